What follows belongs to an exercise in optimizing a design on an open flow for small area, a short achievable clock period and few clock cycles per item; a production flow would make more cautious choices. RTL that was checked went through simulation tests only; none was proved equivalent to the original. The runs stand in the order in which they began. Some may have run side by side, so a run need not build on the results above it, and the first need not be the original design. The series may have gaps, and a smaller design here may also do less where the tests do not look. Function not checked in runs 2 to 4, 8, 9, 12 and 17: the RTL went through the layout flow alone. No activity file was given, so power comes from the tool's default toggle rates.

$ cat run.sh
#!/bin/bash
# synth_recipe.tcl (not shown) runs the flow's synth.tcl, then flattens the netlist and writes it again
# the make line also repeats each setting of config.mk as NAME=value (left out here)
make -C /OpenROAD-flow-scripts/flow DESIGN_CONFIG=/design/flow/config.mk WORK_HOME=/design/flow/orfs CLKGATE_MAP_FILE= SYNTH_SCRIPT=/design/flow/synth_recipe.tcl finish
$ cat constraint.sdc
create_clock -name core_clock -period 10.0 [get_ports {clk}]
set_input_delay 2.0000 -clock core_clock [delete_from_list [all_inputs] [get_ports {clk}]]
set_output_delay 2.0000 -clock core_clock [all_outputs]
set_load 0.01 [all_outputs]
$ cat design.v
`timescale 1ns/10ps
module  CONV(
    input		clk,
    input		reset,
    output reg 	busy,
    input		ready,
    output [11:0]	iaddr,
    input [19:0]	idata,
    output	cwr,
    output reg [11:0]	caddr_wr,
    output reg [19:0]	cdata_wr,
    output	crd,
    output reg [11:0]	caddr_rd,
    input [19:0]	cdata_rd,
    output reg [2:0]	csel
  );
parameter IDLE=4'd0,
          READ_9=4'd1,
          READ_C=4'd2,
          CONV=4'd3,
          RELU=4'd4,
          LAYER0_WRITE=4'd5,
          LAYER0_DONE=4'd6,
          MAX_POOLING=4'd7,
          LAYER1_WRITE=4'd8,
          LAYER1_DONE=4'd9; 
reg [3:0] state,n_state;
reg [6:0] row,col;
reg [6:0] next_row,next_col;
reg [6:0] tmp_row,tmp_col;
reg [3:0] read_counter,next_read_counter;
reg [3:0] conv_count,next_conv_count;
reg [19:0] reg0,reg1,reg2,reg3,reg4,reg5,reg6,reg7,reg8;
wire read_en,conv_en;
wire read9,readc,relu;
wire max_en,layer1_wen;
wire zero_padding;
wire [19:0] tmp_data;
wire [6:0] img_row,img_col;
reg [19:0] weight,img_data;
reg signed [39:0] psum,next_psum,addBias_result;
wire signed [39:0] tmp_result;
reg [19:0] conv_data,next_conv_data;
reg [11:0] caddr_count,next_caddr_count;
reg [19:0] max,n_max;
wire [11:0] max_addr;
assign read9=(state==READ_9)?1'b1:1'b0;
assign readc=(state==READ_C)?1'b1:1'b0;
assign relu=(state==RELU)?1'b1:1'b0;
assign max_en=(state==MAX_POOLING)?1'b1:1'b0;
assign layer1_wen=(state==LAYER1_WRITE)?1'b1:1'b0;
assign read_en=(read9|readc|max_en);  
assign conv_en=(state==CONV)?1'b1:1'b0;  
assign zero_padding=(tmp_row==7'd0||tmp_row==7'd65||tmp_col==7'd0||tmp_col==7'd65)?1'b1:1'b0;
assign cwr=(state==LAYER0_WRITE||state==LAYER1_WRITE)?1'b1:1'b0;
assign crd=(state==MAX_POOLING)?1'b1:1'b0;
assign img_row=tmp_row-7'd1;
assign img_col=tmp_col-7'd1;
assign tmp_data=(zero_padding)?20'd0:idata;
assign iaddr=(zero_padding)?12'd0:(img_row<<6)+img_col;
assign tmp_result=$signed(img_data)*$signed(weight);
assign max_addr=(row<<6)+col;
always@(posedge clk or posedge reset)begin
  if(reset)begin
    state<=IDLE;
  end
  else begin
    state<=n_state;
  end
end
always@(*)begin
  case(state)
      IDLE:begin
        if(ready)begin
          n_state=READ_9;
        end
        else begin
          n_state=state;
        end
      end
      READ_9:begin
        if(read_counter==4'd8)begin
          n_state=CONV;
        end
        else begin
          n_state=state;
        end
      end
      READ_C:begin
        if(read_counter==4'd2)begin
          n_state=CONV;
        end
        else begin
          n_state=state;
        end
      end
      CONV:begin
        if(conv_count==4'd8)begin
          n_state=RELU;
        end
        else begin
          n_state=state;
        end
      end
      RELU:begin
        n_state=LAYER0_WRITE;
      end
      LAYER0_WRITE:begin
        if(caddr_wr==12'd4095)begin
          n_state=LAYER0_DONE;
        end
        else if(col==7'd63)begin
          n_state=READ_9;
        end
        else begin
          n_state=READ_C;
        end
      end
      LAYER0_DONE:begin
        n_state=MAX_POOLING;
      end
      MAX_POOLING:begin
        if(read_counter==4'd3)begin
          n_state=LAYER1_WRITE;
        end
        else begin
          n_state=state;
        end
      end
      LAYER1_WRITE:begin
        if(caddr_wr==12'd1023)begin
          n_state=LAYER1_DONE;
        end
        else begin
          n_state=MAX_POOLING;
        end
      end
      LAYER1_DONE:begin
        n_state=LAYER1_DONE;
      end
      default:begin
        n_state=IDLE;
      end
  endcase
end
always@(posedge clk or posedge reset)begin
  if(reset)begin
    read_counter<=4'd0;
  end
  else if(read_en)begin
    read_counter<=next_read_counter;
  end
  else begin
    read_counter<=4'd0;
  end
end
always@(*)begin
  if(read_en)begin
    next_read_counter=read_counter+4'd1;
  end
  else begin
    next_read_counter=read_counter;
  end
end
always@(posedge clk or posedge reset)begin
  if(reset)begin
    row<=7'd0;
    col<=7'd0;
  end
  else begin
    row<=next_row;
    col<=next_col;
  end
end
always@(*)begin
  if(state==LAYER0_WRITE)begin
    if(row==7'd63 && col==7'd63)begin
      next_row=7'd0;
      next_col=7'd0;
    end
    else if(col==7'd63)begin
      next_row=row+7'd1;
      next_col=7'd0;
    end
    else begin
      next_row=row;
      next_col=col+7'd1;
    end
  end
  else if(state==LAYER1_WRITE)begin
    if(col==7'd62 && row==7'd62)begin
      next_row=7'd0;
      next_col=7'd0;
    end
    else if(col==7'd62)begin
      next_col=7'd0;
      next_row=row+7'd2;
    end
    else begin
      next_col=col+7'd2;
      next_row=row;
    end
  end
  else begin
    next_row=row;
    next_col=col;
  end
end
always@(posedge clk or posedge reset)begin
  if(reset)begin
    reg0<=20'd0;
    reg1<=20'd0;
    reg2<=20'd0;
    reg3<=20'd0;
    reg4<=20'd0;
    reg5<=20'd0;
    reg6<=20'd0;
    reg7<=20'd0;
    reg8<=20'd0;
  end
  else if(read9)begin
    case(read_counter)
        4'd0:reg0<=tmp_data;
        4'd1:reg1<=tmp_data;
        4'd2:reg2<=tmp_data;
        4'd3:reg3<=tmp_data;
        4'd4:reg4<=tmp_data;
        4'd5:reg5<=tmp_data;
        4'd6:reg6<=tmp_data;
        4'd7:reg7<=tmp_data;
        4'd8:reg8<=tmp_data;
        default:begin
        end
    endcase
  end
  else if(readc)begin
    case(read_counter)
        4'd0:begin
            reg0<=reg1;
            reg1<=reg2;
            reg2<=tmp_data;
            reg3<=reg4;
            reg4<=reg5;
            reg5<=20'd0;
            reg6<=reg7;
            reg7<=reg8;
            reg8<=20'd0;
        end
        4'd1:reg5<=tmp_data;
        4'd2:reg8<=tmp_data;
        default:begin
        end
    endcase
  end
  else begin
  end
end
always@(*)begin
  if(read9)begin
    case(read_counter)
      4'd0:begin
        tmp_row=row;
        tmp_col=col;
      end
      4'd1:begin
        tmp_row=row;
        tmp_col=col+7'd1;
      end
      4'd2:begin
        tmp_row=row;
        tmp_col=col+7'd2;
      end
      4'd3:begin
        tmp_row=row+7'd1;
        tmp_col=col;
      end
      4'd4:begin
        tmp_row=row+7'd1;
        tmp_col=col+7'd1;
      end
      4'd5:begin
        tmp_row=row+7'd1;
        tmp_col=col+7'd2;
      end
      4'd6:begin
        tmp_row=row+7'd2;
        tmp_col=col;
      end
      4'd7:begin
        tmp_row=row+7'd2;
        tmp_col=col+7'd1;
      end
      4'd8:begin
        tmp_row=row+7'd2;
        tmp_col=col+7'd2;
      end
      default:begin
        tmp_row=row;
        tmp_col=col;
      end
    endcase
  end
  else if(readc)begin
    case(read_counter)
        4'd0:begin
          tmp_row=row;
          tmp_col=col+7'd2;
        end
        4'd1:begin
          tmp_row=row+7'd1;
          tmp_col=col+7'd2;
        end
        4'd2:begin
          tmp_row=row+7'd2;
          tmp_col=col+7'd2;
        end
        default:begin
          tmp_row=row;
          tmp_col=col;
        end
    endcase
  end
  else begin
    tmp_row=row;
    tmp_col=col;
  end
end
always@(posedge clk or posedge reset)begin
  if(reset)begin
    conv_count<=4'd0;
  end
  else if(conv_en)begin
    conv_count<=next_conv_count;
  end
  else begin
    conv_count<=4'd0;
  end
end
always@(*)begin
  if(conv_en)begin
    next_conv_count=conv_count+4'd1;
  end
  else begin
    next_conv_count=conv_count;
  end
end
always@(*)begin
  if(conv_en)begin
    case(conv_count)
        4'd0:begin
          img_data=reg0;
          weight=20'h0A89E;
        end
        4'd1:begin
          img_data=reg1;
          weight=20'h092D5;
        end
        4'd2:begin
          img_data=reg2;
          weight=20'h06D43;
        end
        4'd3:begin
          img_data=reg3;
          weight=20'h01004;
        end
        4'd4:begin
          img_data=reg4;
          weight=20'hF8F71;
        end
        4'd5:begin
          img_data=reg5;
          weight=20'hF6E54;
        end
        4'd6:begin
          img_data=reg6;
          weight=20'hFA6D7;
        end
        4'd7:begin
          img_data=reg7;
          weight=20'hFC834;
        end
        4'd8:begin
          img_data=reg8;
          weight=20'hFAC19;
        end
        default:begin
          img_data=20'd0;
          weight=20'd0;
        end
    endcase
  end
  else begin
    img_data=20'd0;
    weight=20'd0;
  end
end
always@(posedge clk or posedge reset)begin
  if(reset)begin
    psum<=40'd0;
  end
  else if(conv_en)begin
    psum<=next_psum;
  end
  else begin
    psum<=40'd0;
  end
end
always@(*)begin
  if(conv_en)begin
    next_psum=psum+tmp_result;
  end
  else begin
    next_psum=psum;
  end
end
always@(posedge clk or posedge reset)begin
  if(reset)begin
    conv_data<=20'd0;
  end
  else if(relu)begin
    conv_data<=next_conv_data;
  end
  else begin
    conv_data<=20'd0;
  end
end
always@(*)begin
  addBias_result=psum+{4'd0,20'h01310,16'd0};
  if(relu)begin
    if(addBias_result[39]==1'b1||addBias_result==40'd0)begin
      next_conv_data=20'd0;
    end
    else begin
      if(addBias_result[15]==1'b1)begin
        next_conv_data=addBias_result[35:16]+20'd1;
      end
      else begin
        next_conv_data=addBias_result[35:16];
      end
    end
  end
  else begin
    next_conv_data=conv_data;
  end
end
always@(posedge clk or posedge reset)begin
  if(reset)begin
    max<=20'd0;
  end
  else if(max_en)begin
    max<=n_max;
  end
  else begin
    max<=20'd0;
  end
end
always@(*)begin
  if(max_en)begin
    if(max<cdata_rd)begin
      n_max=cdata_rd;   
    end
    else begin
      n_max=max;
    end
    case(read_counter)
      4'd0:begin
        caddr_rd=max_addr;
      end
      4'd1:begin
        caddr_rd=max_addr+12'd1;
      end
      4'd2:begin
        caddr_rd=max_addr+12'd64;
      end
      4'd3:begin
        caddr_rd=max_addr+12'd65;
      end
      default:begin
        caddr_rd=max_addr;
      end
    endcase
  end
  else begin
    n_max=max;
    caddr_rd=max_addr;
  end
end
always@(posedge clk or posedge reset)begin
  if(reset)begin
    caddr_count<=12'd0;
  end
  else if(layer1_wen)begin
    caddr_count<=next_caddr_count;
  end
  else begin
  end
end
always@(*)begin
  if(layer1_wen)begin
    next_caddr_count=caddr_count+12'd1;
  end
  else begin
    next_caddr_count=caddr_count;
  end
end
always@(*)begin
  if(state==LAYER0_WRITE)begin
    caddr_wr=(row<<6)+col;
    cdata_wr=conv_data;
  end
  else if(state==LAYER1_WRITE)begin
    caddr_wr=caddr_count;
    cdata_wr=max;
  end
  else begin
    caddr_wr=12'd0;
    cdata_wr=20'd0;
  end
end
always@(*)begin
  case(state)
    LAYER0_WRITE:csel=3'b001;
    MAX_POOLING:csel=3'b001;
    LAYER1_WRITE:csel=3'b011;
    default:csel=3'b000;
  endcase
end
always@(posedge clk or posedge reset)begin
  if(reset)begin
    busy<=1'b0;
  end
  else if(ready)begin
    busy<=1'b1;
  end
  else if(state==LAYER1_DONE)begin
    busy<=1'b0;
  end
  else begin
  end
end
endmodule
$ cat config.mk
export PLATFORM = sky130hd
export DESIGN_NAME = CONV
export DESIGN_NICKNAME = CONV
export VERILOG_FILES = /design/flow/design.v
export SDC_FILE = /design/flow/constraint.sdc
export NUM_CORES = 4
export LEC_CHECK = 0
export CAP_MARGIN = 20
export CORE_MARGIN = 2
export CORE_UTILIZATION = 40
export PLACE_DENSITY = 0.6
export SLEW_MARGIN = 20
==> flow_metrics.env, run 1 <==
export IMPL_grt_setup_unrepaired="false"
export IMPL_fin_setup_tns_ns=0
export IMPL_ys_seq_area_share_pct=21.7
export IMPL_antenna_cells=0
export IMPL_grt_pass1_vias=28800
export IMPL_worst_clock_skew_ns=0.0400
export IMPL_muxShareOfSynthArea_pct=0.979
export IMPL_synth_top_area_share_pct=27.1
export IMPL_layout_nets=4674
export IMPL_die_h_um=298
export IMPL_period_needed_ns=9.51
export IMPL_gp_congestion=0.951
export IMPL_crit_family="adder cells"
export IMPL_finalSetupViolations=0
export IMPL_synth_avg_cell_area_um2=8.71
export IMPL_drc=0
export IMPL_initial_core_util_pct=40.5
export IMPL_io_buffers=103
export IMPL_synth_area_mm2=0.0345
export IMPL_syn_num_nets=4650
export IMPL_end_kind="flop"
export IMPL_cpPeakStageDelay_ns=0.95
export IMPL_grt_usage_pct=23.9
export IMPL_worst_hold_path_type="flop to flop"
export IMPL_critPathBufInv=9
export IMPL_dr_pass1_iters=8
export IMPL_synth_top_family_by_area="adder cells"
export IMPL_r2r_end="psum[36]$_DFF_PP0_"
export IMPL_status="timing/DRC/antenna clean"
export IMPL_drv_cap=0
export IMPL_synth_simple_area_share_pct=16.0
export IMPL_reg2reg_depth=33
export IMPL_synth_area_leaders="fa_1, dfrtp_1, inv_1"
export IMPL_cts_sinks=299
export IMPL_worst_r2r_setup_slack_ns=0.49
export IMPL_yosysWarnings=1
export IMPL_timing_fmax_mhz=105
export IMPL_critPathArrivalTime_ns=9.94
export IMPL_timing_hold_violations_final=0
export IMPL_cts_hold_buf=0
export IMPL_clk_pin_slew_ns=0.06
export IMPL_crit_path_top_delay_cell="and2_1"
export IMPL_synth_cells=3959
export IMPL_drt_wl_total_mm=106
export IMPL_required_ns=10.43
export IMPL_ys_seq_elements=299
export IMPL_drive_gt1_share_pct=5.33
export IMPL_ys_types=81
export IMPL_synth_compound_gate_area_share_pct=14.5
export IMPL_min_to="caddr_count[11]$_DFFE_PP0N_"
export IMPL_hp_start="caddr_count[11]$_DFFE_PP0N_"
export IMPL_globalRoute_totalOverflow=0
export IMPL_nFillCells=8451
export IMPL_postCtsSetupBuffers=0
export IMPL_avgViaCountPerCell=5.52
export IMPL_clock_latency_ns=0.60
export IMPL_grt_pass1_wl_mm=167
export IMPL_cts_made_buffers=40
export IMPL_multi_input_area_mm2=0.0236
export IMPL_hpwl_mm=77.3
export IMPL_regArea_mm2=0.00748
export IMPL_clock_path_buffers=3
export IMPL_crit_top_cell="fa_1"
export IMPL_synth_xor_area_share_pct=2.92
export IMPL_synth_edf_count=0
export IMPL_worst_path_max_fanout=17
export IMPL_die_w_um=298
export IMPL_synth_fa_ha_area_share_pct=33.7
export IMPL_slew_headroom_pct=24.6
export IMPL_final_antenna_net_count=0
export IMPL_grt_max_degree=171
export IMPL_cts_tree="built"
export IMPL_crit_type="flop to flop"
export IMPL_synthArstFlopShare_pct=100
export IMPL_reg2reg_from="conv_count[2]$_DFF_PP0_"
export IMPL_num_vias=28500
export IMPL_start_kind="flop"
export IMPL_synth_top_area_cell="fa_1"
export IMPL_slew_violations=0
export IMPL_synthFlopType="dfrtp_1"
export IMPL_cts_root_buffer_cell="clkbuf_16"
export IMPL_syn_to_final_growth_pct=11.1
export IMPL_fin_crit_sh_pct=95.1
export IMPL_die_area_mm2=0.0886
export IMPL_worst_pin_slew_ns=1.13
export IMPL_io_pins=105
export IMPL_num_rows=107
export IMPL_h_tree_depth=2
export IMPL_core_mm2=0.0853
export IMPL_antenna_found_initial=1
export IMPL_min_path_cells=1
export IMPL_first_iter_violations=2589
export IMPL_detail_route_wl_per_cell_um=20.5
cells by family (layout without fill, tap and decap cells):
group,after synthesis,count (layout)
compound gates,744,744
xor+xnor,115,115
fa+ha+maj,648,648
buf+inv,923,979
flops,299,299
mux,33,33
other cells,1,1
simple gates,1196,1196
cells in the mapped netlist (all sizes together), types with 16 or more instances:
cell,n
nor2b,19
nand3,75
xor2,55
dfrtp,299
fa,467
and3,149
mux2i,30
nor3,33
nor2,285
a222oi,20
a221oi,32
a22o,51
a31oi,21
and2,50
inv,695
nand2,491
buf,35
o31ai,130
a21o,30
a221o,22
nand4,16
xnor2,60
clkbuf,193
ha,181
o21ai,130
a21oi,205
final cells by class:
class                           instances  share of cell area [%]
Multi-Input combinational cell       2737                    61.5
Sequential cell                       299                    19.5
Inverter                              695                    6.81
Timing Repair Buffer                  210                    4.97
Tap cell                             1144                    3.73
Clock buffer                           57                    3.01
Clock inverter                         17                   0.493
routing by layer:
metal  vias up  part of all wire, %  GRT usage [%]
met1     14200                   42           32.5
met3       189                  8.4           4.86
met4         4                  3.2           7.55
met5         -                 0.11          0.866
met2      1115                   46           38.1
li1      12900                    -              -
stage by stage:
| stage | hold WS (ns) | cell area, µm² | std cells | util [%] | setup WS, ns |
|---|---|---|---|---|---|
| floorplan | 0.442 | 34500 | 3959 | - | 1.30 |
| global placement | 0.460 | 36900 | 5083 | 43.3 | 0.594 |
| detailed placement | 0.466 | 36900 | 5083 | 43.3 | 0.441 |
| CTS | 0.476 | 38300 | 5157 | 44.9 | 0.385 |
| global route | 0.501 | 38300 | 5159 | 45.0 | 0.132 |
| finish | 0.472 | 38300 | 5159 | 45.0 | 0.492 |
placed cells by master (no fill, tap or decap), types with 55 or more instances in the layout:
cell,netlist,routed
a21oi_1,205,204
and3_1,149,149
buf_4,2,102
clkdlybuf4s50_1,0,103
dfrtp_1,299,299
fa_1,467,467
ha_1,181,180
inv_1,695,694
nand2_1,491,490
nand3_1,75,74
nor2_1,285,283
o21ai_0,124,118
o31ai_1,130,130
xnor2_1,60,60
xor2_1,55,55
what timing repair did:
item                                   CTS  global route
endpoints found under the hold margin    0             0
gates resized for setup                  0             4
setup endpoints to repair                0             5
flip-flops by register name, indices dropped and copies added (netlist names), 7 cells and up:
name and flops:
col 7, row 7, max 20, reg8 20
psum 40, reg3 20, reg5 20, reg7 20
reg6 20, reg0 20, reg2 20, caddr_count 12
conv_data 20, reg1 20, reg4 20
worst max-delay path by stage:
stage / end / slack [ns] / cells past startpoint / startpoint
floorplan: psum[36]$_DFF_PP0_ / 1.30 / 31 / conv_count[2]$_DFF_PP0_
global placement: psum[37]$_DFF_PP0_ / 0.59 / 33 / conv_count[0]$_DFF_PP0_
detailed placement: psum[37]$_DFF_PP0_ / 0.44 / 33 / conv_count[0]$_DFF_PP0_
CTS: psum[37]$_DFF_PP0_ / 0.38 / 33 / conv_count[0]$_DFF_PP0_
global route: psum[36]$_DFF_PP0_ / 0.13 / 34 / conv_count[0]$_DFF_PP0_
finish: psum[36]$_DFF_PP0_ / 0.49 / 33 / conv_count[2]$_DFF_PP0_
Testbench counts, summed over its fixed seeds: cycles 502,808, images 8.
Power of run 1 is not shown: the default activity estimate is doubtful for this run.
## Run 2: large edit since run 1, in outline
design.v: 541 -> 3790 lines; modules unchanged: 0
  CONV: edited, 540 -> 135 lines
  conv_mac: new, 3654 lines, shown in part
==> module CONV as of run 2 <==
module CONV(
    input             clk,
    input             reset,
    output reg        busy,
    input             ready,
    output reg [11:0] iaddr,
    input      [19:0] idata,
    output reg        cwr,
    output reg [11:0] caddr_wr,
    output reg [19:0] cdata_wr,
    output reg        crd,
    output reg [11:0] caddr_rd,
    input      [19:0] cdata_rd,
    output     [2:0]  csel
  );
reg        s_pre, w_pre;
reg  [3:0] s_b, w_b;
reg  [6:0] s_j, w_j;
reg  [3:0] s_ph, w_ph;
reg        s_run, w_run;
reg  [2:0] w_dly;
reg        done;
reg  [3:0] c_ph;       
wire s_last = (s_ph == 4'd9);
always @(posedge clk or posedge reset) begin
  if (reset) begin
    s_pre <= 1'b1; s_b <= 4'd0; s_j <= 7'd0; s_ph <= 4'd0;
  end else if (s_run) begin
    s_ph <= s_last ? 4'd0 : s_ph + 4'd1;
    if (s_last) begin
      if (s_pre) s_pre <= 1'b0;
      else if (s_j == 7'd64) begin s_j <= 7'd0; s_b <= s_b + 4'd1; end
      else s_j <= s_j + 7'd1;
    end
  end
end
wire w_last = (w_ph == 4'd9);
always @(posedge clk or posedge reset) begin
  if (reset) begin
    w_pre <= 1'b1; w_b <= 4'd0; w_j <= 7'd0; w_ph <= 4'd0;
  end else if (w_run) begin
    w_ph <= w_last ? 4'd0 : w_ph + 4'd1;
    if (w_last) begin
      if (w_pre) w_pre <= 1'b0;
      else if (w_j == 7'd64) begin w_j <= 7'd0; w_b <= w_b + 4'd1; end
      else w_j <= w_j + 7'd1;
    end
  end
end
wire w_end = (w_b == 4'd8) && (w_j == 7'd2) && (w_ph == 4'd2);
always @(posedge clk or posedge reset) begin
  if (reset) begin
    busy <= 1'b0; done <= 1'b0; s_run <= 1'b0; w_run <= 1'b0; w_dly <= 3'd0;
  end else begin
    w_dly <= {w_dly[1:0], 1'b0};
    if (ready && !busy && !done) begin
      busy <= 1'b1; s_run <= 1'b1; w_dly[0] <= 1'b1;
    end
    if (w_dly[2]) w_run <= 1'b1;
    if (w_run && w_end) begin
      busy <= 1'b0; done <= 1'b1; s_run <= 1'b0; w_run <= 1'b0;
    end
  end
end
wire [5:0] s_row = {s_b[2:0], 3'b000} + {2'b00, s_ph} - 6'd1;
wire s_zero = s_pre || (s_j == 7'd64) || (s_b[3]) ||
              (s_b[2:0] == 3'd0 && s_ph == 4'd0) || (s_b[2:0] == 3'd7 && s_ph == 4'd9);
reg zero_q;
always @(posedge clk) begin
  iaddr  <= {s_row, s_j[5:0]};
  zero_q <= s_zero;
end
reg [19:0] sr [0:22];
integer k;
always @(posedge clk) begin
  sr[0] <= zero_q ? 20'd0 : idata;
  for (k = 1; k < 23; k = k + 1) sr[k] <= sr[k-1];
end
wire        m_neg;
wire [19:0] m_val;
conv_mac mac(
  .clk(clk),
  .p0(sr[22]), .p1(sr[12]), .p2(sr[2]),
  .p3(sr[21]), .p4(sr[11]), .p5(sr[1]),
  .p6(sr[20]), .p7(sr[10]), .p8(sr[0]),
  .neg(m_neg), .val(m_val)
);
wire [19:0] l0_word = m_neg ? 20'd0 : m_val;
wire [6:0] w_jm3 = w_j - 7'd3;
wire       p_valid = !w_pre && ((w_j >= 7'd3) ? !w_b[3] : (w_j != 7'd2 && w_b != 4'd0));
wire [2:0] p_b     = (w_j >= 7'd3) ? w_b[2:0] : w_b[2:0] - 3'd1;
wire [4:0] p_c     = (w_j >= 7'd3) ? w_jm3[5:1] : 5'd31;
wire       p_h     = (w_j >= 7'd3) ? w_jm3[0] : w_j[0];
wire [6:0] w_jm4 = w_j - 7'd4;
wire       q_valid = !w_pre && ((w_j >= 7'd4) ? !w_b[3] : (w_j != 7'd3 && w_b != 4'd0));
wire [2:0] q_b     = (w_j >= 7'd4) ? w_b[2:0] : w_b[2:0] - 3'd1;
wire [4:0] q_c     = (w_j >= 7'd4) ? w_jm4[5:1] : (w_j == 7'd0 ? 5'd30 : 5'd31);
wire       q_h     = (w_j >= 7'd4) ? w_jm4[0] : (w_j == 7'd0 ? 1'b1 : w_j[1]);
wire [3:0] w_s  = w_ph - 4'd2;
wire       v0   = !w_pre && !w_b[3] && (w_ph >= 4'd2) && (w_j != 7'd0);
wire       v1   = q_valid && (w_ph <= 4'd1);
wire       vrd  = p_valid && (w_ph >= 4'd2);
reg  [19:0] rdq, acc_a, acc_b;
wire [19:0] max_a = (rdq > acc_a) ? rdq : acc_a;
wire [19:0] max_b = (rdq > acc_b) ? rdq : acc_b;
always @(posedge clk) begin
  rdq  <= cdata_rd;
  c_ph <= w_ph;
  if (c_ph == 4'd3) acc_a <= rdq;
  else if (c_ph >= 4'd4 && c_ph <= 4'd6) acc_a <= max_a;
  if (c_ph == 4'd7) acc_b <= rdq;
  else if (c_ph >= 4'd8) acc_b <= max_b;
end
reg cwr_l1;
assign csel = {1'b0, cwr_l1, 1'b1};
always @(posedge clk or posedge reset) begin
  if (reset) begin
    cwr <= 1'b0; crd <= 1'b0; cwr_l1 <= 1'b0;
  end else begin
    cwr    <= w_run && (v0 || v1);
    crd    <= w_run && vrd;
    cwr_l1 <= w_run && v1;
  end
end
always @(posedge clk) begin
  caddr_rd <= {p_b, p_h, w_s[2], w_s[1], p_c, w_s[0]};
  if (v0) begin
    caddr_wr <= {w_b[2:0], w_s[2:0], w_j[5:0] - 6'd1};
    cdata_wr <= l0_word;
  end else begin
    caddr_wr <= {2'b00, q_b, q_h, w_ph[0], q_c};
    cdata_wr <= w_ph[0] ? max_b : acc_a;
  end
end
endmodule
==> module conv_mac as of run 2, first 111 of 3654 lines <==
module conv_mac(
  input clk,
  input [19:0] p0, p1, p2, p3, p4, p5, p6, p7, p8,
  output neg,
  output [19:0] val
);
wire s1, c2;
wire s3, c4;
wire s5, c6;
wire s7, c8;
wire s9, c10;
wire s11, c12;
wire s13, c14;
wire s15, c16;
wire s17, c18;
wire s19, c20;
wire s21, c22;
wire s23, c24;
wire s25, c26;
wire s27, c28;
wire s29, c30;
wire s31, c32;
wire s33, c34;
wire s35, c36;
wire s37, c38;
wire s39, c40;
wire s41, c42;
wire s43, c44;
wire s45, c46;
wire s47, c48;
wire s49, c50;
wire s51, c52;
wire s53, c54;
wire s55, c56;
wire s57, c58;
wire s59, c60;
wire s61, c62;
wire s63, c64;
wire s65, c66;
wire s67, c68;
wire s69, c70;
wire s71, c72;
wire s73, c74;
wire s75, c76;
wire s77, c78;
wire s79, c80;
wire s81, c82;
wire s83, c84;
wire s85, c86;
wire s87, c88;
wire s89, c90;
wire s91, c92;
wire s93, c94;
wire s95, c96;
wire s97, c98;
wire s99, c100;
wire s101, c102;
wire s103, c104;
wire s105, c106;
wire s107, c108;
wire s109, c110;
wire s111, c112;
wire s113, c114;
wire s115, c116;
wire s117, c118;
wire s119, c120;
wire s121, c122;
wire s123, c124;
wire s125, c126;
wire s127, c128;
wire s129, c130;
wire s131, c132;
wire s133, c134;
wire s135, c136;
wire s137, c138;
wire s139, c140;
wire s141, c142;
wire s143, c144;
wire s145, c146;
wire s147, c148;
wire s149, c150;
wire s151, c152;
wire s153, c154;
wire s155, c156;
wire s157, c158;
wire s159, c160;
wire s161, c162;
wire s163, c164;
wire s165, c166;
wire s167, c168;
wire s169, c170;
wire s171, c172;
wire s173, c174;
wire s175, c176;
wire s177, c178;
wire s179, c180;
wire s181, c182;
wire s183, c184;
wire s185, c186;
wire s187, c188;
wire s189, c190;
wire s191, c192;
wire s193, c194;
wire s195, c196;
wire s197, c198;
wire s199, c200;
wire s201, c202;
wire s203, c204;
wire s205, c206;
wire s207, c208;
wire s209, c210;
==> run 2 against run 1 <==
Compared with the run above:
- first-iteration DRC count down 8.8%
- hold slack worse by 0.17 ns
- largest cell class unchanged
- final area grew 42%
- die area increased by 39%
- wire length rose by 41%
==> flow_metrics.env, run 2 <==
export IMPL_status="timing/DRC/antenna clean"
export IMPL_end_kind="flop"
export IMPL_post_route_util_pct=45.6
export IMPL_drv_cap=0
export IMPL_slew_headroom_pct=31.0
export IMPL_worst_clock_skew_ns=0.0384
export IMPL_synth_compound_gate_area_share_pct=3.45
export IMPL_synth_top_area_share_pct=40.1
export IMPL_timing_fmax_mhz=162
export IMPL_avgViaCountPerCell=4.63
export IMPL_timing_hold_violations_final=0
export IMPL_cts_tree="built"
export IMPL_cts_sinks=900
export IMPL_dr_pass1_iters=5
export IMPL_cpPeakStageDelay_ns=0.76
export IMPL_synth_simple_area_share_pct=2.62
export IMPL_crit_top_cell="fa_1"
export IMPL_die_w_um=351
export IMPL_yosysMostFrequentCell="inv_1"
export IMPL_synth_area_leaders="fa_1, dfxtp_1, inv_1"
export IMPL_synth_cells=3859
export IMPL_detail_route_wl_per_cell_um=26.0
export IMPL_worst_pin_slew_ns=1.03
export IMPL_clk_pin_slew_ns=0.06
export IMPL_drt_wl_total_mm=149
export IMPL_globalRoute_totalOverflow=0
export IMPL_synth_top_area_cell="fa_1"
export IMPL_final_common_cell="inv_1"
export IMPL_die_area_mm2=0.123
export IMPL_muxShareOfSynthArea_pct=0.260
export IMPL_yosysWarnings=4
export IMPL_synth_xor_area_share_pct=0.728
export IMPL_crit_path_top_delay_cell="mux2i_4"
export IMPL_path_cells="fa_1, fa_1, inv_1, fa_1, fa_1, inv_1, ha_1, a21oi_1, a211oi_1, or3_1, o2111ai_2, a211o_1, o21a_4, mux2i_4, o32ai_1"
export IMPL_worst_hold_path_type="flop to flop"
export IMPL_initial_core_util_pct=40.2
export IMPL_synthFlopType="dfxtp_1"
export IMPL_regMostFlops="sr"
export IMPL_num_vias=26600
export IMPL_io_buffers=102
export IMPL_critPathArrivalTime_ns=6.73
export IMPL_required_ns=10.55
export IMPL_first_iter_violations=2362
export IMPL_synth_avg_cell_area_um2=12.5
export IMPL_drive_gt1_share_pct=5.40
export IMPL_instances_no_fill=5746
export IMPL_ys_seq_elements=900
export IMPL_nFillCells=11000
export IMPL_grt_usage_pct=25.0
export IMPL_synth_fa_ha_area_share_pct=44.1
export IMPL_synth_common_cells="inv_1, fa_1, dfxtp_1"
export IMPL_num_rows=127
export IMPL_antenna_found_initial=11
export IMPL_gp_congestion=0.997
export IMPL_synth_edf_count=40
export IMPL_layout_nets=5216
export IMPL_fin_setup_tns_ns=0
export IMPL_syn_num_nets=5021
export IMPL_h_tree_depth=3
export IMPL_slew_violations=0
export IMPL_cts_hold_buf=0
export IMPL_hpwl_mm=127
export IMPL_worst_path_max_fanout=19
export IMPL_ys_types=71
export IMPL_critPathBufInv=2
export IMPL_cts_made_buffers=95
export IMPL_io_pins=105
export IMPL_crit_family="adder cells"
export IMPL_crit_type="flop to flop"
export IMPL_grt_pass1_wl_mm=211
export IMPL_period_needed_ns=6.19
export IMPL_die_h_um=351
export IMPL_cts_resized=0
export IMPL_start_kind="flop"
export IMPL_largest_reg_flops=457
export IMPL_clock_path_buffers=3
export IMPL_final_antenna_net_count=0
export IMPL_grt_max_degree=49
export IMPL_dp_cells=5568
export IMPL_grt_pass1_vias=28300
export IMPL_clock_latency_ns=0.72
export IMPL_synth_area_mm2=0.0481
export IMPL_drc=0
export IMPL_synth_top_family_by_area="adder cells"
export IMPL_fin_crit_sh_pct=61.9
export IMPL_syn_to_final_growth_pct=13.4
export IMPL_grt_setup_unrepaired="false"
export IMPL_cts_root_buffer_cell="clkbuf_16"
export IMPL_postCtsSetupBuffers=0
export IMPL_most_common_layout_cells="inv_1, fa_1, dfxtp_1"
export IMPL_ys_seq_area_share_pct=38.7
export IMPL_finalSetupViolations=0
export IMPL_core_mm2=0.120
export IMPL_synthArstFlopShare_pct=4.56
-- run 2: path summary, 6_finish.rpt --
check	from	to	slack, ns	depth (start not counted)
worst min register to register	sr[16][6]$_DFF_P_	sr[17][6]$_DFF_P_	0.31	0
max in group asynchronous	reset	w_b[0]$_DFFE_PP0P_	7.86	3
worst min-delay path	sr[16][6]$_DFF_P_	sr[17][6]$_DFF_P_	0.31	0
worst max-delay path	sr[22][0]$_DFF_P_	cdata_wr[12]$_DFF_P_	3.81	15
worst max register to register	sr[22][0]$_DFF_P_	cdata_wr[12]$_DFF_P_	3.81	15
min in group asynchronous	reset	s_j[1]$_DFFE_PP0P_	1.74	3
-- run 2: routing by layer --
layer / vias up / GRT usage [%] / part of all wire, % / routed length (µm)
li1: 11500 / - / - / -
met1: 13900 / 36.3 / 45 / 67900
met2: 1048 / 37.6 / 44 / 65300
met3: 201 / 5.24 / 7.8 / 11700
met4: 0 / 7.58 / 3.0 / 4500
met5: - / 0 / 0 / 0
-- run 2: cells by family after synthesis --
| logic type | count (synthesis) |
|---|---|
| AO/OA/AOI/OAI | 248 |
| XOR/XNOR | 40 |
| adder cells (fa/ha/maj) | 1119 |
| buffers and inverters | 1284 |
| flip-flops | 900 |
| multiplexers | 11 |
| other | 2 |
| AND/OR/NAND/NOR | 255 |
-- run 2: layout make-up --
cell class                      instances  area [µm²]  share of cell area (%)
Inverter                             1248        4680                    8.59
Multi-Input combinational cell       1675       24700                    45.2
Clock inverter                         59         707                    1.30
Tap cell                             1612        2020                    3.70
Clock buffer                          117        2560                    4.70
Timing Repair Buffer                  134        1280                    2.35
Antenna cell                            1        2.50                 0.00459
Sequential cell                       900       18600                    34.1
-- run 2: stage by stage --
step | setup WS [ns] | area [µm²] | hold slack (ns)
detailed placement | 3.77 | 51300 | 0.312
global route | 3.49 | 54500 | 0.316
floorplan | 5.05 | 48100 | 0.310
global placement | 3.84 | 51300 | 0.310
finish | 3.81 | 54500 | 0.307
CTS | 3.73 | 54500 | 0.314
-- run 2: worst register-to-register path, cell delays in order (launching register included) --
cell and delay [ns]:
dfxtp_1 0.67, fa_1 0.52, fa_1 0.54, inv_1 0.05, fa_1 0.52, fa_1 0.55
inv_1 0.04, ha_1 0.30, a21oi_1 0.17, a211oi_1 0.10, or3_1 0.51, o2111ai_2 0.58
a211o_1 0.31, o21a_4 0.17, mux2i_4 0.76, o32ai_1 0.22
Power of run 2 is not shown: default switching activity piles up to over one toggle a cycle in this logic, so the estimate is an artifact.
--- run 3: outline of the changes from run 2 ---
design.v: 3790 -> 2957 lines; modules unchanged: 0
  CONV: edited, 135 -> 136 lines
  conv_mac: edited, 3654 -> 2812 lines, shown in part
  mac_fa: new, 4 lines
  mac_ha: new, 4 lines
==> module CONV, changes in run 3 <==
@@ -18,7 +18,8 @@
 reg  [6:0] s_j, w_j;
 reg  [3:0] s_ph, w_ph;
 reg        s_run, w_run;
-reg  [2:0] w_dly;
+localparam MACLAT = 2;    
+reg  [MACLAT+1:0] w_dly;
 reg        done;
 reg  [3:0] c_ph;       
 wire s_last = (s_ph == 4'd9);
@@ -50,13 +51,13 @@
 wire w_end = (w_b == 4'd8) && (w_j == 7'd2) && (w_ph == 4'd2);
 always @(posedge clk or posedge reset) begin
   if (reset) begin
-    busy <= 1'b0; done <= 1'b0; s_run <= 1'b0; w_run <= 1'b0; w_dly <= 3'd0;
+    busy <= 1'b0; done <= 1'b0; s_run <= 1'b0; w_run <= 1'b0; w_dly <= 0;
   end else begin
-    w_dly <= {w_dly[1:0], 1'b0};
+    w_dly <= {w_dly[MACLAT:0], 1'b0};
     if (ready && !busy && !done) begin
       busy <= 1'b1; s_run <= 1'b1; w_dly[0] <= 1'b1;
     end
-    if (w_dly[2]) w_run <= 1'b1;
+    if (w_dly[MACLAT+1]) w_run <= 1'b1;
     if (w_run && w_end) begin
       busy <= 1'b0; done <= 1'b1; s_run <= 1'b0; w_run <= 1'b0;
     end
==> module conv_mac as of run 3, first 111 of 2812 lines <==
module conv_mac(
  input clk,
  input [19:0] p0, p1, p2, p3, p4, p5, p6, p7, p8,
  output neg,
  output [19:0] val
);
wire s1, c2;
wire s3, c4;
wire s5, c6;
wire s7, c8;
wire s9, c10;
wire s11, c12;
wire s13, c14;
wire s15, c16;
wire s17, c18;
wire s19, c20;
wire s21, c22;
wire s23, c24;
wire s25, c26;
wire s27, c28;
wire s29, c30;
wire s31, c32;
wire s33, c34;
wire s35, c36;
wire s37, c38;
wire s39, c40;
wire s41, c42;
wire s43, c44;
wire s45, c46;
wire s47, c48;
wire s49, c50;
wire s51, c52;
wire s53, c54;
wire s55, c56;
wire s57, c58;
wire s59, c60;
wire s61, c62;
wire s63, c64;
wire s65, c66;
wire s67, c68;
wire s69, c70;
wire s71, c72;
wire s73, c74;
wire s75, c76;
wire s77, c78;
wire s79, c80;
wire s81, c82;
wire s83, c84;
wire s85, c86;
wire s87, c88;
wire s89, c90;
wire s91, c92;
wire s93, c94;
wire s95, c96;
wire s97, c98;
wire s99, c100;
wire s101, c102;
wire s103, c104;
wire s105, c106;
wire s107, c108;
wire s109, c110;
wire s111, c112;
wire s113, c114;
wire s115, c116;
wire s117, c118;
wire s119, c120;
wire s121, c122;
wire s123, c124;
wire s125, c126;
wire s127, c128;
wire s129, c130;
wire s131, c132;
wire s133, c134;
wire s135, c136;
wire s137, c138;
wire s139, c140;
wire s141, c142;
wire s143, c144;
wire s145, c146;
wire s147, c148;
wire s149, c150;
wire s151, c152;
wire s153, c154;
wire s155, c156;
wire s157, c158;
wire s159, c160;
wire s161, c162;
wire s163, c164;
wire s165, c166;
wire s167, c168;
wire s169, c170;
wire s171, c172;
wire s173, c174;
wire s175, c176;
wire s177, c178;
wire s179, c180;
wire s181, c182;
wire s183, c184;
wire s185, c186;
wire s187, c188;
wire s189, c190;
wire s191, c192;
wire s193, c194;
wire s195, c196;
wire s197, c198;
wire s199, c200;
wire s201, c202;
wire s203, c204;
wire s205, c206;
wire s207, c208;
wire s209, c210;
==> module mac_fa as of run 3 <==
module mac_fa(input a, input b, input c, output s, output co);
assign s = a ^ b ^ c;
assign co = (a & b) | (a & c) | (b & c);
endmodule
==> module mac_ha as of run 3 <==
module mac_ha(input a, input b, output s, output co);
assign s = a ^ b;
assign co = a & b;
endmodule
--- a/config.mk
+++ b/config.mk
@@ -5,8 +5,12 @@
 export SDC_FILE = /design/flow/constraint.sdc
 export NUM_CORES = 4
 export LEC_CHECK = 0
+export ABC_CLOCK_PERIOD_IN_PS = 3000
 export CAP_MARGIN = 20
 export CORE_MARGIN = 2
 export CORE_UTILIZATION = 40
 export PLACE_DENSITY = 0.6
+export SETUP_SLACK_MARGIN = 5
 export SLEW_MARGIN = 20
+export SYNTH_HIERARCHICAL = 1
+export SYNTH_MINIMUM_KEEP_SIZE = 0
==> run 3 against run 2 <==
Compared with the run above:
- cell count is 18% lower
- maximum frequency is 60% higher
- critical path depth is 14 lower
- utilization hardly changed
- critical path type is now flop to output port
==> flow_metrics.env, run 3 <==
export IMPL_dr_pass1_iters=5
export IMPL_met1_length_mm=51.5
export IMPL_synth_cells=2969
export IMPL_gp_congestion=0.989
export IMPL_num_rows=124
export IMPL_end_kind="output port"
export IMPL_required_ns=8.00
export IMPL_most_common_layout_cells="fa_1, dfxtp_1, inv_1"
export IMPL_ys_types=75
export IMPL_path_cells="clkdlybuf4s50_1"
export IMPL_final_antenna_net_count=0
export IMPL_io_buffers=102
export IMPL_regMostFlops="sr"
export IMPL_worst_pin_slew_ns=1.15
export IMPL_synth_avg_cell_area_um2=15.4
export IMPL_yosysMostFrequentCell="fa_1"
export IMPL_syn_num_nets=4166
export IMPL_final_common_cell="fa_1"
export IMPL_post_route_util_pct=45.6
export IMPL_slew_violations=0
export IMPL_crit_family="buffers and inverters"
export IMPL_fin_setup_tns_ns=0
export IMPL_period_needed_ns=3.86
export IMPL_worst_hold_slack_ns=0.290
export IMPL_drive_gt1_share_pct=6.53
export IMPL_critPathBufInv=1
export IMPL_synthArstFlopShare_pct=4.52
export IMPL_globalRoute_totalOverflow=0
export IMPL_cts_sinks=930
export IMPL_wl_met3_mm=11.5
export IMPL_grt_pass1_vias=26400
export IMPL_yosysWarnings=10
export IMPL_ys_seq_elements=930
export IMPL_clock_path_buffers=3
export IMPL_cts_hold_buf=0
export IMPL_largest_reg_flops=460
export IMPL_drc=0
export IMPL_worst_hold_path_type="flop to flop"
export IMPL_die_area_mm2=0.117
export IMPL_synth_area_mm2=0.0458
export IMPL_met2_wirelength_mm=55.6
export IMPL_drv_cap=0
export IMPL_core_mm2=0.114
export IMPL_stdcell_area_mm2=0.0519
export IMPL_cts_made_buffers=96
export IMPL_cts_root_buffer_cell="clkbuf_16"
export IMPL_grt_pass1_wl_mm=183
export IMPL_placed_cell_area_mm2=0.0485
export IMPL_hpwl_mm=95.2
export IMPL_synth_top_area_share_pct=42.4
export IMPL_timing_hold_violations_final=0
export IMPL_crit_path_top_delay_cell="clkdlybuf4s50_1"
export IMPL_avgViaCountPerCell=4.99
export IMPL_antenna_found_initial=7
export IMPL_die_h_um=342
export IMPL_fin_crit_sh_pct=38.6
export IMPL_detail_route_wl_per_cell_um=26.3
export IMPL_regArea_mm2=0.0192
export IMPL_timing_fmax_mhz=259
export IMPL_die_w_um=342
export IMPL_worst_clock_skew_ns=0.0434
export IMPL_cts_resized=0
export IMPL_finalSetupViolations=0
export IMPL_antenna_cells=0
export IMPL_cts_tree="built"
export IMPL_status="timing/DRC/antenna clean"
export IMPL_clk_pin_slew_ns=0.06
export IMPL_grt_setup_unrepaired="false"
export IMPL_synthFlopType="dfxtp_1"
export IMPL_critPathArrivalTime_ns=1.86
export IMPL_synth_edf_count=40
export IMPL_grt_usage_pct=22.2
export IMPL_ys_seq_area_share_pct=42.0
export IMPL_slew_headroom_pct=23.1
export IMPL_clock_latency_ns=0.70
export IMPL_nFillCells=10000
export IMPL_grt_max_degree=48
export IMPL_h_tree_depth=3
export IMPL_multi_input_area_mm2=0.0251
export IMPL_syn_to_final_growth_pct=13.5
export IMPL_num_vias=23600
export IMPL_drt_wl_total_mm=124
export IMPL_crit_type="flop to output port"
export IMPL_io_pins=105
export IMPL_start_kind="flop"
export IMPL_top_layer="met5"
export IMPL_synth_top_area_cell="fa_1"
export IMPL_synth_area_leaders="fa_1, dfxtp_1, ha_1"
export IMPL_cpPeakStageDelay_ns=0.61
export IMPL_initial_core_util_pct=40.2
export IMPL_worst_r2r_setup_slack_ns=6.45
export IMPL_first_iter_violations=1844
export IMPL_postCtsSetupBuffers=0
export IMPL_synth_common_cells="fa_1, dfxtp_1, inv_1"
export IMPL_worst_path_max_fanout=12
export IMPL_layout_nets=4340
-- run 3: area by class of cell --
| cell class | instances | area share, % |
|---|---|---|
| Timing Repair Buffer | 114 | 2.15 |
| Sequential cell | 930 | 37.0 |
| Tap cell | 1512 | 3.64 |
| Inverter | 315 | 2.28 |
| Clock buffer | 123 | 5.21 |
| Clock inverter | 50 | 1.29 |
| Multi-Input combinational cell | 1686 | 48.4 |
-- run 3: per-layer routing --
| layer | up-vias | track usage [%] |
|---|---|---|
| met4 | 2 | 9.11 |
| met5 | - | 0 |
| met2 | 1142 | 34.3 |
| met1 | 12400 | 29.8 |
| met3 | 303 | 5.89 |
| li1 | 9740 | - |
-- run 3: worst paths after layout --
path                                   startpoint                   to  cells past startpoint
worst max-delay path            s_run$_DFFE_PP0P_                 busy                      1
worst min-delay path            sr[7][12]$_DFF_P_    sr[8][12]$_DFF_P_                      0
worst max register to register  mac.q2397$_DFF_P_  cdata_wr[8]$_DFF_P_                     12
worst min register to register  sr[7][12]$_DFF_P_    sr[8][12]$_DFF_P_                      0
max in group asynchronous                   reset    w_pre$_DFFE_PP1P_                      3
min in group asynchronous                   reset   s_j[2]$_DFFE_PP0P_                      3
-- run 3: logic make-up after synthesis --
group	synth area share [%]
fa+ha+maj	47.5
flops	42.0
buf+inv	3.06
simple gates	3.07
compound gates	2.99
xor+xnor	0.881
mux	0.487
other cells	0.0164
-- run 3: per-module statistics from Yosys (local to each module, per instance) --
module	cells	cell area, µm²	flops+latches
mac_fa	1	20.0	0
conv_mac	764	9080	308
CONV	1211	17000	622
mac_ha	1	12.5	0
-- run 3: worst register-to-register path, delay by kind of cell, from the launching register on --
kind | cells | cell delay [ns]
compound gates | 7 | 1.69
buf+inv | 1 | 0.60
simple gates | 2 | 0.44
flops | 1 | 0.30
fa+ha+maj | 1 | 0.29
xor+xnor | 1 | 0.14
-- run 3: through the flow --
step	setup slack (ns)	std cells
floorplan	6.90	2969
detailed placement	6.14	4556
global placement	6.18	4556
finish	6.14	4730
global route	6.05	4730
CTS	6.06	4729
Power of run 3 is left out for the same reason.
==> run 4: changes to the inputs <==
--- a/config.mk
+++ b/config.mk
@@ -8,8 +8,9 @@
 export ABC_CLOCK_PERIOD_IN_PS = 3000
 export CAP_MARGIN = 20
 export CORE_MARGIN = 2
-export CORE_UTILIZATION = 40
-export PLACE_DENSITY = 0.6
+export CORE_UTILIZATION = 60
+export CTS_BUF_LIST = sky130_fd_sc_hd__clkbuf_4 sky130_fd_sc_hd__clkbuf_8
+export PLACE_DENSITY = 0.7
 export SETUP_SLACK_MARGIN = 5
 export SLEW_MARGIN = 20
 export SYNTH_HIERARCHICAL = 1
==> run 4 against run 3 <==
Compared with the run above:
- cell count fell by 9.3%
- register-to-register slack got worse by 0.02 ns
- still clean on timing, DRC and antenna
- critical endpoint unchanged
- non-clock buffer count fell by 4
- synthesized cell count did not move
- critical path depth did not move
==> flow_metrics.env, run 4 <==
export IMPL_status="timing/DRC/antenna clean"
export IMPL_drv_cap=0
export IMPL_largest_reg_flops=460
export IMPL_postCtsSetupBuffers=0
export IMPL_start_kind="flop"
export IMPL_die_area_mm2=0.0785
export IMPL_syn_to_final_growth_pct=12.1
export IMPL_io_buffers=102
export IMPL_worst_pin_slew_ns=1.23
export IMPL_grt_pass1_vias=27900
export IMPL_synth_avg_cell_area_um2=15.4
export IMPL_cts_root_buffer_cell="clkbuf_8"
export IMPL_synthArstFlopShare_pct=4.52
export IMPL_synth_cells=2969
export IMPL_grt_max_degree=52
export IMPL_layout_nets=4389
export IMPL_r2r_end="cdata_wr[11]$_DFF_P_"
export IMPL_first_iter_violations=2016
export IMPL_clock_path_buffers=3
export IMPL_core_mm2=0.0757
export IMPL_most_common_layout_cells="fa_1, dfxtp_1, inv_1"
export IMPL_num_rows=101
export IMPL_cts_hold_buf=0
export IMPL_fin_setup_tns_ns=0
export IMPL_synth_edf_count=40
export IMPL_end_kind="output port"
export IMPL_min_to="sr[8][12]$_DFF_P_"
export IMPL_initial_core_util_pct=60.4
export IMPL_regMostFlops="sr"
export IMPL_grt_pass1_wl_mm=188
export IMPL_finalSetupViolations=0
export IMPL_final_antenna_net_count=0
export IMPL_final_common_cell="fa_1"
export IMPL_die_h_um=280
export IMPL_detail_route_wl_per_cell_um=29.9
export IMPL_synth_top_area_share_pct=42.4
export IMPL_cts_made_buffers=149
export IMPL_crit_type="flop to output port"
export IMPL_hpwl_mm=97.7
export IMPL_cts_tree="built"
export IMPL_hp_start="sr[7][12]$_DFF_P_"
export IMPL_ys_types=75
export IMPL_grt_usage_pct=34.6
export IMPL_worst_clock_skew_ns=0.0732
export IMPL_cts_sinks=930
export IMPL_synth_area_leaders="fa_1, dfxtp_1, ha_1"
export IMPL_dr_pass1_iters=5
export IMPL_yosysMostFrequentCell="fa_1"
export IMPL_min_path_cells=0
export IMPL_drc=0
export IMPL_synth_area_mm2=0.0458
export IMPL_cts_resized=0
export IMPL_fin_crit_sh_pct=39.3
export IMPL_avgViaCountPerCell=5.69
export IMPL_gp_congestion=1.03
export IMPL_synth_top_area_cell="fa_1"
export IMPL_globalRoute_totalOverflow=0
export IMPL_synthFlopType="dfxtp_1"
export IMPL_syn_num_nets=4166
export IMPL_drt_wl_total_mm=128
export IMPL_ys_seq_elements=930
export IMPL_path_cells="clkdlybuf4s50_1"
export IMPL_critPathArrivalTime_ns=1.93
export IMPL_num_vias=24400
export IMPL_reg2reg_from="mac.q2359$_DFF_P_"
export IMPL_critPathBufInv=1
export IMPL_nFillCells=5210
export IMPL_grt_setup_unrepaired="false"
export IMPL_die_w_um=280
export IMPL_timing_fmax_mhz=255
export IMPL_clock_latency_ns=0.83
export IMPL_slew_headroom_pct=17.6
export IMPL_clk_pin_slew_ns=0.06
export IMPL_period_needed_ns=3.93
export IMPL_ys_seq_area_share_pct=42.0
export IMPL_cpPeakStageDelay_ns=0.60
export IMPL_timing_hold_violations_final=0
export IMPL_antenna_found_initial=8
export IMPL_required_ns=8.00
export IMPL_crit_family="buffers and inverters"
export IMPL_yosysWarnings=10
export IMPL_worst_hold_path_type="flop to flop"
export IMPL_worst_r2r_setup_slack_ns=6.43
export IMPL_drive_gt1_share_pct=9.58
export IMPL_worst_path_max_fanout=12
export IMPL_slew_violations=0
export IMPL_crit_path_top_delay_cell="clkdlybuf4s50_1"
export IMPL_io_pins=105
export IMPL_synth_common_cells="fa_1, dfxtp_1, inv_1"
export IMPL_post_route_util_pct=67.7
export IMPL_reg2reg_depth=12
export IMPL_h_tree_depth=4
run 4: cell counts after synthesis:
Identical to the previous run, type by type.
run 4: worst max-delay path by stage:
stage	from	end	cells after the start	slack [ns]
final	s_run$_DFFE_PP0P_	busy	1	6.07
after global routing	s_run$_DFFE_PP0P_	busy	1	5.99
after CTS	s_run$_DFFE_PP0P_	busy	1	6.03
after detailed placement	mac.q2359$_DFF_P_	cdata_wr[15]$_DFF_P_	12	6.37
after global placement	acc_b[19]$_DFFE_PP_	cdata_wr[17]$_DFF_P_	8	6.14
after floorplan	acc_a[5]$_DFFE_PP_	acc_a[0]$_DFFE_PP_	8	6.90
run 4: cells by family after synthesis:
group / share of synthesized area [%]
adders and majority gates: 47.5
muxes: 0.487
buffers and inverters: 3.06
and+or+nand+nor: 3.07
DFF: 42.0
other: 0.0164
AOI/OAI and AO/OA: 2.99
xor gates and xnor gates: 0.881
run 4: metal layers:
layer	GRT usage (%)	vias to the layer above	part of all wire, %
met3	14.5	400	12
met4	16.3	2	5.4
met5	0	-	0.012
li1	-	9878	-
met1	45.4	12800	39
met2	50.4	1348	43
run 4: Yosys stat by module, one instance, submodules excluded:
module / area (µm²) / flops+latches / times used
mac_fa: 20.0 / 0 / 969
mac_ha: 12.5 / 0 / 25
CONV: 17000 / 622 / 1
conv_mac: 9080 / 308 / 1
run 4: stage by stage:
stage	setup slack, ns	hold slack [ns]	instance area, µm²	std cells
finish	6.07	0.312	51300	4289
global route	5.99	0.322	51300	4289
CTS	6.03	0.311	51300	4288
detailed placement	6.37	0.312	47900	4019
global placement	6.14	0.309	47800	4018
floorplan	6.90	0.310	45800	2969
run 4: cell type report:
cell class	instances	area (µm²)	area share, %
inverter	315	1180	2.31
multi-input combinational	1686	25100	49.0
clock inverter	37	543	1.06
timing repair buffer	110	1090	2.12
clock buffer	232	2870	5.59
tap	978	1220	2.39
antenna	1	2.50	0.00488
sequential	930	19200	37.5
Power of run 4 is left out for the same reason.
==> run 5: changes to the inputs <==
--- a/design.v
+++ b/design.v
@@ -20,9 +20,7 @@
 reg  [3:0] s_ph, w_ph;
 reg        s_run, w_run;
 localparam MACLAT = 2;    
-reg  [MACLAT+1:0] w_dly;
-reg        done;
-reg  [3:0] c_ph;       
+reg  [MACLAT+2:0] w_dly;
 wire s_last = (s_ph == 4'd9);
 always @(posedge clk or posedge reset) begin
   if (reset) begin
@@ -50,17 +48,20 @@
   end
 end
 wire w_end = (w_b == 4'd8) && (w_j == 7'd2) && (w_ph == 4'd2);
+wire s_end = s_b[3];
+reg idle;
 always @(posedge clk or posedge reset) begin
   if (reset) begin
-    busy <= 1'b0; done <= 1'b0; s_run <= 1'b0; w_run <= 1'b0; w_dly <= 0;
+    busy <= 1'b0; idle <= 1'b1; s_run <= 1'b0; w_run <= 1'b0; w_dly <= 0;
   end else begin
-    w_dly <= {w_dly[MACLAT:0], 1'b0};
-    if (ready && !busy && !done) begin
-      busy <= 1'b1; s_run <= 1'b1; w_dly[0] <= 1'b1;
+    w_dly <= {w_dly[MACLAT+1:0], 1'b0};
+    if (ready && idle) begin
+      busy <= 1'b1; idle <= 1'b0; s_run <= 1'b1; w_dly[0] <= 1'b1;
     end
-    if (w_dly[MACLAT+1]) w_run <= 1'b1;
+    if (w_dly[MACLAT+2]) w_run <= 1'b1;
+    if (s_end) s_run <= 1'b0;
     if (w_run && w_end) begin
-      busy <= 1'b0; done <= 1'b1; s_run <= 1'b0; w_run <= 1'b0;
+      busy <= 1'b0; w_run <= 1'b0;
     end
   end
 end
@@ -87,7 +88,13 @@
   .p6(sr[20]), .p7(sr[10]), .p8(sr[0]),
   .neg(m_neg), .val(m_val)
 );
-wire [19:0] l0_word = m_neg ? 20'd0 : m_val;
+reg         l0_neg;
+reg  [19:0] l0_val;
+always @(posedge clk) begin
+  l0_neg <= m_neg;
+  l0_val <= m_val;
+end
+wire [19:0] l0_word = l0_neg ? 20'd0 : l0_val;
 wire [6:0] w_jm3 = w_j - 7'd3;
 wire       p_valid = !w_pre && ((w_j >= 7'd3) ? !w_b[3] : (w_j != 7'd2 && w_b != 4'd0));
 wire [2:0] p_b     = (w_j >= 7'd3) ? w_b[2:0] : w_b[2:0] - 3'd1;
@@ -103,15 +110,19 @@
 wire       v1   = q_valid && (w_ph <= 4'd1);
 wire       vrd  = p_valid && (w_ph >= 4'd2);
 reg  [19:0] rdq, acc_a, acc_b;
+reg         a_ld, a_mx, b_ld, b_mx;
 wire [19:0] max_a = (rdq > acc_a) ? rdq : acc_a;
 wire [19:0] max_b = (rdq > acc_b) ? rdq : acc_b;
 always @(posedge clk) begin
   rdq  <= cdata_rd;
-  c_ph <= w_ph;
-  if (c_ph == 4'd3) acc_a <= rdq;
-  else if (c_ph >= 4'd4 && c_ph <= 4'd6) acc_a <= max_a;
-  if (c_ph == 4'd7) acc_b <= rdq;
-  else if (c_ph >= 4'd8) acc_b <= max_b;
+  a_ld <= (w_ph == 4'd3);
+  a_mx <= (w_ph >= 4'd4 && w_ph <= 4'd6);
+  b_ld <= (w_ph == 4'd7);
+  b_mx <= (w_ph >= 4'd8);
+  if (a_ld) acc_a <= rdq;
+  else if (a_mx) acc_a <= max_a;
+  if (b_ld) acc_b <= rdq;
+  else if (b_mx) acc_b <= max_b;
 end
 reg cwr_l1;
 assign csel = {1'b0, cwr_l1, 1'b1};
==> flow/run.sh (new file) <==
#!/bin/bash
set -euo pipefail
export BUFFER_PORTS_ARGS="-buffer_cell sky130_fd_sc_hd__buf_2"
export SETUP_SLACK_MARGIN=6.7
bash standard.sh > standard.log 2>&1
==> standard.sh (new file) <==
#!/bin/bash
# synth_recipe.tcl (not shown) runs the flow's synth.tcl, then flattens the netlist and writes it again
# the make line also repeats each setting of config.mk as NAME=value (left out here)
make -C /OpenROAD-flow-scripts/flow DESIGN_CONFIG=/design/flow/config.mk WORK_HOME=/design/flow/orfs CLKGATE_MAP_FILE= SYNTH_SCRIPT=/design/flow/synth_recipe.tcl "${@:-finish}"
==> config.mk (replaced) <==
export PLATFORM = sky130hd
export DESIGN_NAME = CONV
export DESIGN_NICKNAME = CONV
export VERILOG_FILES = /design/flow/design.v
export SDC_FILE = /design/flow/constraint.sdc
export NUM_CORES = 4
export LEC_CHECK = 0
export ABC_CLOCK_PERIOD_IN_PS = 3000
export CAP_MARGIN = 20
export CORE_MARGIN = 2
export CORE_UTILIZATION = 40
export PLACE_DENSITY = 0.6
export SLEW_MARGIN = 20
export SYNTH_HIERARCHICAL = 1
export SYNTH_MINIMUM_KEEP_SIZE = 0
removed: run.sh
==> run 5 against run 4 <==
Compared with the run above:
- still clean on timing, DRC and antenna
- clock-buffer cell count decreased by 96
- via count decreased by 0.21%
- wire length increased by 0.84%
- register-to-register slack improved by 0.27 ns
- hold slack got worse by 0.032 ns
- final area increased by 2.2%
- synthesized cell count increased by 2.7%
- sequential share of layout area increased by 0.18 points
- maximum frequency increased by 19%
- non-clock buffer count increased by 8
- critical path depth increased by 3
- critical endpoint is now mac.r1797$_DFF_P_
- highest routed layer unchanged
==> flow_metrics.env, run 5 <==
export IMPL_detail_route_wl_per_cell_um=26.8
export IMPL_syn_to_final_growth_pct=12.3
export IMPL_synth_area_leaders="fa_1, dfxtp_1, ha_1"
export IMPL_fin_setup_tns_ns=0
export IMPL_cpPeakStageDelay_ns=0.95
export IMPL_worst_hold_path_type="flop to flop"
export IMPL_placed_cell_area_mm2=0.0489
export IMPL_crit_path_top_delay_cell="dfxtp_1"
export IMPL_status="timing/DRC/antenna clean"
export IMPL_crit_type="flop to flop"
export IMPL_start_kind="flop"
export IMPL_drc=0
export IMPL_regMostFlops="sr"
export IMPL_timing_fmax_mhz=303
export IMPL_io_buffers=102
export IMPL_worst_clock_skew_ns=0.0687
export IMPL_cts_sinks=954
export IMPL_num_vias=24400
export IMPL_drt_wl_total_mm=129
export IMPL_multi_input_area_mm2=0.0256
export IMPL_synth_area_mm2=0.0466
export IMPL_synthArstFlopShare_pct=4.61
export IMPL_synth_common_cells="fa_1, dfxtp_1, inv_1"
export IMPL_synth_top_area_cell="fa_1"
export IMPL_grt_setup_unrepaired="false"
export IMPL_timing_hold_violations_final=0
export IMPL_stdcell_area_mm2=0.0524
export IMPL_finalSetupViolations=0
export IMPL_grt_pass1_wl_mm=190
export IMPL_first_iter_violations=2025
export IMPL_drv_cap=0
export IMPL_largest_reg_flops=460
export IMPL_synthFlopType="dfxtp_1"
export IMPL_required_ns=10.52
export IMPL_hpwl_mm=99.8
export IMPL_h_tree_depth=3
export IMPL_regArea_mm2=0.0197
export IMPL_slew_headroom_pct=27.1
export IMPL_grt_pass1_vias=26900
export IMPL_cp_startpoint="sr[20][14]$_DFF_P_"
export IMPL_grt_max_degree=45
export IMPL_final_common_cell="fa_1"
export IMPL_path_cells="fa_1, fa_1, fa_1, fa_1"
export IMPL_crit_top_cell="fa_1"
export IMPL_globalRoute_totalOverflow=0
export IMPL_synth_edf_count=40
export IMPL_io_pins=105
export IMPL_critPathBufInv=0
export IMPL_fin_crit_sh_pct=33.0
export IMPL_synth_avg_cell_area_um2=15.3
export IMPL_final_antenna_net_count=0
export IMPL_die_area_mm2=0.119
export IMPL_yosysMostFrequentCell="fa_1"
export IMPL_avgViaCountPerCell=5.05
export IMPL_period_needed_ns=3.30
export IMPL_core_mm2=0.116
export IMPL_yosysWarnings=10
export IMPL_clock_path_buffers=3
export IMPL_num_rows=125
export IMPL_die_h_um=345
export IMPL_layout_nets=4412
export IMPL_cts_tree="built"
export IMPL_ys_seq_elements=954
export IMPL_die_w_um=345
export IMPL_drive_gt1_share_pct=10.4
export IMPL_ys_types=75
export IMPL_gp_congestion=0.986
export IMPL_dr_pass1_iters=5
export IMPL_hp_start="sr[19][0]$_DFF_P_"
export IMPL_end_kind="flop"
export IMPL_initial_core_util_pct=40.2
export IMPL_synth_cells=3050
export IMPL_most_common_layout_cells="fa_1, dfxtp_1, inv_1"
export IMPL_cts_made_buffers=99
export IMPL_clock_latency_ns=0.71
export IMPL_nFillCells=10200
export IMPL_synth_top_area_share_pct=41.6
export IMPL_crit_family="adder cells"
export IMPL_grt_usage_pct=22.3
export IMPL_critPathArrivalTime_ns=3.83
export IMPL_cts_hold_buf=0
export IMPL_worst_path_max_fanout=8
export IMPL_antenna_found_initial=10
export IMPL_syn_num_nets=4247
export IMPL_worst_pin_slew_ns=1.09
export IMPL_clk_pin_slew_ns=0.06
export IMPL_reg2reg_from="sr[20][14]$_DFF_P_"
export IMPL_slew_violations=0
export IMPL_ys_seq_area_share_pct=42.3
export IMPL_cts_root_buffer_cell="clkbuf_16"
==> run 5: per-module statistics from Yosys (local to each module, per instance) <==
module | cells inside | flops+latches | area [µm²] | copies in the design
CONV | 1292 | 646 | 17800 | 1
conv_mac | 764 | 308 | 9080 | 1
mac_ha | 1 | 0 | 12.5 | 25
mac_fa | 1 | 0 | 20.0 | 969
==> run 5: layout make-up <==
| type | instances | area share, % |
|---|---|---|
| tap | 1524 | 3.64 |
| clock inverter | 48 | 1.02 |
| clock buffer | 136 | 5.50 |
| inverter | 292 | 2.09 |
| sequential | 954 | 37.7 |
| timing repair buffer | 118 | 1.23 |
| multi-input combinational | 1750 | 48.8 |
| antenna | 1 | 0.00478 |
==> run 5: timing repair <==
| item | in CTS | in global routing |
|---|---|---|
| setup endpoints to repair | 29 | 44 |
| gates resized for setup | 10 | 12 |
| cloned | 1 | 0 |
| pin swaps | 1 | 2 |
| setup buffers | 0 | 5 |
==> run 5: per-stage QoR <==
step | worst slack, ns | cells | hold WS (ns) | utilization, %
final | 6.70 | 4823 | 0.280 | 45.2
after CTS | 6.70 | 4817 | 0.286 | 45.1
after global placement | 6.54 | 4632 | 0.310 | 42.2
after detailed placement | 6.58 | 4632 | 0.312 | 42.2
after global routing | 6.71 | 4822 | 0.297 | 45.2
after floorplan | 6.97 | 3050 | 0.310 | -
==> run 5: final timing paths <==
path                                            end  slack, ns  depth (start not counted)
worst min-delay path              sr[20][0]$_DFF_P_       0.28                          0
min in group asynchronous       s_ph[1]$_DFFE_PP0P_       1.43                          2
max in group asynchronous        w_b[2]$_DFFE_PP0P_       8.10                          2
worst max-delay path              mac.r1797$_DFF_P_       6.70                          4
worst min register to register    sr[20][0]$_DFF_P_       0.28                          0
worst max register to register    mac.r1797$_DFF_P_       6.70                          4
==> run 5: per-layer routing <==
| layer | up-vias | wire length [µm] | global-route usage, % |
|---|---|---|---|
| met1 | 12800 | 54800 | 30.5 |
| met4 | 4 | 6480 | 10.4 |
| met5 | - | 25 | 0 |
| met3 | 333 | 12000 | 5.98 |
| met2 | 1148 | 56000 | 33.2 |
| li1 | 10100 | - | - |
==> run 5: kinds of logic after synthesis <==
family          share of synthesized area (%)
simple gates                             3.54
flops                                    42.3
compound gates                           3.63
xor+xnor                                0.902
other cells                            0.0161
mux                                    0.0778
fa+ha+maj                                46.6
buf+inv                                  2.97
Testbench counts for the RTL of run 5, summed over its fixed seeds: cycles 41,912, images 8.
Power of run 5 is not shown: the default activity estimate is doubtful for this run.
==> run 6: changes to the inputs <==
--- a/config.mk
+++ b/config.mk
@@ -8,8 +8,10 @@
 export ABC_CLOCK_PERIOD_IN_PS = 3000
 export CAP_MARGIN = 20
 export CORE_MARGIN = 2
-export CORE_UTILIZATION = 40
-export PLACE_DENSITY = 0.6
+export CORE_UTILIZATION = 65
+export CTS_CLUSTER_DIAMETER = 100
+export CTS_CLUSTER_SIZE = 30
+export PLACE_DENSITY = 0.75
 export SLEW_MARGIN = 20
 export SYNTH_HIERARCHICAL = 1
 export SYNTH_MINIMUM_KEEP_SIZE = 0
==> run 6 against run 5 <==
Compared with the run above:
- non-clock buffer count increased by 15
- via count increased by 2.4%
- first-iteration DRC count is 30% higher
- final area shrank 4.9%
- synthesized cell count unchanged
- critical path depth unchanged
- clock skew down 0.014 ns
- cell count decreased by 14%
- maximum frequency fell by 1.2%
- register-to-register slack lost 0.04 ns
- setup slack worse by 0.041 ns
==> flow_metrics.env, run 6 <==
export IMPL_nFillCells=4642
export IMPL_finalSetupViolations=0
export IMPL_drt_wl_total_mm=132
export IMPL_cpPeakStageDelay_ns=1.04
export IMPL_num_rows=98
export IMPL_final_antenna_net_count=0
export IMPL_path_cells="fa_1, fa_1, fa_1, fa_1"
export IMPL_fin_crit_sh_pct=33.4
export IMPL_dr_pass1_iters=6
export IMPL_hp_start="sr[16][18]$_DFF_P_"
export IMPL_cts_sinks=954
export IMPL_avgViaCountPerCell=6.01
export IMPL_grt_usage_pct=37.5
export IMPL_synth_area_mm2=0.0466
export IMPL_cts_root_buffer_cell="clkbuf_16"
export IMPL_num_vias=24900
export IMPL_crit_type="flop to flop"
export IMPL_timing_hold_violations_final=0
export IMPL_io_buffers=102
export IMPL_regMostFlops="sr"
export IMPL_slew_violations=0
export IMPL_cts_tree="built"
export IMPL_grt_max_degree=45
export IMPL_grt_pass1_wl_mm=192
export IMPL_critPathBufInv=0
export IMPL_slew_headroom_pct=23.1
export IMPL_start_kind="flop"
export IMPL_cts_hold_buf=0
export IMPL_first_iter_violations=2624
export IMPL_reg2reg_from="sr[2][2]$_DFF_P_"
export IMPL_die_area_mm2=0.0739
export IMPL_syn_to_final_growth_pct=6.79
export IMPL_hpwl_mm=101
export IMPL_clock_latency_ns=0.65
export IMPL_globalRoute_totalOverflow=0
export IMPL_syn_num_nets=4247
export IMPL_worst_hold_path_type="flop to flop"
export IMPL_synth_area_leaders="fa_1, dfxtp_1, ha_1"
export IMPL_most_common_layout_cells="fa_1, dfxtp_1, inv_1"
export IMPL_layout_nets=4372
export IMPL_io_pins=105
export IMPL_stdcell_area_mm2=0.0498
export IMPL_crit_top_cell="fa_1"
export IMPL_fin_setup_tns_ns=0
export IMPL_die_h_um=272
export IMPL_drc=0
export IMPL_drv_cap=0
export IMPL_worst_clock_skew_ns=0.0550
export IMPL_critPathArrivalTime_ns=3.85
export IMPL_grt_setup_unrepaired="false"
export IMPL_synthFlopType="dfxtp_1"
export IMPL_required_ns=10.50
export IMPL_status="timing/DRC/antenna clean"
export IMPL_synthArstFlopShare_pct=4.61
export IMPL_initial_core_util_pct=65.5
export IMPL_largest_reg_flops=460
export IMPL_placed_cell_area_mm2=0.0482
export IMPL_drive_gt1_share_pct=7.91
export IMPL_synth_common_cells="fa_1, dfxtp_1, inv_1"
export IMPL_core_mm2=0.0712
export IMPL_synth_edf_count=40
export IMPL_clk_pin_slew_ns=0.12
export IMPL_ys_types=75
export IMPL_detail_route_wl_per_cell_um=31.9
export IMPL_grt_pass1_vias=28100
export IMPL_yosysWarnings=10
export IMPL_final_common_cell="fa_1"
export IMPL_crit_family="adder cells"
export IMPL_end_kind="flop"
export IMPL_die_w_um=272
export IMPL_h_tree_depth=2
export IMPL_ys_seq_area_share_pct=42.3
export IMPL_cts_made_buffers=43
export IMPL_synth_cells=3050
export IMPL_synth_top_area_share_pct=41.6
export IMPL_cp_startpoint="sr[2][2]$_DFF_P_"
export IMPL_synth_avg_cell_area_um2=15.3
export IMPL_worst_pin_slew_ns=1.15
export IMPL_period_needed_ns=3.34
export IMPL_clock_path_buffers=3
export IMPL_synth_top_area_cell="fa_1"
export IMPL_ys_seq_elements=954
export IMPL_gp_congestion=1.04
export IMPL_timing_fmax_mhz=299
export IMPL_crit_path_top_delay_cell="dfxtp_1"
export IMPL_worst_path_max_fanout=8
export IMPL_yosysMostFrequentCell="fa_1"
export IMPL_antenna_found_initial=4
-- run 6: kinds of logic (layout without fill, tap and decap cells) --
group / after synthesis / count (layout) / share of synthesized area [%]
multiplexers: 3 / 3 / 0.0778
adder cells (fa/ha/maj): 1154 / 1154 / 46.6
AND/OR/NAND/NOR: 309 / 309 / 3.54
flip-flops: 954 / 954 / 42.3
other: 2 / 3 / 0.0161
XOR/XNOR: 48 / 48 / 0.902
AO/OA/AOI/OAI: 233 / 235 / 3.63
buffers and inverters: 347 / 493 / 2.97
-- run 6: path summary, 6_finish.rpt --
| check | endpoint | slack (ns) | depth (start not counted) |
|---|---|---|---|
| setup / recovery | mac.r1726$_DFF_P_ | 6.66 | 4 |
| hold / removal | sr[17][18]$_DFF_P_ | 0.32 | 0 |
| setup reg to reg | mac.r1726$_DFF_P_ | 6.66 | 4 |
| hold reg to reg | sr[17][18]$_DFF_P_ | 0.32 | 0 |
| max in group asynchronous | w_ph[1]$_DFFE_PP0P_ | 7.85 | 2 |
| min in group asynchronous | s_j[1]$_DFFE_PP0P_ | 1.58 | 2 |
-- run 6: stage by stage --
stage          utilization (%)  hold slack [ns]  setup WS, ns  instances
6_report                  69.9            0.316          6.66       4149
5_1_grt                   69.9            0.308          6.70       4148
4_1_cts                   69.8            0.320          6.71       4144
3_5_place_dp              67.7            0.312          6.39       4066
3_3_place_gp              67.7            0.310          6.39       4066
2_1_floorplan                -            0.310          6.97       3050
-- run 6: final cells by class --
| class | count | area [µm²] | share of cell area (%) |
|---|---|---|---|
| diodes | 1 | 2.50 | 0.00503 |
| clock buffers | 52 | 1150 | 2.31 |
| clock inverters | 16 | 273 | 0.548 |
| inverters | 292 | 1100 | 2.21 |
| multi-input cells | 1751 | 25600 | 51.4 |
| flip-flops and latches | 954 | 19700 | 39.6 |
| well taps | 950 | 1190 | 2.39 |
| repair buffers | 133 | 743 | 1.49 |
-- run 6: timing repair --
action                                  CTS  global route
endpoints found under the setup margin   25            35
setup buffers                             8             4
gates cloned                              2             0
pin swaps                                 4             1
resized for setup                         8            14
-- run 6: per-module statistics from Yosys (local to each module, per instance) --
| module | area (µm²) | times used | cells inside |
|---|---|---|---|
| mac_fa | 20.0 | 969 | 1 |
| conv_mac | 9080 | 1 | 764 |
| CONV | 17800 | 1 | 1292 |
| mac_ha | 12.5 | 25 | 1 |
-- run 6: per-layer routing --
metal	track usage, %	share of wire (%)	wire, µm	vias up
met5	0	0.025	33	-
met4	14.9	5.1	6700	4
met3	13.6	12	16000	350
met2	57.4	45	59900	1471
met1	49.4	38	49700	13200
li1	-	-	-	9918
Power of run 6 is not shown: the default activity estimate is doubtful for this run.
==> run 7: changes to the inputs <==
--- a/config.mk
+++ b/config.mk
@@ -8,10 +8,10 @@
 export ABC_CLOCK_PERIOD_IN_PS = 3000
 export CAP_MARGIN = 20
 export CORE_MARGIN = 2
-export CORE_UTILIZATION = 65
-export CTS_CLUSTER_DIAMETER = 100
-export CTS_CLUSTER_SIZE = 30
-export PLACE_DENSITY = 0.75
+export CORE_UTILIZATION = 55
+export CTS_CLUSTER_DIAMETER = 80
+export CTS_CLUSTER_SIZE = 20
+export PLACE_DENSITY = 0.7
 export SLEW_MARGIN = 20
 export SYNTH_HIERARCHICAL = 1
 export SYNTH_MINIMUM_KEEP_SIZE = 0
==> run 7 against run 6 <==
Compared with the run above:
- die area up 18%
- still clean on timing, DRC and antenna
- critical path depth is 1 higher
- flip-flop and latch count is the same
- wire length rose by 1.7%
- synthesized cell count unchanged
- hold slack better by 0.0041 ns
- via count down 1.2%
- cell count up 4.8%
- non-clock buffer count down 7
- sequential share of layout area fell by 0.44 points
- highest routed layer is now met4
- largest cell class unchanged
==> flow_metrics.env, run 7 <==
export IMPL_status="timing/DRC/antenna clean"
export IMPL_cts_made_buffers=60
export IMPL_grt_usage_pct=32.6
export IMPL_worst_path_max_fanout=6
export IMPL_reg2reg_from="sr[0][13]$_SDFF_PP0_"
export IMPL_regArea_mm2=0.0198
export IMPL_grt_setup_unrepaired="true"
export IMPL_num_rows=106
export IMPL_synth_area_mm2=0.0466
export IMPL_dr_pass1_iters=5
export IMPL_crit_path_top_delay_cell="dfxtp_1"
export IMPL_grt_pass1_vias=27800
export IMPL_cts_root_buffer_cell="clkbuf_16"
export IMPL_synth_cells=3050
export IMPL_grt_max_degree=52
export IMPL_io_pins=105
export IMPL_h_tree_depth=2
export IMPL_ys_seq_elements=954
export IMPL_period_needed_ns=3.32
export IMPL_clock_path_buffers=3
export IMPL_clk_pin_slew_ns=0.08
export IMPL_clock_latency_ns=0.71
export IMPL_slew_violations=0
export IMPL_drv_cap=0
export IMPL_layout_nets=4382
export IMPL_required_ns=10.51
export IMPL_min_to="sr[8][13]$_DFF_P_"
export IMPL_min_path_cells=0
export IMPL_ys_seq_area_share_pct=42.3
export IMPL_start_kind="flop"
export IMPL_worst_clock_skew_ns=0.0956
export IMPL_die_area_mm2=0.0871
export IMPL_crit_family="adder cells"
export IMPL_synthArstFlopShare_pct=4.61
export IMPL_antenna_found_initial=13
export IMPL_crit_type="flop to flop"
export IMPL_cts_tree="built"
export IMPL_multi_input_area_mm2=0.0256
export IMPL_timing_fmax_mhz=301
export IMPL_synth_avg_cell_area_um2=15.3
export IMPL_worst_hold_path_type="flop to flop"
export IMPL_nFillCells=6478
export IMPL_critPathArrivalTime_ns=3.82
export IMPL_num_vias=24600
export IMPL_gp_congestion=0.977
export IMPL_drt_wl_total_mm=135
export IMPL_io_buffers=102
export IMPL_grt_pass1_wl_mm=196
export IMPL_worst_pin_slew_ns=1.07
export IMPL_globalRoute_totalOverflow=0
export IMPL_path_cells="inv_1, ha_1, fa_1, fa_1, fa_1"
export IMPL_reg2reg_depth=5
export IMPL_yosysWarnings=10
export IMPL_final_antenna_net_count=0
export IMPL_avgViaCountPerCell=5.66
export IMPL_regMostFlops="sr"
export IMPL_critPathBufInv=1
export IMPL_ys_types=75
export IMPL_cts_hold_buf=0
export IMPL_die_h_um=295
export IMPL_cts_sinks=954
export IMPL_synth_common_cells="fa_1, dfxtp_1, inv_1"
export IMPL_yosysMostFrequentCell="fa_1"
export IMPL_worst_r2r_setup_slack_ns=6.68
export IMPL_syn_to_final_growth_pct=8.11
export IMPL_fin_crit_sh_pct=33.2
export IMPL_synth_area_leaders="fa_1, dfxtp_1, ha_1"
export IMPL_drc=0
export IMPL_drive_gt1_share_pct=8.75
export IMPL_crit_top_cell="fa_1"
export IMPL_detail_route_wl_per_cell_um=31.0
export IMPL_fin_setup_tns_ns=0
export IMPL_slew_headroom_pct=28.8
export IMPL_initial_core_util_pct=55.6
export IMPL_final_common_cell="fa_1"
export IMPL_cpPeakStageDelay_ns=0.90
export IMPL_first_iter_violations=2091
export IMPL_r2r_end="mac.r1906$_DFF_P_"
export IMPL_syn_num_nets=4247
export IMPL_hpwl_mm=103
export IMPL_synth_edf_count=40
export IMPL_core_mm2=0.0838
export IMPL_most_common_layout_cells="fa_1, dfxtp_1, inv_1"
export IMPL_hp_start="sr[7][13]$_DFF_P_"
export IMPL_die_w_um=295
export IMPL_timing_hold_violations_final=0
export IMPL_finalSetupViolations=0
export IMPL_synth_top_area_cell="fa_1"
export IMPL_synth_top_area_share_pct=41.6
export IMPL_synthFlopType="dfxtp_1"
export IMPL_end_kind="flop"
export IMPL_largest_reg_flops=460
==> run 7: metrics by stage <==
stage          cell area [µm²]  setup slack [ns]  std cells  utilization, %  hold slack [ns]
2_1_floorplan            46600              6.97       3050               -            0.310
3_3_place_gp             48400              6.36       4247            57.8            0.309
3_5_place_dp             48400              6.35       4247            57.8            0.312
4_1_cts                  50400              6.72       4347            60.1            0.322
5_1_grt                  50400              6.70       4348            60.1            0.330
6_report                 50400              6.68       4348            60.1            0.320
==> run 7: how the worst max path moves through the flow <==
stage                              start                   end  slack [ns]  cells after the start
global route          sr[12][18]$_DFF_P_     mac.r1906$_DFF_P_        6.70                      5
floorplan                          reset      busy$_DFFE_PP0P_        6.97                      1
CTS                      rdq[14]$_DFF_P_  cdata_wr[19]$_DFF_P_        6.72                      7
global placement      w_j[2]$_DFFE_PP0P_  cdata_wr[14]$_DFF_P_        6.36                      7
finish              sr[0][13]$_SDFF_PP0_     mac.r1906$_DFF_P_        6.68                      5
detailed placement    w_j[2]$_DFFE_PP0P_  cdata_wr[19]$_DFF_P_        6.35                      7
==> run 7: cell families after synthesis <==
logic type | Yosys count | synth area share [%]
and+or+nand+nor | 309 | 3.54
other | 2 | 0.0161
DFF | 954 | 42.3
buffers and inverters | 347 | 2.97
AOI/OAI and AO/OA | 233 | 3.63
xor gates and xnor gates | 48 | 0.902
adders and majority gates | 1154 | 46.6
muxes | 3 | 0.0778
==> run 7: worst reg2reg max path, cell delays in order, from the launching register on <==
cell and delay, ns:
dfxtp_1 0.90, inv_1 0.39, ha_1 0.42, fa_1 0.42
fa_1 0.58, fa_1 0.42
==> run 7: Yosys stat by module, one instance, submodules excluded <==
module    copies in the design  flip-flops and latches
CONV                         1                     646
conv_mac                     1                     308
mac_fa                     969                       0
mac_ha                      25                       0
==> run 7: area by class of cell <==
| type | count | area share, % |
|---|---|---|
| Clock inverter | 20 | 0.558 |
| Multi-Input combinational cell | 1751 | 50.8 |
| Tap cell | 1134 | 2.81 |
| Sequential cell | 954 | 39.2 |
| Timing Repair Buffer | 126 | 1.39 |
| Inverter | 292 | 2.17 |
| Antenna cell | 1 | 0.00496 |
| Clock buffer | 70 | 3.07 |
==> run 7: routing by layer <==
metal,vias to the layer above,global-route usage [%],wire [µm]
li1,9957,-,-
met3,325,7.25,11800
met2,1195,51.0,61500
met5,-,0,0
met4,0,14.5,7510
met1,13200,44.2,53700
==> run 7: timing repair <==
| action | in CTS | in global routing |
|---|---|---|
| hold endpoints to repair | 0 | 0 |
| gates cloned | 2 | 0 |
| resized for setup | 25 | 13 |
| endpoints found under the setup margin | 62 | 25 |
| pin swaps | 4 | 0 |
| setup buffers | 8 | 0 |
Power of run 7 is not shown: the default activity estimate is doubtful for this run.
## Run 8: large edit since run 7, in outline
design.v: 2968 -> 2837 lines; modules unchanged: 3
  conv_mac: edited, 2812 -> 2681 lines, shown in part
==> module conv_mac, changes in run 8, first 119 of 3527 lines <==
@@ -822,47 +822,88 @@
 wire s1631, c1632;
 wire s1633, c1634;
 wire s1635, c1636;
-wire s1637, c1638;
-wire s1639, c1640;
-wire s1641, c1642;
-wire s1643, c1644;
-wire s1645, c1646;
-wire s1647, c1648;
-wire s1649, c1650;
-wire s1651, c1652;
-wire s1653, c1654;
-wire s1655, c1656;
-wire s1657, c1658;
-wire s1659, c1660;
-wire s1661, c1662;
-wire s1663, c1664;
-wire s1665, c1666;
-wire s1667, c1668;
-wire s1669, c1670;
-wire s1671, c1672;
-wire s1673, c1674;
-wire s1675, c1676;
-wire s1677, c1678;
-wire s1679, c1680;
-wire s1681, c1682;
-wire s1683, c1684;
-wire s1685, c1686;
-wire s1687, c1688;
-wire s1689, c1690;
-wire s1691, c1692;
-wire s1693, c1694;
-wire s1695, c1696;
-wire s1697, c1698;
-wire s1699, c1700;
-wire s1701, c1702;
-wire s1703, c1704;
-wire s1705, c1706;
-wire s1707, c1708;
-wire s1709, c1710;
-wire s1711, c1712;
-wire s1713, c1714;
-wire s1715, c1716;
-wire s1717, c1718;
+reg r1637;
+reg r1638;
+reg r1639;
+reg r1640;
+reg r1641;
+reg r1642;
+reg r1643;
+reg r1644;
+reg r1645;
+reg r1646;
+reg r1647;
+reg r1648;
+reg r1649;
+reg r1650;
+reg r1651;
+reg r1652;
+reg r1653;
+reg r1654;
+reg r1655;
+reg r1656;
+reg r1657;
+reg r1658;
+reg r1659;
+reg r1660;
+reg r1661;
+reg r1662;
+reg r1663;
+reg r1664;
+reg r1665;
+reg r1666;
+reg r1667;
+reg r1668;
+reg r1669;
+reg r1670;
+reg r1671;
+reg r1672;
+reg r1673;
+reg r1674;
+reg r1675;
+reg r1676;
+reg r1677;
+reg r1678;
+reg r1679;
+reg r1680;
+reg r1681;
+reg r1682;
+reg r1683;
+reg r1684;
+reg r1685;
+reg r1686;
+reg r1687;
+reg r1688;
+reg r1689;
+reg r1690;
+reg r1691;
+reg r1692;
+reg r1693;
+reg r1694;
+reg r1695;
+reg r1696;
+reg r1697;
+reg r1698;
+reg r1699;
+reg r1700;
+reg r1701;
+reg r1702;
+reg r1703;
+reg r1704;
+reg r1705;
+reg r1706;
+reg r1707;
+reg r1708;
+reg r1709;
+reg r1710;
--- a/config.mk
+++ b/config.mk
@@ -8,10 +8,10 @@
 export ABC_CLOCK_PERIOD_IN_PS = 3000
 export CAP_MARGIN = 20
 export CORE_MARGIN = 2
-export CORE_UTILIZATION = 55
+export CORE_UTILIZATION = 65
 export CTS_CLUSTER_DIAMETER = 80
-export CTS_CLUSTER_SIZE = 20
-export PLACE_DENSITY = 0.7
+export CTS_CLUSTER_SIZE = 24
+export PLACE_DENSITY = 0.75
 export SLEW_MARGIN = 20
 export SYNTH_HIERARCHICAL = 1
 export SYNTH_MINIMUM_KEEP_SIZE = 0
==> run 8 against run 7 <==
Compared with the run above:
- critical endpoint is now mac.r1662$_DFF_P_
- utilization increased by 10 points
- clock-buffer cell count decreased by 7
- first-iteration DRC count increased by 24%
- final area shrank 2.5%
- synthesized area is 1.6% lower
- sequential share of layout area rose by 1.1 points
==> flow_metrics.env, run 8 <==
export IMPL_die_w_um=270
export IMPL_grt_setup_unrepaired="false"
export IMPL_crit_family="adder cells"
export IMPL_drv_cap=0
export IMPL_syn_to_final_growth_pct=7.10
export IMPL_io_buffers=102
export IMPL_hpwl_mm=95.0
export IMPL_clock_latency_ns=0.68
export IMPL_final_antenna_net_count=0
export IMPL_globalRoute_totalOverflow=0
export IMPL_synth_edf_count=40
export IMPL_drt_wl_total_mm=126
export IMPL_avgViaCountPerCell=6.03
export IMPL_drc=0
export IMPL_first_iter_violations=2594
export IMPL_cts_sinks=958
export IMPL_reg2reg_depth=5
export IMPL_antenna_found_initial=10
export IMPL_start_kind="flop"
export IMPL_grt_pass1_vias=27500
export IMPL_ys_seq_elements=958
export IMPL_ys_seq_area_share_pct=43.2
export IMPL_end_kind="flop"
export IMPL_path_cells="fa_1, fa_1, inv_1, fa_1, fa_1"
export IMPL_synth_common_cells="fa_1, dfxtp_1, inv_1"
export IMPL_synth_area_mm2=0.0459
export IMPL_clock_path_buffers=3
export IMPL_final_common_cell="fa_1"
export IMPL_cpPeakStageDelay_ns=1.02
export IMPL_most_common_layout_cells="fa_1, dfxtp_1, inv_1"
export IMPL_crit_top_cell="fa_1"
export IMPL_gp_congestion=1.04
export IMPL_synthFlopType="dfxtp_1"
export IMPL_worst_r2r_setup_slack_ns=6.69
export IMPL_cts_made_buffers=52
export IMPL_worst_hold_path_type="flop to flop"
export IMPL_met1_length_mm=48.5
export IMPL_fin_crit_sh_pct=33.1
export IMPL_worst_clock_skew_ns=0.0741
export IMPL_cts_root_buffer_cell="clkbuf_16"
export IMPL_status="timing/DRC/antenna clean"
export IMPL_grt_pass1_wl_mm=186
export IMPL_yosysMostFrequentCell="fa_1"
export IMPL_reg2reg_from="sr[20][5]$_DFF_P_"
export IMPL_critPathArrivalTime_ns=3.84
export IMPL_slew_violations=0
export IMPL_period_needed_ns=3.31
export IMPL_io_pins=105
export IMPL_core_mm2=0.0699
export IMPL_wl_met3_mm=14.5
export IMPL_h_tree_depth=2
export IMPL_largest_reg_flops=460
export IMPL_die_area_mm2=0.0727
export IMPL_synthArstFlopShare_pct=4.59
export IMPL_met2_wirelength_mm=55.5
export IMPL_detail_route_wl_per_cell_um=31.2
export IMPL_timing_critical_path_to="mac.r1662$_DFF_P_"
export IMPL_r2r_end="mac.r1662$_DFF_P_"
export IMPL_die_h_um=270
export IMPL_top_layer="met5"
export IMPL_syn_num_nets=4093
export IMPL_required_ns=10.53
export IMPL_grt_usage_pct=36.3
export IMPL_cp_startpoint="sr[20][5]$_DFF_P_"
export IMPL_initial_core_util_pct=65.6
export IMPL_clk_pin_slew_ns=0.09
export IMPL_crit_path_top_delay_cell="dfxtp_1"
export IMPL_synth_top_area_share_pct=42.3
export IMPL_slew_headroom_pct=28.0
export IMPL_dr_pass1_iters=5
export IMPL_worst_pin_slew_ns=1.08
export IMPL_worst_path_max_fanout=8
export IMPL_grt_max_degree=52
export IMPL_synth_area_leaders="fa_1, dfxtp_1, ha_1"
export IMPL_synth_top_area_cell="fa_1"
export IMPL_cts_tree="built"
export IMPL_crit_cells=5
export IMPL_drive_gt1_share_pct=7.48
export IMPL_timing_hold_violations_final=0
export IMPL_crit_type="flop to flop"
export IMPL_finalSetupViolations=0
export IMPL_critPathBufInv=1
export IMPL_num_vias=24300
export IMPL_layout_nets=4208
export IMPL_yosysWarnings=10
export IMPL_ys_types=77
export IMPL_synth_cells=2946
export IMPL_timing_fmax_mhz=302
export IMPL_regMostFlops="sr"
export IMPL_fin_setup_tns_ns=0
export IMPL_num_rows=97
export IMPL_synth_avg_cell_area_um2=15.6
run 8: changes by cell type after synthesis, sizes merged, moves of 3 or more:
cell,delta
xnor2,-4
nor3,+3
a21oi,+11
inv,-70
dfxtp,+4
a211o,-3
a21o,+5
and3,+4
ha,-49
a211oi,-7
run 8: what timing repair did:
item	4_1_cts	5_1_grt
hold buffers	0	0
setup buffers	0	1
cloned	1	0
gates resized for setup	2	9
endpoints found under the hold margin	0	0
pin swaps	0	1
setup endpoints to repair	23	32
run 8: worst min path at each step:
| stage | startpoint | end | slack [ns] | cells past startpoint |
|---|---|---|---|---|
| final | sr[9][8]$_DFF_P_ | sr[10][8]$_DFF_P_ | 0.32 | 0 |
| after CTS | sr[19][17]$_DFF_P_ | sr[20][17]$_DFF_P_ | 0.33 | 0 |
| after global routing | sr[6][8]$_DFF_P_ | sr[7][8]$_DFF_P_ | 0.33 | 0 |
| after detailed placement | sr[13][2]$_DFF_P_ | sr[14][2]$_DFF_P_ | 0.31 | 0 |
| after floorplan | mac.r1638$_DFF_P_ | mac.q2256$_DFF_P_ | 0.31 | 0 |
| after global placement | sr[16][0]$_DFF_P_ | sr[17][0]$_DFF_P_ | 0.31 | 0 |
run 8: worst reg2reg max path, cell delays in order, from the launching register on:
cell     delay (ns)
dfxtp_1        1.02
fa_1           0.60
fa_1           0.54
inv_1          0.07
fa_1           0.51
fa_1           0.42
run 8: through the flow:
step | cell area (µm²) | utilization, % | instances | hold WS, ns | setup slack, ns
after floorplan | 45900 | - | 2946 | 0.310 | 6.97
after global placement | 47400 | 67.8 | 3945 | 0.310 | 6.71
after detailed placement | 47400 | 67.8 | 3945 | 0.312 | 6.67
after CTS | 49100 | 70.2 | 4027 | 0.326 | 6.66
after global routing | 49100 | 70.3 | 4029 | 0.331 | 6.70
final | 49100 | 70.3 | 4030 | 0.321 | 6.69
run 8: kinds of logic after synthesis:
logic type / after synthesis / share of synthesized area [%]
buffers and inverters: 277 / 2.45
flip-flops: 958 / 43.2
multiplexers: 3 / 0.0791
other: 2 / 0.0164
adder cells (fa/ha/maj): 1104 / 46.0
AND/OR/NAND/NOR: 318 / 3.74
AO/OA/AOI/OAI: 238 / 3.73
XOR/XNOR: 46 / 0.878
run 8: layout make-up:
| class | instances | area (µm²) |
|---|---|---|
| Clock buffer | 63 | 1370 |
| Timing Repair Buffer | 115 | 621 |
| Clock inverter | 18 | 314 |
| Inverter | 222 | 833 |
| Multi-Input combinational cell | 1712 | 25000 |
| Tap cell | 940 | 1180 |
| Antenna cell | 2 | 5.00 |
| Sequential cell | 958 | 19800 |
| Fill cell | 4551 | 20800 |
run 8: Yosys stat by module, one instance, submodules excluded:
module | times used | cell area (µm²)
mac_ha | 15 | 12.5
mac_fa | 968 | 20.0
CONV | 1 | 17800
conv_mac | 1 | 8470
run 8: layer usage:
metal  GRT usage (%)  vias up
met5               0        -
met4            16.4       12
met3            11.5      418
met2            54.2     1488
met1            49.6    12800
li1                -     9631
Power of run 8 is not shown: the default activity estimate is doubtful for this run.
==> run 9: changes to the inputs <==
--- a/design.v
+++ b/design.v
@@ -109,20 +109,15 @@
 wire       v0   = !w_pre && !w_b[3] && (w_ph >= 4'd2) && (w_j != 7'd0);
 wire       v1   = q_valid && (w_ph <= 4'd1);
 wire       vrd  = p_valid && (w_ph >= 4'd2);
-reg  [19:0] rdq, acc_a, acc_b;
-reg         a_ld, a_mx, b_ld, b_mx;
-wire [19:0] max_a = (rdq > acc_a) ? rdq : acc_a;
-wire [19:0] max_b = (rdq > acc_b) ? rdq : acc_b;
+reg  [19:0] rdq, acc, hold;
+reg         ld, hold_en;
+wire [19:0] mx = (rdq > acc) ? rdq : acc;
 always @(posedge clk) begin
-  rdq  <= cdata_rd;
-  a_ld <= (w_ph == 4'd3);
-  a_mx <= (w_ph >= 4'd4 && w_ph <= 4'd6);
-  b_ld <= (w_ph == 4'd7);
-  b_mx <= (w_ph >= 4'd8);
-  if (a_ld) acc_a <= rdq;
-  else if (a_mx) acc_a <= max_a;
-  if (b_ld) acc_b <= rdq;
-  else if (b_mx) acc_b <= max_b;
+  rdq     <= cdata_rd;
+  ld      <= (w_ph == 4'd3) || (w_ph == 4'd7);
+  hold_en <= (w_ph == 4'd7);
+  acc     <= ld ? rdq : mx;
+  if (hold_en) hold <= acc;
 end
 reg cwr_l1;
 assign csel = {1'b0, cwr_l1, 1'b1};
@@ -142,7 +137,7 @@
     cdata_wr <= l0_word;
   end else begin
     caddr_wr <= {2'b00, q_b, q_h, w_ph[0], q_c};
-    cdata_wr <= w_ph[0] ? max_b : acc_a;
+    cdata_wr <= w_ph[0] ? mx : hold;
   end
 end
 endmodule
==> run 9 against run 8 <==
Compared with the run above:
- register-to-register slack about the same
- setup slack got worse by 0.0083 ns
- final area fell by 2.4%
- wire length grew 0.18%
- critical path type unchanged
- critical endpoint is now mac.r1652$_DFF_P_
==> flow_metrics.env, run 9 <==
export IMPL_start_kind="flop"
export IMPL_post_route_util_pct=70.2
export IMPL_die_w_um=266
export IMPL_nFillCells=4481
export IMPL_clock_path_buffers=3
export IMPL_synth_avg_cell_area_um2=15.9
export IMPL_hpwl_mm=96.4
export IMPL_drt_wl_total_mm=126
export IMPL_io_buffers=102
export IMPL_synth_common_cells="fa_1, dfxtp_1, inv_1"
export IMPL_worst_clock_skew_ns=0.0339
export IMPL_worst_path_max_fanout=8
export IMPL_final_antenna_net_count=0
export IMPL_worst_hold_path_type="flop to flop"
export IMPL_placed_cell_area_mm2=0.0463
export IMPL_regMostFlops="sr"
export IMPL_p_leak_nw=23.0
export IMPL_num_vias=23300
export IMPL_die_area_mm2=0.0710
export IMPL_initial_core_util_pct=65.5
export IMPL_grt_usage_pct=37.4
export IMPL_cts_tree="built"
export IMPL_io_pins=105
export IMPL_worst_r2r_setup_slack_ns=6.69
export IMPL_grt_max_degree=57
export IMPL_ir_drop_mv=0.185
export IMPL_ys_types=73
export IMPL_dr_pass1_iters=5
export IMPL_cts_root_buffer_cell="clkbuf_16"
export IMPL_yosysWarnings=10
export IMPL_layout_nets=4066
export IMPL_fin_setup_tns_ns=0
export IMPL_final_common_cell="fa_1"
export IMPL_ys_seq_area_share_pct=43.7
export IMPL_h_tree_depth=2
export IMPL_crit_type="flop to flop"
export IMPL_die_h_um=266
export IMPL_synth_top_area_cell="fa_1"
export IMPL_critPathArrivalTime_ns=3.85
export IMPL_cp_startpoint="sr[2][3]$_DFF_P_"
export IMPL_core_mm2=0.0683
export IMPL_antenna_found_initial=9
export IMPL_synth_cells=2809
export IMPL_syn_num_nets=3935
export IMPL_slew_violations=0
export IMPL_synth_top_area_share_pct=43.3
export IMPL_timing_hold_violations_final=0
export IMPL_globalRoute_totalOverflow=0
export IMPL_status="timing/DRC/antenna clean"
export IMPL_cts_sinks=956
export IMPL_cts_made_buffers=51
export IMPL_grt_setup_unrepaired="false"
export IMPL_timing_critical_path_to="mac.r1652$_DFF_P_"
export IMPL_synth_edf_count=20
export IMPL_yosysMostFrequentCell="fa_1"
export IMPL_cts_hold_buf=0
export IMPL_timing_fmax_mhz=302
export IMPL_period_needed_ns=3.31
export IMPL_fin_crit_sh_pct=33.1
export IMPL_synth_area_mm2=0.0448
export IMPL_slew_headroom_pct=26.7
export IMPL_drc=0
export IMPL_syn_to_final_growth_pct=7.20
export IMPL_worst_pin_slew_ns=1.10
export IMPL_synthFlopType="dfxtp_1"
export IMPL_clk_pin_slew_ns=0.10
export IMPL_synthArstFlopShare_pct=4.60
export IMPL_most_common_layout_cells="fa_1, dfxtp_1, inv_1"
export IMPL_clock_latency_ns=0.67
export IMPL_first_iter_violations=2267
export IMPL_reg2reg_depth=4
export IMPL_stdcell_area_mm2=0.0480
export IMPL_finalSetupViolations=0
export IMPL_powerDensity_mw_per_mm2=136
export IMPL_synth_area_leaders="fa_1, dfxtp_1, ha_1"
export IMPL_instances_no_fill=3850
export IMPL_worst_hold_slack_ns=0.313
export IMPL_detail_route_wl_per_cell_um=32.7
export IMPL_grt_pass1_wl_mm=181
export IMPL_r2r_end="mac.r1652$_DFF_P_"
export IMPL_reg2reg_from="sr[2][3]$_DFF_P_"
export IMPL_ys_seq_elements=956
export IMPL_gp_congestion=1.05
export IMPL_drive_gt1_share_pct=8.06
export IMPL_grt_pass1_vias=25900
export IMPL_num_rows=96
export IMPL_largest_reg_flops=460
export IMPL_dp_cells=3764
export IMPL_avgViaCountPerCell=6.06
export IMPL_required_ns=10.53
export IMPL_drv_cap=0
export IMPL_end_kind="flop"
[run 9: logic make-up (layout without fill, tap and decap cells)]
| group | count (synthesis) | in the layout | synth area share, % |
|---|---|---|---|
| xor+xnor | 44 | 44 | 0.861 |
| fa+ha+maj | 1083 | 1083 | 46.5 |
| mux | 23 | 23 | 0.579 |
| simple gates | 258 | 258 | 3.12 |
| flops | 956 | 956 | 43.7 |
| compound gates | 201 | 201 | 3.10 |
| buf+inv | 242 | 398 | 2.09 |
| other cells | 2 | 5 | 0.0168 |
[run 9: report_power, final]
part,total (W),switching [W],leakage (nW),internal (W)
sequential,0.00394,0.0000574,8.00,0.00388
clock,0.00232,0.00132,0.758,0.00100
combinational,0.000248,0.000142,14.3,0.000106
[run 9: per-layer routing]
layer  routed length (µm)  track usage [%]  up-vias
met5                   39                0        -
met4                 6420             15.3        6
met3                16800             15.6      371
met2                55100             54.8     1509
met1                47600             49.9    12300
li1                     -                -     9116
[run 9: layout make-up]
| cell class | instances | area (µm²) | area share (%) |
|---|---|---|---|
| Antenna cell | 3 | 7.51 | 0.0156 |
| Clock buffer | 58 | 1300 | 2.71 |
| Clock inverter | 20 | 292 | 0.608 |
| Inverter | 204 | 767 | 1.60 |
| Multi-Input combinational cell | 1611 | 24300 | 50.6 |
| Sequential cell | 956 | 19600 | 40.8 |
| Tap cell | 882 | 1100 | 2.30 |
| Timing Repair Buffer | 116 | 622 | 1.30 |
[run 9: timing repair]
item,4_1_cts,5_1_grt
setup buffers,0,5
resized for setup,10,17
setup endpoints to repair,23,21
[run 9: worst min-delay path by stage]
stage | start | end | depth (start not counted)
2_1_floorplan | mac.r1638$_DFF_P_ | mac.q2256$_DFF_P_ | 0
3_3_place_gp | sr[18][0]$_DFF_P_ | sr[19][0]$_DFF_P_ | 0
3_5_place_dp | sr[6][15]$_DFF_P_ | sr[7][15]$_DFF_P_ | 0
4_1_cts | sr[5][15]$_DFF_P_ | sr[6][15]$_DFF_P_ | 0
5_1_grt | sr[5][15]$_DFF_P_ | sr[6][15]$_DFF_P_ | 0
6_report | sr[5][15]$_DFF_P_ | sr[6][15]$_DFF_P_ | 0
[run 9: modules after synthesis (local to each module, per instance)]
module | cells inside | flip-flops and latches | copies in the design | cell area, µm²
CONV | 1155 | 644 | 1 | 16700
mac_fa | 1 | 0 | 968 | 20.0
conv_mac | 671 | 312 | 1 | 8470
mac_ha | 1 | 0 | 15 | 12.5
[run 9: critical path, cell delays in order, from the launching register on]
cell and delay (ns):
dfxtp_1 1.06, fa_1 0.61, fa_1 0.43, fa_1 0.59, fa_1 0.50
[run 9: per-stage QoR]
stage          setup slack (ns)  power (W)
2_1_floorplan              6.97    0.00419
3_3_place_gp               6.34    0.00426
3_5_place_dp               6.37    0.00427
4_1_cts                    6.70    0.00655
5_1_grt                    6.71    0.00671
6_report                   6.69    0.00651
==> run 10: changes to the inputs <==
--- a/design.v
+++ b/design.v
@@ -34,17 +34,17 @@
     end
   end
 end
-wire w_last = (w_ph == 4'd9);
+wire       w_last = (w_ph == 4'd9);
+wire       w_step = w_run && w_last;
+wire [3:0] wn_ph  = !w_run ? w_ph : (w_last ? 4'd0 : w_ph + 4'd1);
+wire       wn_pre = w_step ? 1'b0 : w_pre;
+wire [6:0] wn_j   = (w_step && !w_pre) ? ((w_j == 7'd64) ? 7'd0 : w_j + 7'd1) : w_j;
+wire [3:0] wn_b   = (w_step && !w_pre && w_j == 7'd64) ? w_b + 4'd1 : w_b;
 always @(posedge clk or posedge reset) begin
   if (reset) begin
     w_pre <= 1'b1; w_b <= 4'd0; w_j <= 7'd0; w_ph <= 4'd0;
-  end else if (w_run) begin
-    w_ph <= w_last ? 4'd0 : w_ph + 4'd1;
-    if (w_last) begin
-      if (w_pre) w_pre <= 1'b0;
-      else if (w_j == 7'd64) begin w_j <= 7'd0; w_b <= w_b + 4'd1; end
-      else w_j <= w_j + 7'd1;
-    end
+  end else begin
+    w_pre <= wn_pre; w_b <= wn_b; w_j <= wn_j; w_ph <= wn_ph;
   end
 end
 wire w_end = (w_b == 4'd8) && (w_j == 7'd2) && (w_ph == 4'd2);
@@ -106,7 +106,8 @@
 wire [4:0] q_c     = (w_j >= 7'd4) ? w_jm4[5:1] : (w_j == 7'd0 ? 5'd30 : 5'd31);
 wire       q_h     = (w_j >= 7'd4) ? w_jm4[0] : (w_j == 7'd0 ? 1'b1 : w_j[1]);
 wire [3:0] w_s  = w_ph - 4'd2;
-wire       v0   = !w_pre && !w_b[3] && (w_ph >= 4'd2) && (w_j != 7'd0);
+reg        v0;      
+always @(posedge clk) v0 <= !wn_pre && !wn_b[3] && (wn_ph >= 4'd2) && (wn_j != 7'd0);
 wire       v1   = q_valid && (w_ph <= 4'd1);
 wire       vrd  = p_valid && (w_ph >= 4'd2);
 reg  [19:0] rdq, acc, hold;
==> flow/run.sh (replaced) <==
#!/bin/bash
# Layout: the standard flow (standard.sh), with these changes to how it is made:
#  - ports are buffered with buf_2 instead of the default weakest buffer;
#  - after placement, the shift register's tap flip-flops are upsized (upsize.tcl).
# Constraints (constraint.sdc, 10 ns clock) are unchanged.
set -euo pipefail
export BUFFER_PORTS_ARGS="-buffer_cell sky130_fd_sc_hd__buf_2"
export SETUP_SLACK_MARGIN=6.7
bash standard.sh synth floorplan place > standard_place.log 2>&1
RESULTS=orfs/results/sky130hd/CONV/base \
LIBERTY=$FLOW_HOME/platforms/sky130hd/lib/sky130_fd_sc_hd__tt_025C_1v80.lib \
  openroad -no_init -exit flow/upsize.tcl > upsize.log 2>&1
bash standard.sh > standard.log 2>&1
==> flow/upsize.tcl (new file) <==
# Upsize the pixel shift register's tap flip-flops (the ones that feed the adder
# tree, fanout 6-9) from dfxtp_1 to dfxtp_2, then legalize. Runs on the placed
# design, before clock tree synthesis.
set results $::env(RESULTS)
read_db $results/3_place.odb
read_liberty $::env(LIBERTY)
set n 0
set m [[ord::get_db] findMaster sky130_fd_sc_hd__dfxtp_2]
foreach inst [[ord::get_db_block] getInsts] {
  set name [$inst getName]
  if {[regexp {^sr\\\[(0|1|2|10|11|12|20|21|22)\\\]} $name] &&
      [[$inst getMaster] getName] eq "sky130_fd_sc_hd__dfxtp_1"} {
    $inst swapMaster $m
    incr n
  }
}
puts "upsized $n tap flip-flops"
detailed_placement
check_placement
write_db $results/3_place.odb
==> run 10 against run 9 <==
Compared with the run above:
- via count down 1.2%
- critical endpoint is now mac.q2316$_DFF_P_
- wire length down 3.3%
- utilization up 0.16 points
- cell count up 0.21%
- die area up 0.41%
- sequential share of layout area up 0.29 points
- combinational power up 31%
- power about the same
- still clean
==> flow_metrics.env, run 10 <==
export IMPL_combPwrFrac_pct=5.0
export IMPL_yosysMostFrequentCell="fa_1"
export IMPL_cts_hold_buf=0
export IMPL_final_antenna_net_count=0
export IMPL_num_vias=23100
export IMPL_r2r_end="mac.q2316$_DFF_P_"
export IMPL_globalRoute_totalOverflow=0
export IMPL_ys_seq_area_share_pct=43.6
export IMPL_ys_seq_elements=957
export IMPL_drive_gt1_share_pct=13.6
export IMPL_ys_types=77
export IMPL_drc=0
export IMPL_clock_power_share_pct=34.6
export IMPL_setup_ws_ns=6.75
export IMPL_synth_area_leaders="fa_1, dfxtp_1, ha_1"
export IMPL_cts_sinks=957
export IMPL_grt_usage_pct=36.3
export IMPL_layout_nets=4074
export IMPL_end_kind="flop"
export IMPL_dp_slack_ns=6.65
export IMPL_worst_clock_skew_ns=0.0355
export IMPL_initial_core_util_pct=65.6
export IMPL_worst_hold_path_type="flop to flop"
export IMPL_antenna_found_initial=11
export IMPL_crit_type="flop to flop"
export IMPL_grt_setup_unrepaired="false"
export IMPL_required_ns=10.51
export IMPL_internal_power_w=0.00504
export IMPL_largest_reg_flops=460
export IMPL_grt_pass1_vias=25900
export IMPL_clk_pin_slew_ns=0.09
export IMPL_status="timing/DRC/antenna clean"
export IMPL_yosysWarnings=10
export IMPL_ir_drop_mv=0.170
export IMPL_critPathArrivalTime_ns=3.76
export IMPL_io_buffers=102
export IMPL_timing_fmax_mhz=308
export IMPL_syn_num_nets=3948
export IMPL_p_leak_nw=23.4
export IMPL_timing_critical_path_to="mac.q2316$_DFF_P_"
export IMPL_die_area_mm2=0.0713
export IMPL_detail_route_wl_per_cell_um=31.6
export IMPL_avgViaCountPerCell=5.98
export IMPL_io_pins=105
export IMPL_synth_common_cells="fa_1, dfxtp_1, inv_1"
export IMPL_cts_resized=0
export IMPL_slew_headroom_pct=24.5
export IMPL_final_common_cell="fa_1"
export IMPL_slew_violations=0
export IMPL_first_iter_violations=2242
export IMPL_nFillCells=4456
export IMPL_drv_cap=0
export IMPL_synth_top_area_share_pct=43.2
export IMPL_sw_frac_of_total_pct=22.6
export IMPL_core_mm2=0.0685
export IMPL_h_tree_depth=2
export IMPL_synthArstFlopShare_pct=4.60
export IMPL_syn_to_final_growth_pct=7.20
export IMPL_hpwl_mm=94.1
export IMPL_grt_max_degree=45
export IMPL_start_kind="flop"
export IMPL_synth_area_mm2=0.0449
export IMPL_worst_path_max_fanout=1
export IMPL_power_switching_w=0.00147
export IMPL_clock_latency_ns=0.67
export IMPL_synthFlopType="dfxtp_1"
export IMPL_powerDensity_mw_per_mm2=135
export IMPL_cts_root_buffer_cell="clkbuf_16"
export IMPL_fin_setup_tns_ns=0
export IMPL_cts_tree="built"
export IMPL_fin_crit_sh_pct=32.5
export IMPL_worst_r2r_setup_slack_ns=6.75
export IMPL_reg2reg_from="mac.r1795$_DFF_P_"
export IMPL_cp_startpoint="mac.r1795$_DFF_P_"
export IMPL_dr_pass1_iters=5
export IMPL_p_total_w=0.00651
export IMPL_reg2reg_depth=5
export IMPL_period_needed_ns=3.25
export IMPL_synth_top_area_cell="fa_1"
export IMPL_regMostFlops="sr"
export IMPL_synth_avg_cell_area_um2=15.9
export IMPL_drt_wl_total_mm=122
export IMPL_clock_path_buffers=3
export IMPL_synth_cells=2822
export IMPL_grt_pass1_wl_mm=178
export IMPL_die_w_um=267
export IMPL_worst_pin_slew_ns=1.13
export IMPL_num_rows=96
export IMPL_timing_hold_violations_final=0
export IMPL_cts_made_buffers=50
export IMPL_most_common_layout_cells="fa_1, dfxtp_1, inv_1"
export IMPL_die_h_um=267
export IMPL_synth_edf_count=20
export IMPL_gp_congestion=1.01
export IMPL_p_seq_share_pct=60.4
export IMPL_finalSetupViolations=0
run 10: power groups by stage:
| stage | Sequential, W | Combinational (W) | Clock, W |
|---|---|---|---|
| 3_5_place_dp | 0.00402 | 0.000322 | 0 |
| 6_report | 0.00394 | 0.000325 | 0.00225 |
| 5_1_grt | 0.00394 | 0.000352 | 0.00242 |
| 2_1_floorplan | 0.00401 | 0.000293 | 0 |
| 3_3_place_gp | 0.00402 | 0.000312 | 0 |
| 4_1_cts | 0.00393 | 0.000325 | 0.00229 |
run 10: worst max-delay path, cell delays in order, from the launching register on:
cell and delay [ns]:
dfxtp_1 0.33, fa_1 0.60, fa_1 0.49, fa_1 0.70, fa_1 0.51, fa_1 0.49
run 10: per-stage QoR:
step	hold WS (ns)	util [%]	std cells	area, µm²
after floorplan	0.310	-	2822	44900
after global placement	0.310	67.8	3776	46400
after detailed placement	0.312	67.8	3776	46400
after CTS	0.316	70.3	3853	48200
after global routing	0.328	70.4	3857	48200
final	0.316	70.4	3858	48200
run 10: Yosys stat by module, one instance, submodules excluded:
module | area [µm²] | cells inside | times used
CONV | 16900 | 1168 | 1
conv_mac | 8470 | 671 | 1
mac_fa | 20.0 | 1 | 968
mac_ha | 12.5 | 1 | 15
run 10: worst min path at each step:
stage | from | end | slack (ns) | cells after the start
2_1_floorplan | mac.r1638$_DFF_P_ | mac.q2256$_DFF_P_ | 0.31 | 0
5_1_grt | sr[18][18]$_DFF_P_ | sr[19][18]$_DFF_P_ | 0.33 | 0
6_report | sr[9][1]$_DFF_P_ | sr[10][1]$_DFF_P_ | 0.32 | 0
3_3_place_gp | sr[5][2]$_DFF_P_ | sr[6][2]$_DFF_P_ | 0.31 | 0
3_5_place_dp | sr[4][12]$_DFF_P_ | sr[5][12]$_DFF_P_ | 0.31 | 0
4_1_cts | sr[9][1]$_DFF_P_ | sr[10][1]$_DFF_P_ | 0.32 | 0
run 10: kinds of logic after synthesis:
group / share of synthesized area (%)
adders and majority gates: 46.3
DFF: 43.6
and+or+nand+nor: 3.14
buffers and inverters: 2.17
AOI/OAI and AO/OA: 2.66
xor gates and xnor gates: 0.896
muxes: 1.21
other: 0.0167
run 10: layer usage:
| metal | track usage (%) | part of all wire, % | vias up |
|---|---|---|---|
| li1 | - | - | 9111 |
| met1 | 50.6 | 40 | 12300 |
| met2 | 54.3 | 45 | 1279 |
| met3 | 9.63 | 9.8 | 407 |
| met4 | 16.8 | 5.7 | 4 |
| met5 | 0 | 0.022 | - |
run 10: cell type report:
cell class / count / area (µm²) / area share, %
inverter: 206 / 773 / 1.60
clock buffer: 58 / 1280 / 2.66
multi-input combinational: 1622 / 24400 / 50.6
antenna: 3 / 7.51 / 0.0156
timing repair buffer: 111 / 578 / 1.20
clock inverter: 19 / 234 / 0.486
tap: 882 / 1100 / 2.29
sequential: 957 / 19800 / 41.1
run 10: timing repair:
item / CTS / global route
setup buffers: 0 / 2
endpoints found under the setup margin: 0 / 8
hold endpoints to repair: 0 / 0
Testbench counts for the RTL of run 10, summed over its fixed seeds: cycles 41,912, images 8.
==> run 11: changes to the inputs <==
--- a/design.v
+++ b/design.v
@@ -1366,114 +1366,135 @@
 wire s2189, c2190;
 wire s2191, c2192;
 wire s2193, c2194;
-wire s2195, c2196;
-wire s2197, c2198;
-wire s2199, c2200;
-wire s2201, c2202;
-wire s2203, c2204;
-wire s2205, c2206;
-wire s2207, c2208;
-wire s2209, c2210;
-wire s2211, c2212;
-wire s2213, c2214;
-wire s2215, c2216;
-wire s2217, c2218;
-wire s2219, c2220;
-wire s2221, c2222;
-wire s2223, c2224;
-wire s2225, c2226;
-wire s2227, c2228;
-wire s2229, c2230;
-wire s2231, c2232;
-wire s2233, c2234;
-wire s2235, c2236;
-wire s2237, c2238;
-wire s2239, c2240;
-wire s2241, c2242;
-wire s2243, c2244;
-wire s2245, c2246;
-wire s2247, c2248;
-wire s2249, c2250;
-wire s2251, c2252;
-wire s2253, c2254;
-reg q2255;
-wire q2293 = 1'b0;
-reg q2256;
-reg q2294;
-reg q2257;
-wire q2295 = 1'b0;
-reg q2258;
-reg q2296;
-reg q2259;
-wire q2297 = 1'b0;
-reg q2260;
-wire q2298 = 1'b0;
-reg q2261;
-reg q2299;
-reg q2262;
-reg q2300;
-reg q2263;
-reg q2301;
-reg q2264;
-reg q2302;
-reg q2265;
-reg q2303;
-reg q2266;
-reg q2304;
-reg q2267;
-reg q2305;
-reg q2268;
-reg q2306;
-reg q2269;
-reg q2307;
-reg q2270;
-reg q2308;
-reg q2271;
-reg q2309;
-reg q2272;
-reg q2310;
-reg q2273;
-reg q2311;
-reg q2274;
-reg q2312;
-reg q2275;
-reg q2313;
-reg q2276;
-reg q2314;
-reg q2277;
-reg q2315;
-reg q2278;
-reg q2316;
-reg q2279;
-reg q2317;
-reg q2280;
-reg q2318;
-reg q2281;
-reg q2319;
-reg q2282;
-reg q2320;
-reg q2283;
-reg q2321;
-reg q2284;
-reg q2322;
-reg q2285;
-reg q2323;
-reg q2286;
-reg q2324;
-reg q2287;
-reg q2325;
-reg q2288;
-reg q2326;
-reg q2289;
-reg q2327;
-reg q2290;
-reg q2328;
-reg q2291;
-reg q2329;
-reg q2292;
-reg q2330;
-wire [37:0] ra = {q2292, q2291, q2290, q2289, q2288, q2287, q2286, q2285, q2284, q2283, q2282, q2281, q2280, q2279, q2278, q2277, q2276, q2275, q2274, q2273, q2272, q2271, q2270, q2269, q2268, q2267, q2266, q2265, q2264, q2263, q2262, q2261, q2260, q2259, q2258, q2257, q2256, q2255} ^ 38'h0;
-wire [37:0] rb = {q2330, q2329, q2328, q2327, q2326, q2325, q2324, q2323, q2322, q2321, q2320, q2319, q2318, q2317, q2316, q2315, q2314, q2313, q2312, q2311, q2310, q2309, q2308, q2307, q2306, q2305, q2304, q2303, q2302, q2301, q2300, q2299, q2298, q2297, q2296, q2295, q2294, q2293} ^ 38'h0;
+reg r2195;
+reg r2196;
+reg r2197;
+reg r2198;
+reg r2199;
+reg r2200;
+reg r2201;
+reg r2202;
+reg r2203;
+reg r2204;
+reg r2205;
+reg r2206;
+reg r2207;
+reg r2208;
+reg r2209;
+reg r2210;
+reg r2211;
+reg r2212;
+reg r2213;
+reg r2214;
+reg r2215;
+reg r2216;
+reg r2217;
+reg r2218;
+reg r2219;
+reg r2220;
+reg r2221;
+reg r2222;
+reg r2223;
+reg r2224;
+reg r2225;
+reg r2226;
+reg r2227;
+reg r2228;
+reg r2229;
+reg r2230;
+reg r2231;
+reg r2232;
+reg r2233;
+reg r2234;
+reg r2235;
+reg r2236;
+reg r2237;
+reg r2238;
+reg r2239;
+reg r2240;
+reg r2241;
+reg r2242;
+reg r2243;
+reg r2244;
+reg r2245;
+reg r2246;
+reg r2247;
+reg r2248;
+reg r2249;
+reg r2250;
+reg r2251;
+reg r2252;
+reg r2253;
+reg r2254;
+reg r2255;
+reg r2256;
+reg r2257;
+reg r2258;
+reg r2259;
+reg r2260;
+reg r2261;
+reg r2262;
+reg r2263;
+reg r2264;
+reg r2265;
+reg r2266;
+reg r2267;
+reg r2268;
+reg r2269;
+reg r2270;
+reg r2271;
+reg r2272;
+reg r2273;
+reg r2274;
+reg r2275;
+reg r2276;
+reg r2277;
+reg r2278;
+reg r2279;
+reg r2280;
+reg r2281;
+reg r2282;
+reg r2283;
+reg r2284;
+reg r2285;
+reg r2286;
+reg r2287;
+reg r2288;
+reg r2289;
+reg r2290;
+reg r2291;
+wire s2292, c2293;
+wire s2294, c2295;
+wire s2296, c2297;
+wire s2298, c2299;
+wire s2300, c2301;
+wire s2302, c2303;
+wire s2304, c2305;
+wire s2306, c2307;
+wire s2308, c2309;
+wire s2310, c2311;
+wire s2312, c2313;
+wire s2314, c2315;
+wire s2316, c2317;
+wire s2318, c2319;
+wire s2320, c2321;
+wire s2322, c2323;
+wire s2324, c2325;
+wire s2326, c2327;
+wire s2328, c2329;
+wire s2330, c2331;
+wire s2332, c2333;
+wire s2334, c2335;
+wire s2336, c2337;
+wire s2338, c2339;
+wire s2340, c2341;
+wire s2342, c2343;
+wire s2344, c2345;
+wire s2346, c2347;
+wire s2348, c2349;
+wire s2350, c2351;
+wire [37:0] ra = {c2351, c2349, c2347, c2345, c2343, c2341, c2339, c2337, c2335, c2333, c2331, c2329, c2327, c2325, c2323, c2321, c2319, c2317, c2315, c2313, c2311, c2309, c2307, c2305, c2303, c2301, c2299, c2297, c2295, c2293, s2292, r2203, r2202, r2201, r2199, r2198, r2196, r2195} ^ 38'h0;
+wire [37:0] rb = {r2291, s2350, s2348, s2346, s2344, s2342, s2340, s2338, s2336, s2334, s2332, s2330, s2328, s2326, s2324, s2322, s2320, s2318, s2316, s2314, s2312, s2310, s2308, s2306, s2304, s2302, s2300, s2298, s2296, s2294, r2207, r2204, 1'b0, 1'b0, r2200, 1'b0, r2197, 1'b0} ^ 38'h0;
 mac_fa f1(.a(p1[0]), .b(p4[0]), .c(p8[0]), .s(s1), .co(c2));
 mac_fa f3(.a(p1[1]), .b(p4[1]), .c(p8[1]), .s(s3), .co(c4));
 mac_fa f5(.a(p0[0]), .b(p2[1]), .c(p6[1]), .s(s5), .co(c6));
@@ -2473,36 +2494,36 @@
 mac_fa f2189(.a(c2098), .b(s2099), .c(~c2004), .s(s2189), .co(c2190));
 mac_ha h2191(.a(c2100), .b(s2101), .s(s2191), .co(c2192));
 mac_ha h2193(.a(c2102), .b(s2009), .s(s2193), .co(c2194));
-mac_ha h2195(.a(c2020), .b(s2021), .s(s2195), .co(c2196));
-mac_fa f2197(.a(c2022), .b(s2023), .c(~r1663), .s(s2197), .co(c2198));
-mac_ha h2199(.a(c2024), .b(s2025), .s(s2199), .co(c2200));
-mac_fa f2201(.a(~s2149), .b(c1892), .c(r1675), .s(s2201), .co(c2202));
-mac_fa f2203(.a(c2150), .b(s2151), .c(~s1899), .s(s2203), .co(c2204));
-mac_fa f2205(.a(c2152), .b(s2153), .c(~s1903), .s(s2205), .co(c2206));
-mac_fa f2207(.a(c2154), .b(s2155), .c(~s1907), .s(s2207), .co(c2208));
-mac_fa f2209(.a(c2156), .b(s2157), .c(~s2037), .s(s2209), .co(c2210));
-mac_fa f2211(.a(c2158), .b(s2159), .c(~s2041), .s(s2211), .co(c2212));
-mac_fa f2213(.a(c2160), .b(s2161), .c(~s2045), .s(s2213), .co(c2214));
-mac_fa f2215(.a(c2162), .b(s2163), .c(~s2049), .s(s2215), .co(c2216));
-mac_fa f2217(.a(c2164), .b(s2165), .c(~s2117), .s(s2217), .co(c2218));
-mac_fa f2219(.a(c2166), .b(s2167), .c(~s2059), .s(s2219), .co(c2220));
-mac_fa f2221(.a(c2168), .b(s2169), .c(~s2123), .s(s2221), .co(c2222));
-mac_fa f2223(.a(c2170), .b(s2171), .c(~s2129), .s(s2223), .co(c2224));
-mac_fa f2225(.a(c2172), .b(s2173), .c(~s2133), .s(s2225), .co(c2226));
-mac_fa f2227(.a(c2174), .b(s2175), .c(~c2134), .s(s2227), .co(c2228));
-mac_fa f2229(.a(c2176), .b(s2177), .c(~s2081), .s(s2229), .co(c2230));
-mac_fa f2231(.a(c2178), .b(s2179), .c(~s2085), .s(s2231), .co(c2232));
-mac_fa f2233(.a(c2180), .b(s2181), .c(~s2089), .s(s2233), .co(c2234));
-mac_fa f2235(.a(c2182), .b(s2183), .c(~s2093), .s(s2235), .co(c2236));
-mac_fa f2237(.a(c2184), .b(s2185), .c(~s2147), .s(s2237), .co(c2238));
-mac_fa f2239(.a(c2186), .b(s2187), .c(~s2003), .s(s2239), .co(c2240));
-mac_fa f2241(.a(c2188), .b(s2189), .c(~s2005), .s(s2241), .co(c2242));
-mac_fa f2243(.a(c2190), .b(s2191), .c(~s2007), .s(s2243), .co(c2244));
-mac_fa f2245(.a(c2192), .b(s2193), .c(~s2103), .s(s2245), .co(c2246));
-mac_fa f2247(.a(c2194), .b(s2105), .c(~c2104), .s(s2247), .co(c2248));
-mac_ha h2249(.a(c2106), .b(s2107), .s(s2249), .co(c2250));
-mac_ha h2251(.a(c2108), .b(s2109), .s(s2251), .co(c2252));
-mac_ha h2253(.a(c2110), .b(s2015), .s(s2253), .co(c2254));
+mac_ha h2292(.a(r2205), .b(r2206), .s(s2292), .co(c2293));
+mac_fa f2294(.a(r2208), .b(r2209), .c(r2210), .s(s2294), .co(c2295));
+mac_ha h2296(.a(r2211), .b(r2212), .s(s2296), .co(c2297));
+mac_fa f2298(.a(r2213), .b(r2214), .c(r2215), .s(s2298), .co(c2299));
+mac_fa f2300(.a(r2216), .b(r2217), .c(r2218), .s(s2300), .co(c2301));
+mac_fa f2302(.a(r2219), .b(r2220), .c(r2221), .s(s2302), .co(c2303));
+mac_fa f2304(.a(r2222), .b(r2223), .c(r2224), .s(s2304), .co(c2305));
+mac_fa f2306(.a(r2225), .b(r2226), .c(r2227), .s(s2306), .co(c2307));
+mac_fa f2308(.a(r2228), .b(r2229), .c(r2230), .s(s2308), .co(c2309));
+mac_fa f2310(.a(r2231), .b(r2232), .c(r2233), .s(s2310), .co(c2311));
+mac_fa f2312(.a(r2234), .b(r2235), .c(r2236), .s(s2312), .co(c2313));
+mac_fa f2314(.a(r2237), .b(r2238), .c(r2239), .s(s2314), .co(c2315));
+mac_fa f2316(.a(r2240), .b(r2241), .c(r2242), .s(s2316), .co(c2317));
+mac_fa f2318(.a(r2243), .b(r2244), .c(r2245), .s(s2318), .co(c2319));
+mac_fa f2320(.a(r2246), .b(r2247), .c(r2248), .s(s2320), .co(c2321));
+mac_fa f2322(.a(r2249), .b(r2250), .c(r2251), .s(s2322), .co(c2323));
+mac_fa f2324(.a(r2252), .b(r2253), .c(r2254), .s(s2324), .co(c2325));
+mac_fa f2326(.a(r2255), .b(r2256), .c(r2257), .s(s2326), .co(c2327));
+mac_fa f2328(.a(r2258), .b(r2259), .c(r2260), .s(s2328), .co(c2329));
+mac_fa f2330(.a(r2261), .b(r2262), .c(r2263), .s(s2330), .co(c2331));
+mac_fa f2332(.a(r2264), .b(r2265), .c(r2266), .s(s2332), .co(c2333));
+mac_fa f2334(.a(r2267), .b(r2268), .c(r2269), .s(s2334), .co(c2335));
+mac_fa f2336(.a(r2270), .b(r2271), .c(r2272), .s(s2336), .co(c2337));
+mac_fa f2338(.a(r2273), .b(r2274), .c(r2275), .s(s2338), .co(c2339));
+mac_fa f2340(.a(r2276), .b(r2277), .c(r2278), .s(s2340), .co(c2341));
+mac_fa f2342(.a(r2279), .b(r2280), .c(r2281), .s(s2342), .co(c2343));
+mac_fa f2344(.a(r2282), .b(r2283), .c(r2284), .s(s2344), .co(c2345));
+mac_ha h2346(.a(r2285), .b(r2286), .s(s2346), .co(c2347));
+mac_ha h2348(.a(r2287), .b(r2288), .s(s2348), .co(c2349));
+mac_ha h2350(.a(r2289), .b(r2290), .s(s2350), .co(c2351));
 always @(posedge clk) begin
   r1637 <= s663;
   r1638 <= s665;
@@ -2746,78 +2767,103 @@
   r1876 <= s1635;
   r1877 <= c1636;
   r1878 <= c1130;
-  q2255 <= ~r1637;
-  q2256 <= r1638;
-  q2294 <= ~r1639;
-  q2257 <= r1640;
-  q2258 <= r1641;
-  q2296 <= ~r1642;
-  q2259 <= s1879;
-  q2260 <= s2017;
-  q2261 <= c2018;
-  q2299 <= s2019;
-  q2262 <= s2195;
-  q2300 <= ~r1658;
-  q2263 <= c2196;
-  q2301 <= s2197;
-  q2264 <= c2198;
-  q2302 <= s2199;
-  q2265 <= c2200;
-  q2303 <= ~s2201;
-  q2266 <= ~c2202;
-  q2304 <= s2203;
-  q2267 <= c2204;
-  q2305 <= s2205;
-  q2268 <= c2206;
-  q2306 <= s2207;
-  q2269 <= c2208;
-  q2307 <= s2209;
-  q2270 <= c2210;
-  q2308 <= s2211;
-  q2271 <= c2212;
-  q2309 <= s2213;
-  q2272 <= c2214;
-  q2310 <= s2215;
-  q2273 <= c2216;
-  q2311 <= s2217;
-  q2274 <= c2218;
-  q2312 <= s2219;
-  q2275 <= c2220;
-  q2313 <= s2221;
-  q2276 <= c2222;
-  q2314 <= s2223;
-  q2277 <= c2224;
-  q2315 <= s2225;
-  q2278 <= c2226;
-  q2316 <= s2227;
-  q2279 <= c2228;
-  q2317 <= s2229;
-  q2280 <= c2230;
-  q2318 <= s2231;
-  q2281 <= c2232;
-  q2319 <= s2233;
-  q2282 <= c2234;
-  q2320 <= s2235;
-  q2283 <= c2236;
-  q2321 <= s2237;
-  q2284 <= c2238;
-  q2322 <= s2239;
-  q2285 <= c2240;
-  q2323 <= s2241;
-  q2286 <= c2242;
-  q2324 <= s2243;
-  q2287 <= c2244;
-  q2325 <= s2245;
-  q2288 <= c2246;
-  q2326 <= s2247;
-  q2289 <= c2248;
-  q2327 <= s2249;
-  q2290 <= c2250;
-  q2328 <= s2251;
-  q2291 <= c2252;
-  q2329 <= s2253;
-  q2292 <= c2254;
-  q2330 <= c2016;
+  r2195 <= ~r1637;
+  r2196 <= r1638;
+  r2197 <= ~r1639;
+  r2198 <= r1640;
+  r2199 <= r1641;
+  r2200 <= ~r1642;
+  r2201 <= s1879;
+  r2202 <= s2017;
+  r2203 <= c2018;
+  r2204 <= s2019;
+  r2205 <= c2020;
+  r2206 <= s2021;
+  r2207 <= ~r1658;
+  r2208 <= c2022;
+  r2209 <= s2023;
+  r2210 <= ~r1663;
+  r2211 <= c2024;
+  r2212 <= s2025;
+  r2213 <= s2149;
+  r2214 <= ~c1892;
+  r2215 <= ~r1675;
+  r2216 <= c2150;
+  r2217 <= s2151;
+  r2218 <= ~s1899;
+  r2219 <= c2152;
+  r2220 <= s2153;
+  r2221 <= ~s1903;
+  r2222 <= c2154;
+  r2223 <= s2155;
+  r2224 <= ~s1907;
+  r2225 <= c2156;
+  r2226 <= s2157;
+  r2227 <= ~s2037;
+  r2228 <= c2158;
+  r2229 <= s2159;
+  r2230 <= ~s2041;
+  r2231 <= c2160;
+  r2232 <= s2161;
+  r2233 <= ~s2045;
+  r2234 <= c2162;
+  r2235 <= s2163;
+  r2236 <= ~s2049;
+  r2237 <= c2164;
+  r2238 <= s2165;
+  r2239 <= ~s2117;
+  r2240 <= c2166;
+  r2241 <= s2167;
+  r2242 <= ~s2059;
+  r2243 <= c2168;
+  r2244 <= s2169;
+  r2245 <= ~s2123;
+  r2246 <= c2170;
+  r2247 <= s2171;
+  r2248 <= ~s2129;
+  r2249 <= c2172;
+  r2250 <= s2173;
+  r2251 <= ~s2133;
+  r2252 <= c2174;
+  r2253 <= s2175;
+  r2254 <= ~c2134;
+  r2255 <= c2176;
+  r2256 <= s2177;
+  r2257 <= ~s2081;
+  r2258 <= c2178;
+  r2259 <= s2179;
+  r2260 <= ~s2085;
+  r2261 <= c2180;
+  r2262 <= s2181;
+  r2263 <= ~s2089;
+  r2264 <= c2182;
+  r2265 <= s2183;
+  r2266 <= ~s2093;
+  r2267 <= c2184;
+  r2268 <= s2185;
+  r2269 <= ~s2147;
+  r2270 <= c2186;
+  r2271 <= s2187;
+  r2272 <= ~s2003;
+  r2273 <= c2188;
+  r2274 <= s2189;
+  r2275 <= ~s2005;
+  r2276 <= c2190;
+  r2277 <= s2191;
+  r2278 <= ~s2007;
+  r2279 <= c2192;
+  r2280 <= s2193;
+  r2281 <= ~s2103;
+  r2282 <= c2194;
+  r2283 <= s2105;
+  r2284 <= ~c2104;
+  r2285 <= c2106;
+  r2286 <= s2107;
+  r2287 <= c2108;
+  r2288 <= s2109;
+  r2289 <= c2110;
+  r2290 <= s2015;
+  r2291 <= c2016;
 end
 wire [37:0] t = ra + rb;
 assign neg = t[37];
--- a/config.mk
+++ b/config.mk
@@ -8,10 +8,10 @@
 export ABC_CLOCK_PERIOD_IN_PS = 3000
 export CAP_MARGIN = 20
 export CORE_MARGIN = 2
-export CORE_UTILIZATION = 65
+export CORE_UTILIZATION = 72
 export CTS_CLUSTER_DIAMETER = 80
 export CTS_CLUSTER_SIZE = 24
-export PLACE_DENSITY = 0.75
+export PLACE_DENSITY = 0.8
 export SLEW_MARGIN = 20
 export SYNTH_HIERARCHICAL = 1
 export SYNTH_MINIMUM_KEEP_SIZE = 0
==> run 11 against run 10 <==
Compared with the run above:
- still clean on timing, DRC and antenna
- combinational power grew 3%
- sequential power grew 2%
- largest cell class unchanged
- maximum frequency grew 2.4%
- utilization grew 7.2 points
- clock skew shrank 0.0058 ns
- power grew 2.0%
- clock power is essentially flat
==> flow_metrics.env, run 11 <==
export IMPL_critPathBufInv=1
export IMPL_antenna_found_initial=6
export IMPL_ys_seq_elements=982
export IMPL_synth_top_area_cell="fa_1"
export IMPL_hpwl_mm=99.8
export IMPL_core_mm2=0.0627
export IMPL_synth_cells=2846
export IMPL_grt_pass1_wl_mm=186
export IMPL_final_antenna_net_count=0
export IMPL_dr_pass1_iters=5
export IMPL_cts_root_buffer_cell="clkbuf_16"
export IMPL_cts_sinks=982
export IMPL_nFillCells=3384
export IMPL_path_cells="buf_2"
export IMPL_grt_pass1_vias=27100
export IMPL_yosysWarnings=10
export IMPL_yosysMostFrequentCell="fa_1"
export IMPL_final_common_cell="fa_1"
export IMPL_cts_tree="built"
export IMPL_clk_pin_slew_ns=0.09
export IMPL_synthArstFlopShare_pct=4.48
export IMPL_cts_made_buffers=50
export IMPL_p_total_w=0.00664
export IMPL_gp_congestion=1.13
export IMPL_end_kind="output port"
export IMPL_largest_reg_flops=460
export IMPL_multi_input_area_mm2=0.0244
export IMPL_clock_path_buffers=3
export IMPL_grt_setup_unrepaired="false"
export IMPL_slew_violations=0
export IMPL_worst_hold_path_type="flop to flop"
export IMPL_layout_nets=4104
export IMPL_hp_start="sr[7][0]$_DFF_P_"
export IMPL_io_pins=105
export IMPL_synthFlopType="dfxtp_1"
export IMPL_ir_drop_mv=0.202
export IMPL_p_leak_nw=23.6
export IMPL_reg2reg_from="acc[18]$_DFF_P_"
export IMPL_required_ns=8.00
export IMPL_most_common_layout_cells="fa_1, dfxtp_1, inv_1"
export IMPL_period_needed_ns=3.17
export IMPL_fin_crit_sh_pct=31.7
export IMPL_grt_max_degree=45
export IMPL_syn_num_nets=3972
export IMPL_grt_usage_pct=42.2
export IMPL_syn_to_final_growth_pct=7.08
export IMPL_drv_cap=0
export IMPL_crit_type="flop to output port"
export IMPL_timing_hold_violations_final=0
export IMPL_drive_gt1_share_pct=13.5
export IMPL_worst_clock_skew_ns=0.0297
export IMPL_regArea_mm2=0.0203
export IMPL_cts_hold_buf=0
export IMPL_drc=0
export IMPL_die_h_um=255
export IMPL_globalRoute_totalOverflow=0
export IMPL_first_iter_violations=2942
export IMPL_synth_common_cells="fa_1, dfxtp_1, inv_1"
export IMPL_powerDensity_mw_per_mm2=136
export IMPL_worst_pin_slew_ns=1.08
export IMPL_setup_ws_ns=6.83
export IMPL_h_tree_depth=2
export IMPL_crit_path_top_delay_cell="dfrtp_1"
export IMPL_slew_headroom_pct=28.1
export IMPL_finalSetupViolations=0
export IMPL_detail_route_wl_per_cell_um=33.7
export IMPL_crit_family="flip-flops"
export IMPL_dp_slack_ns=6.64
export IMPL_cp_startpoint="busy$_DFFE_PP0P_"
export IMPL_synth_top_area_share_pct=42.7
export IMPL_regMostFlops="sr"
export IMPL_timing_fmax_mhz=315
export IMPL_synth_area_leaders="fa_1, dfxtp_1, ha_1"
export IMPL_die_w_um=255
export IMPL_drt_wl_total_mm=130
export IMPL_num_rows=92
export IMPL_cpPeakStageDelay_ns=0.39
export IMPL_clock_latency_ns=0.64
export IMPL_ys_types=77
export IMPL_die_area_mm2=0.0651
export IMPL_synth_avg_cell_area_um2=16.0
export IMPL_status="timing/DRC/antenna clean"
export IMPL_synth_area_mm2=0.0454
export IMPL_worst_path_max_fanout=2
export IMPL_critPathArrivalTime_ns=1.17
export IMPL_avgViaCountPerCell=6.29
export IMPL_worst_r2r_setup_slack_ns=6.84
export IMPL_ys_seq_area_share_pct=44.2
export IMPL_synth_edf_count=20
export IMPL_initial_core_util_pct=72.4
export IMPL_fin_setup_tns_ns=0
export IMPL_num_vias=24200
export IMPL_io_buffers=102
export IMPL_start_kind="flop"
## run 11: cell count changes in the layout (fill, tap and decap cells not counted), moves of 2 or more
cell / previous run / this run
inv_1: 206 / 204
buf_4: 9 / 14
clkinv_2: 3 / 0
dfxtp_1: 712 / 738
inv_6: 7 / 4
clkbuf_8: 0 / 5
clkbuf_1: 8 / 10
inv_12: 0 / 2
clkinv_8: 3 / 1
## run 11: logic make-up after synthesis
logic type               after synthesis  synth area share, %
XOR/XNOR                              46                0.887
buffers and inverters                242                 2.13
AO/OA/AOI/OAI                        179                 2.64
other                                  2               0.0165
AND/OR/NAND/NOR                      268                 3.11
adder cells (fa/ha/maj)             1083                 45.8
flip-flops                           982                 44.2
multiplexers                          44                 1.19
## run 11: path summary, 6_finish.rpt
path | cells after the start | endpoint
max | 1 | busy
min | 0 | sr[8][0]$_DFF_P_
max reg2reg | 9 | acc[1]$_DFF_P_
min reg2reg | 0 | sr[8][0]$_DFF_P_
max in group asynchronous | 3 | w_pre$_DFF_PP1_
min in group asynchronous | 3 | s_j[0]$_DFFE_PP0P_
## run 11: Yosys stat by module, one instance, submodules excluded
module    flops+latches  cell area, µm²
conv_mac            337            8970
mac_ha                0            12.5
mac_fa                0            20.0
CONV                645           16900
## run 11: repair_timing
| action | 4_1_cts | 5_1_grt |
|---|---|---|
| endpoints found under the hold margin | 0 | 0 |
| setup buffers | 0 | 0 |
| gates resized for setup | 0 | 1 |
| endpoints found under the setup margin | 0 | 20 |
## run 11: routing by layer
metal	up-vias	wire [µm]	global-route usage (%)	part of all wire, %
met5	-	25	0	0.019
met4	4	8990	22.0	6.9
met3	575	18800	20.6	15
met2	1817	55900	60.9	43
met1	12600	46000	53.3	35
li1	9191	-	-	-
## run 11: final cells by class
| type | count | share of cell area (%) |
|---|---|---|
| Clock buffer | 65 | 2.79 |
| Antenna cell | 4 | 0.0206 |
| Sequential cell | 982 | 41.7 |
| Multi-Input combinational cell | 1623 | 50.2 |
| Timing Repair Buffer | 116 | 1.27 |
| Clock inverter | 10 | 0.270 |
| Tap cell | 846 | 2.18 |
| Inverter | 205 | 1.58 |
## run 11: through the flow
stage / hold WS, ns / util (%) / cells / area (µm²)
6_report: 0.319 / 77.6 / 3851 / 48700
5_1_grt: 0.324 / 77.5 / 3848 / 48600
4_1_cts: 0.326 / 77.5 / 3846 / 48600
3_5_place_dp: 0.312 / 74.8 / 3771 / 46900
3_3_place_gp: 0.310 / 74.8 / 3771 / 46900
2_1_floorplan: 0.310 / - / 2846 / 45400
## run 11: power by group
group,switching (W),internal (W)
logic,0.000156,0.000179
registers,0.0000514,0.00398
clock network,0.00129,0.000981
Testbench counts for the RTL of run 11, summed over its fixed seeds: cycles 41,912, images 8.
==> run 12: changes to the inputs <==
--- a/design.v
+++ b/design.v
@@ -110,14 +110,13 @@
 always @(posedge clk) v0 <= !wn_pre && !wn_b[3] && (wn_ph >= 4'd2) && (wn_j != 7'd0);
 wire       v1   = q_valid && (w_ph <= 4'd1);
 wire       vrd  = p_valid && (w_ph >= 4'd2);
-reg  [19:0] rdq, acc, hold;
+reg  [19:0] acc, hold;
 reg         ld, hold_en;
-wire [19:0] mx = (rdq > acc) ? rdq : acc;
+wire [19:0] mx = (cdata_rd > acc) ? cdata_rd : acc;
 always @(posedge clk) begin
-  rdq     <= cdata_rd;
-  ld      <= (w_ph == 4'd3) || (w_ph == 4'd7);
-  hold_en <= (w_ph == 4'd7);
-  acc     <= ld ? rdq : mx;
+  ld      <= (w_ph == 4'd2) || (w_ph == 4'd6);
+  hold_en <= (w_ph == 4'd6);
+  acc     <= ld ? cdata_rd : mx;
   if (hold_en) hold <= acc;
 end
 reg cwr_l1;
@@ -137,8 +136,8 @@
     caddr_wr <= {w_b[2:0], w_s[2:0], w_j[5:0] - 6'd1};
     cdata_wr <= l0_word;
   end else begin
-    caddr_wr <= {2'b00, q_b, q_h, w_ph[0], q_c};
-    cdata_wr <= w_ph[0] ? mx : hold;
+    caddr_wr <= {2'b00, q_b, q_h, ~w_ph[0], q_c};
+    cdata_wr <= w_ph[0] ? hold : mx;
   end
 end
 endmodule
--- a/config.mk
+++ b/config.mk
@@ -8,10 +8,10 @@
 export ABC_CLOCK_PERIOD_IN_PS = 3000
 export CAP_MARGIN = 20
 export CORE_MARGIN = 2
-export CORE_UTILIZATION = 72
+export CORE_UTILIZATION = 65
 export CTS_CLUSTER_DIAMETER = 80
 export CTS_CLUSTER_SIZE = 24
-export PLACE_DENSITY = 0.8
+export PLACE_DENSITY = 0.75
 export SLEW_MARGIN = 20
 export SYNTH_HIERARCHICAL = 1
 export SYNTH_MINIMUM_KEEP_SIZE = 0
==> run 12 against run 11 <==
Compared with the run above:
- power up 5.6%
- clock skew grew 0.0054 ns
- sequential power barely moved
- synthesized cell count rose by 1.2%
- maximum frequency decreased by 7.6%
- sequential share of layout area fell by 1.4 points
- critical endpoint is now acc[6]$_DFF_P_
- largest cell class unchanged
- largest power group unchanged
- highest routed layer unchanged
==> flow_metrics.env, run 12 <==
export IMPL_syn_num_nets=4005
export IMPL_dr_pass1_iters=5
export IMPL_drive_gt1_share_pct=15.9
export IMPL_h_tree_depth=2
export IMPL_antenna_found_initial=14
export IMPL_detail_route_wl_per_cell_um=31.2
export IMPL_slew_violations=0
export IMPL_cts_hold_buf=0
export IMPL_synth_top_area_share_pct=42.9
export IMPL_end_kind="flop"
export IMPL_timing_fmax_mhz=291
export IMPL_cts_root_buffer_cell="clkbuf_16"
export IMPL_drt_wl_total_mm=124
export IMPL_timing_hold_violations_final=0
export IMPL_p_leak_nw=23.8
export IMPL_top_layer="met5"
export IMPL_status="timing/DRC/antenna clean"
export IMPL_worst_clock_skew_ns=0.0351
export IMPL_finalSetupViolations=0
export IMPL_grt_usage_pct=36.4
export IMPL_fin_crit_sh_pct=34.3
export IMPL_wl_met3_mm=14.7
export IMPL_io_buffers=102
export IMPL_synth_area_leaders="fa_1, dfxtp_1, ha_1"
export IMPL_globalRoute_totalOverflow=0
export IMPL_drc=0
export IMPL_start_kind="input pin"
export IMPL_cts_sinks=962
export IMPL_synth_top_area_cell="fa_1"
export IMPL_reg2reg_from="sr[12][12]$_DFF_P_"
export IMPL_grt_pass1_vias=26900
export IMPL_synth_cells=2879
export IMPL_powerDensity_mw_per_mm2=142
export IMPL_synthFlopType="dfxtp_1"
export IMPL_min_to="sr[19][16]$_DFF_P_"
export IMPL_cts_made_buffers=51
export IMPL_die_h_um=268
export IMPL_num_vias=23700
export IMPL_path_cells="buf_4, ha_4, and4_1, and4_4, a21bo_4, o2111ai_4, a21oi_2, buf_4, clkbuf_16, mux2_4"
export IMPL_num_rows=96
export IMPL_syn_to_final_growth_pct=9.07
export IMPL_cts_tree="built"
export IMPL_worst_hold_slack_ns=0.324
export IMPL_ys_types=74
export IMPL_regMostFlops="sr"
export IMPL_crit_top_cell="buf_4"
export IMPL_critPathArrivalTime_ns=3.97
export IMPL_grt_pass1_wl_mm=181
export IMPL_clock_path_buffers=3
export IMPL_required_ns=10.54
export IMPL_yosysWarnings=10
export IMPL_synth_area_mm2=0.0452
export IMPL_synth_common_cells="fa_1, dfxtp_1, inv_1"
export IMPL_r2r_end="mac.r1705$_DFF_P_"
export IMPL_cpPeakStageDelay_ns=0.30
export IMPL_fin_setup_tns_ns=0
export IMPL_worst_pin_slew_ns=1.06
export IMPL_die_area_mm2=0.0717
export IMPL_reg2reg_depth=4
export IMPL_min_path_cells=0
export IMPL_core_mm2=0.0687
export IMPL_most_common_layout_cells="fa_1, dfxtp_1, inv_1"
export IMPL_ys_seq_elements=962
export IMPL_synthArstFlopShare_pct=4.57
export IMPL_clock_latency_ns=0.66
export IMPL_synth_edf_count=20
export IMPL_crit_path_top_delay_cell="mux2_4"
export IMPL_clk_pin_slew_ns=0.10
export IMPL_largest_reg_flops=460
export IMPL_synth_avg_cell_area_um2=15.7
export IMPL_slew_headroom_pct=29.2
export IMPL_hp_start="sr[18][16]$_DFF_P_"
export IMPL_grt_max_degree=73
export IMPL_worst_r2r_setup_slack_ns=6.92
export IMPL_met2_wirelength_mm=55.8
export IMPL_crit_type="input pin to flop"
export IMPL_first_iter_violations=2419
export IMPL_grt_setup_unrepaired="true"
export IMPL_worst_hold_path_type="flop to flop"
export IMPL_avgViaCountPerCell=5.96
export IMPL_ir_drop_mv=0.201
export IMPL_yosysMostFrequentCell="fa_1"
export IMPL_gp_congestion=1.03
export IMPL_drv_cap=0
export IMPL_initial_core_util_pct=65.8
export IMPL_final_common_cell="fa_1"
export IMPL_post_route_util_pct=71.8
export IMPL_die_w_um=268
export IMPL_io_pins=105
export IMPL_hpwl_mm=92.1
export IMPL_period_needed_ns=3.43
export IMPL_met1_length_mm=46.3
export IMPL_setup_ws_ns=6.57
export IMPL_dp_slack_ns=4.90
export IMPL_final_antenna_net_count=0
export IMPL_ys_seq_area_share_pct=43.5
export IMPL_layout_nets=4140
export IMPL_worst_path_max_fanout=5
run 12: metal layers:
| metal | global-route usage [%] | up-vias |
|---|---|---|
| li1 | - | 9351 |
| met1 | 47.7 | 12400 |
| met2 | 55.6 | 1469 |
| met3 | 12.6 | 410 |
| met4 | 16.7 | 6 |
| met5 | 0 | - |
run 12: critical path: cells and delay by family:
| family | cells | cell delay (ns) |
|---|---|---|
| buffers and inverters | 3 | 0.49 |
| and+or+nand+nor | 2 | 0.42 |
| muxes | 1 | 0.30 |
| AOI/OAI and AO/OA | 3 | 0.53 |
| adders and majority gates | 1 | 0.22 |
run 12: what timing repair did:
action,CTS,global route
pin swaps,6,21
resized for setup,11,43
setup endpoints to repair,40,40
endpoints found under the hold margin,0,0
setup buffers,4,6
cloned,2,3
run 12: stage by stage:
step | total power (W) | instance area [µm²] | std cells
2_1_floorplan | 0.00449 | 45600 | 2879
3_3_place_gp | 0.00462 | 47200 | 3877
3_5_place_dp | 0.00464 | 47200 | 3877
4_1_cts | 0.00694 | 49100 | 3960
5_1_grt | 0.00725 | 49300 | 3969
6_report | 0.00701 | 49300 | 3973
run 12: power by group:
| group | total (W) | internal (W) | switching, W |
|---|---|---|---|
| clock | 0.00230 | 0.00100 | 0.00130 |
| sequential | 0.00402 | 0.00394 | 0.0000799 |
| combinational | 0.000690 | 0.000366 | 0.000323 |
| total | 0.00701 | 0.00531 | 0.00170 |
run 12: worst max-delay path by stage:
| stage | start | end | slack (ns) | cells past startpoint |
|---|---|---|---|---|
| 3_3_place_gp | cdata_rd[19] | acc[16]$_DFF_P_ | 4.97 | 8 |
| 2_1_floorplan | cdata_rd[16] | acc[0]$_DFF_P_ | 6.31 | 8 |
| 3_5_place_dp | cdata_rd[19] | acc[9]$_DFF_P_ | 4.90 | 8 |
| 4_1_cts | cdata_rd[16] | acc[10]$_DFF_P_ | 6.67 | 10 |
| 5_1_grt | cdata_rd[10] | acc[2]$_DFF_P_ | 6.60 | 9 |
| 6_report | cdata_rd[4] | acc[6]$_DFF_P_ | 6.57 | 10 |
run 12: cell families (layout without fill, tap and decap cells):
logic type	count (synthesis)	count (layout)	share of synthesized area, %
mux	29	29	0.705
flops	962	962	43.5
simple gates	242	243	2.92
other cells	2	6	0.0166
fa+ha+maj	1083	1083	46.0
buf+inv	276	433	2.39
compound gates	241	242	3.57
xor+xnor	44	44	0.852
run 12: area by class of cell:
class / count / area (µm²)
fillers: 4309 / 19400
diodes: 4 / 10.0
clock buffers: 61 / 1360
repair buffers: 128 / 848
multi-input cells: 1643 / 25000
clock inverters: 16 / 248
inverters: 228 / 856
flip-flops and latches: 962 / 19900
well taps: 931 / 1160
run 12: per-module statistics from Yosys (local to each module, per instance):
module,cells inside,copies in the design
CONV,1201,1
conv_mac,695,1
mac_fa,1,968
mac_ha,1,15
==> run 13: changes to the inputs <==
--- a/design.v
+++ b/design.v
@@ -110,13 +110,14 @@
 always @(posedge clk) v0 <= !wn_pre && !wn_b[3] && (wn_ph >= 4'd2) && (wn_j != 7'd0);
 wire       v1   = q_valid && (w_ph <= 4'd1);
 wire       vrd  = p_valid && (w_ph >= 4'd2);
-reg  [19:0] acc, hold;
+reg  [19:0] rdq, acc, hold;
 reg         ld, hold_en;
-wire [19:0] mx = (cdata_rd > acc) ? cdata_rd : acc;
+wire [19:0] mx = (rdq > acc) ? rdq : acc;
 always @(posedge clk) begin
-  ld      <= (w_ph == 4'd2) || (w_ph == 4'd6);
-  hold_en <= (w_ph == 4'd6);
-  acc     <= ld ? cdata_rd : mx;
+  rdq     <= cdata_rd;
+  ld      <= (w_ph == 4'd3) || (w_ph == 4'd7);
+  hold_en <= (w_ph == 4'd7);
+  acc     <= ld ? rdq : mx;
   if (hold_en) hold <= acc;
 end
 reg cwr_l1;
@@ -136,8 +137,8 @@
     caddr_wr <= {w_b[2:0], w_s[2:0], w_j[5:0] - 6'd1};
     cdata_wr <= l0_word;
   end else begin
-    caddr_wr <= {2'b00, q_b, q_h, ~w_ph[0], q_c};
-    cdata_wr <= w_ph[0] ? hold : mx;
+    caddr_wr <= {2'b00, q_b, q_h, w_ph[0], q_c};
+    cdata_wr <= w_ph[0] ? mx : hold;
   end
 end
 endmodule
--- a/flow/run.sh
+++ b/flow/run.sh
@@ -5,7 +5,7 @@
 # Constraints (constraint.sdc, 10 ns clock) are unchanged.
 set -euo pipefail
 export BUFFER_PORTS_ARGS="-buffer_cell sky130_fd_sc_hd__buf_2"
-export SETUP_SLACK_MARGIN=6.7
+export SETUP_SLACK_MARGIN=7.0
 bash standard.sh synth floorplan place > standard_place.log 2>&1
 RESULTS=orfs/results/sky130hd/CONV/base \
 LIBERTY=$FLOW_HOME/platforms/sky130hd/lib/sky130_fd_sc_hd__tt_025C_1v80.lib \
==> run 13 against run 12 <==
Compared with the run above:
- die area up 0.44%
- wire length decreased by 0.53%
- clock skew decreased by 0.0081 ns
- highest routed layer unchanged
- non-clock buffer count shrank 15
- sequential power is essentially flat
- combinational power is 52% lower
- power down 3.3%
- critical path type is now flop to output port
- maximum frequency up 8.5%
==> flow_metrics.env, run 13 <==
export IMPL_status="timing/DRC/antenna clean"
export IMPL_dp_cells=3848
export IMPL_period_needed_ns=3.16
export IMPL_die_area_mm2=0.0720
export IMPL_clock_power_share_pct=35.7
export IMPL_combPwrFrac_pct=4.8
export IMPL_path_cells="buf_2"
export IMPL_critPathBufInv=1
export IMPL_h_tree_depth=2
export IMPL_cts_made_buffers=52
export IMPL_num_vias=23300
export IMPL_clock_latency_ns=0.66
export IMPL_num_rows=96
export IMPL_cts_sinks=982
export IMPL_drc=0
export IMPL_cpPeakStageDelay_ns=0.38
export IMPL_clock_path_buffers=3
export IMPL_post_route_util_pct=71.3
export IMPL_p_leak_nw=23.7
export IMPL_dr_pass1_iters=7
export IMPL_first_iter_violations=2202
export IMPL_worst_clock_skew_ns=0.0270
export IMPL_globalRoute_totalOverflow=0
export IMPL_worst_r2r_setup_slack_ns=7.00
export IMPL_avgViaCountPerCell=5.91
export IMPL_crit_family="flip-flops"
export IMPL_grt_usage_pct=36.3
export IMPL_grt_pass1_wl_mm=179
export IMPL_grt_setup_unrepaired="true"
export IMPL_fin_setup_tns_ns=0
export IMPL_ys_seq_area_share_pct=44.2
export IMPL_crit_path_top_delay_cell="dfrtp_1"
export IMPL_setup_ws_ns=6.84
export IMPL_synthArstFlopShare_pct=4.48
export IMPL_most_common_layout_cells="fa_1, dfxtp_1, inv_1"
export IMPL_detail_route_wl_per_cell_um=31.3
export IMPL_io_buffers=102
export IMPL_die_h_um=268
export IMPL_initial_core_util_pct=65.9
export IMPL_crit_type="flop to output port"
export IMPL_io_pins=105
export IMPL_grt_max_degree=45
export IMPL_synth_area_leaders="fa_1, dfxtp_1, ha_1"
export IMPL_ir_drop_mv=0.248
export IMPL_drive_gt1_share_pct=14.8
export IMPL_cts_root_buffer_cell="clkbuf_16"
export IMPL_worst_pin_slew_ns=1.08
export IMPL_yosysWarnings=10
export IMPL_gp_congestion=1.05
export IMPL_nFillCells=4471
export IMPL_drv_cap=0
export IMPL_p_seq_share_pct=59.4
export IMPL_finalSetupViolations=0
export IMPL_regMostFlops="sr"
export IMPL_final_common_cell="fa_1"
export IMPL_grt_pass1_vias=26300
export IMPL_syn_to_final_growth_pct=8.23
export IMPL_final_antenna_net_count=0
export IMPL_synth_top_area_share_pct=42.7
export IMPL_slew_headroom_pct=27.8
export IMPL_dp_slack_ns=6.67
export IMPL_timing_hold_violations_final=0
export IMPL_die_w_um=268
export IMPL_timing_fmax_mhz=316
export IMPL_worst_path_max_fanout=2
export IMPL_drt_wl_total_mm=123
export IMPL_fin_crit_sh_pct=31.6
export IMPL_start_kind="flop"
export IMPL_antenna_found_initial=4
export IMPL_sw_frac_of_total_pct=22.8
export IMPL_required_ns=8.00
export IMPL_critPathArrivalTime_ns=1.16
export IMPL_slew_violations=0
export IMPL_synth_area_mm2=0.0454
export IMPL_synth_top_area_cell="fa_1"
export IMPL_synth_common_cells="fa_1, dfxtp_1, inv_1"
export IMPL_worst_hold_path_type="flop to flop"
export IMPL_instances_no_fill=3938
export IMPL_synthFlopType="dfxtp_1"
export IMPL_yosysMostFrequentCell="fa_1"
export IMPL_powerDensity_mw_per_mm2=138
export IMPL_synth_cells=2846
export IMPL_clk_pin_slew_ns=0.09
export IMPL_layout_nets=4103
export IMPL_hpwl_mm=94.2
export IMPL_end_kind="output port"
export IMPL_internal_power_w=0.00524
export IMPL_largest_reg_flops=460
export IMPL_synth_edf_count=20
export IMPL_ys_types=77
export IMPL_syn_num_nets=3972
export IMPL_cts_hold_buf=0
export IMPL_ys_seq_elements=982
export IMPL_core_mm2=0.0689
export IMPL_cts_tree="built"
export IMPL_power_switching_w=0.00154
export IMPL_synth_avg_cell_area_um2=16.0
export IMPL_worst_hold_slack_ns=0.317
## run 13: cell count changes in the layout (fill, tap and decap cells not counted), moves of 18 or more
cell     before  now
dfxtp_2     181  203
a21oi_1     101   48
inv_1       227  204
a211o_1      42    1
nor3_2       23    2
nand2_1      44   64
or2_1         0   20
o21ai_0      28   48
buf_6         8   26
nand3_1      26   48
a22oi_1       2   21
## run 13: power by group through the flow
stage | clock [W] | sequential, W | combinational, W
2_1_floorplan | 0 | 0.00411 | 0.000293
3_3_place_gp | 0 | 0.00412 | 0.000314
3_5_place_dp | 0 | 0.00412 | 0.000323
4_1_cts | 0.00246 | 0.00403 | 0.000327
5_1_grt | 0.00259 | 0.00404 | 0.000354
6_report | 0.00242 | 0.00403 | 0.000329
## run 13: cell type report
type                            instances  area (µm²)  area share [%]
Multi-Input combinational cell       1623       24500            49.7
Sequential cell                       982       20300            41.4
Clock buffer                           61        1350            2.73
Tap cell                              931        1160            2.37
Inverter                              205         773            1.57
Timing Repair Buffer                  113         756            1.54
Clock inverter                         19         320           0.651
Antenna cell                            4        10.0          0.0204
## run 13: final timing paths
path / from / to / depth (start not counted)
hold / removal: sr[19][2]$_DFF_P_ / sr[20][2]$_DFF_P_ / 0
setup reg to reg: sr[2][15]$_DFF_P_ / mac.r1856$_DFF_P_ / 5
setup / recovery: busy$_DFFE_PP0P_ / busy / 1
min in group asynchronous: reset / s_b[2]$_DFFE_PP0P_ / 2
hold reg to reg: sr[19][2]$_DFF_P_ / sr[20][2]$_DFF_P_ / 0
max in group asynchronous: reset / w_j[1]$_DFF_PP0_ / 2
## run 13: modules after synthesis (local to each module, per instance)
| module | flops+latches | times used |
|---|---|---|
| CONV | 645 | 1 |
| mac_ha | 0 | 15 |
| conv_mac | 337 | 1 |
| mac_fa | 0 | 968 |
## run 13: logic make-up (layout without fill, tap and decap cells)
family,after synthesis,in the layout,share of synthesized area [%]
AND/OR/NAND/NOR,268,269,3.11
multiplexers,44,44,1.19
buffers and inverters,242,398,2.13
adder cells (fa/ha/maj),1083,1083,45.8
flip-flops,982,982,44.2
XOR/XNOR,46,46,0.887
AO/OA/AOI/OAI,179,179,2.64
other,2,6,0.0165
## run 13: layer usage
metal / up-vias / part of all wire [%] / GRT usage (%)
met3: 399 / 10 / 9.57
met5: - / 0.013 / 0
met1: 12400 / 38 / 47.8
met2: 1287 / 46 / 56.5
li1: 9206 / - / -
met4: 2 / 6.5 / 18.5
## run 13: per-stage QoR
stage | instance area, µm² | power [W]
after global routing | 49200 | 0.00698
after global placement | 47000 | 0.00443
after floorplan | 45400 | 0.00440
after CTS | 49000 | 0.00682
after detailed placement | 47000 | 0.00445
final | 49200 | 0.00678
## run 13: what timing repair did
action,CTS,global route
endpoints found under the setup margin,64,80
pin swaps,3,3
buffers inserted,2,3
resized for setup,21,43
gates cloned,0,1
Testbench counts for the RTL of run 13, summed over its fixed seeds: cycles 41,912, images 8.
==> run 14: changes to the inputs <==
--- a/flow/run.sh
+++ b/flow/run.sh
@@ -5,7 +5,7 @@
 # Constraints (constraint.sdc, 10 ns clock) are unchanged.
 set -euo pipefail
 export BUFFER_PORTS_ARGS="-buffer_cell sky130_fd_sc_hd__buf_2"
-export SETUP_SLACK_MARGIN=7.0
+export SETUP_SLACK_MARGIN=6.7
 bash standard.sh synth floorplan place > standard_place.log 2>&1
 RESULTS=orfs/results/sky130hd/CONV/base \
 LIBERTY=$FLOW_HOME/platforms/sky130hd/lib/sky130_fd_sc_hd__tt_025C_1v80.lib \
==> run 14 against run 13 <==
Compared with the run above:
- still clean on timing, DRC and antenna
- hold slack better by 0.0029 ns
- clock-buffer cell count up 3
- die area unchanged
- critical path type unchanged
- critical endpoint unchanged
- largest cell class unchanged
==> flow_metrics.env, run 14 <==
export IMPL_gp_congestion=1.00
export IMPL_crit_type="flop to output port"
export IMPL_grt_setup_unrepaired="false"
export IMPL_ys_seq_area_share_pct=44.2
export IMPL_syn_to_final_growth_pct=7.58
export IMPL_crit_path_top_delay_cell="dfrtp_1"
export IMPL_clock_power_share_pct=35.7
export IMPL_die_w_um=268
export IMPL_sw_frac_of_total_pct=23.2
export IMPL_p_leak_nw=23.6
export IMPL_regMostFlops="sr"
export IMPL_yosysWarnings=10
export IMPL_drc=0
export IMPL_period_needed_ns=3.17
export IMPL_antenna_found_initial=6
export IMPL_initial_core_util_pct=65.9
export IMPL_grt_usage_pct=36.5
export IMPL_placed_cell_area_mm2=0.0470
export IMPL_critPathBufInv=1
export IMPL_start_kind="flop"
export IMPL_yosysMostFrequentCell="fa_1"
export IMPL_num_vias=23200
export IMPL_combPwrFrac_pct=4.7
export IMPL_h_tree_depth=2
export IMPL_slew_violations=0
export IMPL_first_iter_violations=2117
export IMPL_timing_fmax_mhz=316
export IMPL_worst_clock_skew_ns=0.0381
export IMPL_cpPeakStageDelay_ns=0.39
export IMPL_most_common_layout_cells="fa_1, dfxtp_1, inv_1"
export IMPL_cts_hold_buf=0
export IMPL_required_ns=8.00
export IMPL_p_seq_share_pct=59.5
export IMPL_slew_headroom_pct=30.8
export IMPL_clock_path_buffers=3
export IMPL_worst_pin_slew_ns=1.03
export IMPL_dr_pass1_iters=5
export IMPL_die_h_um=268
export IMPL_clock_latency_ns=0.67
export IMPL_cts_resized=0
export IMPL_layout_nets=4100
export IMPL_largest_reg_flops=460
export IMPL_avgViaCountPerCell=5.91
export IMPL_path_cells="buf_2"
export IMPL_cts_root_buffer_cell="clkbuf_16"
export IMPL_clk_pin_slew_ns=0.09
export IMPL_nFillCells=4480
export IMPL_powerDensity_mw_per_mm2=139
export IMPL_fin_crit_sh_pct=31.7
export IMPL_end_kind="output port"
export IMPL_dp_cells=3849
export IMPL_die_area_mm2=0.0720
export IMPL_synth_edf_count=20
export IMPL_final_common_cell="fa_1"
export IMPL_detail_route_wl_per_cell_um=31.2
export IMPL_critPathArrivalTime_ns=1.17
export IMPL_worst_hold_path_type="flop to flop"
export IMPL_regArea_mm2=0.0203
export IMPL_instances_no_fill=3932
export IMPL_multi_input_area_mm2=0.0244
export IMPL_worst_hold_slack_ns=0.320
export IMPL_synthFlopType="dfxtp_1"
export IMPL_final_antenna_net_count=0
export IMPL_status="timing/DRC/antenna clean"
export IMPL_cts_tree="built"
export IMPL_ys_types=77
export IMPL_syn_num_nets=3972
export IMPL_synth_area_mm2=0.0454
export IMPL_synth_avg_cell_area_um2=16.0
export IMPL_grt_max_degree=45
export IMPL_synthArstFlopShare_pct=4.48
export IMPL_grt_pass1_vias=26700
export IMPL_fin_setup_tns_ns=0
export IMPL_stdcell_area_mm2=0.0489
export IMPL_power_switching_w=0.00157
export IMPL_io_pins=105
export IMPL_antenna_cells=0
export IMPL_synth_common_cells="fa_1, dfxtp_1, inv_1"
export IMPL_drive_gt1_share_pct=13.6
export IMPL_ir_drop_mv=0.191
export IMPL_synth_top_area_cell="fa_1"
export IMPL_globalRoute_totalOverflow=0
export IMPL_hpwl_mm=92.6
export IMPL_synth_area_leaders="fa_1, dfxtp_1, ha_1"
export IMPL_drv_cap=0
export IMPL_io_buffers=102
export IMPL_drt_wl_total_mm=123
export IMPL_cts_made_buffers=54
export IMPL_synth_cells=2846
export IMPL_num_rows=96
export IMPL_timing_hold_violations_final=0
export IMPL_crit_family="flip-flops"
export IMPL_postCtsSetupBuffers=0
export IMPL_worst_path_max_fanout=2
export IMPL_ys_seq_elements=982
export IMPL_core_mm2=0.0689
export IMPL_grt_pass1_wl_mm=181
export IMPL_finalSetupViolations=0
export IMPL_synth_top_area_share_pct=42.7
export IMPL_internal_power_w=0.00520
export IMPL_cts_sinks=982
[run 14: cell counts after synthesis]
No cell type changed its count.
[run 14: per-module statistics from Yosys (local to each module, per instance)]
module / area [µm²] / cells / flip-flops and latches / copies in the design
mac_ha: 12.5 / 1 / 0 / 15
conv_mac: 8970 / 695 / 337 / 1
CONV: 16900 / 1168 / 645 / 1
mac_fa: 20.0 / 1 / 0 / 968
[run 14: per-stage QoR]
stage | util, % | setup WS (ns) | power [W]
2_1_floorplan | - | 6.97 | 0.00440
3_5_place_dp | 68.1 | 6.61 | 0.00444
5_1_grt | 70.9 | 6.73 | 0.00698
6_report | 70.9 | 6.83 | 0.00678
4_1_cts | 70.9 | 6.80 | 0.00681
3_3_place_gp | 68.1 | 6.58 | 0.00443
[run 14: logic make-up (layout without fill, tap and decap cells)]
kind of cell             after synthesis  after routing  synth area share [%]
adder cells (fa/ha/maj)             1083           1083                  45.8
XOR/XNOR                              46             46                 0.887
buffers and inverters                242            397                  2.13
multiplexers                          44             44                  1.19
AND/OR/NAND/NOR                      268            268                  3.11
other                                  2              2                0.0165
flip-flops                           982            982                  44.2
AO/OA/AOI/OAI                        179            179                  2.64
[run 14: worst paths after layout]
check / slack, ns / start / cells after the start / to
setup / recovery: 6.83 / busy$_DFFE_PP0P_ / 1 / busy
hold / removal: 0.32 / sr[19][13]$_DFF_P_ / 0 / sr[20][13]$_DFF_P_
setup reg to reg: 6.88 / mac.r2231$_DFF_P_ / 10 / l0_val[15]$_DFF_P_
hold reg to reg: 0.32 / sr[19][13]$_DFF_P_ / 0 / sr[20][13]$_DFF_P_
max in group asynchronous: 8.12 / reset / 3 / w_pre$_DFF_PP1_
min in group asynchronous: 1.48 / reset / 3 / s_ph[2]$_DFFE_PP0P_
[run 14: routing by layer]
metal | track usage (%) | part of all wire (%)
met2 | 58.1 | 47
met1 | 47.5 | 38
met5 | 0 | 0.011
met3 | 8.69 | 8.7
met4 | 18.7 | 6.4
[run 14: final cells by class]
type | instances | area share (%)
inverter | 205 | 1.57
sequential | 982 | 41.5
multi-input combinational | 1622 | 49.9
clock inverter | 19 | 0.604
tap | 931 | 2.38
clock buffer | 64 | 2.84
timing repair buffer | 109 | 1.15
[run 14: power by group through the flow]
stage                     combinational, W  sequential [W]  clock [W]
after floorplan                   0.000293         0.00411          0
after global placement            0.000313         0.00412          0
after detailed placement          0.000318         0.00413          0
after CTS                         0.000321         0.00403    0.00245
after global routing              0.000350         0.00404    0.00258
final                             0.000321         0.00403    0.00242
[run 14: worst register-to-register path: cells and delay by family, from the launching register on]
kind	cells	cell delay, ns
adder cells (fa/ha/maj)	2	0.94
AO/OA/AOI/OAI	4	0.98
AND/OR/NAND/NOR	4	0.79
flip-flops	1	0.33
==> run 15: changes to the inputs <==
--- a/config.mk
+++ b/config.mk
@@ -8,10 +8,10 @@
 export ABC_CLOCK_PERIOD_IN_PS = 3000
 export CAP_MARGIN = 20
 export CORE_MARGIN = 2
-export CORE_UTILIZATION = 65
+export CORE_UTILIZATION = 80
 export CTS_CLUSTER_DIAMETER = 80
 export CTS_CLUSTER_SIZE = 24
-export PLACE_DENSITY = 0.75
+export PLACE_DENSITY = 0.86
 export SLEW_MARGIN = 20
 export SYNTH_HIERARCHICAL = 1
 export SYNTH_MINIMUM_KEEP_SIZE = 0
==> run 15 against run 14 <==
Compared with the run above:
- synthesized cell count is the same
- synthesized area is the same
- the run now fails in 5_1_grt
==> flow_metrics.env, run 15 <==
export IMPL_synth_top_area_cell="fa_1"
export IMPL_synthArstFlopShare_pct=4.48
export IMPL_die_w_um=242
export IMPL_synth_common_cells="fa_1, dfxtp_1, inv_1"
export IMPL_cts_hold_buf=0
export IMPL_grt_worst_setup_endpoint="l0_neg$_DFF_P_/D"
export IMPL_num_rows=87
export IMPL_antenna_found_initial=22
export IMPL_hpwl_mm=101
export IMPL_h_tree_depth=2
export IMPL_synth_cells=2846
export IMPL_die_h_um=242
export IMPL_cts_resized=0
export IMPL_status="stopped before the end"
export IMPL_ys_seq_elements=982
export IMPL_synthFlopType="dfxtp_1"
export IMPL_placed_cell_area_mm2=0.0468
export IMPL_globalRoute_totalOverflow=41
export IMPL_ys_seq_area_share_pct=44.2
export IMPL_error_line="[ERROR GRT-0232] Routing congestion too high. Check the congestion heatmap in the GUI."
export IMPL_cts_made_buffers=49
export IMPL_grt_max_degree=45
export IMPL_haltStage="5_1_grt"
export IMPL_cts_root_buffer_cell="clkbuf_16"
export IMPL_synth_avg_cell_area_um2=16.0
export IMPL_cts_sinks=982
export IMPL_postCtsSetupBuffers=0
export IMPL_syn_num_nets=3972
export IMPL_synth_area_mm2=0.0454
export IMPL_yosysWarnings=10
export IMPL_initial_core_util_pct=80.7
export IMPL_synth_area_leaders="fa_1, dfxtp_1, ha_1"
export IMPL_synth_edf_count=20
export IMPL_ys_types=77
export IMPL_worst_endpoint_kind="register data pin"
export IMPL_io_pins=105
export IMPL_dp_cells=3678
export IMPL_grt_usage_pct=78.6
export IMPL_io_buffers=102
export IMPL_yosysMostFrequentCell="fa_1"
export IMPL_clock_path_buffers=3
export IMPL_gp_congestion=1.12
export IMPL_synth_top_area_share_pct=42.7
==> run 15: worst min path at each step <==
stage | cells past startpoint | from | endpoint
after floorplan | 0 | mac.r1638$_DFF_P_ | mac.r2196$_DFF_P_
after global placement | 0 | sr[5][18]$_DFF_P_ | sr[6][18]$_DFF_P_
after detailed placement | 0 | sr[15][4]$_DFF_P_ | sr[16][4]$_DFF_P_
after CTS | 0 | sr[7][18]$_DFF_P_ | sr[8][18]$_DFF_P_
==> run 15: stage by stage <==
step	hold slack, ns	worst slack, ns	util [%]
2_1_floorplan	0.310	6.97	-
3_3_place_gp	0.310	6.74	83.1
3_5_place_dp	0.312	6.71	83.1
4_1_cts	0.327	6.73	86.0
==> run 15: per-module statistics from Yosys, one instance, submodules excluded <==
module / flops+latches / cell area [µm²] / cells inside
CONV: 645 / 16900 / 1168
conv_mac: 337 / 8970 / 695
mac_fa: 0 / 20.0 / 1
mac_ha: 0 / 12.5 / 1
==> run 15: logic make-up after synthesis <==
| logic type | after synthesis | share of synthesized area, % |
|---|---|---|
| fa+ha+maj | 1083 | 45.8 |
| flops | 982 | 44.2 |
| simple gates | 268 | 3.11 |
| buf+inv | 242 | 2.13 |
| compound gates | 179 | 2.64 |
| xor+xnor | 46 | 0.887 |
| mux | 44 | 1.19 |
| other cells | 2 | 0.0165 |
==> run 15: metal layers <==
metal  GRT usage, %  GRT overflow
met3           68.6             0
met2           91.4            17
met4           78.2            23
met1           76.3             1
met5           50.9             0
==> run 16: changes to the inputs <==
--- a/config.mk
+++ b/config.mk
@@ -8,10 +8,11 @@
 export ABC_CLOCK_PERIOD_IN_PS = 3000
 export CAP_MARGIN = 20
 export CORE_MARGIN = 2
-export CORE_UTILIZATION = 80
-export CTS_CLUSTER_DIAMETER = 80
-export CTS_CLUSTER_SIZE = 24
-export PLACE_DENSITY = 0.86
+export CORE_UTILIZATION = 65
+export CTS_BUF_LIST = sky130_fd_sc_hd__clkbuf_4 sky130_fd_sc_hd__clkbuf_8
+export CTS_CLUSTER_DIAMETER = 60
+export CTS_CLUSTER_SIZE = 16
+export PLACE_DENSITY = 0.75
 export SLEW_MARGIN = 20
 export SYNTH_HIERARCHICAL = 1
 export SYNTH_MINIMUM_KEEP_SIZE = 0
==> run 16 against run 15 <==
Compared with the run above:
- the run now finishes clean
- synthesized area did not move
- synthesized cell count unchanged
==> flow_metrics.env, run 16 <==
export IMPL_synthArstFlopShare_pct=4.48
export IMPL_final_common_cell="fa_1"
export IMPL_die_h_um=268
export IMPL_synth_cells=2846
export IMPL_num_rows=96
export IMPL_core_mm2=0.0689
export IMPL_critPathArrivalTime_ns=1.25
export IMPL_instances_no_fill=3973
export IMPL_synth_common_cells="fa_1, dfxtp_1, inv_1"
export IMPL_clock_path_buffers=3
export IMPL_syn_num_nets=3972
export IMPL_synth_top_family_by_area="adder cells"
export IMPL_p_leak_nw=23.6
export IMPL_layout_nets=4125
export IMPL_cts_sinks=982
export IMPL_cts_made_buffers=78
export IMPL_most_common_layout_cells="fa_1, dfxtp_1, inv_1"
export IMPL_detail_route_wl_per_cell_um=30.4
export IMPL_antenna_found_initial=10
export IMPL_start_kind="flop"
export IMPL_ys_types=77
export IMPL_yosysWarnings=10
export IMPL_die_w_um=268
export IMPL_worst_hold_path_type="flop to flop"
export IMPL_num_vias=23200
export IMPL_syn_to_final_growth_pct=7.25
export IMPL_cts_hold_buf=0
export IMPL_worst_clock_skew_ns=0.0510
export IMPL_status="timing/DRC/antenna clean"
export IMPL_use_met2_pct=56.3
export IMPL_muxShareOfSynthArea_pct=1.19
export IMPL_synth_top_area_cell="fa_1"
export IMPL_synth_xor_area_share_pct=0.887
export IMPL_clk_pin_slew_ns=0.09
export IMPL_grt_usage_pct=36.0
export IMPL_cpPeakStageDelay_ns=0.39
export IMPL_synth_compound_gate_area_share_pct=2.64
export IMPL_worst_pin_slew_ns=1.09
export IMPL_ys_seq_area_share_pct=44.2
export IMPL_largest_reg_flops=460
export IMPL_worst_hold_slack_ns=0.292
export IMPL_synthFlopType="dfxtp_1"
export IMPL_synth_simple_area_share_pct=3.11
export IMPL_synth_fa_ha_area_share_pct=45.8
export IMPL_drive_gt1_share_pct=14.9
export IMPL_met3_usage_pct=9.15
export IMPL_regMostFlops="sr"
export IMPL_ir_drop_mv=0.164
export IMPL_drt_wl_total_mm=121
export IMPL_hpwl_mm=92.6
export IMPL_synth_area_leaders="fa_1, dfxtp_1, ha_1"
export IMPL_synth_avg_cell_area_um2=16.0
export IMPL_period_needed_ns=3.25
export IMPL_finalSetupViolations=0
export IMPL_synth_top_area_share_pct=42.7
export IMPL_io_buffers=102
export IMPL_grt_setup_unrepaired="false"
export IMPL_fin_crit_sh_pct=32.5
export IMPL_slew_violations=0
export IMPL_powerDensity_mw_per_mm2=135
export IMPL_grt_max_degree=45
export IMPL_synth_area_mm2=0.0454
export IMPL_crit_family="flip-flops"
export IMPL_timing_fmax_mhz=308
export IMPL_avgViaCountPerCell=5.85
export IMPL_dp_cells=3849
export IMPL_crit_path_top_delay_cell="dfrtp_1"
export IMPL_dr_pass1_iters=7
export IMPL_crit_type="flop to output port"
export IMPL_drv_cap=0
export IMPL_path_cells="buf_2"
export IMPL_worst_path_max_fanout=2
export IMPL_synth_edf_count=20
export IMPL_fin_setup_tns_ns=0
export IMPL_cts_root_buffer_cell="clkbuf_8"
export IMPL_gp_congestion=1.00
export IMPL_initial_core_util_pct=65.9
export IMPL_grt_pass1_wl_mm=178
export IMPL_final_antenna_net_count=0
export IMPL_grtUsageMet1_pct=46.9
export IMPL_cts_tree="built"
export IMPL_clock_latency_ns=0.75
export IMPL_io_pins=105
export IMPL_h_tree_depth=3
export IMPL_critPathBufInv=1
export IMPL_required_ns=8.00
export IMPL_grt_busiest_layer="met2"
export IMPL_drc=0
export IMPL_end_kind="output port"
export IMPL_slew_headroom_pct=27.4
export IMPL_placed_cell_area_mm2=0.0470
export IMPL_first_iter_violations=2063
export IMPL_timing_hold_violations_final=0
export IMPL_die_area_mm2=0.0720
export IMPL_globalRoute_totalOverflow=0
export IMPL_ys_seq_elements=982
export IMPL_grt_pass1_vias=26500
export IMPL_stdcell_area_mm2=0.0487
export IMPL_yosysMostFrequentCell="fa_1"
run 16: power by group:
group / internal [W] / switching (W)
sequential: 0.00398 / 0.0000512
clock: 0.000889 / 0.00132
combinational: 0.000175 / 0.000146
run 16: area by class of cell:
| cell class | instances | area (µm²) |
|---|---|---|
| multi-input combinational | 1622 | 24400 |
| sequential | 982 | 20300 |
| fill | 4551 | 20200 |
| clock buffer | 98 | 1260 |
| tap | 931 | 1160 |
| inverter | 205 | 769 |
| timing repair buffer | 110 | 571 |
| clock inverter | 22 | 259 |
| antenna | 3 | 7.51 |
run 16: worst paths after layout:
path	from	end	slack (ns)	cells past startpoint
max reg2reg	mac.r2231$_DFF_P_	l0_val[15]$_DFF_P_	6.86	10
max in group asynchronous	reset	cwr$_DFF_PP0_	8.18	3
min	sr[9][5]$_DFF_P_	sr[10][5]$_DFF_P_	0.29	0
min in group asynchronous	reset	s_ph[1]$_DFFE_PP0P_	1.41	3
min reg2reg	sr[9][5]$_DFF_P_	sr[10][5]$_DFF_P_	0.29	0
max	busy$_DFFE_PP0P_	busy	6.75	1
run 16: metal layers:
layer	wire length, µm	share of wire (%)
met5	12	0.0099
met4	7450	6.2
met3	11200	9.3
met2	56200	47
met1	45900	38
run 16: Yosys stat by module, one instance, submodules excluded:
module / area [µm²] / flops+latches
mac_fa: 20.0 / 0
conv_mac: 8970 / 337
mac_ha: 12.5 / 0
CONV: 16900 / 645
run 16: worst register-to-register path, delay by kind of cell, from the launching register on:
family	cells	cell delay [ns]
flip-flops	1	0.33
AO/OA/AOI/OAI	4	0.99
AND/OR/NAND/NOR	4	0.77
adder cells (fa/ha/maj)	2	0.94
run 16: logic make-up (layout without fill, tap and decap cells):
logic type                 after synthesis  in the layout
AOI/OAI and AO/OA                      179            179
adders and majority gates             1083           1083
muxes                                   44             44
xor gates and xnor gates                46             46
DFF                                    982            982
other                                    2              5
and+or+nand+nor                        268            268
buffers and inverters                  242            435
run 16: timing repair:
action                     4_1_cts  5_1_grt
buffers inserted                 0        1
gates resized for setup          0        0
setup endpoints to repair        0        1
run 16: per-stage QoR:
step / utilization (%) / setup WS, ns / total power [W]
detailed placement: 68.1 / 6.61 / 0.00444
finish: 70.7 / 6.75 / 0.00656
floorplan: - / 6.97 / 0.00440
global route: 70.7 / 6.70 / 0.00679
CTS: 70.7 / 6.71 / 0.00661
global placement: 68.1 / 6.58 / 0.00443
==> run 17: changes to the inputs <==
--- a/design.v
+++ b/design.v
@@ -966,144 +966,75 @@
 wire s1631, c1632;
 wire s1633, c1634;
 wire s1635, c1636;
-reg r1637;
-reg r1638;
-reg r1639;
-reg r1640;
-reg r1641;
-reg r1642;
-reg r1643;
-reg r1644;
-reg r1645;
-reg r1646;
-reg r1647;
-reg r1648;
-reg r1649;
-reg r1650;
-reg r1651;
-reg r1652;
-reg r1653;
-reg r1654;
-reg r1655;
-reg r1656;
-reg r1657;
-reg r1658;
-reg r1659;
-reg r1660;
-reg r1661;
-reg r1662;
-reg r1663;
-reg r1664;
-reg r1665;
-reg r1666;
-reg r1667;
-reg r1668;
-reg r1669;
-reg r1670;
-reg r1671;
-reg r1672;
-reg r1673;
-reg r1674;
-reg r1675;
-reg r1676;
-reg r1677;
-reg r1678;
-reg r1679;
-reg r1680;
-reg r1681;
-reg r1682;
-reg r1683;
-reg r1684;
-reg r1685;
-reg r1686;
-reg r1687;
-reg r1688;
-reg r1689;
-reg r1690;
-reg r1691;
-reg r1692;
-reg r1693;
-reg r1694;
-reg r1695;
-reg r1696;
-reg r1697;
-reg r1698;
-reg r1699;
-reg r1700;
-reg r1701;
-reg r1702;
-reg r1703;
-reg r1704;
-reg r1705;
-reg r1706;
-reg r1707;
-reg r1708;
-reg r1709;
-reg r1710;
-reg r1711;
-reg r1712;
-reg r1713;
-reg r1714;
-reg r1715;
-reg r1716;
-reg r1717;
-reg r1718;
-reg r1719;
-reg r1720;
-reg r1721;
-reg r1722;
-reg r1723;
-reg r1724;
-reg r1725;
-reg r1726;
-reg r1727;
-reg r1728;
-reg r1729;
-reg r1730;
-reg r1731;
-reg r1732;
-reg r1733;
-reg r1734;
-reg r1735;
-reg r1736;
-reg r1737;
-reg r1738;
-reg r1739;
-reg r1740;
-reg r1741;
-reg r1742;
-reg r1743;
-reg r1744;
-reg r1745;
-reg r1746;
-reg r1747;
-reg r1748;
-reg r1749;
-reg r1750;
-reg r1751;
-reg r1752;
-reg r1753;
-reg r1754;
-reg r1755;
-reg r1756;
-reg r1757;
-reg r1758;
-reg r1759;
-reg r1760;
-reg r1761;
-reg r1762;
-reg r1763;
-reg r1764;
-reg r1765;
-reg r1766;
-reg r1767;
-reg r1768;
-reg r1769;
-reg r1770;
-reg r1771;
-reg r1772;
-reg r1773;
-reg r1774;
+wire s1637, c1638;
+wire s1639, c1640;
+wire s1641, c1642;
+wire s1643, c1644;
+wire s1645, c1646;
+wire s1647, c1648;
+wire s1649, c1650;
+wire s1651, c1652;
+wire s1653, c1654;
+wire s1655, c1656;
+wire s1657, c1658;
+wire s1659, c1660;
+wire s1661, c1662;
+wire s1663, c1664;
+wire s1665, c1666;
+wire s1667, c1668;
+wire s1669, c1670;
+wire s1671, c1672;
+wire s1673, c1674;
+wire s1675, c1676;
+wire s1677, c1678;
+wire s1679, c1680;
+wire s1681, c1682;
+wire s1683, c1684;
+wire s1685, c1686;
+wire s1687, c1688;
+wire s1689, c1690;
+wire s1691, c1692;
+wire s1693, c1694;
+wire s1695, c1696;
+wire s1697, c1698;
+wire s1699, c1700;
+wire s1701, c1702;
+wire s1703, c1704;
+wire s1705, c1706;
+wire s1707, c1708;
+wire s1709, c1710;
+wire s1711, c1712;
+wire s1713, c1714;
+wire s1715, c1716;
+wire s1717, c1718;
+wire s1719, c1720;
+wire s1721, c1722;
+wire s1723, c1724;
+wire s1725, c1726;
+wire s1727, c1728;
+wire s1729, c1730;
+wire s1731, c1732;
+wire s1733, c1734;
+wire s1735, c1736;
+wire s1737, c1738;
+wire s1739, c1740;
+wire s1741, c1742;
+wire s1743, c1744;
+wire s1745, c1746;
+wire s1747, c1748;
+wire s1749, c1750;
+wire s1751, c1752;
+wire s1753, c1754;
+wire s1755, c1756;
+wire s1757, c1758;
+wire s1759, c1760;
+wire s1761, c1762;
+wire s1763, c1764;
+wire s1765, c1766;
+wire s1767, c1768;
+wire s1769, c1770;
+wire s1771, c1772;
+wire s1773, c1774;
 reg r1775;
 reg r1776;
 reg r1777;
@@ -1208,41 +1139,76 @@
 reg r1876;
 reg r1877;
 reg r1878;
-wire s1879, c1880;
-wire s1881, c1882;
-wire s1883, c1884;
-wire s1885, c1886;
-wire s1887, c1888;
-wire s1889, c1890;
-wire s1891, c1892;
-wire s1893, c1894;
-wire s1895, c1896;
-wire s1897, c1898;
-wire s1899, c1900;
-wire s1901, c1902;
-wire s1903, c1904;
-wire s1905, c1906;
-wire s1907, c1908;
-wire s1909, c1910;
-wire s1911, c1912;
-wire s1913, c1914;
-wire s1915, c1916;
-wire s1917, c1918;
-wire s1919, c1920;
-wire s1921, c1922;
-wire s1923, c1924;
-wire s1925, c1926;
-wire s1927, c1928;
-wire s1929, c1930;
-wire s1931, c1932;
-wire s1933, c1934;
-wire s1935, c1936;
-wire s1937, c1938;
-wire s1939, c1940;
-wire s1941, c1942;
-wire s1943, c1944;
-wire s1945, c1946;
-wire s1947, c1948;
+reg r1879;
+reg r1880;
+reg r1881;
+reg r1882;
+reg r1883;
+reg r1884;
+reg r1885;
+reg r1886;
+reg r1887;
+reg r1888;
+reg r1889;
+reg r1890;
+reg r1891;
+reg r1892;
+reg r1893;
+reg r1894;
+reg r1895;
+reg r1896;
+reg r1897;
+reg r1898;
+reg r1899;
+reg r1900;
+reg r1901;
+reg r1902;
+reg r1903;
+reg r1904;
+reg r1905;
+reg r1906;
+reg r1907;
+reg r1908;
+reg r1909;
+reg r1910;
+reg r1911;
+reg r1912;
+reg r1913;
+reg r1914;
+reg r1915;
+reg r1916;
+reg r1917;
+reg r1918;
+reg r1919;
+reg r1920;
+reg r1921;
+reg r1922;
+reg r1923;
+reg r1924;
+reg r1925;
+reg r1926;
+reg r1927;
+reg r1928;
+reg r1929;
+reg r1930;
+reg r1931;
+reg r1932;
+reg r1933;
+reg r1934;
+reg r1935;
+reg r1936;
+reg r1937;
+reg r1938;
+reg r1939;
+reg r1940;
+reg r1941;
+reg r1942;
+reg r1943;
+reg r1944;
+reg r1945;
+reg r1946;
+reg r1947;
+reg r1948;
 wire s1949, c1950;
 wire s1951, c1952;
 wire s1953, c1954;
@@ -1362,139 +1328,84 @@
 wire s2181, c2182;
 wire s2183, c2184;
 wire s2185, c2186;
-wire s2187, c2188;
-wire s2189, c2190;
-wire s2191, c2192;
-wire s2193, c2194;
-reg r2195;
-reg r2196;
-reg r2197;
-reg r2198;
-reg r2199;
-reg r2200;
-reg r2201;
-reg r2202;
-reg r2203;
-reg r2204;
-reg r2205;
-reg r2206;
-reg r2207;
-reg r2208;
-reg r2209;
-reg r2210;
-reg r2211;
-reg r2212;
-reg r2213;
-reg r2214;
-reg r2215;
-reg r2216;
-reg r2217;
-reg r2218;
-reg r2219;
-reg r2220;
-reg r2221;
-reg r2222;
-reg r2223;
-reg r2224;
-reg r2225;
-reg r2226;
-reg r2227;
-reg r2228;
-reg r2229;
-reg r2230;
-reg r2231;
-reg r2232;
-reg r2233;
-reg r2234;
-reg r2235;
-reg r2236;
-reg r2237;
-reg r2238;
-reg r2239;
-reg r2240;
-reg r2241;
-reg r2242;
-reg r2243;
-reg r2244;
-reg r2245;
-reg r2246;
-reg r2247;
-reg r2248;
-reg r2249;
-reg r2250;
-reg r2251;
-reg r2252;
-reg r2253;
-reg r2254;
-reg r2255;
-reg r2256;
-reg r2257;
-reg r2258;
-reg r2259;
-reg r2260;
-reg r2261;
-reg r2262;
-reg r2263;
-reg r2264;
-reg r2265;
-reg r2266;
-reg r2267;
-reg r2268;
-reg r2269;
-reg r2270;
-reg r2271;
-reg r2272;
-reg r2273;
-reg r2274;
-reg r2275;
-reg r2276;
-reg r2277;
-reg r2278;
-reg r2279;
-reg r2280;
-reg r2281;
-reg r2282;
-reg r2283;
-reg r2284;
-reg r2285;
-reg r2286;
-reg r2287;
-reg r2288;
-reg r2289;
-reg r2290;
-reg r2291;
-wire s2292, c2293;
-wire s2294, c2295;
-wire s2296, c2297;
-wire s2298, c2299;
-wire s2300, c2301;
-wire s2302, c2303;
-wire s2304, c2305;
-wire s2306, c2307;
-wire s2308, c2309;
-wire s2310, c2311;
-wire s2312, c2313;
-wire s2314, c2315;
-wire s2316, c2317;
-wire s2318, c2319;
-wire s2320, c2321;
-wire s2322, c2323;
-wire s2324, c2325;
-wire s2326, c2327;
-wire s2328, c2329;
-wire s2330, c2331;
-wire s2332, c2333;
-wire s2334, c2335;
-wire s2336, c2337;
-wire s2338, c2339;
-wire s2340, c2341;
-wire s2342, c2343;
-wire s2344, c2345;
-wire s2346, c2347;
-wire s2348, c2349;
-wire s2350, c2351;
-wire [37:0] ra = {c2351, c2349, c2347, c2345, c2343, c2341, c2339, c2337, c2335, c2333, c2331, c2329, c2327, c2325, c2323, c2321, c2319, c2317, c2315, c2313, c2311, c2309, c2307, c2305, c2303, c2301, c2299, c2297, c2295, c2293, s2292, r2203, r2202, r2201, r2199, r2198, r2196, r2195} ^ 38'h0;
-wire [37:0] rb = {r2291, s2350, s2348, s2346, s2344, s2342, s2340, s2338, s2336, s2334, s2332, s2330, s2328, s2326, s2324, s2322, s2320, s2318, s2316, s2314, s2312, s2310, s2308, s2306, s2304, s2302, s2300, s2298, s2296, s2294, r2207, r2204, 1'b0, 1'b0, r2200, 1'b0, r2197, 1'b0} ^ 38'h0;
+reg q2187;
+wire q2225 = 1'b0;
+reg q2188;
+reg q2226;
+reg q2189;
+wire q2227 = 1'b0;
+reg q2190;
+reg q2228;
+reg q2191;
+wire q2229 = 1'b0;
+reg q2192;
+wire q2230 = 1'b0;
+reg q2193;
+reg q2231;
+reg q2194;
+reg q2232;
+reg q2195;
+reg q2233;
+reg q2196;
+reg q2234;
+reg q2197;
+reg q2235;
+reg q2198;
+reg q2236;
+reg q2199;
+reg q2237;
+reg q2200;
+reg q2238;
+reg q2201;
+reg q2239;
+reg q2202;
+reg q2240;
+reg q2203;
+reg q2241;
+reg q2204;
+reg q2242;
+reg q2205;
+reg q2243;
+reg q2206;
+reg q2244;
+reg q2207;
+reg q2245;
+reg q2208;
+reg q2246;
+reg q2209;
+reg q2247;
+reg q2210;
+reg q2248;
+reg q2211;
+reg q2249;
+reg q2212;
+reg q2250;
+reg q2213;
+reg q2251;
+reg q2214;
+reg q2252;
+reg q2215;
+reg q2253;
+reg q2216;
+reg q2254;
+reg q2217;
+reg q2255;
+reg q2218;
+reg q2256;
+reg q2219;
+reg q2257;
+reg q2220;
+reg q2258;
+reg q2221;
+reg q2259;
+reg q2222;
+reg q2260;
+reg q2223;
+reg q2261;
+reg q2224;
+reg q2262;
+wire [37:0] ra = {q2224, q2223, q2222, q2221, q2220, q2219, q2218, q2217, q2216, q2215, q2214, q2213, q2212, q2211, q2210, q2209, q2208, q2207, q2206, q2205, q2204, q2203, q2202, q2201, q2200, q2199, q2198, q2197, q2196, q2195, q2194, q2193, q2192, q2191, q2190, q2189, q2188, q2187} ^ 38'h0;
+wire [37:0] rb = {q2262, q2261, q2260, q2259, q2258, q2257, q2256, q2255, q2254, q2253, q2252, q2251, q2250, q2249, q2248, q2247, q2246, q2245, q2244, q2243, q2242, q2241, q2240, q2239, q2238, q2237, q2236, q2235, q2234, q2233, q2232, q2231, q2230, q2229, q2228, q2227, q2226, q2225} ^ 38'h0;
 mac_fa f1(.a(p1[0]), .b(p4[0]), .c(p8[0]), .s(s1), .co(c2));
 mac_fa f3(.a(p1[1]), .b(p4[1]), .c(p8[1]), .s(s3), .co(c4));
 mac_fa f5(.a(p0[0]), .b(p2[1]), .c(p6[1]), .s(s5), .co(c6));
@@ -2333,537 +2244,444 @@
 mac_fa f1631(.a(c1424), .b(s1427), .c(~c1426), .s(s1631), .co(c1632));
 mac_fa f1633(.a(c1428), .b(c1124), .c(s1127), .s(s1633), .co(c1634));
 mac_fa f1635(.a(c1128), .b(s1129), .c(~c1432), .s(s1635), .co(c1636));
-mac_fa f1879(.a(r1643), .b(r1644), .c(~r1645), .s(s1879), .co(c1880));
-mac_fa f1881(.a(r1646), .b(r1648), .c(~r1647), .s(s1881), .co(c1882));
-mac_fa f1883(.a(r1650), .b(r1652), .c(~r1651), .s(s1883), .co(c1884));
-mac_fa f1885(.a(r1654), .b(r1656), .c(r1657), .s(s1885), .co(c1886));
-mac_fa f1887(.a(r1659), .b(r1660), .c(r1661), .s(s1887), .co(c1888));
-mac_fa f1889(.a(r1664), .b(r1665), .c(r1666), .s(s1889), .co(c1890));
-mac_fa f1891(.a(~r1667), .b(r1668), .c(r1669), .s(s1891), .co(c1892));
-mac_fa f1893(.a(r1670), .b(r1671), .c(r1673), .s(s1893), .co(c1894));
-mac_fa f1895(.a(r1674), .b(r1676), .c(~r1672), .s(s1895), .co(c1896));
-mac_fa f1897(.a(r1677), .b(r1678), .c(r1680), .s(s1897), .co(c1898));
-mac_fa f1899(.a(~r1682), .b(r1679), .c(r1681), .s(s1899), .co(c1900));
-mac_fa f1901(.a(r1683), .b(r1685), .c(r1686), .s(s1901), .co(c1902));
-mac_fa f1903(.a(r1684), .b(r1688), .c(r1689), .s(s1903), .co(c1904));
-mac_fa f1905(.a(r1690), .b(r1691), .c(r1694), .s(s1905), .co(c1906));
-mac_fa f1907(.a(r1692), .b(r1693), .c(r1696), .s(s1907), .co(c1908));
-mac_fa f1909(.a(r1695), .b(r1698), .c(~r1697), .s(s1909), .co(c1910));
-mac_fa f1911(.a(r1699), .b(r1700), .c(r1703), .s(s1911), .co(c1912));
-mac_fa f1913(.a(r1701), .b(r1702), .c(r1706), .s(s1913), .co(c1914));
-mac_fa f1915(.a(r1704), .b(r1705), .c(~r1707), .s(s1915), .co(c1916));
-mac_fa f1917(.a(r1709), .b(r1710), .c(r1711), .s(s1917), .co(c1918));
-mac_fa f1919(.a(r1713), .b(r1714), .c(r1717), .s(s1919), .co(c1920));
-mac_fa f1921(.a(r1712), .b(r1715), .c(r1716), .s(s1921), .co(c1922));
-mac_fa f1923(.a(r1719), .b(r1720), .c(r1723), .s(s1923), .co(c1924));
-mac_fa f1925(.a(r1721), .b(r1722), .c(r1725), .s(s1925), .co(c1926));
-mac_fa f1927(.a(r1724), .b(r1727), .c(~r1726), .s(s1927), .co(c1928));
-mac_fa f1929(.a(r1728), .b(r1729), .c(r1732), .s(s1929), .co(c1930));
-mac_fa f1931(.a(r1733), .b(r1734), .c(r1735), .s(s1931), .co(c1932));
-mac_fa f1933(.a(r1730), .b(r1731), .c(r1736), .s(s1933), .co(c1934));
-mac_fa f1935(.a(r1737), .b(r1738), .c(r1739), .s(s1935), .co(c1936));
-mac_fa f1937(.a(r1740), .b(r1741), .c(r1742), .s(s1937), .co(c1938));
-mac_fa f1939(.a(r1745), .b(r1746), .c(r1747), .s(s1939), .co(c1940));
-mac_fa f1941(.a(r1743), .b(r1744), .c(r1748), .s(s1941), .co(c1942));
-mac_fa f1943(.a(r1751), .b(r1752), .c(r1753), .s(s1943), .co(c1944));
-mac_fa f1945(.a(r1756), .b(r1757), .c(r1758), .s(s1945), .co(c1946));
-mac_fa f1947(.a(r1754), .b(r1755), .c(r1759), .s(s1947), .co(c1948));
-mac_fa f1949(.a(r1760), .b(r1761), .c(r1762), .s(s1949), .co(c1950));
-mac_fa f1951(.a(r1763), .b(r1764), .c(r1765), .s(s1951), .co(c1952));
-mac_fa f1953(.a(r1768), .b(r1769), .c(r1770), .s(s1953), .co(c1954));
-mac_fa f1955(.a(r1766), .b(r1767), .c(r1771), .s(s1955), .co(c1956));
-mac_fa f1957(.a(r1774), .b(r1775), .c(r1776), .s(s1957), .co(c1958));
-mac_fa f1959(.a(r1779), .b(r1780), .c(r1783), .s(s1959), .co(c1960));
-mac_fa f1961(.a(r1777), .b(r1778), .c(r1781), .s(s1961), .co(c1962));
-mac_fa f1963(.a(r1784), .b(r1785), .c(r1788), .s(s1963), .co(c1964));
-mac_fa f1965(.a(r1789), .b(r1790), .c(r1793), .s(s1965), .co(c1966));
-mac_fa f1967(.a(r1786), .b(r1787), .c(r1791), .s(s1967), .co(c1968));
-mac_fa f1969(.a(r1795), .b(r1796), .c(r1799), .s(s1969), .co(c1970));
-mac_fa f1971(.a(r1800), .b(r1803), .c(r1804), .s(s1971), .co(c1972));
-mac_fa f1973(.a(r1797), .b(r1798), .c(r1801), .s(s1973), .co(c1974));
-mac_fa f1975(.a(r1805), .b(r1806), .c(r1809), .s(s1975), .co(c1976));
-mac_fa f1977(.a(r1807), .b(r1808), .c(r1811), .s(s1977), .co(c1978));
-mac_fa f1979(.a(r1810), .b(r1813), .c(~r1812), .s(s1979), .co(c1980));
-mac_fa f1981(.a(r1814), .b(r1815), .c(r1818), .s(s1981), .co(c1982));
-mac_fa f1983(.a(r1816), .b(r1817), .c(r1820), .s(s1983), .co(c1984));
-mac_fa f1985(.a(~r1819), .b(r1821), .c(r1822), .s(s1985), .co(c1986));
-mac_fa f1987(.a(r1823), .b(r1824), .c(r1827), .s(s1987), .co(c1988));
-mac_fa f1989(.a(r1825), .b(r1826), .c(r1828), .s(s1989), .co(c1990));
-mac_fa f1991(.a(r1830), .b(r1831), .c(~r1829), .s(s1991), .co(c1992));
-mac_fa f1993(.a(r1832), .b(r1835), .c(r1837), .s(s1993), .co(c1994));
-mac_fa f1995(.a(r1833), .b(r1834), .c(r1836), .s(s1995), .co(c1996));
-mac_fa f1997(.a(r1839), .b(r1841), .c(r1842), .s(s1997), .co(c1998));
-mac_fa f1999(.a(r1840), .b(r1843), .c(r1845), .s(s1999), .co(c2000));
-mac_fa f2001(.a(r1846), .b(r1848), .c(r1850), .s(s2001), .co(c2002));
-mac_fa f2003(.a(r1847), .b(r1849), .c(r1851), .s(s2003), .co(c2004));
-mac_fa f2005(.a(r1853), .b(r1855), .c(r1856), .s(s2005), .co(c2006));
-mac_fa f2007(.a(r1858), .b(r1859), .c(r1861), .s(s2007), .co(c2008));
-mac_fa f2009(.a(r1862), .b(r1864), .c(r1866), .s(s2009), .co(c2010));
-mac_fa f2011(.a(r1867), .b(r1869), .c(~r1868), .s(s2011), .co(c2012));
-mac_fa f2013(.a(r1871), .b(r1872), .c(~r1873), .s(s2013), .co(c2014));
-assign s2015 = r1877 ^ r1878 ^ 1'b1;
-assign c2016 = (r1877 & r1878) | (r1877 & 1'b1) | (r1878 & 1'b1);
-mac_fa f2017(.a(c1880), .b(s1881), .c(~r1649), .s(s2017), .co(c2018));
-mac_fa f2019(.a(c1882), .b(s1883), .c(~r1653), .s(s2019), .co(c2020));
-mac_fa f2021(.a(c1884), .b(s1885), .c(~r1655), .s(s2021), .co(c2022));
-mac_fa f2023(.a(c1886), .b(s1887), .c(r1662), .s(s2023), .co(c2024));
-mac_fa f2025(.a(c1888), .b(s1889), .c(~s1891), .s(s2025), .co(c2026));
-mac_fa f2027(.a(c1890), .b(s1893), .c(s1895), .s(s2027), .co(c2028));
-mac_fa f2029(.a(c1894), .b(c1896), .c(s1897), .s(s2029), .co(c2030));
-mac_fa f2031(.a(c1898), .b(s1901), .c(r1687), .s(s2031), .co(c2032));
-mac_fa f2033(.a(c1902), .b(s1905), .c(s1909), .s(s2033), .co(c2034));
-mac_fa f2035(.a(c1906), .b(c1910), .c(s1911), .s(s2035), .co(c2036));
-mac_fa f2037(.a(c1908), .b(s1913), .c(r1708), .s(s2037), .co(c2038));
-mac_fa f2039(.a(c1912), .b(c1916), .c(s1917), .s(s2039), .co(c2040));
-mac_fa f2041(.a(c1914), .b(s1921), .c(r1718), .s(s2041), .co(c2042));
-mac_fa f2043(.a(c1918), .b(c1920), .c(s1923), .s(s2043), .co(c2044));
-mac_fa f2045(.a(~s1927), .b(c1922), .c(s1925), .s(s2045), .co(c2046));
-mac_fa f2047(.a(c1924), .b(c1928), .c(s1929), .s(s2047), .co(c2048));
-mac_fa f2049(.a(c1926), .b(s1933), .c(s1935), .s(s2049), .co(c2050));
-mac_fa f2051(.a(c1930), .b(c1932), .c(s1937), .s(s2051), .co(c2052));
-mac_fa f2053(.a(c1934), .b(c1936), .c(s1941), .s(s2053), .co(c2054));
-mac_fa f2055(.a(~s1939), .b(r1749), .c(r1750), .s(s2055), .co(c2056));
-mac_fa f2057(.a(c1938), .b(c1940), .c(s1943), .s(s2057), .co(c2058));
-mac_fa f2059(.a(c1942), .b(s1947), .c(s1949), .s(s2059), .co(c2060));
-mac_fa f2061(.a(c1944), .b(c1946), .c(s1951), .s(s2061), .co(c2062));
-mac_fa f2063(.a(c1948), .b(c1950), .c(s1955), .s(s2063), .co(c2064));
-mac_fa f2065(.a(~s1953), .b(r1772), .c(r1773), .s(s2065), .co(c2066));
-mac_fa f2067(.a(c1952), .b(c1954), .c(s1957), .s(s2067), .co(c2068));
-mac_fa f2069(.a(c1956), .b(s1961), .c(r1782), .s(s2069), .co(c2070));
-mac_fa f2071(.a(c1958), .b(c1960), .c(s1963), .s(s2071), .co(c2072));
-mac_fa f2073(.a(c1962), .b(s1967), .c(r1792), .s(s2073), .co(c2074));
-mac_fa f2075(.a(c1964), .b(c1966), .c(s1969), .s(s2075), .co(c2076));
-mac_fa f2077(.a(c1968), .b(s1973), .c(r1802), .s(s2077), .co(c2078));
-mac_fa f2079(.a(c1970), .b(c1972), .c(s1975), .s(s2079), .co(c2080));
-mac_fa f2081(.a(~s1979), .b(c1974), .c(s1977), .s(s2081), .co(c2082));
-mac_fa f2083(.a(c1976), .b(c1980), .c(s1981), .s(s2083), .co(c2084));
-mac_fa f2085(.a(c1978), .b(s1983), .c(s1985), .s(s2085), .co(c2086));
-mac_fa f2087(.a(c1982), .b(s1987), .c(s1991), .s(s2087), .co(c2088));
-mac_fa f2089(.a(c1984), .b(c1986), .c(s1989), .s(s2089), .co(c2090));
-mac_fa f2091(.a(c1988), .b(c1992), .c(s1993), .s(s2091), .co(c2092));
-mac_fa f2093(.a(c1990), .b(s1995), .c(r1838), .s(s2093), .co(c2094));
-mac_fa f2095(.a(c1994), .b(s1997), .c(r1844), .s(s2095), .co(c2096));
-mac_fa f2097(.a(c1998), .b(s2001), .c(~c2000), .s(s2097), .co(c2098));
-mac_fa f2099(.a(c2002), .b(r1852), .c(r1854), .s(s2099), .co(c2100));
-mac_fa f2101(.a(r1857), .b(r1860), .c(~c2006), .s(s2101), .co(c2102));
-mac_fa f2103(.a(c2008), .b(r1863), .c(r1865), .s(s2103), .co(c2104));
-mac_fa f2105(.a(c2010), .b(s2011), .c(~r1870), .s(s2105), .co(c2106));
-mac_fa f2107(.a(c2012), .b(s2013), .c(~r1874), .s(s2107), .co(c2108));
-mac_fa f2109(.a(c2014), .b(r1875), .c(r1876), .s(s2109), .co(c2110));
-mac_ha h2111(.a(c2036), .b(s2039), .s(s2111), .co(c2112));
-mac_ha h2113(.a(c2040), .b(s2043), .s(s2113), .co(c2114));
-mac_fa f2115(.a(c2044), .b(s2047), .c(s1931), .s(s2115), .co(c2116));
-mac_fa f2117(.a(c2050), .b(s2053), .c(s2055), .s(s2117), .co(c2118));
-mac_fa f2119(.a(c2052), .b(s2057), .c(s1945), .s(s2119), .co(c2120));
-assign s2121 = c2054 ^ c2056;
-assign c2122 = c2054 | c2056;
-mac_fa f2123(.a(c2060), .b(s2063), .c(s2065), .s(s2123), .co(c2124));
-mac_ha h2125(.a(c2058), .b(s2061), .s(s2125), .co(c2126));
-mac_fa f2127(.a(c2062), .b(s2067), .c(s1959), .s(s2127), .co(c2128));
-mac_fa f2129(.a(c2064), .b(c2066), .c(s2069), .s(s2129), .co(c2130));
-mac_fa f2131(.a(c2068), .b(s2071), .c(s1965), .s(s2131), .co(c2132));
-mac_fa f2133(.a(~r1794), .b(c2070), .c(s2073), .s(s2133), .co(c2134));
-mac_fa f2135(.a(c2072), .b(s2075), .c(s1971), .s(s2135), .co(c2136));
-assign s2137 = c2074 ^ s2077;
-assign c2138 = c2074 | s2077;
-mac_fa f2139(.a(c2076), .b(s2079), .c(~c2078), .s(s2139), .co(c2140));
-mac_ha h2141(.a(c2080), .b(s2083), .s(s2141), .co(c2142));
-mac_ha h2143(.a(c2084), .b(s2087), .s(s2143), .co(c2144));
-mac_ha h2145(.a(c2088), .b(s2091), .s(s2145), .co(c2146));
-mac_fa f2147(.a(c2094), .b(c1996), .c(s1999), .s(s2147), .co(c2148));
-mac_ha h2149(.a(c2026), .b(s2027), .s(s2149), .co(c2150));
-mac_ha h2151(.a(c2028), .b(s2029), .s(s2151), .co(c2152));
-mac_fa f2153(.a(c2030), .b(s2031), .c(~c1900), .s(s2153), .co(c2154));
-mac_fa f2155(.a(c2032), .b(s2033), .c(~c1904), .s(s2155), .co(c2156));
-mac_fa f2157(.a(c2034), .b(s2035), .c(s1915), .s(s2157), .co(c2158));
-mac_fa f2159(.a(s2111), .b(s1919), .c(~c2038), .s(s2159), .co(c2160));
-mac_fa f2161(.a(c2112), .b(s2113), .c(~c2042), .s(s2161), .co(c2162));
-mac_fa f2163(.a(c2114), .b(s2115), .c(~c2046), .s(s2163), .co(c2164));
-mac_fa f2165(.a(c2116), .b(c2048), .c(s2051), .s(s2165), .co(c2166));
-mac_fa f2167(.a(s2119), .b(s2121), .c(~c2118), .s(s2167), .co(c2168));
-mac_fa f2169(.a(c2120), .b(s2125), .c(~c2122), .s(s2169), .co(c2170));
-mac_fa f2171(.a(c2126), .b(s2127), .c(~c2124), .s(s2171), .co(c2172));
-mac_fa f2173(.a(c2128), .b(s2131), .c(~c2130), .s(s2173), .co(c2174));
-mac_fa f2175(.a(c2132), .b(s2135), .c(s2137), .s(s2175), .co(c2176));
-mac_fa f2177(.a(c2136), .b(s2139), .c(~c2138), .s(s2177), .co(c2178));
-mac_fa f2179(.a(c2140), .b(s2141), .c(~c2082), .s(s2179), .co(c2180));
-mac_fa f2181(.a(c2142), .b(s2143), .c(~c2086), .s(s2181), .co(c2182));
-mac_fa f2183(.a(c2144), .b(s2145), .c(~c2090), .s(s2183), .co(c2184));
-mac_fa f2185(.a(c2146), .b(c2092), .c(s2095), .s(s2185), .co(c2186));
-mac_fa f2187(.a(c2096), .b(s2097), .c(~c2148), .s(s2187), .co(c2188));
-mac_fa f2189(.a(c2098), .b(s2099), .c(~c2004), .s(s2189), .co(c2190));
-mac_ha h2191(.a(c2100), .b(s2101), .s(s2191), .co(c2192));
-mac_ha h2193(.a(c2102), .b(s2009), .s(s2193), .co(c2194));
-mac_ha h2292(.a(r2205), .b(r2206), .s(s2292), .co(c2293));
-mac_fa f2294(.a(r2208), .b(r2209), .c(r2210), .s(s2294), .co(c2295));
-mac_ha h2296(.a(r2211), .b(r2212), .s(s2296), .co(c2297));
-mac_fa f2298(.a(r2213), .b(r2214), .c(r2215), .s(s2298), .co(c2299));
-mac_fa f2300(.a(r2216), .b(r2217), .c(r2218), .s(s2300), .co(c2301));
-mac_fa f2302(.a(r2219), .b(r2220), .c(r2221), .s(s2302), .co(c2303));
-mac_fa f2304(.a(r2222), .b(r2223), .c(r2224), .s(s2304), .co(c2305));
-mac_fa f2306(.a(r2225), .b(r2226), .c(r2227), .s(s2306), .co(c2307));
-mac_fa f2308(.a(r2228), .b(r2229), .c(r2230), .s(s2308), .co(c2309));
-mac_fa f2310(.a(r2231), .b(r2232), .c(r2233), .s(s2310), .co(c2311));
-mac_fa f2312(.a(r2234), .b(r2235), .c(r2236), .s(s2312), .co(c2313));
-mac_fa f2314(.a(r2237), .b(r2238), .c(r2239), .s(s2314), .co(c2315));
-mac_fa f2316(.a(r2240), .b(r2241), .c(r2242), .s(s2316), .co(c2317));
-mac_fa f2318(.a(r2243), .b(r2244), .c(r2245), .s(s2318), .co(c2319));
-mac_fa f2320(.a(r2246), .b(r2247), .c(r2248), .s(s2320), .co(c2321));
-mac_fa f2322(.a(r2249), .b(r2250), .c(r2251), .s(s2322), .co(c2323));
-mac_fa f2324(.a(r2252), .b(r2253), .c(r2254), .s(s2324), .co(c2325));
-mac_fa f2326(.a(r2255), .b(r2256), .c(r2257), .s(s2326), .co(c2327));
-mac_fa f2328(.a(r2258), .b(r2259), .c(r2260), .s(s2328), .co(c2329));
-mac_fa f2330(.a(r2261), .b(r2262), .c(r2263), .s(s2330), .co(c2331));
-mac_fa f2332(.a(r2264), .b(r2265), .c(r2266), .s(s2332), .co(c2333));
-mac_fa f2334(.a(r2267), .b(r2268), .c(r2269), .s(s2334), .co(c2335));
-mac_fa f2336(.a(r2270), .b(r2271), .c(r2272), .s(s2336), .co(c2337));
-mac_fa f2338(.a(r2273), .b(r2274), .c(r2275), .s(s2338), .co(c2339));
-mac_fa f2340(.a(r2276), .b(r2277), .c(r2278), .s(s2340), .co(c2341));
-mac_fa f2342(.a(r2279), .b(r2280), .c(r2281), .s(s2342), .co(c2343));
-mac_fa f2344(.a(r2282), .b(r2283), .c(r2284), .s(s2344), .co(c2345));
-mac_ha h2346(.a(r2285), .b(r2286), .s(s2346), .co(c2347));
-mac_ha h2348(.a(r2287), .b(r2288), .s(s2348), .co(c2349));
-mac_ha h2350(.a(r2289), .b(r2290), .s(s2350), .co(c2351));
+mac_fa f1637(.a(c1434), .b(s1435), .c(~s1437), .s(s1637), .co(c1638));
+mac_fa f1639(.a(c1436), .b(s1439), .c(~c1438), .s(s1639), .co(c1640));
+mac_fa f1641(.a(c1440), .b(s1443), .c(~c1442), .s(s1641), .co(c1642));
+mac_fa f1643(.a(c1444), .b(s1447), .c(s1449), .s(s1643), .co(c1644));
+mac_fa f1645(.a(c1448), .b(c1450), .c(s1451), .s(s1645), .co(c1646));
+mac_fa f1647(.a(c1452), .b(c1454), .c(s1455), .s(s1647), .co(c1648));
+mac_fa f1649(.a(~s1457), .b(s1459), .c(s735), .s(s1649), .co(c1650));
+mac_fa f1651(.a(c1456), .b(c1458), .c(s1461), .s(s1651), .co(c1652));
+mac_fa f1653(.a(s1463), .b(s749), .c(~c1460), .s(s1653), .co(c1654));
+mac_fa f1655(.a(c1462), .b(c1464), .c(s1467), .s(s1655), .co(c1656));
+mac_fa f1657(.a(~s1471), .b(c1466), .c(s1469), .s(s1657), .co(c1658));
+mac_fa f1659(.a(c1468), .b(c1472), .c(s1473), .s(s1659), .co(c1660));
+mac_fa f1661(.a(c1470), .b(s1477), .c(s1479), .s(s1661), .co(c1662));
+mac_fa f1663(.a(c1474), .b(c1476), .c(s1481), .s(s1663), .co(c1664));
+mac_fa f1665(.a(c1478), .b(c1480), .c(s1485), .s(s1665), .co(c1666));
+mac_fa f1667(.a(s1483), .b(s1207), .c(~s1487), .s(s1667), .co(c1668));
+mac_fa f1669(.a(c1482), .b(c1484), .c(s1489), .s(s1669), .co(c1670));
+mac_fa f1671(.a(c1486), .b(c1488), .c(s1495), .s(s1671), .co(c1672));
+mac_fa f1673(.a(s1491), .b(s1493), .c(~s1221), .s(s1673), .co(c1674));
+mac_fa f1675(.a(c1490), .b(c1492), .c(c1494), .s(s1675), .co(c1676));
+mac_fa f1677(.a(s1497), .b(s1499), .c(s1231), .s(s1677), .co(c1678));
+mac_fa f1679(.a(c1496), .b(s1501), .c(s1503), .s(s1679), .co(c1680));
+mac_fa f1681(.a(c1498), .b(c1500), .c(s1505), .s(s1681), .co(c1682));
+mac_fa f1683(.a(c1502), .b(c1504), .c(s1509), .s(s1683), .co(c1684));
+mac_fa f1685(.a(s1507), .b(s1513), .c(~s1511), .s(s1685), .co(c1686));
+mac_fa f1687(.a(c1506), .b(c1508), .c(c1514), .s(s1687), .co(c1688));
+mac_fa f1689(.a(s1515), .b(s1517), .c(s1519), .s(s1689), .co(c1690));
+mac_fa f1691(.a(c1510), .b(c1512), .c(s1521), .s(s1691), .co(c1692));
+mac_fa f1693(.a(s1523), .b(s1267), .c(p8[3]), .s(s1693), .co(c1694));
+mac_fa f1695(.a(c1516), .b(c1518), .c(c1520), .s(s1695), .co(c1696));
+mac_fa f1697(.a(s1525), .b(s1527), .c(s1529), .s(s1697), .co(c1698));
+mac_fa f1699(.a(c1522), .b(c1524), .c(s1531), .s(s1699), .co(c1700));
+mac_fa f1701(.a(c1526), .b(c1528), .c(c1530), .s(s1701), .co(c1702));
+mac_fa f1703(.a(s1535), .b(s1537), .c(s1539), .s(s1703), .co(c1704));
+mac_fa f1705(.a(c1532), .b(c1534), .c(s1541), .s(s1705), .co(c1706));
+mac_fa f1707(.a(s1543), .b(s1299), .c(s937), .s(s1707), .co(c1708));
+mac_fa f1709(.a(c1536), .b(c1538), .c(c1540), .s(s1709), .co(c1710));
+mac_fa f1711(.a(s1545), .b(s1547), .c(s1549), .s(s1711), .co(c1712));
+mac_fa f1713(.a(c1542), .b(c1544), .c(s1551), .s(s1713), .co(c1714));
+mac_fa f1715(.a(c1546), .b(c1548), .c(c1550), .s(s1715), .co(c1716));
+mac_fa f1717(.a(s1555), .b(s1557), .c(s1563), .s(s1717), .co(c1718));
+mac_fa f1719(.a(c1552), .b(c1554), .c(s1559), .s(s1719), .co(c1720));
+mac_fa f1721(.a(c1556), .b(c1558), .c(c1564), .s(s1721), .co(c1722));
+mac_fa f1723(.a(s1565), .b(s1567), .c(s1335), .s(s1723), .co(c1724));
+mac_fa f1725(.a(c1560), .b(c1562), .c(s1569), .s(s1725), .co(c1726));
+mac_fa f1727(.a(c1566), .b(c1568), .c(s1573), .s(s1727), .co(c1728));
+mac_fa f1729(.a(s1575), .b(s1349), .c(s1019), .s(s1729), .co(c1730));
+mac_fa f1731(.a(c1570), .b(c1572), .c(s1577), .s(s1731), .co(c1732));
+mac_fa f1733(.a(c1574), .b(c1576), .c(s1581), .s(s1733), .co(c1734));
+mac_fa f1735(.a(c1578), .b(c1580), .c(s1585), .s(s1735), .co(c1736));
+mac_fa f1737(.a(s1583), .b(s535), .c(~s1587), .s(s1737), .co(c1738));
+mac_fa f1739(.a(c1582), .b(c1584), .c(s1589), .s(s1739), .co(c1740));
+mac_fa f1741(.a(c1586), .b(c1588), .c(s1593), .s(s1741), .co(c1742));
+mac_fa f1743(.a(~s1591), .b(s1595), .c(s1049), .s(s1743), .co(c1744));
+mac_fa f1745(.a(c1590), .b(c1592), .c(s1597), .s(s1745), .co(c1746));
+mac_fa f1747(.a(c1594), .b(c1596), .c(s1599), .s(s1747), .co(c1748));
+mac_fa f1749(.a(s1379), .b(s1381), .c(~s1601), .s(s1749), .co(c1750));
+mac_fa f1751(.a(c1598), .b(s1603), .c(s1607), .s(s1751), .co(c1752));
+mac_fa f1753(.a(c1600), .b(c1602), .c(s1605), .s(s1753), .co(c1754));
+mac_fa f1755(.a(c1604), .b(c1608), .c(s1609), .s(s1755), .co(c1756));
+mac_fa f1757(.a(c1606), .b(s1611), .c(s1401), .s(s1757), .co(c1758));
+mac_fa f1759(.a(c1610), .b(s1613), .c(s1405), .s(s1759), .co(c1760));
+mac_fa f1761(.a(c1612), .b(s1615), .c(s1409), .s(s1761), .co(c1762));
+mac_fa f1763(.a(c1616), .b(s1619), .c(s1621), .s(s1763), .co(c1764));
+mac_fa f1765(.a(c1620), .b(c1622), .c(s1625), .s(s1765), .co(c1766));
+mac_fa f1767(.a(c1624), .b(s1627), .c(s1121), .s(s1767), .co(c1768));
+mac_fa f1769(.a(c1628), .b(s1631), .c(~c1630), .s(s1769), .co(c1770));
+mac_fa f1771(.a(c1632), .b(s1633), .c(~c1430), .s(s1771), .co(c1772));
+assign s1773 = c1636 ^ c1130 ^ 1'b1;
+assign c1774 = (c1636 & c1130) | (c1636 & 1'b1) | (c1130 & 1'b1);
+mac_fa f1949(.a(r1782), .b(r1783), .c(~r1784), .s(s1949), .co(c1950));
+mac_fa f1951(.a(r1785), .b(r1786), .c(~r1787), .s(s1951), .co(c1952));
+mac_fa f1953(.a(r1788), .b(r1789), .c(~r1790), .s(s1953), .co(c1954));
+mac_fa f1955(.a(r1792), .b(r1793), .c(r1794), .s(s1955), .co(c1956));
+mac_fa f1957(.a(r1796), .b(r1797), .c(~r1798), .s(s1957), .co(c1958));
+mac_fa f1959(.a(r1799), .b(r1801), .c(r1802), .s(s1959), .co(c1960));
+mac_fa f1961(.a(r1804), .b(r1805), .c(r1806), .s(s1961), .co(c1962));
+mac_fa f1963(.a(r1808), .b(r1810), .c(r1812), .s(s1963), .co(c1964));
+mac_fa f1965(.a(r1813), .b(r1815), .c(r1817), .s(s1965), .co(c1966));
+mac_fa f1967(.a(r1818), .b(r1820), .c(r1821), .s(s1967), .co(c1968));
+mac_fa f1969(.a(r1819), .b(r1822), .c(r1824), .s(s1969), .co(c1970));
+mac_fa f1971(.a(r1825), .b(r1827), .c(r1828), .s(s1971), .co(c1972));
+mac_fa f1973(.a(r1826), .b(r1830), .c(r1831), .s(s1973), .co(c1974));
+mac_fa f1975(.a(r1832), .b(r1833), .c(r1835), .s(s1975), .co(c1976));
+mac_fa f1977(.a(~r1837), .b(r1834), .c(r1836), .s(s1977), .co(c1978));
+mac_fa f1979(.a(r1838), .b(r1840), .c(r1841), .s(s1979), .co(c1980));
+mac_fa f1981(.a(r1839), .b(r1843), .c(r1844), .s(s1981), .co(c1982));
+mac_fa f1983(.a(r1845), .b(r1846), .c(r1849), .s(s1983), .co(c1984));
+mac_fa f1985(.a(r1847), .b(r1848), .c(r1851), .s(s1985), .co(c1986));
+mac_fa f1987(.a(~r1850), .b(r1852), .c(r1853), .s(s1987), .co(c1988));
+mac_fa f1989(.a(r1854), .b(r1855), .c(r1857), .s(s1989), .co(c1990));
+mac_fa f1991(.a(r1856), .b(r1859), .c(r1860), .s(s1991), .co(c1992));
+mac_fa f1993(.a(r1861), .b(r1862), .c(r1865), .s(s1993), .co(c1994));
+mac_fa f1995(.a(r1863), .b(r1864), .c(r1867), .s(s1995), .co(c1996));
+mac_fa f1997(.a(~r1866), .b(r1868), .c(r1869), .s(s1997), .co(c1998));
+mac_fa f1999(.a(r1870), .b(r1871), .c(r1873), .s(s1999), .co(c2000));
+mac_fa f2001(.a(r1872), .b(r1875), .c(r1876), .s(s2001), .co(c2002));
+mac_fa f2003(.a(r1877), .b(r1878), .c(r1880), .s(s2003), .co(c2004));
+mac_fa f2005(.a(r1879), .b(r1882), .c(r1884), .s(s2005), .co(c2006));
+mac_fa f2007(.a(r1885), .b(r1886), .c(r1888), .s(s2007), .co(c2008));
+mac_fa f2009(.a(r1887), .b(r1890), .c(r1891), .s(s2009), .co(c2010));
+mac_fa f2011(.a(r1892), .b(r1893), .c(r1895), .s(s2011), .co(c2012));
+mac_fa f2013(.a(~r1897), .b(r1894), .c(r1896), .s(s2013), .co(c2014));
+mac_fa f2015(.a(r1898), .b(r1900), .c(r1901), .s(s2015), .co(c2016));
+mac_fa f2017(.a(r1899), .b(r1902), .c(r1903), .s(s2017), .co(c2018));
+mac_fa f2019(.a(r1904), .b(r1907), .c(r1909), .s(s2019), .co(c2020));
+mac_fa f2021(.a(r1905), .b(r1906), .c(r1908), .s(s2021), .co(c2022));
+mac_fa f2023(.a(r1910), .b(r1912), .c(r1913), .s(s2023), .co(c2024));
+mac_fa f2025(.a(r1911), .b(r1914), .c(r1915), .s(s2025), .co(c2026));
+mac_fa f2027(.a(r1916), .b(r1918), .c(r1920), .s(s2027), .co(c2028));
+mac_fa f2029(.a(r1921), .b(r1923), .c(~r1922), .s(s2029), .co(c2030));
+mac_fa f2031(.a(r1925), .b(r1928), .c(r1929), .s(s2031), .co(c2032));
+mac_fa f2033(.a(r1932), .b(r1933), .c(~r1930), .s(s2033), .co(c2034));
+mac_fa f2035(.a(r1934), .b(r1936), .c(r1937), .s(s2035), .co(c2036));
+mac_fa f2037(.a(r1938), .b(r1939), .c(~r1940), .s(s2037), .co(c2038));
+mac_fa f2039(.a(r1941), .b(r1942), .c(~r1943), .s(s2039), .co(c2040));
+mac_fa f2041(.a(r1944), .b(r1945), .c(r1946), .s(s2041), .co(c2042));
+mac_ha h2043(.a(c1968), .b(s1971), .s(s2043), .co(c2044));
+mac_ha h2045(.a(c1972), .b(s1975), .s(s2045), .co(c2046));
+mac_fa f2047(.a(c1976), .b(s1979), .c(r1842), .s(s2047), .co(c2048));
+mac_fa f2049(.a(c1982), .b(s1985), .c(s1987), .s(s2049), .co(c2050));
+mac_fa f2051(.a(c1984), .b(s1989), .c(r1858), .s(s2051), .co(c2052));
+assign s2053 = c1986 ^ c1988;
+assign c2054 = c1986 | c1988;
+mac_fa f2055(.a(c1992), .b(s1995), .c(s1997), .s(s2055), .co(c2056));
+mac_ha h2057(.a(c1990), .b(s1993), .s(s2057), .co(c2058));
+mac_fa f2059(.a(c1994), .b(s1999), .c(r1874), .s(s2059), .co(c2060));
+mac_fa f2061(.a(c1996), .b(c1998), .c(s2001), .s(s2061), .co(c2062));
+mac_fa f2063(.a(c2000), .b(s2003), .c(r1881), .s(s2063), .co(c2064));
+mac_fa f2065(.a(~r1883), .b(c2002), .c(s2005), .s(s2065), .co(c2066));
+mac_fa f2067(.a(c2004), .b(s2007), .c(r1889), .s(s2067), .co(c2068));
+assign s2069 = c2006 ^ s2009;
+assign c2070 = c2006 | s2009;
+mac_fa f2071(.a(c2008), .b(s2011), .c(~c2010), .s(s2071), .co(c2072));
+mac_ha h2073(.a(c2012), .b(s2015), .s(s2073), .co(c2074));
+mac_ha h2075(.a(c2016), .b(s2019), .s(s2075), .co(c2076));
+mac_ha h2077(.a(c2020), .b(s2023), .s(s2077), .co(c2078));
+mac_fa f2079(.a(c2026), .b(r1917), .c(r1919), .s(s2079), .co(c2080));
+mac_ha h2081(.a(c1958), .b(s1959), .s(s2081), .co(c2082));
+mac_ha h2083(.a(c1960), .b(s1961), .s(s2083), .co(c2084));
+mac_fa f2085(.a(c1962), .b(s1963), .c(~r1809), .s(s2085), .co(c2086));
+mac_fa f2087(.a(c1964), .b(s1965), .c(~r1814), .s(s2087), .co(c2088));
+mac_fa f2089(.a(c1966), .b(s1967), .c(r1823), .s(s2089), .co(c2090));
+mac_fa f2091(.a(s2043), .b(r1829), .c(~c1970), .s(s2091), .co(c2092));
+mac_fa f2093(.a(c2044), .b(s2045), .c(~c1974), .s(s2093), .co(c2094));
+mac_fa f2095(.a(c2046), .b(s2047), .c(~c1978), .s(s2095), .co(c2096));
+mac_fa f2097(.a(c2048), .b(c1980), .c(s1983), .s(s2097), .co(c2098));
+mac_fa f2099(.a(s2051), .b(s2053), .c(~c2050), .s(s2099), .co(c2100));
+mac_fa f2101(.a(c2052), .b(s2057), .c(~c2054), .s(s2101), .co(c2102));
+mac_fa f2103(.a(c2058), .b(s2059), .c(~c2056), .s(s2103), .co(c2104));
+mac_fa f2105(.a(c2060), .b(s2063), .c(~c2062), .s(s2105), .co(c2106));
+mac_fa f2107(.a(c2064), .b(s2067), .c(s2069), .s(s2107), .co(c2108));
+mac_fa f2109(.a(c2068), .b(s2071), .c(~c2070), .s(s2109), .co(c2110));
+mac_fa f2111(.a(c2072), .b(s2073), .c(~c2014), .s(s2111), .co(c2112));
+mac_fa f2113(.a(c2074), .b(s2075), .c(~c2018), .s(s2113), .co(c2114));
+mac_fa f2115(.a(c2076), .b(s2077), .c(~c2022), .s(s2115), .co(c2116));
+mac_fa f2117(.a(c2078), .b(c2024), .c(s2027), .s(s2117), .co(c2118));
+mac_fa f2119(.a(c2028), .b(s2029), .c(~c2080), .s(s2119), .co(c2120));
+mac_fa f2121(.a(c2030), .b(s2031), .c(~r1926), .s(s2121), .co(c2122));
+mac_ha h2123(.a(c2032), .b(s2033), .s(s2123), .co(c2124));
+mac_ha h2125(.a(c2034), .b(r1935), .s(s2125), .co(c2126));
+mac_ha h2127(.a(c1952), .b(s1953), .s(s2127), .co(c2128));
+mac_fa f2129(.a(c1954), .b(s1955), .c(~r1795), .s(s2129), .co(c2130));
+mac_ha h2131(.a(c1956), .b(s1957), .s(s2131), .co(c2132));
+mac_fa f2133(.a(~s2081), .b(r1800), .c(r1803), .s(s2133), .co(c2134));
+mac_fa f2135(.a(c2082), .b(s2083), .c(~r1807), .s(s2135), .co(c2136));
+mac_fa f2137(.a(c2084), .b(s2085), .c(~r1811), .s(s2137), .co(c2138));
+mac_fa f2139(.a(c2086), .b(s2087), .c(~r1816), .s(s2139), .co(c2140));
+mac_fa f2141(.a(c2088), .b(s2089), .c(~s1969), .s(s2141), .co(c2142));
+mac_fa f2143(.a(c2090), .b(s2091), .c(~s1973), .s(s2143), .co(c2144));
+mac_fa f2145(.a(c2092), .b(s2093), .c(~s1977), .s(s2145), .co(c2146));
+mac_fa f2147(.a(c2094), .b(s2095), .c(~s1981), .s(s2147), .co(c2148));
+mac_fa f2149(.a(c2096), .b(s2097), .c(~s2049), .s(s2149), .co(c2150));
+mac_fa f2151(.a(c2098), .b(s2099), .c(~s1991), .s(s2151), .co(c2152));
+mac_fa f2153(.a(c2100), .b(s2101), .c(~s2055), .s(s2153), .co(c2154));
+mac_fa f2155(.a(c2102), .b(s2103), .c(~s2061), .s(s2155), .co(c2156));
+mac_fa f2157(.a(c2104), .b(s2105), .c(~s2065), .s(s2157), .co(c2158));
+mac_fa f2159(.a(c2106), .b(s2107), .c(~c2066), .s(s2159), .co(c2160));
+mac_fa f2161(.a(c2108), .b(s2109), .c(~s2013), .s(s2161), .co(c2162));
+mac_fa f2163(.a(c2110), .b(s2111), .c(~s2017), .s(s2163), .co(c2164));
+mac_fa f2165(.a(c2112), .b(s2113), .c(~s2021), .s(s2165), .co(c2166));
+mac_fa f2167(.a(c2114), .b(s2115), .c(~s2025), .s(s2167), .co(c2168));
+mac_fa f2169(.a(c2116), .b(s2117), .c(~s2079), .s(s2169), .co(c2170));
+mac_fa f2171(.a(c2118), .b(s2119), .c(~r1924), .s(s2171), .co(c2172));
+mac_fa f2173(.a(c2120), .b(s2121), .c(~r1927), .s(s2173), .co(c2174));
+mac_fa f2175(.a(c2122), .b(s2123), .c(~r1931), .s(s2175), .co(c2176));
+mac_fa f2177(.a(c2124), .b(s2125), .c(~s2035), .s(s2177), .co(c2178));
+mac_fa f2179(.a(c2126), .b(s2037), .c(~c2036), .s(s2179), .co(c2180));
+mac_ha h2181(.a(c2038), .b(s2039), .s(s2181), .co(c2182));
+mac_ha h2183(.a(c2040), .b(s2041), .s(s2183), .co(c2184));
+mac_ha h2185(.a(c2042), .b(r1947), .s(s2185), .co(c2186));
 always @(posedge clk) begin
-  r1637 <= s663;
-  r1638 <= s665;
-  r1639 <= c664;
-  r1640 <= s1131;
-  r1641 <= s1433;
-  r1642 <= s1135;
-  r1643 <= c1434;
-  r1644 <= s1435;
-  r1645 <= s1437;
-  r1646 <= c1436;
-  r1647 <= c1438;
-  r1648 <= s1439;
-  r1649 <= s1441;
-  r1650 <= c1440;
-  r1651 <= c1442;
-  r1652 <= s1443;
-  r1653 <= s1445;
-  r1654 <= c1444;
-  r1655 <= c1446;
-  r1656 <= s1447;
-  r1657 <= s1449;
-  r1658 <= s1155;
-  r1659 <= c1448;
-  r1660 <= c1450;
-  r1661 <= s1451;
-  r1662 <= s1453;
-  r1663 <= s1161;
-  r1664 <= c1452;
-  r1665 <= c1454;
-  r1666 <= s1455;
-  r1667 <= s1457;
-  r1668 <= s1459;
-  r1669 <= s735;
-  r1670 <= c1456;
-  r1671 <= c1458;
-  r1672 <= c1460;
-  r1673 <= s1461;
-  r1674 <= s1463;
-  r1675 <= s1465;
-  r1676 <= s749;
-  r1677 <= c1462;
-  r1678 <= c1464;
-  r1679 <= c1466;
-  r1680 <= s1467;
-  r1681 <= s1469;
-  r1682 <= s1471;
-  r1683 <= c1468;
-  r1684 <= c1470;
-  r1685 <= c1472;
-  r1686 <= s1473;
-  r1687 <= s1475;
-  r1688 <= s1477;
-  r1689 <= s1479;
-  r1690 <= c1474;
-  r1691 <= c1476;
-  r1692 <= c1478;
-  r1693 <= c1480;
-  r1694 <= s1481;
-  r1695 <= s1483;
-  r1696 <= s1485;
-  r1697 <= s1487;
-  r1698 <= s1207;
-  r1699 <= c1482;
-  r1700 <= c1484;
-  r1701 <= c1486;
-  r1702 <= c1488;
-  r1703 <= s1489;
-  r1704 <= s1491;
-  r1705 <= s1493;
-  r1706 <= s1495;
-  r1707 <= s1221;
-  r1708 <= s1223;
-  r1709 <= c1490;
-  r1710 <= c1492;
-  r1711 <= c1494;
-  r1712 <= c1496;
-  r1713 <= s1497;
-  r1714 <= s1499;
-  r1715 <= s1501;
-  r1716 <= s1503;
-  r1717 <= s1231;
-  r1718 <= s845;
-  r1719 <= c1498;
-  r1720 <= c1500;
-  r1721 <= c1502;
-  r1722 <= c1504;
-  r1723 <= s1505;
-  r1724 <= s1507;
-  r1725 <= s1509;
-  r1726 <= s1511;
-  r1727 <= s1513;
-  r1728 <= c1506;
-  r1729 <= c1508;
-  r1730 <= c1510;
-  r1731 <= c1512;
-  r1732 <= c1514;
-  r1733 <= s1515;
-  r1734 <= s1517;
-  r1735 <= s1519;
-  r1736 <= s1521;
-  r1737 <= s1523;
-  r1738 <= s1267;
-  r1739 <= p8[3];
-  r1740 <= c1516;
-  r1741 <= c1518;
-  r1742 <= c1520;
-  r1743 <= c1522;
-  r1744 <= c1524;
-  r1745 <= s1525;
-  r1746 <= s1527;
-  r1747 <= s1529;
-  r1748 <= s1531;
-  r1749 <= s1533;
-  r1750 <= s1285;
-  r1751 <= c1526;
-  r1752 <= c1528;
-  r1753 <= c1530;
-  r1754 <= c1532;
-  r1755 <= c1534;
-  r1756 <= s1535;
-  r1757 <= s1537;
-  r1758 <= s1539;
-  r1759 <= s1541;
-  r1760 <= s1543;
-  r1761 <= s1299;
-  r1762 <= s937;
-  r1763 <= c1536;
-  r1764 <= c1538;
-  r1765 <= c1540;
-  r1766 <= c1542;
-  r1767 <= c1544;
-  r1768 <= s1545;
-  r1769 <= s1547;
-  r1770 <= s1549;
-  r1771 <= s1551;
-  r1772 <= s1553;
-  r1773 <= s959;
-  r1774 <= c1546;
-  r1775 <= c1548;
-  r1776 <= c1550;
-  r1777 <= c1552;
-  r1778 <= c1554;
-  r1779 <= s1555;
-  r1780 <= s1557;
-  r1781 <= s1559;
-  r1782 <= s1561;
-  r1783 <= s1563;
-  r1784 <= c1556;
-  r1785 <= c1558;
-  r1786 <= c1560;
-  r1787 <= c1562;
-  r1788 <= c1564;
-  r1789 <= s1565;
-  r1790 <= s1567;
-  r1791 <= s1569;
-  r1792 <= s1571;
-  r1793 <= s1335;
-  r1794 <= s1343;
-  r1795 <= c1566;
-  r1796 <= c1568;
-  r1797 <= c1570;
-  r1798 <= c1572;
-  r1799 <= s1573;
-  r1800 <= s1575;
-  r1801 <= s1577;
-  r1802 <= s1579;
-  r1803 <= s1349;
-  r1804 <= s1019;
-  r1805 <= c1574;
-  r1806 <= c1576;
-  r1807 <= c1578;
-  r1808 <= c1580;
-  r1809 <= s1581;
-  r1810 <= s1583;
-  r1811 <= s1585;
-  r1812 <= s1587;
-  r1813 <= s535;
-  r1814 <= c1582;
-  r1815 <= c1584;
-  r1816 <= c1586;
-  r1817 <= c1588;
-  r1818 <= s1589;
-  r1819 <= s1591;
-  r1820 <= s1593;
-  r1821 <= s1595;
-  r1822 <= s1049;
-  r1823 <= c1590;
-  r1824 <= c1592;
-  r1825 <= c1594;
-  r1826 <= c1596;
-  r1827 <= s1597;
-  r1828 <= s1599;
-  r1829 <= s1601;
-  r1830 <= s1379;
-  r1831 <= s1381;
-  r1832 <= c1598;
-  r1833 <= c1600;
-  r1834 <= c1602;
-  r1835 <= s1603;
-  r1836 <= s1605;
-  r1837 <= s1607;
-  r1838 <= s599;
-  r1839 <= c1604;
-  r1840 <= c1606;
-  r1841 <= c1608;
-  r1842 <= s1609;
-  r1843 <= s1611;
-  r1844 <= s1397;
-  r1845 <= s1401;
-  r1846 <= c1610;
-  r1847 <= c1612;
-  r1848 <= s1613;
-  r1849 <= s1615;
-  r1850 <= s1405;
-  r1851 <= s1409;
-  r1852 <= c1614;
-  r1853 <= c1616;
-  r1854 <= s1617;
-  r1855 <= s1619;
-  r1856 <= s1621;
-  r1857 <= c1618;
-  r1858 <= c1620;
-  r1859 <= c1622;
-  r1860 <= s1623;
-  r1861 <= s1625;
-  r1862 <= c1624;
-  r1863 <= c1626;
-  r1864 <= s1627;
-  r1865 <= s1629;
-  r1866 <= s1121;
-  r1867 <= c1628;
-  r1868 <= c1630;
-  r1869 <= s1631;
-  r1870 <= s1429;
-  r1871 <= c1632;
-  r1872 <= s1633;
-  r1873 <= c1430;
-  r1874 <= s1431;
-  r1875 <= c1634;
-  r1876 <= s1635;
-  r1877 <= c1636;
-  r1878 <= c1130;
-  r2195 <= ~r1637;
-  r2196 <= r1638;
-  r2197 <= ~r1639;
-  r2198 <= r1640;
-  r2199 <= r1641;
-  r2200 <= ~r1642;
-  r2201 <= s1879;
-  r2202 <= s2017;
-  r2203 <= c2018;
-  r2204 <= s2019;
-  r2205 <= c2020;
-  r2206 <= s2021;
-  r2207 <= ~r1658;
-  r2208 <= c2022;
-  r2209 <= s2023;
-  r2210 <= ~r1663;
-  r2211 <= c2024;
-  r2212 <= s2025;
-  r2213 <= s2149;
-  r2214 <= ~c1892;
-  r2215 <= ~r1675;
-  r2216 <= c2150;
-  r2217 <= s2151;
-  r2218 <= ~s1899;
-  r2219 <= c2152;
-  r2220 <= s2153;
-  r2221 <= ~s1903;
-  r2222 <= c2154;
-  r2223 <= s2155;
-  r2224 <= ~s1907;
-  r2225 <= c2156;
-  r2226 <= s2157;
-  r2227 <= ~s2037;
-  r2228 <= c2158;
-  r2229 <= s2159;
-  r2230 <= ~s2041;
-  r2231 <= c2160;
-  r2232 <= s2161;
-  r2233 <= ~s2045;
-  r2234 <= c2162;
-  r2235 <= s2163;
-  r2236 <= ~s2049;
-  r2237 <= c2164;
-  r2238 <= s2165;
-  r2239 <= ~s2117;
-  r2240 <= c2166;
-  r2241 <= s2167;
-  r2242 <= ~s2059;
-  r2243 <= c2168;
-  r2244 <= s2169;
-  r2245 <= ~s2123;
-  r2246 <= c2170;
-  r2247 <= s2171;
-  r2248 <= ~s2129;
-  r2249 <= c2172;
-  r2250 <= s2173;
-  r2251 <= ~s2133;
-  r2252 <= c2174;
-  r2253 <= s2175;
-  r2254 <= ~c2134;
-  r2255 <= c2176;
-  r2256 <= s2177;
-  r2257 <= ~s2081;
-  r2258 <= c2178;
-  r2259 <= s2179;
-  r2260 <= ~s2085;
-  r2261 <= c2180;
-  r2262 <= s2181;
-  r2263 <= ~s2089;
-  r2264 <= c2182;
-  r2265 <= s2183;
-  r2266 <= ~s2093;
-  r2267 <= c2184;
-  r2268 <= s2185;
-  r2269 <= ~s2147;
-  r2270 <= c2186;
-  r2271 <= s2187;
-  r2272 <= ~s2003;
-  r2273 <= c2188;
-  r2274 <= s2189;
-  r2275 <= ~s2005;
-  r2276 <= c2190;
-  r2277 <= s2191;
-  r2278 <= ~s2007;
-  r2279 <= c2192;
-  r2280 <= s2193;
-  r2281 <= ~s2103;
-  r2282 <= c2194;
-  r2283 <= s2105;
-  r2284 <= ~c2104;
-  r2285 <= c2106;
-  r2286 <= s2107;
-  r2287 <= c2108;
-  r2288 <= s2109;
-  r2289 <= c2110;
-  r2290 <= s2015;
-  r2291 <= c2016;
+  r1775 <= s663;
+  r1776 <= s665;
+  r1777 <= c664;
+  r1778 <= s1131;
+  r1779 <= s1433;
+  r1780 <= s1135;
+  r1781 <= s1637;
+  r1782 <= c1638;
+  r1783 <= s1639;
+  r1784 <= s1441;
+  r1785 <= c1640;
+  r1786 <= s1641;
+  r1787 <= s1445;
+  r1788 <= c1642;
+  r1789 <= s1643;
+  r1790 <= c1446;
+  r1791 <= s1155;
+  r1792 <= c1644;
+  r1793 <= s1645;
+  r1794 <= s1453;
+  r1795 <= s1161;
+  r1796 <= c1646;
+  r1797 <= s1647;
+  r1798 <= s1649;
+  r1799 <= c1648;
+  r1800 <= c1650;
+  r1801 <= s1651;
+  r1802 <= s1653;
+  r1803 <= s1465;
+  r1804 <= c1652;
+  r1805 <= c1654;
+  r1806 <= s1655;
+  r1807 <= s1657;
+  r1808 <= c1656;
+  r1809 <= c1658;
+  r1810 <= s1659;
+  r1811 <= s1661;
+  r1812 <= s1475;
+  r1813 <= c1660;
+  r1814 <= c1662;
+  r1815 <= s1663;
+  r1816 <= s1665;
+  r1817 <= s1667;
+  r1818 <= c1664;
+  r1819 <= c1666;
+  r1820 <= c1668;
+  r1821 <= s1669;
+  r1822 <= s1671;
+  r1823 <= s1673;
+  r1824 <= s1223;
+  r1825 <= c1670;
+  r1826 <= c1672;
+  r1827 <= c1674;
+  r1828 <= s1675;
+  r1829 <= s1677;
+  r1830 <= s1679;
+  r1831 <= s845;
+  r1832 <= c1676;
+  r1833 <= c1678;
+  r1834 <= c1680;
+  r1835 <= s1681;
+  r1836 <= s1683;
+  r1837 <= s1685;
+  r1838 <= c1682;
+  r1839 <= c1684;
+  r1840 <= c1686;
+  r1841 <= s1687;
+  r1842 <= s1689;
+  r1843 <= s1691;
+  r1844 <= s1693;
+  r1845 <= c1688;
+  r1846 <= c1690;
+  r1847 <= c1692;
+  r1848 <= c1694;
+  r1849 <= s1695;
+  r1850 <= s1697;
+  r1851 <= s1699;
+  r1852 <= s1533;
+  r1853 <= s1285;
+  r1854 <= c1696;
+  r1855 <= c1698;
+  r1856 <= c1700;
+  r1857 <= s1701;
+  r1858 <= s1703;
+  r1859 <= s1705;
+  r1860 <= s1707;
+  r1861 <= c1702;
+  r1862 <= c1704;
+  r1863 <= c1706;
+  r1864 <= c1708;
+  r1865 <= s1709;
+  r1866 <= s1711;
+  r1867 <= s1713;
+  r1868 <= s1553;
+  r1869 <= s959;
+  r1870 <= c1710;
+  r1871 <= c1712;
+  r1872 <= c1714;
+  r1873 <= s1715;
+  r1874 <= s1717;
+  r1875 <= s1719;
+  r1876 <= s1561;
+  r1877 <= c1716;
+  r1878 <= c1718;
+  r1879 <= c1720;
+  r1880 <= s1721;
+  r1881 <= s1723;
+  r1882 <= s1725;
+  r1883 <= s1343;
+  r1884 <= s1571;
+  r1885 <= c1722;
+  r1886 <= c1724;
+  r1887 <= c1726;
+  r1888 <= s1727;
+  r1889 <= s1729;
+  r1890 <= s1731;
+  r1891 <= s1579;
+  r1892 <= c1728;
+  r1893 <= c1730;
+  r1894 <= c1732;
+  r1895 <= s1733;
+  r1896 <= s1735;
+  r1897 <= s1737;
+  r1898 <= c1734;
+  r1899 <= c1736;
+  r1900 <= c1738;
+  r1901 <= s1739;
+  r1902 <= s1741;
+  r1903 <= s1743;
+  r1904 <= c1740;
+  r1905 <= c1742;
+  r1906 <= c1744;
+  r1907 <= s1745;
+  r1908 <= s1747;
+  r1909 <= s1749;
+  r1910 <= c1746;
+  r1911 <= c1748;
+  r1912 <= c1750;
+  r1913 <= s1751;
+  r1914 <= s1753;
+  r1915 <= s599;
+  r1916 <= c1752;
+  r1917 <= c1754;
+  r1918 <= s1755;
+  r1919 <= s1757;
+  r1920 <= s1397;
+  r1921 <= c1756;
+  r1922 <= c1758;
+  r1923 <= s1759;
+  r1924 <= s1761;
+  r1925 <= c1760;
+  r1926 <= c1762;
+  r1927 <= s1763;
+  r1928 <= c1614;
+  r1929 <= s1617;
+  r1930 <= c1764;
+  r1931 <= s1765;
+  r1932 <= c1618;
+  r1933 <= s1623;
+  r1934 <= c1766;
+  r1935 <= s1767;
+  r1936 <= c1626;
+  r1937 <= s1629;
+  r1938 <= c1768;
+  r1939 <= s1769;
+  r1940 <= s1429;
+  r1941 <= c1770;
+  r1942 <= s1771;
+  r1943 <= s1431;
+  r1944 <= c1772;
+  r1945 <= c1634;
+  r1946 <= s1635;
+  r1947 <= s1773;
+  r1948 <= c1774;
+  q2187 <= ~r1775;
+  q2188 <= r1776;
+  q2226 <= ~r1777;
+  q2189 <= r1778;
+  q2190 <= r1779;
+  q2228 <= ~r1780;
+  q2191 <= r1781;
+  q2192 <= s1949;
+  q2193 <= c1950;
+  q2231 <= s1951;
+  q2194 <= s2127;
+  q2232 <= ~r1791;
+  q2195 <= c2128;
+  q2233 <= s2129;
+  q2196 <= c2130;
+  q2234 <= s2131;
+  q2197 <= c2132;
+  q2235 <= ~s2133;
+  q2198 <= ~c2134;
+  q2236 <= s2135;
+  q2199 <= c2136;
+  q2237 <= s2137;
+  q2200 <= c2138;
+  q2238 <= s2139;
+  q2201 <= c2140;
+  q2239 <= s2141;
+  q2202 <= c2142;
+  q2240 <= s2143;
+  q2203 <= c2144;
+  q2241 <= s2145;
+  q2204 <= c2146;
+  q2242 <= s2147;
+  q2205 <= c2148;
+  q2243 <= s2149;
+  q2206 <= c2150;
+  q2244 <= s2151;
+  q2207 <= c2152;
+  q2245 <= s2153;
+  q2208 <= c2154;
+  q2246 <= s2155;
+  q2209 <= c2156;
+  q2247 <= s2157;
+  q2210 <= c2158;
+  q2248 <= s2159;
+  q2211 <= c2160;
+  q2249 <= s2161;
+  q2212 <= c2162;
+  q2250 <= s2163;
+  q2213 <= c2164;
+  q2251 <= s2165;
+  q2214 <= c2166;
+  q2252 <= s2167;
+  q2215 <= c2168;
+  q2253 <= s2169;
+  q2216 <= c2170;
+  q2254 <= s2171;
+  q2217 <= c2172;
+  q2255 <= s2173;
+  q2218 <= c2174;
+  q2256 <= s2175;
+  q2219 <= c2176;
+  q2257 <= s2177;
+  q2220 <= c2178;
+  q2258 <= s2179;
+  q2221 <= c2180;
+  q2259 <= s2181;
+  q2222 <= c2182;
+  q2260 <= s2183;
+  q2223 <= c2184;
+  q2261 <= s2185;
+  q2224 <= c2186;
+  q2262 <= r1948;
 end
 wire [37:0] t = ra + rb;
 assign neg = t[37];
==> flow/upsize.tcl (replaced) <==
# Upsize the pixel shift register's tap flip-flops (the ones that feed the adder
# tree, fanout 6-9) from dfxtp_1 to dfxtp_4, then legalize. Runs on the placed
# design, before clock tree synthesis.
set results $::env(RESULTS)
read_db $results/3_place.odb
read_liberty $::env(LIBERTY)
set n 0
set m [[ord::get_db] findMaster sky130_fd_sc_hd__dfxtp_4]
foreach inst [[ord::get_db_block] getInsts] {
  set name [$inst getName]
  if {[regexp {^sr\\\[(0|1|2|10|11|12|20|21|22)\\\]} $name] &&
      [[$inst getMaster] getName] eq "sky130_fd_sc_hd__dfxtp_1"} {
    $inst swapMaster $m
    incr n
  }
}
puts "upsized $n tap flip-flops"
detailed_placement
check_placement
write_db $results/3_place.odb
--- a/config.mk
+++ b/config.mk
@@ -9,9 +9,8 @@
 export CAP_MARGIN = 20
 export CORE_MARGIN = 2
 export CORE_UTILIZATION = 65
-export CTS_BUF_LIST = sky130_fd_sc_hd__clkbuf_4 sky130_fd_sc_hd__clkbuf_8
-export CTS_CLUSTER_DIAMETER = 60
-export CTS_CLUSTER_SIZE = 16
+export CTS_CLUSTER_DIAMETER = 80
+export CTS_CLUSTER_SIZE = 24
 export PLACE_DENSITY = 0.75
 export SLEW_MARGIN = 20
 export SYNTH_HIERARCHICAL = 1
==> run 17 against run 16 <==
Compared with the run above:
- sequential share of layout area fell by 2.2 points
- die area fell by 4.0%
- wire length rose by 2.0%
- clock-buffer cell count fell by 26
- via count fell by 0.64%
- global-route usage rose by 1.1 points
- setup slack got worse by 0.16 ns
- utilization rose by 1.7 points
==> flow_metrics.env, run 17 <==
export IMPL_clock_path_buffers=3
export IMPL_drive_gt1_share_pct=15.4
export IMPL_cts_made_buffers=47
export IMPL_yosysMostFrequentCell="fa_1"
export IMPL_io_buffers=102
export IMPL_timing_hold_violations_final=0
export IMPL_grt_pass1_wl_mm=179
export IMPL_crit_top_cell="fa_1"
export IMPL_synth_edf_count=20
export IMPL_p_total_w=0.00610
export IMPL_die_h_um=263
export IMPL_synth_common_cells="fa_1, dfxtp_1, inv_1"
export IMPL_synth_avg_cell_area_um2=15.8
export IMPL_core_mm2=0.0661
export IMPL_die_area_mm2=0.0691
export IMPL_crit_family="adder cells"
export IMPL_synth_top_area_cell="fa_1"
export IMPL_cts_hold_buf=0
export IMPL_ys_seq_area_share_pct=41.8
export IMPL_worst_pin_slew_ns=1.12
export IMPL_end_kind="flop"
export IMPL_stdcell_area_mm2=0.0478
export IMPL_drv_cap=0
export IMPL_fin_crit_sh_pct=34.1
export IMPL_crit_cells=6
export IMPL_cpPeakStageDelay_ns=0.69
export IMPL_required_ns=10.52
export IMPL_synth_compound_gate_area_share_pct=2.75
export IMPL_critPathArrivalTime_ns=3.92
export IMPL_finalSetupViolations=0
export IMPL_synth_xor_area_share_pct=0.925
export IMPL_synth_top_family_by_area="adder cells"
export IMPL_cts_sinks=889
export IMPL_layout_nets=4061
export IMPL_worst_hold_slack_ns=0.318
export IMPL_synth_area_mm2=0.0436
export IMPL_most_common_layout_cells="fa_1, dfxtp_1, inv_1"
export IMPL_ir_drop_mv=0.167
export IMPL_synth_fa_ha_area_share_pct=47.8
export IMPL_post_route_util_pct=72.3
export IMPL_h_tree_depth=2
export IMPL_cts_tree="built"
export IMPL_slew_headroom_pct=25.4
export IMPL_crit_type="flop to flop"
export IMPL_crit_path_top_delay_cell="fa_1"
export IMPL_timing_fmax_mhz=294
export IMPL_period_needed_ns=3.41
export IMPL_reg2reg_depth=6
export IMPL_synthArstFlopShare_pct=4.95
export IMPL_die_w_um=263
export IMPL_final_antenna_net_count=0
export IMPL_critPathBufInv=1
export IMPL_grt_max_degree=45
export IMPL_fin_setup_tns_ns=0
export IMPL_synth_cells=2752
export IMPL_globalRoute_totalOverflow=0
export IMPL_first_iter_violations=2274
export IMPL_grt_usage_pct=37.1
export IMPL_path_cells="buf_4, fa_1, fa_1, fa_1, fa_1, fa_1"
export IMPL_nFillCells=4112
export IMPL_hpwl_mm=93.8
export IMPL_placed_cell_area_mm2=0.0451
export IMPL_detail_route_wl_per_cell_um=32.1
export IMPL_muxShareOfSynthArea_pct=1.24
export IMPL_initial_core_util_pct=65.9
export IMPL_num_vias=23100
export IMPL_powerDensity_mw_per_mm2=128
export IMPL_slew_violations=0
export IMPL_yosysWarnings=10
export IMPL_syn_num_nets=3878
export IMPL_clock_latency_ns=0.64
export IMPL_worst_clock_skew_ns=0.0372
export IMPL_synth_simple_area_share_pct=3.24
export IMPL_status="timing/DRC/antenna clean"
export IMPL_drc=0
export IMPL_antenna_found_initial=9
export IMPL_p_leak_nw=23.2
export IMPL_regMostFlops="sr"
export IMPL_io_pins=105
export IMPL_worst_hold_path_type="flop to flop"
export IMPL_gp_congestion=1.03
export IMPL_drt_wl_total_mm=123
export IMPL_synth_area_leaders="fa_1, dfxtp_1, ha_1"
export IMPL_dr_pass1_iters=5
export IMPL_synth_top_area_share_pct=44.5
export IMPL_avgViaCountPerCell=6.01
export IMPL_min_path_cells=0
export IMPL_worst_path_max_fanout=5
export IMPL_cts_root_buffer_cell="clkbuf_16"
export IMPL_start_kind="flop"
export IMPL_grt_setup_unrepaired="true"
export IMPL_clk_pin_slew_ns=0.09
export IMPL_synthFlopType="dfxtp_1"
export IMPL_ys_seq_elements=889
export IMPL_syn_to_final_growth_pct=9.73
export IMPL_largest_reg_flops=460
export IMPL_final_common_cell="fa_1"
export IMPL_num_rows=94
export IMPL_ys_types=77
export IMPL_grt_pass1_vias=26300
==> run 17: final cells by class <==
cell class                 instances  area [µm²]  share of cell area [%]
antenna                            3        7.51                  0.0157
clock buffer                      72        1270                    2.66
clock inverter                    16         218                   0.455
inverter                         204         766                    1.60
multi-input combinational       1622       24400                    51.0
sequential                       889       18900                    39.5
tap                              864        1080                    2.26
timing repair buffer             171        1180                    2.47
==> run 17: worst paths after layout <==
path | from | end | slack (ns)
setup reg to reg | sr[12][19]$_DFF_P_ | mac.r1927$_DFF_P_ | 6.59
min in group asynchronous | reset | s_j[0]$_DFFE_PP0P_ | 1.48
hold reg to reg | sr[18][2]$_DFF_P_ | sr[19][2]$_DFF_P_ | 0.32
max in group asynchronous | reset | w_j[3]$_DFF_PP0_ | 8.10
setup / recovery | sr[12][19]$_DFF_P_ | mac.r1927$_DFF_P_ | 6.59
hold / removal | sr[18][2]$_DFF_P_ | sr[19][2]$_DFF_P_ | 0.32
==> run 17: metal layers <==
layer / GRT usage [%] / share of wire, %
met5: 0 / 0.046
met3: 11.5 / 11
met1: 49.3 / 38
met2: 56.5 / 45
met4: 17.9 / 6.1
==> run 17: modules after synthesis, one instance, submodules excluded <==
| module | cells inside | copies in the design | flops+latches |
|---|---|---|---|
| CONV | 1168 | 1 | 645 |
| mac_ha | 1 | 15 | 0 |
| mac_fa | 1 | 968 | 0 |
| conv_mac | 601 | 1 | 244 |
==> run 17: timing repair <==
| item | 4_1_cts | 5_1_grt |
|---|---|---|
| buffers inserted | 3 | 55 |
| setup endpoints to repair | 1 | 13 |
| pin swaps | 0 | 2 |
| gates resized for setup | 0 | 2 |
==> run 17: metrics by stage <==
| step | std cells | setup slack, ns |
|---|---|---|
| after CTS | 3783 | 6.70 |
| after floorplan | 2752 | 6.71 |
| final | 3841 | 6.59 |
| after detailed placement | 3692 | 6.14 |
| after global placement | 3692 | 6.11 |
| after global routing | 3839 | 6.57 |
==> run 17: worst register-to-register path, stage by stage, from the launching register on <==
cell	delay [ns]
dfxtp_4	0.39
buf_4	0.19
fa_1	0.60
fa_1	0.69
fa_1	0.47
fa_1	0.54
fa_1	0.42
==> run 17: kinds of logic (layout without fill, tap and decap cells) <==
family          count (synthesis)  count (layout)
compound gates                179             179
xor+xnor                       46              46
fa+ha+maj                    1083            1083
buf+inv                       241             463
flops                         889             889
mux                            44              44
other cells                     2               5
simple gates                  268             268
==> run 17: power breakdown <==
group          internal (W)  switching, W
combinational      0.000175      0.000144
clock              0.000950       0.00122
sequential          0.00357     0.0000508
total               0.00469       0.00141
==> run 18: changes to the inputs <==
==> design.v: back to that of run 11 <==
==> flow/upsize.tcl (replaced) <==
# Upsize the pixel shift register's tap flip-flops (the ones that feed the adder
# tree, fanout 6-9) from dfxtp_1 to dfxtp_2, then legalize. Runs on the placed
# design, before clock tree synthesis.
set results $::env(RESULTS)
read_db $results/3_place.odb
read_liberty $::env(LIBERTY)
set n 0
set m [[ord::get_db] findMaster sky130_fd_sc_hd__dfxtp_2]
foreach inst [[ord::get_db_block] getInsts] {
  set name [$inst getName]
  if {[regexp {^sr\\\[(0|1|2|10|11|12|20|21|22)\\\]} $name] &&
      [[$inst getMaster] getName] eq "sky130_fd_sc_hd__dfxtp_1"} {
    $inst swapMaster $m
    incr n
  }
}
puts "upsized $n tap flip-flops"
detailed_placement
check_placement
write_db $results/3_place.odb
--- a/config.mk
+++ b/config.mk
@@ -5,7 +5,7 @@
 export SDC_FILE = /design/flow/constraint.sdc
 export NUM_CORES = 4
 export LEC_CHECK = 0
-export ABC_CLOCK_PERIOD_IN_PS = 3000
+export ABC_CLOCK_PERIOD_IN_PS = 4500
 export CAP_MARGIN = 20
 export CORE_MARGIN = 2
 export CORE_UTILIZATION = 65
==> run 18 against run 17 <==
Compared with the run above:
- still clean
- first-iteration DRC count decreased by 6.9%
- die area is 4.2% higher
- hold slack better by 0.0018 ns
- critical path depth down 5
- critical endpoint is now busy
- largest cell class unchanged
- largest power group unchanged
==> flow_metrics.env, run 18 <==
export IMPL_status="timing/DRC/antenna clean"
export IMPL_powerDensity_mw_per_mm2=139
export IMPL_worst_clock_skew_ns=0.0381
export IMPL_internal_power_w=0.00520
export IMPL_ys_seq_elements=982
export IMPL_start_kind="flop"
export IMPL_reg2reg_from="mac.r2231$_DFF_P_"
export IMPL_synth_avg_cell_area_um2=16.0
export IMPL_cpPeakStageDelay_ns=0.39
export IMPL_grt_max_degree=45
export IMPL_post_route_util_pct=70.9
export IMPL_sw_frac_of_total_pct=23.2
export IMPL_num_rows=96
export IMPL_fin_crit_sh_pct=31.7
export IMPL_io_pins=105
export IMPL_gp_congestion=1.00
export IMPL_io_buffers=102
export IMPL_most_common_layout_cells="fa_1, dfxtp_1, inv_1"
export IMPL_die_area_mm2=0.0720
export IMPL_grt_usage_pct=36.5
export IMPL_period_needed_ns=3.17
export IMPL_core_mm2=0.0689
export IMPL_syn_num_nets=3972
export IMPL_synth_xor_area_share_pct=0.887
export IMPL_final_common_cell="fa_1"
export IMPL_cts_resized=0
export IMPL_drv_cap=0
export IMPL_cts_sinks=982
export IMPL_detail_route_wl_per_cell_um=31.2
export IMPL_antenna_found_initial=6
export IMPL_crit_type="flop to output port"
export IMPL_syn_to_final_growth_pct=7.58
export IMPL_synth_simple_area_share_pct=3.11
export IMPL_yosysWarnings=10
export IMPL_fin_setup_tns_ns=0
export IMPL_drive_gt1_share_pct=13.6
export IMPL_crit_cells=1
export IMPL_slew_headroom_pct=30.8
export IMPL_path_cells="buf_2"
export IMPL_num_vias=23200
export IMPL_dp_slack_ns=6.61
export IMPL_largest_reg_flops=460
export IMPL_synthFlopType="dfxtp_1"
export IMPL_combPwrFrac_pct=4.7
export IMPL_p_total_w=0.00678
export IMPL_synth_area_mm2=0.0454
export IMPL_synth_top_family_by_area="adder cells"
export IMPL_p_seq_share_pct=59.5
export IMPL_ys_types=77
export IMPL_final_antenna_net_count=0
export IMPL_cts_tree="built"
export IMPL_timing_fmax_mhz=316
export IMPL_critPathArrivalTime_ns=1.17
export IMPL_reg2reg_depth=10
export IMPL_grt_pass1_wl_mm=181
export IMPL_dr_pass1_iters=5
export IMPL_clock_path_buffers=3
export IMPL_die_h_um=268
export IMPL_avgViaCountPerCell=5.91
export IMPL_end_kind="output port"
export IMPL_power_switching_w=0.00157
export IMPL_cp_startpoint="busy$_DFFE_PP0P_"
export IMPL_synth_area_leaders="fa_1, dfxtp_1, ha_1"
export IMPL_layout_nets=4100
export IMPL_clk_pin_slew_ns=0.09
export IMPL_muxShareOfSynthArea_pct=1.19
export IMPL_ys_seq_area_share_pct=44.2
export IMPL_finalSetupViolations=0
export IMPL_cts_hold_buf=0
export IMPL_worst_r2r_setup_slack_ns=6.88
export IMPL_worst_hold_slack_ns=0.320
export IMPL_die_w_um=268
export IMPL_worst_hold_path_type="flop to flop"
export IMPL_antenna_cells=0
export IMPL_initial_core_util_pct=65.9
export IMPL_grt_pass1_vias=26700
export IMPL_regMostFlops="sr"
export IMPL_r2r_end="l0_val[15]$_DFF_P_"
export IMPL_ir_drop_mv=0.191
export IMPL_synth_top_area_cell="fa_1"
export IMPL_synth_common_cells="fa_1, dfxtp_1, inv_1"
export IMPL_crit_path_top_delay_cell="dfrtp_1"
export IMPL_timing_hold_violations_final=0
export IMPL_cts_root_buffer_cell="clkbuf_16"
export IMPL_synthArstFlopShare_pct=4.48
export IMPL_synth_compound_gate_area_share_pct=2.64
export IMPL_required_ns=8.00
export IMPL_regArea_mm2=0.0203
export IMPL_synth_edf_count=20
export IMPL_globalRoute_totalOverflow=0
export IMPL_yosysMostFrequentCell="fa_1"
export IMPL_drc=0
export IMPL_synth_cells=2846
export IMPL_cts_made_buffers=54
export IMPL_worst_path_max_fanout=2
export IMPL_synth_fa_ha_area_share_pct=45.8
export IMPL_synth_top_area_share_pct=42.7
export IMPL_hpwl_mm=92.6
export IMPL_timing_critical_path_to="busy"
export IMPL_clock_latency_ns=0.67
export IMPL_crit_family="flip-flops"
export IMPL_drt_wl_total_mm=123
export IMPL_multi_input_area_mm2=0.0244
export IMPL_critPathBufInv=1
export IMPL_slew_violations=0
export IMPL_clock_power_share_pct=35.7
export IMPL_postCtsSetupBuffers=0
export IMPL_p_leak_nw=23.6
export IMPL_worst_pin_slew_ns=1.03
export IMPL_grt_setup_unrepaired="false"
export IMPL_h_tree_depth=2
export IMPL_first_iter_violations=2117
export IMPL_nFillCells=4480
export IMPL_setup_ws_ns=6.83
## run 18: cell type report
cell class	instances	area share, %
Multi-Input combinational cell	1622	49.9
Sequential cell	982	41.5
Clock buffer	64	2.84
Tap cell	931	2.38
Inverter	205	1.57
Timing Repair Buffer	109	1.15
Clock inverter	19	0.604
## run 18: routing by layer
layer / up-vias / wire length, µm / global-route usage (%)
li1: 9172 / - / -
met1: 12400 / 46700 / 47.5
met2: 1230 / 57600 / 58.1
met3: 405 / 10700 / 8.69
met4: 2 / 7840 / 18.7
met5: - / 13 / 0
## run 18: worst min-delay path by stage
stage / start / to / slack [ns] / cells past startpoint
after CTS: sr[19][13]$_DFF_P_ / sr[20][13]$_DFF_P_ / 0.32 / 0
after global placement: sr[7][15]$_DFF_P_ / sr[8][15]$_DFF_P_ / 0.31 / 0
after floorplan: mac.r1638$_DFF_P_ / mac.r2196$_DFF_P_ / 0.31 / 0
after global routing: sr[19][13]$_DFF_P_ / sr[20][13]$_DFF_P_ / 0.32 / 0
final: sr[19][13]$_DFF_P_ / sr[20][13]$_DFF_P_ / 0.32 / 0
after detailed placement: sr[3][12]$_DFF_P_ / sr[4][12]$_DFF_P_ / 0.31 / 0
## run 18: power groups by stage
stage	registers [W]	clock network [W]	logic [W]
after floorplan	0.00411	0	0.000293
after global placement	0.00412	0	0.000313
after detailed placement	0.00413	0	0.000318
after CTS	0.00403	0.00245	0.000321
after global routing	0.00404	0.00258	0.000350
final	0.00403	0.00242	0.000321
## run 18: Yosys stat by module, one instance, submodules excluded
module,cells inside,cell area (µm²)
conv_mac,695,8970
mac_fa,1,20.0
mac_ha,1,12.5
CONV,1168,16900
## run 18: cell families (layout without fill, tap and decap cells)
family | Yosys count | count (layout)
other cells | 2 | 2
buf+inv | 242 | 397
compound gates | 179 | 179
xor+xnor | 46 | 46
flops | 982 | 982
simple gates | 268 | 268
fa+ha+maj | 1083 | 1083
mux | 44 | 44
## run 18: per-stage QoR
| stage | instance area, µm² | instances |
|---|---|---|
| detailed placement | 47000 | 3849 |
| finish | 48900 | 3932 |
| CTS | 48900 | 3932 |
| global route | 48900 | 3932 |
| global placement | 47000 | 3849 |
| floorplan | 45400 | 2846 |
Testbench counts for the RTL of run 18, summed over its fixed seeds: cycles 41,912, images 8.
==> run 19: changes to the inputs <==
--- a/config.mk
+++ b/config.mk
@@ -5,10 +5,11 @@
 export SDC_FILE = /design/flow/constraint.sdc
 export NUM_CORES = 4
 export LEC_CHECK = 0
-export ABC_CLOCK_PERIOD_IN_PS = 4500
+export ABC_CLOCK_PERIOD_IN_PS = 3000
 export CAP_MARGIN = 20
 export CORE_MARGIN = 2
 export CORE_UTILIZATION = 65
+export CTS_BUF_LIST = sky130_fd_sc_hd__clkbuf_8 sky130_fd_sc_hd__clkbuf_16
 export CTS_CLUSTER_DIAMETER = 80
 export CTS_CLUSTER_SIZE = 24
 export PLACE_DENSITY = 0.75
==> run 19 against run 18 <==
Compared with the run above:
- critical path depth is the same
- wire length hardly changed
- non-clock buffer count stayed put
- final area unchanged
- global-route usage unchanged
- sequential share of layout area did not move
- clock-buffer cell count fell by 10
- first-iteration DRC count grew 2.6%
- register-to-register slack better by 0.02 ns
- critical endpoint unchanged
- largest cell class unchanged
- highest routed layer unchanged
==> flow_metrics.env, run 19 <==
export IMPL_layout_nets=4100
export IMPL_initial_core_util_pct=65.9
export IMPL_start_kind="flop"
export IMPL_drive_gt1_share_pct=13.6
export IMPL_synthFlopType="dfxtp_1"
export IMPL_num_vias=23200
export IMPL_synth_avg_cell_area_um2=16.0
export IMPL_p_total_w=0.00677
export IMPL_hpwl_mm=92.6
export IMPL_drv_cap=0
export IMPL_worst_path_max_fanout=2
export IMPL_gp_congestion=1.00
export IMPL_die_area_mm2=0.0720
export IMPL_critPathBufInv=1
export IMPL_cts_hold_buf=0
export IMPL_first_iter_violations=2171
export IMPL_h_tree_depth=2
export IMPL_cpPeakStageDelay_ns=0.39
export IMPL_syn_to_final_growth_pct=7.58
export IMPL_post_route_util_pct=70.9
export IMPL_fin_crit_sh_pct=31.6
export IMPL_drt_wl_total_mm=123
export IMPL_grt_usage_pct=36.5
export IMPL_power_switching_w=0.00157
export IMPL_p_seq_share_pct=59.6
export IMPL_grtUsageMet1_pct=47.5
export IMPL_use_met2_pct=58.1
export IMPL_synth_edf_count=20
export IMPL_slew_violations=0
export IMPL_antenna_found_initial=6
export IMPL_clock_power_share_pct=35.6
export IMPL_p_leak_nw=23.7
export IMPL_num_rows=96
export IMPL_io_buffers=102
export IMPL_grt_busiest_layer="met2"
export IMPL_multi_input_area_mm2=0.0244
export IMPL_period_needed_ns=3.16
export IMPL_grt_max_degree=45
export IMPL_powerDensity_mw_per_mm2=138
export IMPL_reg2reg_from="mac.r2231$_DFF_P_"
export IMPL_nFillCells=4480
export IMPL_synth_area_leaders="fa_1, dfxtp_1, ha_1"
export IMPL_clk_pin_slew_ns=0.09
export IMPL_io_pins=105
export IMPL_globalRoute_totalOverflow=0
export IMPL_largest_reg_flops=460
export IMPL_timing_fmax_mhz=316
export IMPL_synth_top_area_share_pct=42.7
export IMPL_sw_frac_of_total_pct=23.2
export IMPL_final_common_cell="fa_1"
export IMPL_regMostFlops="sr"
export IMPL_avgViaCountPerCell=5.90
export IMPL_clock_latency_ns=0.68
export IMPL_timing_hold_violations_final=0
export IMPL_detail_route_wl_per_cell_um=31.3
export IMPL_fin_setup_tns_ns=0
export IMPL_slew_headroom_pct=32.2
export IMPL_ys_types=77
export IMPL_clock_path_buffers=3
export IMPL_cts_resized=0
export IMPL_drc=0
export IMPL_crit_family="flip-flops"
export IMPL_setup_ws_ns=6.84
export IMPL_synth_area_mm2=0.0454
export IMPL_cts_made_buffers=54
export IMPL_combPwrFrac_pct=4.7
export IMPL_cts_tree="built"
export IMPL_status="timing/DRC/antenna clean"
export IMPL_worst_hold_path_type="flop to flop"
export IMPL_grt_setup_unrepaired="false"
export IMPL_final_antenna_net_count=0
export IMPL_grt_pass1_wl_mm=181
export IMPL_core_mm2=0.0689
export IMPL_required_ns=8.00
export IMPL_synth_top_area_cell="fa_1"
export IMPL_cp_startpoint="busy$_DFFE_PP0P_"
export IMPL_postCtsSetupBuffers=0
export IMPL_worst_r2r_setup_slack_ns=6.90
export IMPL_dp_slack_ns=6.61
export IMPL_ys_seq_elements=982
export IMPL_dr_pass1_iters=5
export IMPL_synth_cells=2846
export IMPL_synth_common_cells="fa_1, dfxtp_1, inv_1"
export IMPL_yosysWarnings=10
export IMPL_dp_cells=3849
export IMPL_cts_sinks=982
export IMPL_finalSetupViolations=0
export IMPL_ir_drop_mv=0.191
export IMPL_synthArstFlopShare_pct=4.48
export IMPL_worst_clock_skew_ns=0.0391
export IMPL_die_w_um=268
export IMPL_hp_start="sr[19][13]$_DFF_P_"
export IMPL_worst_pin_slew_ns=1.01
export IMPL_path_cells="buf_2"
export IMPL_antenna_cells=0
export IMPL_regArea_mm2=0.0203
export IMPL_grt_pass1_vias=26700
export IMPL_most_common_layout_cells="fa_1, dfxtp_1, inv_1"
export IMPL_met3_usage_pct=8.69
export IMPL_critPathArrivalTime_ns=1.16
export IMPL_cts_root_buffer_cell="clkbuf_16"
export IMPL_crit_type="flop to output port"
export IMPL_crit_path_top_delay_cell="dfrtp_1"
export IMPL_yosysMostFrequentCell="fa_1"
export IMPL_syn_num_nets=3972
export IMPL_instances_no_fill=3932
export IMPL_die_h_um=268
export IMPL_end_kind="output port"
export IMPL_internal_power_w=0.00519
export IMPL_ys_seq_area_share_pct=44.2
## run 19: worst paths after layout
path / end / cells after the start
setup / recovery: busy / 1
hold / removal: sr[20][13]$_DFF_P_ / 0
setup reg to reg: l0_val[15]$_DFF_P_ / 10
hold reg to reg: sr[20][13]$_DFF_P_ / 0
max in group asynchronous: w_pre$_DFF_PP1_ / 3
min in group asynchronous: s_ph[2]$_DFFE_PP0P_ / 3
## run 19: kinds of logic (layout without fill, tap and decap cells)
logic type      after synthesis  count (layout)  synth area share [%]
xor+xnor                     46              46                 0.887
simple gates                268             268                  3.11
flops                       982             982                  44.2
fa+ha+maj                  1083            1083                  45.8
other cells                   2               2                0.0165
compound gates              179             179                  2.64
buf+inv                     242             397                  2.13
mux                          44              44                  1.19
## run 19: power groups by stage
| stage | Clock [W] | Combinational [W] | Sequential (W) |
|---|---|---|---|
| 2_1_floorplan | 0 | 0.000293 | 0.00411 |
| 3_3_place_gp | 0 | 0.000313 | 0.00412 |
| 3_5_place_dp | 0 | 0.000318 | 0.00413 |
| 4_1_cts | 0.00244 | 0.000321 | 0.00403 |
| 5_1_grt | 0.00258 | 0.000350 | 0.00404 |
| 6_report | 0.00241 | 0.000321 | 0.00403 |
## run 19: final cells by class
cell class,instances,share of cell area (%)
clock buffer,54,2.76
clock inverter,29,0.681
inverter,205,1.57
multi-input combinational,1622,49.9
sequential,982,41.5
tap,931,2.38
timing repair buffer,109,1.15
## run 19: metal layers
metal | wire (µm) | share of wire, %
met3 | 10800 | 8.8
met5 | 13 | 0.011
met4 | 7770 | 6.3
met2 | 57700 | 47
met1 | 46500 | 38
## run 19: modules after synthesis, one instance, submodules excluded
module / cells inside / times used / cell area [µm²] / flip-flops and latches
mac_fa: 1 / 968 / 20.0 / 0
conv_mac: 695 / 1 / 8970 / 337
mac_ha: 1 / 15 / 12.5 / 0
CONV: 1168 / 1 / 16900 / 645
## run 19: stage by stage
step	cell area (µm²)	hold WS [ns]
2_1_floorplan	45400	0.310
3_3_place_gp	47000	0.309
3_5_place_dp	47000	0.312
4_1_cts	48900	0.318
5_1_grt	48900	0.317
6_report	48900	0.320

[port drivers added, routing unchanged]
Ports are ideal in the flow. The routed layouts listed here were re-timed in OpenROAD.
Step 1: set_driving_cell puts a clkbuf_16 on clk and a buf_2 on each other input, an assumption about the parent block.
Step 2 times the ports against the registers' clock, not the clock port: input delays grow and output delays shrink by t, the midpoint of the rising clock arrivals with the driver on.
Slacks: no drivers / after step 1 / after step 2; pairs: no drivers / after step 1.
run	t, ns	slack for setup (ns)	worst hold slack (ns)	latest minus earliest clock arrival (ns)	worst data-port slew with drivers (ns)
run 1	0.643	0.492 / 0.492 / 0.492	0.472 / 0.472 / 0.472	0.040 / 0.040	0.05
run 2	0.790	3.815 / 3.815 / 3.815	0.307 / 0.307 / 0.307	0.049 / 0.048	0.05
run 3	0.748	6.142 / 6.071 / 6.449	0.290 / 0.290 / 0.290	0.044 / 0.044	0.07
run 4	0.857	6.075 / 6.016 / 6.427	0.312 / 0.312 / 0.312	0.073 / 0.073	0.05
run 5	0.740	6.698 / 6.698 / 6.698	0.280 / 0.280 / 0.280	0.070 / 0.070	0.08
run 6	0.693	6.657 / 6.657 / 6.657	0.316 / 0.316 / 0.316	0.056 / 0.056	0.04
run 7	0.734	6.683 / 6.683 / 6.683	0.320 / 0.320 / 0.320	0.097 / 0.096	0.04
run 8	0.712	6.693 / 6.693 / 6.693	0.321 / 0.321 / 0.321	0.075 / 0.075	0.05
run 9	0.721	6.685 / 6.685 / 6.685	0.313 / 0.313 / 0.313	0.036 / 0.036	0.07
run 10	0.713	6.753 / 6.753 / 6.753	0.316 / 0.316 / 0.316	0.040 / 0.040	0.07
run 11	0.693	6.828 / 6.764 / 6.844	0.319 / 0.319 / 0.319	0.030 / 0.030	0.07
run 12	0.712	6.569 / 6.595 / 5.884	0.324 / 0.324 / 0.324	0.039 / 0.039	0.06
run 13	0.720	6.838 / 6.768 / 7.003	0.317 / 0.317 / 0.317	0.027 / 0.027	0.06
run 14	0.722	6.834 / 6.765 / 6.878	0.320 / 0.320 / 0.320	0.038 / 0.038	0.05
run 16	0.787	6.753 / 6.692 / 6.863	0.292 / 0.292 / 0.292	0.051 / 0.051	0.05
run 17	0.690	6.593 / 6.593 / 6.593	0.318 / 0.318 / 0.318	0.038 / 0.037	0.08
run 18	0.722	6.834 / 6.765 / 6.878	0.320 / 0.320 / 0.320	0.038 / 0.038	0.05
run 19	0.724	6.836 / 6.767 / 6.897	0.320 / 0.320 / 0.320	0.039 / 0.040	0.05
After both steps setup and hold are still met in every run listed. The setup slack of run 12, which loses most, moves by +0.026 ns with the drivers and by -0.685 ns with both steps.
